Background: an optimization exercise with open tools, aiming at small area and a short achievable clock period. Do not read the settings as production practice.
RTL that was checked went through simulation tests only; none was proved equivalent to the original.
Order is by start time. A run may have started before the one above it ended, and the first run may already hold edits.
Some runs may be left out. An edit can pass the tests and still lose a function that they never use.
For runs 1, 9, 21 and 22, only the layout was checked, not whether the RTL still works.
No driver is modelled on the clock port, so clock power and skew are understated where the tree is cut down; a real chip needs a root buffer or a tree.
No activity file was given, so power comes from the tool's default toggle rates.

--- flow/config.mk ---
export PLATFORM = sky130hd
export DESIGN_NAME = IOTDF
export DESIGN_NICKNAME = IOTDF
export VERILOG_FILES = /design/flow/design.v
export SDC_FILE = /design/flow/constraint.sdc
export NUM_CORES = 4
export LEC_CHECK = 0
export CAP_MARGIN = 20
export CORE_MARGIN = 2
export CORE_UTILIZATION = 40
export PLACE_DENSITY = 0.6
export SLEW_MARGIN = 20
--- flow/constraint.sdc ---
create_clock -name core_clock -period 10.0 [get_ports {clk}]
set_input_delay 2.0000 -clock core_clock [delete_from_list [all_inputs] [get_ports {clk}]]
set_output_delay 2.0000 -clock core_clock [all_outputs]
set_load 0.01 [all_outputs]
--- flow/design.v ---
`timescale 1ns/10ps
module IOTDF( clk, rst, in_en, iot_in, fn_sel, busy, valid, iot_out);
input        clk;
input        rst;
input        in_en;
input  [7:0] iot_in;
input  [2:0] fn_sel;
output     busy;
output reg valid;
output reg [127:0] iot_out;
parameter GRAY2BIN = 3'b001; 
parameter FIR      = 3'b010; 
reg [9:0] counter;
reg [9:0] counter_delay1;
reg [9:0] counter_delay2;
reg [127:0] iot_data;
reg [127:0] prep_to_out;
reg [127:0] prep_to_output;
reg [127:0] wait_to;
always @(posedge clk or posedge rst) begin
    if(rst) begin
        counter <= 0;
    end else if(in_en) begin
        if (counter == 960) counter <= 0;
        else counter <= counter + 1;
    end else begin
        counter <= counter;
    end 
end
always @(posedge clk or posedge rst) begin
    if(rst) begin
        counter_delay1 <= 0;
        counter_delay2 <= 0;
    end else if(in_en) begin
        counter_delay1 <= counter;
        counter_delay2 <= counter_delay1;
    end else begin
        counter_delay1 <= counter_delay1;
        counter_delay2 <= counter_delay2;
    end
end
always @(posedge clk or posedge rst) begin
    if(rst) begin
        iot_data <= 0;
    end else if(in_en) begin
        iot_data[7:0] <= iot_in;
        iot_data[127:8] <= iot_data[119:0];
    end else begin
        iot_data <= iot_data;
    end
end
always @(posedge clk) begin
    if(!rst && in_en) begin
        wait_to <= iot_data;
    end else begin
        wait_to <= wait_to;
    end
end
integer idx;
always @(*) begin
    if(rst) begin
        prep_to_out = 0;
        prep_to_output = 0;
    end else if(in_en) begin
        if(fn_sel == GRAY2BIN) begin
            if (counter_delay1[3:0] == 15) begin
                prep_to_output = 0;
                prep_to_out[127] = iot_data[127];
                for (idx = 126; idx >= 0; idx = idx - 1) begin
                    prep_to_out[idx] = prep_to_out[idx + 1] ^ iot_data[idx];
                end
            end else begin
                prep_to_out = 0;
                prep_to_output = 0;
            end
        end else if(fn_sel == FIR) begin
            if (counter_delay1[3:0] == 15) begin
                prep_to_out = iot_data;
                prep_to_output = 0;
            end else if (counter_delay2[3:0] == 15) begin
                prep_to_out = wait_to;
                prep_to_output[127:120] = (((prep_to_out[127:120] * 8'd5) >> 3)+ 1) >> 1;
                prep_to_output[119:112] = ((((prep_to_out[119:112] * 8'd5)+(prep_to_out[127:120] * 8'd9)) >> 3)+ 1) >> 1;
                prep_to_output[111:104] = ((((prep_to_out[111:104] * 8'd5)+(prep_to_out[119:112] * 8'd9)+(prep_to_out[127:120] * 8'd2)) >>3)+ 1) >> 1;
                prep_to_output[103:96] = ((((prep_to_out[103:96] * 8'd5)+(prep_to_out[111:104] * 8'd9)+(prep_to_out[119:112] * 8'd2)) >>3)+ 1) >> 1;
                prep_to_output[95:88] = ((((prep_to_out[95:88] * 8'd5)+(prep_to_out[103:96] * 8'd9)+(prep_to_out[111:104] * 8'd2)) >>3)+ 1) >> 1;
                prep_to_output[87:80] = ((((prep_to_out[87:80] * 8'd5)+(prep_to_out[95:88] * 8'd9)+(prep_to_out[103:96] * 8'd2)) >>3)+ 1) >> 1;
                prep_to_output[79:72] = ((((prep_to_out[79:72] * 8'd5)+(prep_to_out[87:80] * 8'd9)+(prep_to_out[95:88] * 8'd2)) >>3)+ 1) >> 1;
                prep_to_output[71:64] = ((((prep_to_out[71:64] * 8'd5)+(prep_to_out[79:72] * 8'd9)+(prep_to_out[87:80] * 8'd2)) >>3)+ 1) >> 1;
                prep_to_output[63:56] = ((((prep_to_out[63:56] * 8'd5)+(prep_to_out[71:64] * 8'd9)+(prep_to_out[79:72] * 8'd2)) >>3)+ 1) >> 1;
                prep_to_output[55:48] = ((((prep_to_out[55:48] * 8'd5)+(prep_to_out[63:56] * 8'd9)+(prep_to_out[71:64] * 8'd2)) >>3)+ 1) >> 1;
                prep_to_output[47:40] = ((((prep_to_out[47:40] * 8'd5)+(prep_to_out[55:48] * 8'd9)+(prep_to_out[63:56] * 8'd2)) >>3)+ 1) >> 1;
                prep_to_output[39:32] = ((((prep_to_out[39:32] * 8'd5)+(prep_to_out[47:40] * 8'd9)+(prep_to_out[55:48] * 8'd2)) >>3)+ 1) >> 1;
                prep_to_output[31:24] = ((((prep_to_out[31:24] * 8'd5)+(prep_to_out[39:32] * 8'd9)+(prep_to_out[47:40] * 8'd2)) >>3)+ 1) >> 1;
                prep_to_output[23:16] = ((((prep_to_out[23:16] * 8'd5)+(prep_to_out[31:24] * 8'd9)+(prep_to_out[39:32] * 8'd2)) >>3)+ 1) >> 1;
                prep_to_output[15:8] = ((((prep_to_out[15:8] * 8'd5)+(prep_to_out[23:16] * 8'd9)+(prep_to_out[31:24] * 8'd2)) >>3)+ 1) >> 1;
                prep_to_output[7:0] = ((((prep_to_out[7:0] * 8'd5)+(prep_to_out[15:8] * 8'd9)+(prep_to_out[23:16] * 8'd2)) >>3)+ 1) >> 1;
            end else begin
                prep_to_out = 0;
                prep_to_output = 0;
            end
        end else begin
            prep_to_out = 0;
            prep_to_output = 0;
        end
    end else begin
        prep_to_out = 0;
        prep_to_output = 0;
    end
end
assign busy = 0;
always @(posedge clk or posedge rst) begin
    if(rst) begin
        valid <= 0;
    end else if(in_en) begin
        case(fn_sel)
            GRAY2BIN: begin
                if (counter_delay1[3:0] == 15) begin
                    valid <= 1;
                end else begin
                    valid <= 0;
                end
            end
            FIR: begin
                if (counter_delay2[3:0] == 15) begin
                    valid <= 1;
                end else begin
                    valid <= 0;
                end
            end
            default: begin
                valid <= 0;
            end
        endcase
    end
end
always @(posedge clk or posedge rst) begin
    if(rst) begin
        iot_out <= 0;
    end else if(in_en) begin
        case(fn_sel)
            GRAY2BIN: begin
                if (counter_delay1[3:0] == 15) begin
                    iot_out <= prep_to_out;
                end
            end
            FIR: begin
                if (counter_delay2[3:0] == 15) begin
                    iot_out <= prep_to_output;
                end 
            end
            default: begin
                iot_out <= 1'b0;
            end
        endcase
    end
end
endmodule
--- flow/run.sh ---
#!/bin/bash
# synth_recipe.tcl (not shown) runs the flow's synth.tcl, then flattens the netlist and writes it again
# the make line also repeats each setting of config.mk as NAME=value (left out here)
make -C /OpenROAD-flow-scripts/flow DESIGN_CONFIG=/design/flow/config.mk WORK_HOME=/design/flow/orfs CLKGATE_MAP_FILE= SYNTH_SCRIPT=/design/flow/synth_recipe.tcl finish
==> reports/qor.yml, run 1 <==
sta:
  period_minus_slack_ns: 5.07
  slew_violations: 0
  hold_slack_ns: 0.491
  rsz0062_at_grt: "no"
  period_share_pct: 50.7
  fin_setup_tns_ns: 0
  max_slew_margin_pct: 33.8
  finalSetupViolCount: 0
  tightest_slew_ns: 0.992
  finalHoldViolCount: 0
  fin_worst_skew_ns: 0.0136
  timing.fmax_ghz: 0.197
synthesis:
  synth_cell_types: 57
  netlist_area_mm2: 0.0353
  synth-edff-count: 128
  synth-seq-cells: 403
  syn-num-nets: 3938
  synth.avg_cell_area_um2: 11.1
  yosysWarnings: 1
  synth_cells: 3183
  synth.yosys.seq_area_share_pct: 30.4
  synth_top_flop_cell: "dfrtp_1"
  postSynth.asyncResetShare_pct: 68.2
drt:
  viasPerCell: 5.06
  drc: 0
  ant_nets: 0
  drtPass1Iterations: 5
  dr_total_vias: 22855
  first_iter_violations: 1216
  drt-wirelength-per-cell_um: 19.2
  drt_wl_total_mm: 86.6
critical_path:
  crit_path_end_kind: "flop"
  criticalPathCategory: "reg -> reg"
  r2r_cells: 12
  r2r_end: "iot_out[16]"
  cp-start-kind: "flop"
  r2r-start: "iot_data[125]"
  r2r_slack_ns: 4.93
  worstPathRequired_ns: 10.46
  arrival_ns: 5.53
  cp_max_fo: 7
cts:
  cts_made_buffers: 47
  cts_tree: "built"
  cts_resized: 0
  holdBufCountCts: 0
  clock-sinks: 403
  clock_path_buffers: 3
  clkTransAtPathRegs_ns: 0.06
  root_buffer: "clkbuf_16"
  clk_latency_ns: 0.59
  cts_setup_buffers: 0
  h-tree-depth: 2
global_routing:
  grt_antenna_before_repair: 0
  grt.total_usage_pct: 19.6
  grt-ovfl-total: 0
  grt_pass1_wl_mm: 137
  grt_max_degree: 95
  first_global_vias: 23346
floorplanning:
  rows: 108
  pin_count: 144
  fp.dieArea_mm2: 0.0906
  initial_utilization_pct: 40.5
  die_w_um: 301
  die_h_um: 301
  core_mm2: 0.0872
final_layout:
  nets: 4074
  area_growth_pct: 12.8
  n_fill_cell: 8117
  final_area_mm2: 0.0398
  final_core_util_pct: 45.7
  drive_gt1_share_pct: 7.65
  diodes: 0
status:
  outcome: "complete, no violations"
hold_path:
  hp-class: "reg -> reg"
  min_delay_path_depth: 0
  whs_endpoint: "wait_to[125]"
  hp-start: "iot_data[125]"
placed_design:
  postPlaceCellArea_mm2: 0.0381
  port_buffers: 142
  gp_congestion: 0.848
  dp_hpwl_mm: 67.2
flow_run:
  drv_cap: 0
[worst max-delay path by stage]
| stage | slack (ns) | from | cells after the start | to |
|---|---|---|---|---|
| floorplan | 0.38 | rst | 1 | counter[0] |
| global placement | 4.80 | fn_sel[0] | 9 | iot_out[7] |
| detailed placement | 4.78 | fn_sel[0] | 8 | iot_out[23] |
| CTS | 4.95 | wait_to[124] | 18 | iot_out[119] |
| global route | 4.62 | wait_to[124] | 18 | iot_out[119] |
| finish | 4.93 | iot_data[125] | 12 | iot_out[16] |
[synth_stat cells, types with 4 or more instances]
| cell type | n | area [µm²] |
|---|---|---|
| a21o_1 | 18 | 135 |
| a21oi_1 | 123 | 616 |
| a221oi_1 | 67 | 587 |
| a22o_1 | 7 | 61.3 |
| a22oi_1 | 5 | 37.5 |
| a2bb2oi_1 | 6 | 52.6 |
| and3_1 | 19 | 119 |
| and4b_1 | 14 | 140 |
| clkbuf_1 | 66 | 248 |
| dfrtp_1 | 275 | 6880 |
| edfxtp_1 | 128 | 3840 |
| fa_1 | 291 | 5830 |
| ha_1 | 450 | 5630 |
| inv_1 | 548 | 2060 |
| mux2_2 | 136 | 1530 |
| nand2_1 | 60 | 225 |
| nand3_1 | 50 | 250 |
| nand3b_1 | 4 | 30.0 |
| nand4_1 | 6 | 37.5 |
| nor2_1 | 209 | 785 |
| nor3_1 | 26 | 130 |
| nor3b_1 | 4 | 30.0 |
| o21a_1 | 25 | 188 |
| o21ai_0 | 42 | 210 |
| o21bai_1 | 74 | 556 |
| o221ai_1 | 26 | 228 |
| o22ai_1 | 7 | 43.8 |
| xnor2_1 | 265 | 2320 |
| xnor2_2 | 7 | 114 |
| xnor3_1 | 20 | 450 |
| xor2_1 | 162 | 1420 |
| xor3_1 | 5 | 119 |
[final cells by class]
type                            instances  area (µm²)  share of cell area (%)
Clock inverter                         19         255                   0.641
Sequential cell                       403       10700                    26.9
Clock buffer                           69        1460                    3.65
Inverter                              548        2060                    5.18
Tap cell                             1155        1450                    3.63
Multi-Input combinational cell       2162       22300                    56.0
Timing Repair Buffer                  157        1580                    3.96
[per-stage QoR]
stage | setup slack (ns) | cells
after global routing | 4.62 | 4513
after floorplan | 0.381 | 3183
after global placement | 4.80 | 4423
final | 4.93 | 4513
after detailed placement | 4.78 | 4423
after CTS | 4.95 | 4511
[layout by cell type, fill, tap and decap left out, types with 4 or more instances in the layout]
cell type        instances
dfrtp_1                275
nor3_1                  26
o22ai_1                  7
nand4_1                  6
clkinv_2                 5
bufinv_16                5
a22o_1                   7
a21oi_1                123
a221oi_1                67
and3_1                  19
a2bb2oi_1                6
inv_6                    4
clkbuf_1                 8
o21a_1                  24
inv_1                  547
xnor3_1                 20
o21ai_0                 41
nor2_1                 207
nand3b_1                 4
o21bai_1                74
and4b_1                 14
ha_1                   450
clkdlybuf4s50_1        141
clkbuf_16               52
buf_4                   13
xnor2_1                265
a22oi_1                  5
edfxtp_1               128
o221ai_1                26
fa_1                   291
nand2_1                 59
nand3_1                 50
xnor2_2                  7
a21o_1                  18
clkbuf_8                 9
nor3b_1                  4
xor2_1                 162
xor3_1                   5
mux2_2                 136
[kinds of logic after synthesis]
family,after synthesis,share of synthesized area [%]
buffers and inverters,618,6.58
AND/OR/NAND/NOR,404,5.17
multiplexers,137,4.37
adder cells (fa/ha/maj),741,32.5
other,1,0.0106
flip-flops,403,30.4
XOR/XNOR,468,13.1
AO/OA/AOI/OAI,411,7.93
[state kept, by name (all words and copies together), names as in the netlist]
signal,count
iot_data,128
valid,1
counter_delay1,4
iot_out,128
wait_to,128
counter,10
counter_delay2,4
[routing by layer]
metal	global-route usage, %	vias up	share of wire (%)
met5	0	-	0
met4	4.13	0	1.9
met3	2.23	100	4.4
met2	31.3	468	46
met1	28.7	11391	48
li1	-	10896	-
[critical path, stage by stage, from the launching register on]
cell and delay, ns:
dfrtp_1 0.39, xor3_1 0.48, xnor3_1 0.28, xnor2_1 0.36, xnor3_1 0.41, xnor2_2 0.32, xnor3_1 0.51, xnor3_2 0.75
xor3_2 0.41, xor2_1 0.42, xor2_1 0.12, a221oi_1 0.39, nor2_1 0.07
Power of run 1 is left out: the tool's default activity adds up to more than one toggle a clock period on the data nets, which glitch-free logic cannot reach.
==> run 2, diff against run 1 <==
==> flow/design.v (replaced) <==
`timescale 1ns/10ps
module IOTDF( clk, rst, in_en, iot_in, fn_sel, busy, valid, iot_out);
input        clk;
input        rst;
input        in_en;
input  [7:0] iot_in;
input  [2:0] fn_sel;
output     busy;
output reg valid;
output reg [127:0] iot_out;
parameter GRAY2BIN = 3'b001;
parameter FIR      = 3'b010;
assign busy = 1'b0;
reg [9:0] counter;
reg       e2;
reg [7:0] r1, r2, r3;
reg       par;
reg [127:0] fir_q;
wire       acc  = in_en;                              
wire       wrap = (counter[9:6] == 4'b1111);          
wire [3:0] lo   = counter[3:0];                       
wire       e1   = (lo == 4'd0) && (counter[9:4] != 6'd0);
always @(posedge clk or posedge rst) begin
    if (rst) begin
        counter <= 10'd0;
        e2      <= 1'b0;
        valid   <= 1'b0;
    end else if (acc) begin
        counter <= wrap ? 10'd0 : counter + 10'd1;
        e2      <= e1;
        valid   <= ((fn_sel == GRAY2BIN) && e1) || ((fn_sel == FIR) && e2);
    end
end
function [7:0] g2b;
    input [7:0] g;
    input       p;
    integer i;
    begin
        g2b[7] = p ^ g[7];
        for (i = 6; i >= 0; i = i - 1)
            g2b[i] = g2b[i+1] ^ g[i];
    end
endfunction
function [7:0] fir;
    input [7:0] a, b, c;
    reg [11:0] s;
    begin
        s = {a, 2'b00} + a + {b, 3'b000} + b + {c, 1'b0} + 12'd8;
        fir = s[11:4];
    end
endfunction
wire [7:0] fb = (lo == 4'd1) ? 8'd0 : r2;
wire [7:0] fc = (lo == 4'd1 || lo == 4'd2) ? 8'd0 : r3;
always @(posedge clk) begin
    if (acc) begin
        r1    <= iot_in;
        r2    <= r1;
        r3    <= r2;
        par   <= ((lo == 4'd1) ? 1'b0 : par) ^ (^r1);
        fir_q <= {fir_q[119:0], fir(r1, fb, fc)};
    end
end
wire [7:0] conv_r1 = g2b(r1, par);
wire [7:0] conv_r2 = g2b(r2, 1'b0);
genvar k;
generate
    for (k = 0; k < 16; k = k + 1) begin : lane
        wire       w  = (k == 0)  ? (lo == 4'd2) :
                        (k == 15) ? e1 :
                                    (lo == k + 1);
        wire [7:0] cv = (k == 0) ? conv_r2 : conv_r1;
        always @(posedge clk) begin
            if (acc) begin
                if (e2)
                    iot_out[127-8*k -: 8] <= fir_q[127-8*k -: 8];
                else if (w)
                    iot_out[127-8*k -: 8] <= cv;
            end
        end
    end
endgenerate
endmodule
==> reports/qor.yml, run 2 <==
status:
  outcome: "complete, no violations"
critical_path:
  arrival_ns: 5.15  # -0.38 ns
  cp-start-kind: "flop"
  worstPathRequired_ns: 10.30  # -0.16 ns
  cp_max_fo: 6  # -1
  crit_path_end_kind: "flop"
  criticalPathCategory: "reg -> reg"
floorplanning:
  fp.dieArea_mm2: 0.0308  # -66%
  die_h_um: 175  # -42%
  pin_count: 144  # unchanged
  core_mm2: 0.0289  # -67%
  rows: 62  # -43%
  die_w_um: 175  # -42%
  initial_utilization_pct: 40.7  # +0.24 points
sta:
  timing.fmax_ghz: 0.206  # +4.5%
  slew_violations: 0  # unchanged
  rsz0062_at_grt: "no"
  fin_setup_tns_ns: 0  # unchanged
  finalHoldViolCount: 0  # unchanged
  period_share_pct: 48.5  # -2.2 points
  max_slew_margin_pct: 34.4  # +0.53 points
  finalSetupViolCount: 0  # unchanged
  setup_ws_ns: 5.15  # +0.218 ns
  tightest_slew_ns: 0.983  # -0.00908 ns
  period_minus_slack_ns: 4.85  # -0.218 ns
  fin_worst_skew_ns: 0.0171  # +0.00348 ns
final_layout:
  area_growth_pct: 23.0
  drive_gt1_share_pct: 5.80  # -1.9 points
  top_regs: "fir_q: 128 flops, iot_out: 128 flops, counter: 10 flops"
  final_area_mm2: 0.0145  # -64%
  mostFrequentLayoutCells: "281 x edfxtp_1, 141 x clkdlybuf4s50_1, 109 x nand2_1, 76 x a21o_1, 45 x inv_1"
  diodes: 0  # unchanged
  nets: 949  # -77%
  layoutNonFillerInstCount: 1298  # -71%
  final_common_cell: "edfxtp_1"
  final_core_util_pct: 50.1  # +4.4 points
synthesis:
  synth.avg_cell_area_um2: 15.8  # +42%
  yosysWarnings: 1  # unchanged
  synth_cells: 746  # -77%
  synth_top_flop_cell: "edfxtp_1"
  ys_top_cells_by_count: "281 x edfxtp_1, 109 x nand2_1, 76 x a21o_1"
  syn-num-nets: 802  # -80%
  postSynth.asyncResetShare_pct: 4.10  # -64 points
  netlist_area_mm2: 0.0118  # -67%
  yosys.area.top_type: "edfxtp_1"
  synth-edff-count: 281  # +120%
  synth-seq-cells: 293  # -27%
  synth.yosys.seq_area_share_pct: 74.3  # +44 points
  yosys-top-cells-area: "edfxtp_1 72%, a21o_1 4.9%, nand2_1 3.5%"
  yosysMostFrequentCell: "edfxtp_1"
  synth_cell_types: 41  # -28%
  synth_top_area_share_pct: 71.8  # +52 points
placed_design:
  dp_hpwl_mm: 16.6  # -75%
  gp_congestion: 0.811  # -4.4%
  port_buffers: 142  # unchanged
  postPlaceCellArea_mm2: 0.0136  # -64%
  pre_cts_ws_ns: 5.14  # +0.356 ns
  dpl.cell_count: 1245  # -72%
power_and_ir_drop:
  leakagePower_nw: 5.54
  p_sw_mw: 1.46
  peakVddDrop_mv: 0.232
  seqPwrFrac_pct: 42.2
  p_int_mw: 2.95
  switching_share_pct: 33.1
  clockPowerShare_pct: 23.2
  powerDensity_mw_per_mm2: 306
  comb_power_share_pct: 34.7
cts:
  clock_path_buffers: 3  # unchanged
  cts_resized: 0  # unchanged
  cts_tree: "built"
  holdBufCountCts: 0  # unchanged
  cts_made_buffers: 30  # -36%
  h-tree-depth: 1  # -1
  clk_latency_ns: 0.56  # -0.03 ns
  root_buffer: "clkbuf_16"
  clock-sinks: 293  # -27%
  cts_setup_buffers: 0  # unchanged
  clkTransAtPathRegs_ns: 0.06  # about the same
global_routing:
  grt_antenna_before_repair: 0  # unchanged
  first_global_vias: 6365  # -73%
  grt.total_usage_pct: 16.3  # -3.3 points
  grt_pass1_wl_mm: 38.2  # -72%
  grt-ovfl-total: 0  # unchanged
  grt_max_degree: 97  # +2.1%
drt:
  drt_wl_total_mm: 25.0  # -71%
  drtPass1Iterations: 5  # unchanged
  drt-wirelength-per-cell_um: 19.3  # +0.50%
  drc: 0  # unchanged
  first_iter_violations: 547  # -55%
  dr_total_vias: 6371  # -72%
  viasPerCell: 4.91  # -3.1%
  ant_nets: 0  # unchanged
flow_run:
  drv_cap: 0  # unchanged
hold_path:
  hp-class: "reg -> reg"
run 2: power by group through the flow:
stage               clock network [mW]  logic (mW)  registers [mW]
finish                            1.02        1.53            1.86
global route                      1.10        1.73            1.88
CTS                               1.05        1.56            1.87
detailed placement                   0        1.55            1.89
global placement                     0        1.54            1.89
floorplan                            0        1.01            1.86
run 2: per-stage QoR:
step	power, mW	hold slack (ns)
2_1_floorplan	2.87	0.426
3_3_place_gp	3.43	0.430
3_5_place_dp	3.44	0.434
4_1_cts	4.47	0.440
5_1_grt	4.71	0.452
6_report	4.42	0.439
run 2: cell families after synthesis:
logic type | synth area share [%]
muxes | 0.660
adders and majority gates | 5.68
AOI/OAI and AO/OA | 6.60
buffers and inverters | 2.69
xor gates and xnor gates | 3.55
DFF | 74.3
and+or+nand+nor | 6.45
other | 0.0319
run 2: final cells by class:
cell class                      count  area (µm²)
Tap cell                          384         480
Multi-Input combinational cell    376        2710
Sequential cell                   293        8740
Fill cell                        2506       14400
Clock buffer                       40         788
Clock inverter                     13         109
Inverter                           45         169
Timing Repair Buffer              147        1460
run 2: final timing paths:
kind                             from        end  slack, ns  cells after the start
setup / recovery           counter[1]   fir_q[6]       5.15                     15
hold / removal              fir_q[47]  fir_q[55]       0.44                      0
setup reg to reg           counter[1]   fir_q[6]       5.15                     15
hold reg to reg             fir_q[47]  fir_q[55]       0.44                      0
max in group asynchronous         rst         e2       7.84                      2
min in group asynchronous         rst         e2       1.77                      2
run 2: per-layer routing:
layer,GRT usage [%],wire (µm)
met1,23.8,11400
met2,25.8,11600
met3,3.20,1540
met4,3.24,456
met5,0,0
run 2: worst max-delay path, cell delays in order, from the launching register on:
cell and delay, ns:
dfrtp_1 0.42, inv_1 0.12, ha_1 0.30, nor3b_1 0.59, nor2b_1 0.16, inv_1 0.11
fa_1 0.44, fa_1 0.51, fa_1 0.54, inv_1 0.04, ha_1 0.33, nand2_1 0.06
o41ai_1 0.49, nor3_1 0.12, o21ai_0 0.24, xor2_1 0.10
==> run 3, diff against run 2 <==
==> flow/design.v (replaced) <==
`timescale 1ns/10ps
module IOTDF( clk, rst, in_en, iot_in, fn_sel, busy, valid, iot_out);
input        clk;
input        rst;
input        in_en;
input  [7:0] iot_in;
input  [2:0] fn_sel;
output     busy;
output reg valid;
output reg [127:0] iot_out;
parameter GRAY2BIN = 3'b001;
parameter FIR      = 3'b010;
assign busy = 1'b0;
reg [9:0] counter;
reg       e2;
reg [7:0] r1, r2;
reg       par;
reg [11:0] part;
reg [127:0] fir_q;
wire       wrap = (counter[9:6] == 4'b1111);          
wire [3:0] lo   = counter[3:0];                       
wire       e1   = (lo == 4'd0) && (counter[9:4] != 6'd0);
always @(posedge clk or posedge rst) begin
    if (rst) begin
        counter <= 10'd0;
        e2      <= 1'b0;
        valid   <= 1'b0;
    end else if (in_en) begin
        counter <= wrap ? 10'd0 : counter + 10'd1;
        e2      <= e1;
        valid   <= ((fn_sel == GRAY2BIN) && e1) || ((fn_sel == FIR) && e2);
    end
end
function [7:0] g2b;
    input [7:0] g;
    input       p;
    integer i;
    begin
        g2b[7] = p ^ g[7];
        for (i = 6; i >= 0; i = i - 1)
            g2b[i] = g2b[i+1] ^ g[i];
    end
endfunction
wire [7:0]  pc       = (lo == 4'd1) ? 8'd0 : r2;
wire [11:0] part_nxt = (lo == 4'd0) ? 12'd8 :
                       ({1'b0, r1, 3'b000} + {4'b0, r1} + {3'b0, pc, 1'b0} + 12'd8);
wire [11:0] fsum     = {2'b0, r1, 2'b00} + {4'b0, r1} + part;
wire [7:0]  fir_nxt  = fsum[11:4];
always @(posedge clk) begin
    if (in_en) begin
        r1    <= iot_in;
        r2    <= r1;
        par   <= ((lo == 4'd1) ? 1'b0 : par) ^ (^r1);
        part  <= part_nxt;
        fir_q <= {fir_q[119:0], fir_nxt};
    end
end
wire [7:0] conv_r1 = g2b(r1, par);
wire [7:0] conv_r2 = g2b(r2, 1'b0);
genvar k;
generate
    for (k = 0; k < 16; k = k + 1) begin : lane
        wire       w  = (k == 0)  ? (lo == 4'd2) :
                        (k == 15) ? e1 :
                                    (lo == k + 1);
        wire [7:0] cv = (k == 0) ? conv_r2 : conv_r1;
        always @(posedge clk) begin
            if (in_en && (e2 || w))
                iot_out[127-8*k -: 8] <= e2 ? fir_q[127-8*k -: 8] : cv;
        end
    end
endgenerate
endmodule
==> reports/qor.yml, run 3 <==
status:
  outcome: "complete, no violations"
synthesis:
  synth_cells: 742  # -0.54%
  yosys-top-cells-area: "edfxtp_1 72%, a21o_1 6.7%, ha_1 3.7%"
  synth.avg_cell_area_um2: 16.1  # +2.3%
  yosysMostFrequentCell: "edfxtp_1"
  synth_top_area_share_pct: 71.5  # -0.25 points
  ys_top_cells_by_count: "285 x edfxtp_1, 106 x a21o_1, 52 x nand2_1"
  syn-num-nets: 803  # +0.12%
  synth_top_flop_cell: "edfxtp_1"
  synth-edff-count: 285  # +1.4%
  synth_cell_types: 44  # +7.3%
  synth-seq-cells: 297  # +1.4%
  yosysWarnings: 1  # unchanged
  synth.yosys.seq_area_share_pct: 74.0  # -0.29 points
  netlist_area_mm2: 0.0120  # +1.8%
  yosys.area.top_type: "edfxtp_1"
  postSynth.asyncResetShare_pct: 4.04  # -0.055 points
critical_path:
  r2r_slack_ns: 6.19  # +1.04 ns
  criticalPathCategory: "reg -> reg"
  r2r_end: "part[9]"
  worstPathRequired_ns: 10.27  # -0.03 ns
  r2r_cells: 17  # +2
  r2r-start: "counter[1]"
  cp-start-kind: "flop"
  crit_path_end_kind: "flop"
  cp_max_fo: 9  # +3
  arrival_ns: 4.08  # -1.07 ns
floorplanning:
  pin_count: 144  # unchanged
  initial_utilization_pct: 40.5  # -0.26 points
  core_mm2: 0.0296  # +2.4%
  rows: 63  # +1.6%
  die_h_um: 177  # +0.87%
  die_w_um: 177  # +0.87%
  fp.dieArea_mm2: 0.0313  # +1.7%
global_routing:
  grt.busiest_layer: "met2"
  grt.total_usage_pct: 16.9  # +0.53 points
  grt_pass1_wl_mm: 39.8  # +4.2%
  grt-ovfl-total: 0  # unchanged
  use_met2_pct: 27.3  # +1.4 points
  grt_antenna_before_repair: 0  # unchanged
  met3_usage_pct: 2.90  # -0.30 points
  grtUsageMet1_pct: 24.1  # +0.35 points
  grt_max_degree: 99  # +2.1%
  first_global_vias: 6570  # +3.2%
power_and_ir_drop:
  powerDensity_mw_per_mm2: 297  # -2.9%
  leakagePower_nw: 5.76  # +4.0%
  peakVddDrop_mv: 0.148  # -36%
placed_design:
  dp_hpwl_mm: 17.1  # +2.9%
  gp_congestion: 0.819  # +1.0%
  port_buffers: 142  # unchanged
  dpl.cell_count: 1246  # +0.080%
cts:
  clkTransAtPathRegs_ns: 0.06  # about the same
  clock-sinks: 297  # +1.4%
  cts_setup_buffers: 0  # unchanged
  root_buffer: "clkbuf_16"
  holdBufCountCts: 0  # unchanged
  clock_path_buffers: 3  # unchanged
  clk_latency_ns: 0.55  # about the same
  cts_resized: 0  # unchanged
  h-tree-depth: 1  # unchanged
  cts_tree: "built"
  cts_made_buffers: 30  # unchanged
drt:
  viasPerCell: 5.02  # +2.2%
  ant_nets: 0  # unchanged
  drtPass1Iterations: 5  # unchanged
  first_iter_violations: 594  # +8.6%
  dr_total_vias: 6520  # +2.3%
  drc: 0  # unchanged
  drt_wl_total_mm: 26.1  # +4.3%
  drt-wirelength-per-cell_um: 20.1  # +4.1%
sta:
  timing.fmax_ghz: 0.262  # +27%
  finalSetupViolCount: 0  # unchanged
  period_minus_slack_ns: 3.81  # -1.04 ns
  period_share_pct: 38.1  # -10 points
  rsz0062_at_grt: "no"
  slew_violations: 0  # unchanged
  max_slew_margin_pct: 26.0  # -8.4 points
  finalHoldViolCount: 0  # unchanged
  fin_setup_tns_ns: 0  # unchanged
  fin_worst_skew_ns: 0.0201  # +0.00303 ns
  tightest_slew_ns: 1.11  # +0.126 ns
hold_path:
  hp-class: "reg -> reg"
  whs_endpoint: "fir_q[56]"
  hp-start: "fir_q[48]"
  min_delay_path_depth: 0  # unchanged
final_layout:
  nets: 949  # unchanged
  top_regs: "fir_q: 128 flops, iot_out: 128 flops, part: 12 flops"
  drive_gt1_share_pct: 7.47  # +1.7 points
  final_core_util_pct: 50.1  # about the same
  diodes: 0  # unchanged
  layoutNonFillerInstCount: 1300  # +0.15%
  final_common_cell: "edfxtp_1"
  area_growth_pct: 23.9
  mostFrequentLayoutCells: "285 x edfxtp_1, 141 x clkdlybuf4s50_1, 106 x a21o_1, 52 x nand2_1, 35 x ha_1"
flow_run:
  drv_cap: 0  # unchanged
[run 3: changes by cell type after synthesis, moves of 6 or more]
cell	previous run	this run
inv_1	45	30
fa_1	19	12
nand2_1	109	52
nor2_1	18	24
a21o_1	76	106
ha_1	23	35
xor2_1	15	8
[run 3: power breakdown]
part | switching (mW) | internal, mW
clock network | 0.463 | 0.718
logic | 0.776 | 0.583
registers | 0.116 | 1.74
[run 3: critical path, stage by stage (launching register included)]
cell      delay, ns
dfrtp_1        0.44
inv_1          0.12
ha_1           0.26
nand2_1        0.26
and2_1         0.26
ha_1           0.18
inv_1          0.07
fa_1           0.40
inv_1          0.07
ha_1           0.16
inv_1          0.06
fa_1           0.37
nor2b_1        0.16
o21ai_0        0.12
a21boi_0       0.27
o21a_1         0.17
o21a_1         0.13
nor3_1         0.05
[run 3: logic make-up (layout without fill, tap and decap cells)]
group                    count (synthesis)  in the layout  synth area share, %
other                                    1              1               0.0313
multiplexers                             7              7                0.648
AND/OR/NAND/NOR                        134            134                 5.35
flip-flops                             297            297                 74.0
XOR/XNOR                                34             34                 2.90
AO/OA/AOI/OAI                          159            159                 9.24
buffers and inverters                   63            231                 2.12
adder cells (fa/ha/maj)                 47             47                 5.67
[run 3: stage by stage]
step | worst slack [ns] | cell area, µm² | total power [mW] | hold WS, ns
finish | 6.19 | 14800 | 4.40 | 0.432
global route | 5.79 | 14800 | 4.64 | 0.455
CTS | 6.23 | 14800 | 4.44 | 0.434
detailed placement | 5.66 | 13800 | 3.25 | 0.434
global placement | 5.74 | 13800 | 3.25 | 0.430
floorplan | 6.33 | 12000 | 2.71 | 0.427
[run 3: worst max path at each step]
stage / cells after the start / from / to
floorplan: 3 / in_en / iot_out[112]
finish: 17 / counter[1] / part[9]
detailed placement: 3 / in_en / iot_out[90]
CTS: 17 / counter[1] / part[9]
global placement: 3 / in_en / iot_out[93]
global route: 16 / counter[2] / part[9]
[run 3: final cells by class]
cell class / instances / area [µm²]
fillers: 2465 / 14700
flip-flops and latches: 297 / 8860
multi-input cells: 382 / 2860
repair buffers: 147 / 1460
clock buffers: 35 / 791
well taps: 390 / 488
clock inverters: 19 / 246
inverters: 30 / 113
[run 3: routing by layer]
| layer | share of wire, % | wire [µm] | vias to the layer above |
|---|---|---|---|
| met1 | 45 | 11800 | 3229 |
| met5 | 0 | 0 | - |
| met4 | 1.8 | 470 | 0 |
| met3 | 5.3 | 1380 | 35 |
| met2 | 48 | 12500 | 221 |
| li1 | - | - | 3035 |
==> run 4, diff against run 3 <==
==> flow/flow/run.sh (new file) <==
#!/bin/bash
set -euo pipefail
MARGIN=$(cat flow/margin.txt)
bash standard.sh SETUP_SLACK_MARGIN=$MARGIN \
  "BUFFER_PORTS_ARGS=-buffer_cell sky130_fd_sc_hd__buf_2" finish > standard.log 2>&1
==> flow/flow/margin.txt (new file) <==
6.8
==> flow/standard.sh (new file) <==
#!/bin/bash
# synth_recipe.tcl (not shown) runs the flow's synth.tcl, then flattens the netlist and writes it again
# the make line also repeats each setting of config.mk as NAME=value (left out here)
make -C /OpenROAD-flow-scripts/flow DESIGN_CONFIG=/design/flow/config.mk WORK_HOME=/design/flow/orfs CLKGATE_MAP_FILE= SYNTH_SCRIPT=/design/flow/synth_recipe.tcl "${@:-finish}"
removed: flow/run.sh
==> reports/qor.yml, run 4 <==
synthesis:
  synth_top_area_share_pct: 71.5  # unchanged
  yosys-top-cells-area: "edfxtp_1 72%, a21o_1 6.7%, ha_1 3.7%"
  netlist_area_mm2: 0.0120  # unchanged
  synth_cells: 742  # unchanged
  syn-num-nets: 803  # unchanged
  synth_cell_types: 44  # unchanged
  ys_top_cells_by_count: "285 x edfxtp_1, 106 x a21o_1, 52 x nand2_1"
  yosysWarnings: 1  # unchanged
  synth-seq-cells: 297  # unchanged
  yosys.area.top_type: "edfxtp_1"
  synth-edff-count: 285  # unchanged
  yosysMostFrequentCell: "edfxtp_1"
  postSynth.asyncResetShare_pct: 4.04  # unchanged
  synth.yosys.seq_area_share_pct: 74.0  # unchanged
  synth.avg_cell_area_um2: 16.1  # unchanged
  synth_top_flop_cell: "edfxtp_1"
sta:
  finalSetupViolCount: 0  # unchanged
  tightest_slew_ns: 1.08  # -0.0327 ns
  max_slew_margin_pct: 28.1  # +2.2 points
  period_share_pct: 31.7  # -6.4 points
  finalHoldViolCount: 0  # unchanged
  fin_setup_tns_ns: 0  # unchanged
  period_minus_slack_ns: 3.17  # -0.643 ns
  timing.fmax_ghz: 0.316  # +20%
  fin_worst_skew_ns: 0.0115  # -0.00860 ns
  hold_slack_ns: 0.444  # +0.0123 ns
  rsz0062_at_grt: "yes"
  slew_violations: 0  # unchanged
cts:
  cts_tree: "built"
  clk_latency_ns: 0.55  # about the same
  cts_made_buffers: 31  # +3.3%
  h-tree-depth: 1  # unchanged
  root_buffer: "clkbuf_16"
  clkTransAtPathRegs_ns: 0.06  # about the same
  clock_path_buffers: 3  # unchanged
  clock-sinks: 297  # unchanged
power_and_ir_drop:
  powerDensity_mw_per_mm2: 298  # +0.25%
  peakVddDrop_mv: 0.175  # +18%
  leakagePower_nw: 5.91  # +2.6%
hold_path:
  hp-class: "reg -> reg"
drt:
  first_iter_violations: 525  # -12%
  dr_total_vias: 6543  # +0.35%
  drtPass1Iterations: 5  # unchanged
  drt_wl_total_mm: 25.5  # -2.2%
  ant_nets: 0  # unchanged
  drt-wirelength-per-cell_um: 19.2  # -4.4%
  drc: 0  # unchanged
  viasPerCell: 4.92  # -1.9%
placed_design:
  gp_congestion: 0.752  # -8.2%
  dp_hpwl_mm: 16.6  # -2.9%
  port_buffers: 142  # unchanged
critical_path:
  r2r_slack_ns: 6.84  # +0.65 ns
  crit_buf_inv: 1  # -3
  worst_path_max_delay_cell: "edfxtp_1"
  r2r_cells: 16  # -1
  r2r-start: "counter[0]"
  cp_top_family: "flip-flops"
  criticalPathCategory: "reg -> out"
  worstSetupStartpoint: "iot_out[39]"
  arrival_ns: 1.17  # -2.91 ns
  r2r_end: "part[11]"
  endpoint: "iot_out[39]"
  max_stage_delay_ns: 0.45  # about the same
  crit_path_end_kind: "primary output"
  cp-start-kind: "flop"
  worstPathRequired_ns: 8.00  # -2.27 ns
  cp.depth: 1  # -16
  cp_max_fo: 1  # -8
  worstPathCellList: "buf_2"
floorplanning:
  rows: 63  # unchanged
  die_h_um: 177  # unchanged
  initial_utilization_pct: 40.5  # unchanged
  die_w_um: 177  # unchanged
  fp.dieArea_mm2: 0.0313  # unchanged
  pin_count: 144  # unchanged
  core_mm2: 0.0296  # unchanged
global_routing:
  grt_max_degree: 91  # -8.1%
  grt_antenna_before_repair: 0  # unchanged
  grt-ovfl-total: 0  # unchanged
  first_global_vias: 6457  # -1.7%
  grt.total_usage_pct: 16.4  # -0.50 points
  grt_pass1_wl_mm: 38.7  # -2.7%
final_layout:
  final_common_cell: "edfxtp_1"
  drive_gt1_share_pct: 29.3  # +22 points
  top_regs: "fir_q: 128 flops, iot_out: 128 flops, part: 12 flops"
  area_growth_pct: 21.1
  nets: 978  # +3.1%
  n_fill_cell: 2525  # +2.4%
  diodes: 0  # unchanged
  mostFrequentLayoutCells: "285 x edfxtp_1, 141 x buf_2, 106 x a21o_1, 51 x nand2_1, 31 x clkbuf_16"
flow_run:
  drv_cap: 0  # unchanged
status:
  outcome: "complete, no violations"
## run 4: cell count changes in the layout (fill, tap and decap cells not counted), sizes merged
cell	before	now
clkdlybuf4s50	141	0
clkinvlp	0	1
buf	6	174
inv	31	32
bufinv	6	1
clkbuf	35	44
bufbuf	0	1
clkinv	12	8
## run 4: worst min path at each step
stage                     cells past startpoint  startpoint         end
final                                         0  fir_q[103]  fir_q[111]
after global routing                          0   fir_q[29]   fir_q[37]
after CTS                                     0  fir_q[103]  fir_q[111]
after detailed placement                      0   fir_q[27]   fir_q[35]
after global placement                        0   fir_q[24]   fir_q[32]
after floorplan                               0   fir_q[99]  fir_q[107]
## run 4: kinds of logic after synthesis
family	after synthesis	synth area share, %
buf+inv	63	2.12
simple gates	134	5.35
xor+xnor	34	2.90
compound gates	159	9.24
mux	7	0.648
fa+ha+maj	47	5.67
flops	297	74.0
other cells	1	0.0313
## run 4: routing by layer
| metal | track usage, % | vias up | part of all wire (%) |
|---|---|---|---|
| met2 | 25.3 | 182 | 46 |
| met5 | 0 | - | 0 |
| met4 | 3.93 | 0 | 2.0 |
| met1 | 24.6 | 3228 | 47 |
| met3 | 2.30 | 42 | 4.8 |
| li1 | - | 3091 | - |
## run 4: timing repair
action | 4_1_cts | 5_1_grt
setup buffers | 19 | 7
endpoints found under the setup margin | 45 | 6
hold buffers | 0 | 0
pin swaps | 6 | 12
resized for setup | 12 | 26
cloned | 1 | 0
## run 4: power by group
part	leakage [nW]	total [mW]	switching, mW	internal, mW
Combinational	2.59	1.38	0.794	0.591
Clock	0.469	1.07	0.454	0.619
Sequential	2.85	1.85	0.109	1.75
Total	5.91	4.31	1.36	2.96
## run 4: stage by stage
step | std cells | setup slack [ns] | utilization (%) | power (mW) | area (µm²)
finish | 1330 | 6.83 | 49.0 | 4.31 | 14500
global route | 1330 | 6.73 | 49.0 | 4.56 | 14500
CTS | 1323 | 6.81 | 48.4 | 4.30 | 14300
detailed placement | 1247 | 6.02 | 44.4 | 3.17 | 13100
global placement | 1247 | 6.06 | 44.4 | 3.18 | 13100
floorplan | 742 | 6.82 | - | 2.72 | 12000
## run 4: area by class of cell
type / instances / area, µm² / share of cell area, %
Sequential cell: 297 / 8870 / 61.2
Multi-Input combinational cell: 382 / 3040 / 21.0
Timing Repair Buffer: 175 / 1030 / 7.12
Clock buffer: 44 / 855 / 5.90
Tap cell: 390 / 488 / 3.37
Inverter: 30 / 113 / 0.777
Clock inverter: 12 / 96.3 / 0.665
==> run 5, diff against run 4 <==
--- a/flow/config.mk
+++ b/flow/config.mk
@@ -8,5 +8,6 @@
 export CAP_MARGIN = 20
 export CORE_MARGIN = 2
 export CORE_UTILIZATION = 40
+export CTS_BUF_LIST = sky130_fd_sc_hd__clkbuf_4 sky130_fd_sc_hd__clkbuf_8
 export PLACE_DENSITY = 0.6
 export SLEW_MARGIN = 20
==> reports/qor.yml, run 5 <==
floorplanning:
  die_w_um: 177  # unchanged
  die_h_um: 177  # unchanged
  fp.dieArea_mm2: 0.0313  # unchanged
  rows: 63  # unchanged
  core_mm2: 0.0296  # unchanged
  initial_utilization_pct: 40.5  # unchanged
  pin_count: 144  # unchanged
hold_path:
  hp-class: "reg -> reg"
sta:
  timing.fmax_ghz: 0.316  # about the same
  max_slew_margin_pct: 27.7  # -0.42 points
  tightest_slew_ns: 1.08  # +0.00626 ns
  finalHoldViolCount: 0  # unchanged
  finalSetupViolCount: 0  # unchanged
  rsz0062_at_grt: "yes"
  period_minus_slack_ns: 3.17  # +0.000330 ns
  period_share_pct: 31.7  # about the same
  fin_worst_skew_ns: 0.0221  # +0.0106 ns
  slew_violations: 0  # unchanged
  fin_setup_tns_ns: 0  # unchanged
synthesis:
  yosysWarnings: 1  # unchanged
  yosysMostFrequentCell: "edfxtp_1"
  synth.yosys.seq_area_share_pct: 74.0  # unchanged
  synth-seq-cells: 297  # unchanged
  synth_cells: 742  # unchanged
  synth_top_flop_cell: "edfxtp_1"
  yosys-top-cells-area: "edfxtp_1 72%, a21o_1 6.7%, ha_1 3.7%"
  yosys.area.top_type: "edfxtp_1"
  synth_cell_types: 44  # unchanged
  postSynth.asyncResetShare_pct: 4.04  # unchanged
  ys_top_cells_by_count: "285 x edfxtp_1, 106 x a21o_1, 52 x nand2_1"
  netlist_area_mm2: 0.0120  # unchanged
  syn-num-nets: 803  # unchanged
  synth-edff-count: 285  # unchanged
  synth_top_area_share_pct: 71.5  # unchanged
  synth.avg_cell_area_um2: 16.1  # unchanged
final_layout:
  diodes: 0  # unchanged
  nets: 996  # +1.8%
  final_area_mm2: 0.0144  # -0.39%
  layoutNonFillerInstCount: 1359  # +2.2%
  multiInputGateArea_mm2: 0.00300  # -1.2%
  area_growth_pct: 20.6
  drive_gt1_share_pct: 31.3  # +2.0 points
  n_fill_cell: 2547  # +0.87%
  mostFrequentLayoutCells: "285 x edfxtp_1, 141 x buf_2, 106 x a21o_1, 52 x clkbuf_8, 51 x nand2_1"
  regArea_mm2: 0.00887  # unchanged
  final_common_cell: "edfxtp_1"
  top_regs: "fir_q: 128 flops, iot_out: 128 flops, part: 12 flops"
  final_core_util_pct: 48.8  # -0.19 points
cts:
  cts_made_buffers: 48  # +55%
  clkTransAtPathRegs_ns: 0.06  # about the same
  holdBufCountCts: 0  # unchanged
  root_buffer: "clkbuf_8"
  h-tree-depth: 2  # +1
  clock_path_buffers: 3  # unchanged
  clk_latency_ns: 0.56  # about the same
  cts_tree: "built"
  clock-sinks: 297  # unchanged
status:
  outcome: "complete, no violations"
power_and_ir_drop:
  peakVddDrop_mv: 0.132  # -24%
  powerDensity_mw_per_mm2: 293  # -1.5%
  leakagePower_nw: 5.95  # +0.67%
global_routing:
  grt_max_degree: 91  # unchanged
  first_global_vias: 6594  # +2.1%
  grt.total_usage_pct: 16.8  # +0.47 points
  grt-ovfl-total: 0  # unchanged
  grt_pass1_wl_mm: 39.4  # +1.9%
  grt_antenna_before_repair: 0  # unchanged
flow_run:
  drv_cap: 0  # unchanged
placed_design:
  postPlaceCellArea_mm2: 0.0131  # unchanged
  dp_hpwl_mm: 16.6  # unchanged
  dpl.cell_count: 1247  # unchanged
  port_buffers: 142  # unchanged
  gp_congestion: 0.752  # unchanged
critical_path:
  worstPathCellList: "buf_2"
  worstPathRequired_ns: 8.00  # about the same
  crit_buf_inv: 1  # unchanged
  cp_max_fo: 1  # unchanged
  cp-start-kind: "flop"
  criticalPathCategory: "reg -> out"
  cp_top_family: "flip-flops"
  worst_path_max_delay_cell: "edfxtp_1"
  crit_path_end_kind: "primary output"
  arrival_ns: 1.17  # about the same
  max_stage_delay_ns: 0.45  # about the same
drt:
  dr_total_vias: 6610  # +1.0%
  drt-wirelength-per-cell_um: 19.0  # -1.0%
  ant_nets: 0  # unchanged
  drc: 0  # unchanged
  first_iter_violations: 495  # -5.7%
  drtPass1Iterations: 5  # unchanged
  drt_wl_total_mm: 25.8  # +1.2%
  viasPerCell: 4.86  # -1.1%
-- run 5: cell types whose count changed in the layout (fill, tap and decap cells not counted), moves of 3 or more --
cell and delta:
clkbuf_8 +49, clkbuf_16 -31, clkinv_1 +6, clkbuf_1 -10, clkbuf_4 +17, ha_1 +3
ha_4 -3
-- run 5: final timing paths --
path,startpoint,to,slack (ns),cells after the start
min in group asynchronous,rst,valid,1.52,2
min,fir_q[51],fir_q[59],0.45,0
max,iot_out[39],iot_out[39],6.83,1
min reg2reg,fir_q[51],fir_q[59],0.45,0
max in group asynchronous,rst,e2,8.04,2
max reg2reg,counter[0],part[11],6.84,13
-- run 5: routing by layer --
| metal | share of wire, % | global-route usage [%] |
|---|---|---|
| met5 | 0 | 0 |
| met1 | 47 | 24.9 |
| met2 | 46 | 25.5 |
| met4 | 1.9 | 4.72 |
| met3 | 5.0 | 3.03 |
-- run 5: report_power, final --
group / switching [mW] / internal [mW]
clock network: 0.454 / 0.542
logic: 0.792 / 0.587
registers: 0.108 / 1.75
-- run 5: timing repair --
action | in CTS | in global routing
gates cloned | 1 | 0
gates resized for setup | 12 | 21
setup buffers | 18 | 9
setup endpoints to repair | 45 | 7
hold endpoints to repair | 0 | 0
pin swaps | 6 | 11
-- run 5: kinds of logic after synthesis --
| kind of cell | after synthesis | share of synthesized area [%] |
|---|---|---|
| muxes | 7 | 0.648 |
| buffers and inverters | 63 | 2.12 |
| other | 1 | 0.0313 |
| AOI/OAI and AO/OA | 159 | 9.24 |
| DFF | 297 | 74.0 |
| and+or+nand+nor | 134 | 5.35 |
| xor gates and xnor gates | 34 | 2.90 |
| adders and majority gates | 47 | 5.67 |
-- run 5: layout make-up --
type | count | area share [%]
clock buffer | 69 | 5.84
clock inverter | 15 | 0.503
inverter | 30 | 0.780
multi-input combinational | 382 | 20.8
sequential | 297 | 61.4
tap | 390 | 3.38
timing repair buffer | 176 | 7.26
-- run 5: through the flow --
stage | hold slack, ns | setup WS, ns | power [mW]
after CTS | 0.446 | 6.80 | 4.23
after global routing | 0.459 | 6.72 | 4.50
after floorplan | 0.427 | 6.82 | 2.72
after global placement | 0.431 | 6.06 | 3.18
after detailed placement | 0.435 | 6.02 | 3.17
final | 0.446 | 6.83 | 4.23
==> run 6, diff against run 5 <==
==> flow/flow/margin.txt (replaced) <==
7.0
==> reports/qor.yml, run 6 <==
critical_path:
  cp_top_family: "flip-flops"
  cp-start-kind: "flop"
  crit_buf_inv: 1  # unchanged
  criticalPathCategory: "reg -> out"
  crit_path_end_kind: "primary output"
  cp_max_fo: 1  # unchanged
  max_stage_delay_ns: 0.44  # about the same
  arrival_ns: 1.15  # -0.02 ns
  worst_path_max_delay_cell: "edfxtp_1"
  worstPathCellList: "buf_2"
  worstPathRequired_ns: 8.00  # about the same
synthesis:
  yosysWarnings: 1  # unchanged
  synth-seq-cells: 297  # unchanged
  synth.yosys.seq_area_share_pct: 74.0  # unchanged
  synth_cell_types: 44  # unchanged
  synth_top_flop_cell: "edfxtp_1"
  yosysMostFrequentCell: "edfxtp_1"
  synth.avg_cell_area_um2: 16.1  # unchanged
  synth_top_area_share_pct: 71.5  # unchanged
  synth_cells: 742  # unchanged
  postSynth.asyncResetShare_pct: 4.04  # unchanged
  syn-num-nets: 803  # unchanged
  yosys.area.top_type: "edfxtp_1"
  ys_top_cells_by_count: "285 x edfxtp_1, 106 x a21o_1, 52 x nand2_1"
  netlist_area_mm2: 0.0120  # unchanged
  yosys-top-cells-area: "edfxtp_1 72%, a21o_1 6.7%, ha_1 3.7%"
  synth-edff-count: 285  # unchanged
cts:
  clkTransAtPathRegs_ns: 0.06  # about the same
  h-tree-depth: 2  # unchanged
  cts_made_buffers: 48  # unchanged
  clock_path_buffers: 3  # unchanged
  holdBufCountCts: 0  # unchanged
  cts_tree: "built"
  root_buffer: "clkbuf_8"
  clk_latency_ns: 0.56  # about the same
  clock-sinks: 297  # unchanged
sta:
  finalHoldViolCount: 0  # unchanged
  fin_setup_tns_ns: 0  # unchanged
  hold_slack_ns: 0.428  # -0.0178 ns
  period_minus_slack_ns: 3.15  # -0.0160 ns
  tightest_slew_ns: 1.04  # -0.0421 ns
  slew_violations: 0  # unchanged
  fin_worst_skew_ns: 0.0244  # +0.00224 ns
  period_share_pct: 31.5  # -0.16 points
  timing.fmax_ghz: 0.317  # +0.51%
  rsz0062_at_grt: "yes"
  finalSetupViolCount: 0  # unchanged
  max_slew_margin_pct: 30.5  # +2.8 points
drt:
  drc: 0  # unchanged
  viasPerCell: 4.90  # +0.78%
  dr_total_vias: 6647  # +0.56%
  drt_wl_total_mm: 25.6  # -0.95%
  drtPass1Iterations: 5  # unchanged
  ant_nets: 0  # unchanged
  first_iter_violations: 590  # +19%
  drt-wirelength-per-cell_um: 18.9  # -0.73%
power_and_ir_drop:
  leakagePower_nw: 5.92  # -0.42%
  peakVddDrop_mv: 0.143  # +8.2%
  powerDensity_mw_per_mm2: 294  # +0.42%
global_routing:
  grt.total_usage_pct: 16.7  # -0.12 points
  grt_max_degree: 94  # +3.3%
  grt_pass1_wl_mm: 39.4  # about the same
  grt-ovfl-total: 0  # unchanged
  grt_antenna_before_repair: 0  # unchanged
  first_global_vias: 6700  # +1.6%
floorplanning:
  die_w_um: 177  # unchanged
  pin_count: 144  # unchanged
  initial_utilization_pct: 40.5  # unchanged
  rows: 63  # unchanged
  core_mm2: 0.0296  # unchanged
  die_h_um: 177  # unchanged
  fp.dieArea_mm2: 0.0313  # unchanged
final_layout:
  regArea_mm2: 0.00887  # about the same
  area_growth_pct: 21.2
  nets: 988  # -0.80%
  diodes: 0  # unchanged
  drive_gt1_share_pct: 30.6  # -0.63 points
  multiInputGateArea_mm2: 0.00309  # +3.1%
  top_regs: "fir_q: 128 flops, iot_out: 128 flops, part: 12 flops"
  n_fill_cell: 2580  # +1.3%
  mostFrequentLayoutCells: "285 x edfxtp_1, 134 x buf_2, 106 x a21o_1, 49 x nand2_1, 48 x clkbuf_8"
  final_core_util_pct: 49.1  # +0.25 points
  final_common_cell: "edfxtp_1"
flow_run:
  drv_cap: 0  # unchanged
status:
  outcome: "complete, no violations"
placed_design:
  gp_congestion: 0.780  # +3.8%
  dp_hpwl_mm: 17.1  # +2.9%
  port_buffers: 142  # unchanged
hold_path:
  hp-class: "reg -> reg"
[run 6: what timing repair did]
action | CTS | global route
pin swaps | 12 | 4
gates resized for setup | 24 | 24
setup buffers | 18 | 1
setup endpoints to repair | 294 | 184
[run 6: final timing paths]
kind | from | endpoint | slack, ns | cells after the start
setup reg to reg | counter[0] | part[11] | 6.92 | 12
hold reg to reg | fir_q[55] | fir_q[63] | 0.43 | 0
min in group asynchronous | rst | e2 | 1.50 | 2
hold / removal | fir_q[55] | fir_q[63] | 0.43 | 0
setup / recovery | iot_out[39] | iot_out[39] | 6.85 | 1
max in group asynchronous | rst | counter[2] | 8.09 | 2
[run 6: area by class of cell]
cell class	instances	share of cell area, %
clock buffer	57	5.02
clock inverter	32	1.48
inverter	30	0.776
multi-input combinational	382	21.3
sequential	297	61.1
tap	390	3.36
timing repair buffer	168	6.90
[run 6: per-layer routing]
layer,global-route usage (%),routed length [µm]
met3,2.94,1440
met5,0,0
met1,24.0,11600
met4,4.58,487
met2,26.2,12000
[run 6: through the flow]
step | total power, mW | instances | worst slack [ns] | area [µm²]
finish | 4.27 | 1356 | 6.85 | 14500
CTS | 4.29 | 1355 | 6.81 | 14400
floorplan | 2.74 | 742 | 6.94 | 12100
global route | 4.53 | 1356 | 6.80 | 14500
global placement | 3.18 | 1248 | 5.90 | 13200
detailed placement | 3.19 | 1248 | 5.85 | 13200
[run 6: cells by family (layout without fill, tap and decap cells)]
logic type / Yosys count / after routing / share of synthesized area [%]
buf+inv: 63 / 287 / 2.12
mux: 7 / 7 / 0.648
simple gates: 134 / 134 / 5.35
other cells: 1 / 1 / 0.0313
fa+ha+maj: 47 / 47 / 5.67
flops: 297 / 297 / 74.0
compound gates: 159 / 159 / 9.24
xor+xnor: 34 / 34 / 2.90
[run 6: worst register-to-register path: stages, from the launching register on]
cell and delay (ns):
dfrtp_2 0.42, ha_4 0.19, nand2_8 0.08, buf_4 0.12
nand2_1 0.07, fa_1 0.50, inv_1 0.04, ha_1 0.28
ha_1 0.33, a21boi_2 0.17, o21a_1 0.19, o21a_1 0.19
o31a_1 0.24
[run 6: power by group]
part / switching (mW) / total [mW] / internal (mW) / leakage, nW
sequential: 0.112 / 1.86 / 1.75 / 2.85
combinational: 0.791 / 1.38 / 0.588 / 2.58
clock: 0.469 / 1.03 / 0.562 / 0.490
total: 1.37 / 4.27 / 2.90 / 5.92
==> run 7, diff against run 6 <==
--- a/flow/config.mk
+++ b/flow/config.mk
@@ -9,5 +9,7 @@
 export CORE_MARGIN = 2
 export CORE_UTILIZATION = 40
 export CTS_BUF_LIST = sky130_fd_sc_hd__clkbuf_4 sky130_fd_sc_hd__clkbuf_8
+export CTS_CLUSTER_DIAMETER = 80
+export CTS_CLUSTER_SIZE = 20
 export PLACE_DENSITY = 0.6
 export SLEW_MARGIN = 20
==> reports/qor.yml, run 7 <==
synthesis:
  synth.avg_cell_area_um2: 16.1  # unchanged
  synth_cell_types: 44  # unchanged
  yosysWarnings: 1  # unchanged
  synth.yosys.seq_area_share_pct: 74.0  # unchanged
  synth_cells: 742  # unchanged
  synth_top_flop_cell: "edfxtp_1"
  yosys.area.top_type: "edfxtp_1"
  yosysMostFrequentCell: "edfxtp_1"
  synth-seq-cells: 297  # unchanged
  netlist_area_mm2: 0.0120  # unchanged
  ys_top_cells_by_count: "285 x edfxtp_1, 106 x a21o_1, 52 x nand2_1"
  yosys-top-cells-area: "edfxtp_1 72%, a21o_1 6.7%, ha_1 3.7%"
  synth_top_area_share_pct: 71.5  # unchanged
  synth-edff-count: 285  # unchanged
  postSynth.asyncResetShare_pct: 4.04  # unchanged
  syn-num-nets: 803  # unchanged
final_layout:
  diodes: 0  # unchanged
  drive_gt1_share_pct: 28.8  # -1.9 points
  final_core_util_pct: 47.2  # -1.9 points
  area_growth_pct: 16.6
  mostFrequentLayoutCells: "285 x edfxtp_1, 134 x buf_2, 106 x a21o_1, 49 x nand2_1, 28 x ha_1"
  final_common_cell: "edfxtp_1"
  nets: 960  # -2.8%
  top_regs: "fir_q: 128 flops, iot_out: 128 flops, part: 12 flops"
placed_design:
  port_buffers: 142  # unchanged
  gp_congestion: 0.780  # unchanged
  dp_hpwl_mm: 17.1  # unchanged
  pre_cts_ws_ns: 5.85  # unchanged
global_routing:
  grt_max_degree: 94  # unchanged
  grt_antenna_before_repair: 0  # unchanged
  grt.total_usage_pct: 16.2  # -0.51 points
  grt-ovfl-total: 0  # unchanged
  grt_pass1_wl_mm: 38.4  # -2.5%
  first_global_vias: 6452  # -3.7%
flow_run:
  drv_cap: 0  # unchanged
drt:
  drt-wirelength-per-cell_um: 19.4  # +2.6%
  drtPass1Iterations: 5  # unchanged
  dr_total_vias: 6439  # -3.1%
  first_iter_violations: 544  # -7.8%
  drt_wl_total_mm: 25.2  # -1.5%
  drc: 0  # unchanged
  ant_nets: 0  # unchanged
  viasPerCell: 4.95  # +0.97%
cts:
  h-tree-depth: 1  # -1
  clkTransAtPathRegs_ns: 0.12  # +0.06 ns
  holdBufCountCts: 0  # unchanged
  cts_tree: "built"
  clk_latency_ns: 0.54  # -0.02 ns
  clock_path_buffers: 3  # unchanged
  root_buffer: "clkbuf_8"
  cts_made_buffers: 19  # -60%
  clock-sinks: 297  # unchanged
sta:
  fin_setup_tns_ns: 0  # unchanged
  finalHoldViolCount: 0  # unchanged
  period_minus_slack_ns: 3.19  # +0.0346 ns
  rsz0062_at_grt: "yes"
  hold_slack_ns: 0.460  # +0.0324 ns
  finalSetupViolCount: 0  # unchanged
  max_slew_margin_pct: 29.2  # -1.3 points
  period_share_pct: 31.9  # +0.35 points
  fin_worst_skew_ns: 0.0285  # +0.00409 ns
  timing.fmax_ghz: 0.314  # -1.1%
  setup_ws_ns: 6.81  # -0.0346 ns
  slew_violations: 0  # unchanged
  tightest_slew_ns: 1.06  # +0.0196 ns
critical_path:
  worstPathRequired_ns: 8.00  # about the same
  cp_max_fo: 1  # unchanged
  crit_path_end_kind: "primary output"
  cp_top_family: "flip-flops"
  arrival_ns: 1.19  # +0.04 ns
  crit_buf_inv: 1  # unchanged
  criticalPathCategory: "reg -> out"
  worstPathCellList: "buf_2"
  max_stage_delay_ns: 0.48  # +0.04 ns
  cp-start-kind: "flop"
  worst_path_max_delay_cell: "edfxtp_1"
floorplanning:
  fp.dieArea_mm2: 0.0313  # unchanged
  initial_utilization_pct: 40.5  # unchanged
  core_mm2: 0.0296  # unchanged
  pin_count: 144  # unchanged
  die_h_um: 177  # unchanged
  die_w_um: 177  # unchanged
  rows: 63  # unchanged
power_and_ir_drop:
  powerDensity_mw_per_mm2: 275  # -6.4%
  peakVddDrop_mv: 0.132  # -7.5%
  leakagePower_nw: 5.64  # -4.8%
  finalPower_mw: 3.84  # -10%
hold_path:
  hp-class: "reg -> reg"
status:
  outcome: "complete, no violations"
## run 7: cell counts after synthesis
No cell type changed its count.
## run 7: layer usage
layer,vias up,track usage (%),part of all wire [%]
met2,181,25.8,47
met5,-,0,0
li1,3025,-,-
met1,3203,23.8,46
met4,0,3.41,1.9
met3,30,2.21,4.6
## run 7: where the power goes
part,switching [mW],internal (mW)
sequential,0.111,1.74
combinational,0.794,0.590
clock,0.374,0.231
## run 7: path summary, 6_finish.rpt
check                            startpoint          end  slack [ns]  cells after the start
worst max-delay path            iot_out[39]  iot_out[39]        6.81                      1
worst max register to register   counter[0]     part[11]        6.92                     16
min in group asynchronous               rst           e2        1.49                      2
worst min register to register    fir_q[55]    fir_q[63]        0.46                      0
worst min-delay path              fir_q[55]    fir_q[63]        0.46                      0
max in group asynchronous               rst           e2        8.12                      2
## run 7: area by class of cell
| class | count | area [µm²] |
|---|---|---|
| repair buffers | 169 | 1010 |
| inverters | 30 | 113 |
| fillers | 2631 | 15600 |
| well taps | 390 | 488 |
| clock inverters | 2 | 25.0 |
| multi-input cells | 382 | 3090 |
| clock buffers | 31 | 352 |
| flip-flops and latches | 297 | 8870 |
## run 7: worst reg2reg max path: cells and delay by family, from the launching register on
kind | cells | cell delay [ns]
adder cells (fa/ha/maj) | 5 | 1.16
AO/OA/AOI/OAI | 5 | 0.84
flip-flops | 1 | 0.45
AND/OR/NAND/NOR | 3 | 0.28
buffers and inverters | 3 | 0.13
## run 7: stage by stage
step	std cells	cell area, µm²
3_3_place_gp	1248	13200
4_1_cts	1297	13800
2_1_floorplan	742	12100
6_report	1301	13900
3_5_place_dp	1248	13200
5_1_grt	1301	13900
## run 7: repair_timing
item	CTS	global route
pin swaps	12	5
resized for setup	23	25
setup endpoints to repair	294	192
buffers inserted	16	4
hold endpoints to repair	0	0
## run 7: cells by family (layout without fill, tap and decap cells)
kind of cell	count (synthesis)	count (layout)	share of synthesized area, %
and+or+nand+nor	134	134	5.35
AOI/OAI and AO/OA	159	159	9.24
adders and majority gates	47	47	5.67
muxes	7	7	0.648
other	1	1	0.0313
buffers and inverters	63	232	2.12
xor gates and xnor gates	34	34	2.90
DFF	297	297	74.0
==> run 8, diff against run 7 <==
--- a/flow/config.mk
+++ b/flow/config.mk
@@ -8,8 +8,8 @@
 export CAP_MARGIN = 20
 export CORE_MARGIN = 2
 export CORE_UTILIZATION = 40
-export CTS_BUF_LIST = sky130_fd_sc_hd__clkbuf_4 sky130_fd_sc_hd__clkbuf_8
-export CTS_CLUSTER_DIAMETER = 80
-export CTS_CLUSTER_SIZE = 20
+export CTS_BUF_LIST = sky130_fd_sc_hd__clkbuf_8 sky130_fd_sc_hd__clkbuf_16
+export CTS_CLUSTER_DIAMETER = 100
+export CTS_CLUSTER_SIZE = 30
 export PLACE_DENSITY = 0.6
 export SLEW_MARGIN = 20
==> reports/qor.yml, run 8 <==
floorplanning:
  pin_count: 144  # unchanged
  die_h_um: 177  # unchanged
  core_mm2: 0.0296  # unchanged
  fp.dieArea_mm2: 0.0313  # unchanged
  die_w_um: 177  # unchanged
  rows: 63  # unchanged
  initial_utilization_pct: 40.5  # unchanged
placed_design:
  port_buffers: 142  # unchanged
  postPlaceCellArea_mm2: 0.0132  # unchanged
  gp_congestion: 0.780  # unchanged
  dp_hpwl_mm: 17.1  # unchanged
final_layout:
  diodes: 0  # unchanged
  drive_gt1_share_pct: 26.7  # -2.1 points
  final_common_cell: "edfxtp_1"
  top_regs: "fir_q: 128 flops, iot_out: 128 flops, part: 12 flops"
  final_area_mm2: 0.0139  # -0.28%
  nets: 954  # -0.63%
  area_growth_pct: 16.2
  mostFrequentLayoutCells: "285 x edfxtp_1, 134 x buf_2, 106 x a21o_1, 49 x nand2_1, 28 x ha_1"
  n_fill_cell: 2616  # -0.57%
synthesis:
  yosysMostFrequentCell: "edfxtp_1"
  synth_top_area_share_pct: 71.5  # unchanged
  synth.yosys.seq_area_share_pct: 74.0  # unchanged
  ys_top_cells_by_count: "285 x edfxtp_1, 106 x a21o_1, 52 x nand2_1"
  synth-seq-cells: 297  # unchanged
  synth_cell_types: 44  # unchanged
  synth-edff-count: 285  # unchanged
  synth_top_flop_cell: "edfxtp_1"
  yosysWarnings: 1  # unchanged
  synth_cells: 742  # unchanged
  syn-num-nets: 803  # unchanged
  synth.avg_cell_area_um2: 16.1  # unchanged
  netlist_area_mm2: 0.0120  # unchanged
  postSynth.asyncResetShare_pct: 4.04  # unchanged
  yosys.area.top_type: "edfxtp_1"
  yosys-top-cells-area: "edfxtp_1 72%, a21o_1 6.7%, ha_1 3.7%"
power_and_ir_drop:
  leakagePower_nw: 5.62  # -0.41%
  clockPowerShare_pct: 15.4  # -0.3 points
  switching_share_pct: 32.7  # -0.58 points
  p_int_mw: 2.57  # +0.26%
  powerDensity_mw_per_mm2: 275  # -0.33%
  peakVddDrop_mv: 0.181  # +37%
  p_sw_mw: 1.25  # -2.3%
  comb_power_share_pct: 36.1  # about the same
  seqPwrFrac_pct: 48.5  # +0.3 points
cts:
  root_buffer: "clkbuf_16"
  cts_made_buffers: 13  # -6
  clock-sinks: 297  # unchanged
  h-tree-depth: 1  # unchanged
  cts_tree: "built"
  holdBufCountCts: 0  # unchanged
  clkTransAtPathRegs_ns: 0.10  # -0.02 ns
  clock_path_buffers: 3  # unchanged
  clk_latency_ns: 0.49  # -0.05 ns
critical_path:
  cp_max_fo: 1  # unchanged
  r2r_slack_ns: 6.92  # about the same
  criticalPathCategory: "reg -> out"
  cp.depth: 1  # unchanged
  endpoint: "iot_out[39]"
  crit_buf_inv: 1  # unchanged
  worstSetupStartpoint: "iot_out[39]"
  crit_path_end_kind: "primary output"
  max_stage_delay_ns: 0.46  # -0.02 ns
  cp-start-kind: "flop"
  r2r-start: "counter[0]"
  worst_path_max_delay_cell: "edfxtp_1"
  arrival_ns: 1.12  # -0.07 ns
  worstPathCellList: "buf_2"
  cp_top_family: "flip-flops"
  r2r_end: "part[11]"
  r2r_cells: 16  # unchanged
  worstPathRequired_ns: 8.00  # about the same
drt:
  drt_wl_total_mm: 25.0  # -0.75%
  drt-wirelength-per-cell_um: 19.5  # +0.49%
  viasPerCell: 4.99  # +0.82%
  drc: 0  # unchanged
  drtPass1Iterations: 7  # +2
  ant_nets: 0  # unchanged
  first_iter_violations: 698  # +28%
  dr_total_vias: 6412  # -0.42%
sta:
  period_share_pct: 31.2  # -0.68 points
  fin_setup_tns_ns: 0  # unchanged
  period_minus_slack_ns: 3.12  # -0.0681 ns
  rsz0062_at_grt: "yes"
  timing.fmax_ghz: 0.321  # +2.2%
  slew_violations: 0  # unchanged
  finalHoldViolCount: 0  # unchanged
  tightest_slew_ns: 1.05  # -0.00717 ns
  finalSetupViolCount: 0  # unchanged
  fin_worst_skew_ns: 0.0277  # -0.000743 ns
  max_slew_margin_pct: 29.7  # +0.48 points
global_routing:
  first_global_vias: 6434  # -0.28%
  grt_antenna_before_repair: 0  # unchanged
  grt-ovfl-total: 0  # unchanged
  grt.total_usage_pct: 16.2  # -0.025 points
  grt_max_degree: 94  # unchanged
  grt_pass1_wl_mm: 38.3  # -0.18%
flow_run:
  drv_cap: 0  # unchanged
hold_path:
  hp-class: "reg -> reg"
status:
  outcome: "complete, no violations"
run 8: cell counts after synthesis:
Identical to the previous run, type by type.
run 8: cell type report:
class                      instances  area (µm²)  area share, %
sequential                       297        8870           63.8
multi-input combinational        382        3090           22.2
timing repair buffer             169        1010           7.29
clock inverter                     4        15.0          0.108
inverter                          30         113          0.810
tap                              390         488           3.51
clock buffer                      13         325           2.34
run 8: worst min-delay path by stage:
| stage | startpoint | endpoint | slack [ns] | depth (start not counted) |
|---|---|---|---|---|
| 6_report | fir_q[56] | fir_q[64] | 0.46 | 0 |
| 5_1_grt | fir_q[73] | fir_q[81] | 0.47 | 0 |
| 4_1_cts | fir_q[55] | fir_q[63] | 0.46 | 0 |
| 3_5_place_dp | fir_q[56] | fir_q[64] | 0.44 | 0 |
| 3_3_place_gp | fir_q[21] | fir_q[29] | 0.43 | 0 |
| 2_1_floorplan | fir_q[99] | fir_q[107] | 0.43 | 0 |
run 8: metrics by stage:
stage / instances / utilization (%) / power (mW) / hold WS, ns / setup WS, ns
final: 1285 / 47.1 / 3.82 / 0.458 / 6.88
after detailed placement: 1248 / 44.6 / 3.19 / 0.435 / 5.85
after floorplan: 742 / - / 2.74 / 0.427 / 6.94
after CTS: 1283 / 46.7 / 3.84 / 0.456 / 6.87
after global routing: 1285 / 47.1 / 4.07 / 0.468 / 6.80
after global placement: 1248 / 44.6 / 3.18 / 0.430 / 5.90
run 8: what timing repair did:
| item | CTS | global route |
|---|---|---|
| resized for setup | 29 | 16 |
| setup buffers | 18 | 2 |
| pin swaps | 12 | 5 |
| endpoints found under the setup margin | 340 | 228 |
run 8: cell families (layout without fill, tap and decap cells):
kind of cell,count (synthesis),after routing,synth area share (%)
and+or+nand+nor,134,134,5.35
AOI/OAI and AO/OA,159,159,9.24
muxes,7,7,0.648
xor gates and xnor gates,34,34,2.90
adders and majority gates,47,47,5.67
other,1,1,0.0313
buffers and inverters,63,216,2.12
DFF,297,297,74.0
run 8: power by group through the flow:
stage	Sequential (mW)	Combinational (mW)	Clock, mW
final	1.85	1.38	0.588
after global routing	1.87	1.55	0.642
after CTS	1.85	1.38	0.607
after detailed placement	1.89	1.29	0
after global placement	1.89	1.29	0
after floorplan	1.87	0.877	0
run 8: layer usage:
layer	wire, µm	track usage, %	vias to the layer above
met4	412	3.13	0
met1	11600	23.8	3221
li1	-	-	3010
met5	0	0	-
met3	1170	1.93	21
met2	11800	26.1	160
==> run 9, diff against run 8 <==
--- a/flow/design.v
+++ b/flow/design.v
@@ -13,6 +13,7 @@
 assign busy = 1'b0;
 reg [9:0] counter;
 reg       e2;
+reg       f0, f1;
 reg [7:0] r1, r2;
 reg       par;
 reg [11:0] part;
@@ -23,10 +24,14 @@
 always @(posedge clk or posedge rst) begin
     if (rst) begin
         counter <= 10'd0;
+        f0      <= 1'b1;
+        f1      <= 1'b0;
         e2      <= 1'b0;
         valid   <= 1'b0;
     end else if (in_en) begin
         counter <= wrap ? 10'd0 : counter + 10'd1;
+        f0      <= wrap || (lo == 4'd15);
+        f1      <= !wrap && (lo == 4'd0);
         e2      <= e1;
         valid   <= ((fn_sel == GRAY2BIN) && e1) || ((fn_sel == FIR) && e2);
     end
@@ -41,8 +46,8 @@
             g2b[i] = g2b[i+1] ^ g[i];
     end
 endfunction
-wire [7:0]  pc       = (lo == 4'd1) ? 8'd0 : r2;
-wire [11:0] part_nxt = (lo == 4'd0) ? 12'd8 :
+wire [7:0]  pc       = f1 ? 8'd0 : r2;
+wire [11:0] part_nxt = f0 ? 12'd8 :
                        ({1'b0, r1, 3'b000} + {4'b0, r1} + {3'b0, pc, 1'b0} + 12'd8);
 wire [11:0] fsum     = {2'b0, r1, 2'b00} + {4'b0, r1} + part;
 wire [7:0]  fir_nxt  = fsum[11:4];
@@ -50,7 +55,7 @@
     if (in_en) begin
         r1    <= iot_in;
         r2    <= r1;
-        par   <= ((lo == 4'd1) ? 1'b0 : par) ^ (^r1);
+        par   <= (f1 ? 1'b0 : par) ^ (^r1);
         part  <= part_nxt;
         fir_q <= {fir_q[119:0], fir_nxt};
     end
@@ -64,10 +69,10 @@
                         (k == 15) ? e1 :
                                     (lo == k + 1);
         wire [7:0] cv = (k == 0) ? conv_r2 : conv_r1;
-        always @(posedge clk) begin
-            if (in_en && (e2 || w))
-                iot_out[127-8*k -: 8] <= e2 ? fir_q[127-8*k -: 8] : cv;
-        end
+        wire       ld = in_en && (e2 || w);
+        wire [7:0] nv = e2 ? fir_q[127-8*k -: 8] : cv;
+        always @(posedge clk)
+            iot_out[127-8*k -: 8] <= (nv & {8{ld}}) | (iot_out[127-8*k -: 8] & {8{~ld}});
     end
 endgenerate
 endmodule
==> reports/qor.yml, run 9 <==
synthesis:
  synth_cell_types: 48  # +9.1%
  postSynth.asyncResetShare_pct: 4.68  # +0.64 points
  yosys.area.top_type: "edfxtp_1"
  synth_top_flop_cell: "edfxtp_1"
  synth-edff-count: 285  # unchanged
  yosysWarnings: 1  # unchanged
  synth.yosys.seq_area_share_pct: 73.7  # -0.31 points
  yosys-top-cells-area: "edfxtp_1 71%, a21o_1 5.0%, ha_1 3.6%"
  synth-seq-cells: 299  # +0.67%
  syn-num-nets: 829  # +3.2%
  ys_top_cells_by_count: "285 x edfxtp_1, 80 x a21o_1, 57 x a21oi_1"
  synth.avg_cell_area_um2: 15.7  # -2.4%
  synth_cells: 768  # +3.5%
  netlist_area_mm2: 0.0121  # +1.0%
  synth_top_area_share_pct: 70.8  # -0.71 points
  yosysMostFrequentCell: "edfxtp_1"
critical_path:
  worstPathCellList: "buf_6"
  r2r_cells: 11  # -5
  crit_buf_inv: 1  # unchanged
  criticalPathCategory: "reg -> out"
  r2r_slack_ns: 7.03  # +0.11 ns
  cp-start-kind: "flop"
  r2r_end: "fir_q[6]"
  max_stage_delay_ns: 0.48  # +0.02 ns
  worst_path_max_delay_cell: "edfxtp_1"
  crit_path_end_kind: "primary output"
  cp_max_fo: 1  # unchanged
  cp_top_family: "flip-flops"
  r2r-start: "r1[0]"
  arrival_ns: 1.15  # +0.03 ns
  worstPathRequired_ns: 8.00  # about the same
sta:
  slew_violations: 0  # unchanged
  fin_worst_skew_ns: 0.0345  # +0.00680 ns
  finalSetupViolCount: 0  # unchanged
  fin_setup_tns_ns: 0  # unchanged
  period_share_pct: 31.5  # +0.35 points
  max_slew_margin_pct: 31.9  # +2.1 points
  rsz0062_at_grt: "yes"
  finalHoldViolCount: 0  # unchanged
  period_minus_slack_ns: 3.15  # +0.0352 ns
  tightest_slew_ns: 1.02  # -0.0321 ns
  timing.fmax_ghz: 0.317  # -1.1%
drt:
  first_iter_violations: 499  # -29%
  ant_nets: 0  # unchanged
  drc: 0  # unchanged
  drtPass1Iterations: 5  # -2
  drt_wl_total_mm: 25.2  # +0.84%
  drt-wirelength-per-cell_um: 19.1  # -1.8%
  dr_total_vias: 6464  # +0.81%
  viasPerCell: 4.90  # -1.9%
global_routing:
  grt-ovfl-total: 0  # unchanged
  grt_antenna_before_repair: 0  # unchanged
  grt_pass1_wl_mm: 37.5  # -2.1%
  grt_max_degree: 88  # -6.4%
  grt.total_usage_pct: 15.8  # -0.38 points
  first_global_vias: 6272  # -2.5%
floorplanning:
  core_mm2: 0.0297  # +0.53%
  pin_count: 144  # unchanged
  fp.dieArea_mm2: 0.0316  # +0.98%
  die_w_um: 178  # +0.49%
  initial_utilization_pct: 40.7  # +0.19 points
  die_h_um: 178  # +0.49%
  rows: 63  # unchanged
placed_design:
  dpl.cell_count: 1274  # +2.1%
  port_buffers: 142  # unchanged
  postPlaceCellArea_mm2: 0.0132  # +0.40%
  gp_congestion: 0.734  # -6.0%
  dp_hpwl_mm: 17.0  # -0.30%
cts:
  clock-sinks: 299  # +0.67%
  clkTransAtPathRegs_ns: 0.11  # about the same
  cts_made_buffers: 14  # +1
  root_buffer: "clkbuf_16"
  cts_tree: "built"
  clock_path_buffers: 3  # unchanged
  clk_latency_ns: 0.51  # +0.02 ns
  h-tree-depth: 1  # unchanged
hold_path:
  min_delay_path_depth: 0  # unchanged
  whs_endpoint: "fir_q[39]"
  hp-start: "fir_q[31]"
  hp-class: "reg -> reg"
final_layout:
  drive_gt1_share_pct: 25.6  # -1.1 points
  nets: 983  # +3.0%
  final_area_mm2: 0.0141  # +1.4%
  area_growth_pct: 16.7
  multiInputGateArea_mm2: 0.00301  # -2.6%
  mostFrequentLayoutCells: "285 x edfxtp_1, 137 x buf_2, 80 x a21o_1, 57 x inv_1, 53 x a21oi_1"
  n_fill_cell: 2582  # -1.3%
  regArea_mm2: 0.00891  # +0.54%
  final_common_cell: "edfxtp_1"
  diodes: 0  # unchanged
  layoutNonFillerInstCount: 1320  # +2.7%
status:
  outcome: "complete, no violations"
power_and_ir_drop:
  powerDensity_mw_per_mm2: 253  # -8.0%
  peakVddDrop_mv: 0.110  # -39%
  finalPower_mw: 3.56  # -6.7%
  leakagePower_nw: 5.70  # +1.5%
flow_run:
  drv_cap: 0  # unchanged
[run 9: changes by cell type in the layout (fill, tap and decap cells not counted), sizes merged, moves of 4 or more]
cell / change
nor2b: +9
nand2: -6
clkbuf: +5
a21o: -26
a21oi: +36
o21ai: -5
nor3: -7
inv: +27
and2: -4
o21a: -5
a31oi: -4
nor2: +7
xnor2: +4
[run 9: report_power, final]
group / internal (mW) / switching (mW)
Clock: 0.283 / 0.387
Sequential: 1.69 / 0.0904
Combinational: 0.454 / 0.655
Total: 2.43 / 1.13
[run 9: final cells by class]
class	count	area share (%)
inverters	52	1.38
flip-flops and latches	299	63.2
well taps	390	3.46
clock inverters	9	0.399
clock buffers	15	2.66
repair buffers	170	7.53
multi-input cells	385	21.3
[run 9: layer usage]
metal / track usage [%] / up-vias / part of all wire, %
met5: 0 / - / 0
met4: 3.42 / 0 / 1.9
met3: 1.80 / 24 / 4.0
met2: 25.1 / 164 / 47
met1: 23.4 / 3199 / 47
li1: - / 3077 / -
[run 9: how the worst max path moves through the flow]
stage                        to  slack (ns)  depth (start not counted)
detailed placement         flop        5.83                          3
global placement           flop        5.88                          3
finish              iot_out[31]        6.85                          1
global route        iot_out[35]        6.82                          1
floorplan              part[11]        7.00                         12
CTS                 iot_out[31]        6.84                          1
[run 9: logic make-up after synthesis]
kind of cell | after synthesis | synth area share, %
flip-flops | 299 | 73.7
AO/OA/AOI/OAI | 161 | 8.66
AND/OR/NAND/NOR | 130 | 5.20
buffers and inverters | 84 | 2.87
adder cells (fa/ha/maj) | 47 | 5.61
XOR/XNOR | 40 | 3.35
multiplexers | 6 | 0.559
other | 1 | 0.0310
[run 9: timing repair]
action                     4_1_cts  5_1_grt
hold buffers                     0        0
cloned                           0        2
setup endpoints to repair      380      239
pin swaps                        1        7
resized for setup               29       13
setup buffers                   13        7
[run 9: through the flow]
step,hold WS [ns],worst slack (ns),utilization [%]
final,0.439,6.85,47.4
after global routing,0.461,6.82,47.4
after CTS,0.441,6.84,46.8
after detailed placement,0.432,5.83,44.6
after global placement,0.429,5.88,44.6
after floorplan,0.426,7.00,-
==> run 10, diff against run 9 <==
--- a/flow/design.v
+++ b/flow/design.v
@@ -69,10 +69,10 @@
                         (k == 15) ? e1 :
                                     (lo == k + 1);
         wire [7:0] cv = (k == 0) ? conv_r2 : conv_r1;
-        wire       ld = in_en && (e2 || w);
-        wire [7:0] nv = e2 ? fir_q[127-8*k -: 8] : cv;
-        always @(posedge clk)
-            iot_out[127-8*k -: 8] <= (nv & {8{ld}}) | (iot_out[127-8*k -: 8] & {8{~ld}});
+        always @(posedge clk) begin
+            if (in_en && (e2 || w))
+                iot_out[127-8*k -: 8] <= e2 ? fir_q[127-8*k -: 8] : cv;
+        end
     end
 endgenerate
 endmodule
==> reports/qor.yml, run 10 <==
drt:
  dr_total_vias: 6423  # -0.63%
  drt_wl_total_mm: 25.3  # +0.17%
  ant_nets: 0  # unchanged
  drt-wirelength-per-cell_um: 19.4  # +1.3%
  first_iter_violations: 708  # +42%
  drc: 0  # unchanged
  drtPass1Iterations: 4  # -1
  viasPerCell: 4.92  # +0.51%
global_routing:
  grt_max_degree: 89  # +1.1%
  grt_pass1_wl_mm: 37.5  # about the same
  use_met2_pct: 25.1  # about the same
  grt.busiest_layer: "met2"
  grt-ovfl-total: 0  # unchanged
  met3_usage_pct: 1.83  # +0.033 points
  first_global_vias: 6271  # -0.016%
  grt_antenna_before_repair: 1  # +1
  grt.total_usage_pct: 15.7  # -0.049 points
  grtUsageMet1_pct: 23.6  # +0.13 points
synthesis:
  synth-edff-count: 285  # unchanged
  muxShareOfSynthArea_pct: 0.651  # +0.092 points
  yosysMostFrequentCell: "edfxtp_1"
  synthXorXnorAreaFrac_pct: 3.84  # +0.49 points
  synth-simple-area-share_pct: 4.68  # -0.52 points
  yosys-top-cells-area: "edfxtp_1 71%, a21o_1 3.9%, ha_1 3.6%"
  synth-seq-cells: 299  # unchanged
  synth_compound_area_share_pct: 8.62  # -0.039 points
  synth_cell_types: 50  # +4.2%
  synth_cells: 761  # -0.91%
  synth.avg_cell_area_um2: 15.9  # +1.1%
  synth.yosys.seq_area_share_pct: 73.6  # -0.15 points
  synth_fa_ha_area_share_pct: 5.60  # -0.012 points
  ys_top_cells_by_count: "285 x edfxtp_1, 63 x a21o_1, 57 x inv_1"
  synth_top_flop_cell: "edfxtp_1"
  synth_top_family_by_area: "compound AO/OA/AOI/OAI gates"
  netlist_area_mm2: 0.0121  # +0.21%
  synth_top_area_share_pct: 70.7  # -0.15 points
  syn-num-nets: 822  # -0.84%
  yosysWarnings: 1  # unchanged
  postSynth.asyncResetShare_pct: 4.68  # unchanged
  yosys.area.top_type: "edfxtp_1"
cts:
  clkTransAtPathRegs_ns: 0.11  # about the same
  clock_path_buffers: 3  # unchanged
  clock-sinks: 299  # unchanged
  cts_made_buffers: 14  # unchanged
  clk_latency_ns: 0.50  # about the same
  h-tree-depth: 1  # unchanged
  root_buffer: "clkbuf_16"
  cts_tree: "built"
placed_design:
  gp_congestion: 0.780  # +6.3%
  dp_hpwl_mm: 16.9  # -0.58%
  port_buffers: 142  # unchanged
floorplanning:
  core_mm2: 0.0297  # unchanged
  initial_utilization_pct: 40.8  # +0.084 points
  die_w_um: 178  # +0.10%
  rows: 63  # unchanged
  die_h_um: 178  # +0.10%
  pin_count: 144  # unchanged
  fp.dieArea_mm2: 0.0317  # +0.20%
flow_run:
  drv_cap: 0  # unchanged
power_and_ir_drop:
  peakVddDrop_mv: 0.122  # +11%
  leakagePower_nw: 5.65  # -0.88%
  powerDensity_mw_per_mm2: 255  # +1.0%
sta:
  slew_violations: 0  # unchanged
  period_share_pct: 31.6  # +0.086 points
  rsz0062_at_grt: "yes"
  fin_setup_tns_ns: 0  # unchanged
  finalHoldViolCount: 0  # unchanged
  period_minus_slack_ns: 3.16  # +0.00861 ns
  tightest_slew_ns: 1.05  # +0.0327 ns
  max_slew_margin_pct: 29.7  # -2.2 points
  hold_slack_ns: 0.452  # +0.0134 ns
  timing.fmax_ghz: 0.316  # -0.27%
  finalSetupViolCount: 0  # unchanged
  fin_worst_skew_ns: 0.0175  # -0.0171 ns
final_layout:
  diodes: 0  # unchanged
  drive_gt1_share_pct: 26.2  # +0.64 points
  area_growth_pct: 15.5
  mostFrequentLayoutCells: "285 x edfxtp_1, 136 x buf_2, 63 x a21o_1, 62 x inv_1, 50 x a21oi_1"
  final_common_cell: "edfxtp_1"
  n_fill_cell: 2557  # -0.97%
  top_regs: "fir_q: 128 flops, iot_out: 128 flops, part: 12 flops"
  nets: 969  # -1.4%
critical_path:
  cp_max_fo: 1  # unchanged
  worst_path_max_delay_cell: "edfxtp_1"
  cp-start-kind: "flop"
  worstPathCellList: "buf_2"
  arrival_ns: 1.16  # about the same
  max_stage_delay_ns: 0.48  # about the same
  crit_buf_inv: 1  # unchanged
  criticalPathCategory: "reg -> out"
  worstPathRequired_ns: 8.00  # about the same
  crit_path_end_kind: "primary output"
  cp_top_family: "flip-flops"
status:
  outcome: "complete, no violations"
hold_path:
  hp-class: "reg -> reg"
[run 10: cell types whose count changed in the layout (fill, tap and decap cells not counted), sizes merged, moves of 2 or more]
| cell | before | now |
|---|---|---|
| nor2 | 34 | 32 |
| clkbuf | 18 | 16 |
| a21oi | 57 | 54 |
| inv | 60 | 64 |
| a21o | 80 | 78 |
| buf | 167 | 161 |
| a41oi | 3 | 1 |
| nand3 | 7 | 5 |
[run 10: cell families after synthesis]
group | after synthesis
multiplexers | 7
AO/OA/AOI/OAI | 157
flip-flops | 299
adder cells (fa/ha/maj) | 47
AND/OR/NAND/NOR | 120
buffers and inverters | 89
XOR/XNOR | 41
other | 1
[run 10: stage by stage]
step / setup slack, ns / power (mW) / cells / util (%) / cell area [µm²]
2_1_floorplan: 7.01 / 2.55 / 761 / - / 12200
3_3_place_gp: 5.70 / 2.91 / 1268 / 44.6 / 13300
3_5_place_dp: 5.64 / 2.92 / 1268 / 44.6 / 13300
4_1_cts: 6.80 / 3.60 / 1300 / 46.6 / 13800
5_1_grt: 6.78 / 3.78 / 1305 / 47.1 / 14000
6_report: 6.84 / 3.57 / 1305 / 47.1 / 14000
[run 10: cell type report]
cell class | instances | area, µm² | share of cell area (%)
Clock buffer | 15 | 375 | 2.68
Timing Repair Buffer | 163 | 996 | 7.12
Tap cell | 390 | 488 | 3.49
Clock inverter | 8 | 58.8 | 0.420
Inverter | 57 | 214 | 1.53
Sequential cell | 299 | 8910 | 63.7
Multi-Input combinational cell | 373 | 2940 | 21.0
[run 10: power breakdown]
group | internal [mW] | switching [mW]
registers | 1.70 | 0.0967
logic | 0.461 | 0.650
clock network | 0.283 | 0.380
[run 10: final timing paths]
path | startpoint | endpoint | slack, ns | cells after the start
worst min register to register | fir_q[49] | fir_q[57] | 0.45 | 0
max in group asynchronous | rst | e2 | 7.99 | 2
worst max register to register | f1 | part[10] | 7.10 | 10
worst min-delay path | fir_q[49] | fir_q[57] | 0.45 | 0
min in group asynchronous | rst | valid | 1.55 | 2
worst max-delay path | iot_out[39] | iot_out[39] | 6.84 | 1
[run 10: timing repair]
action,in CTS,in global routing
gates cloned,1,1
gates resized for setup,14,16
hold buffers,0,0
setup buffers,8,4
setup endpoints to repair,323,191
[run 10: layer usage]
metal  wire [µm]  vias up
met5           0        -
met1       11700     3201
met2       11800      173
met4         369        0
met3        1310       21
li1            -     3028
==> run 11, diff against run 10 <==
==> flow/flow/run.sh (replaced) <==
#!/bin/bash
set -euo pipefail
MARGIN=$(cat flow/margin.txt)
bash standard.sh SETUP_SLACK_MARGIN=$MARGIN \
  "BUFFER_PORTS_ARGS=-buffer_cell sky130_fd_sc_hd__buf_2" \
  POST_CTS_TCL=$PWD/flow/post_cts.tcl finish > standard.log 2>&1
==> flow/flow/post_cts.tcl (new file) <==
set block [ord::get_db_block]
set root [$block findInst clkbuf_0_clk]
if {$root ne "NULL"} {
  set in_net  [[$root findITerm A] getNet]
  set out_net [[$root findITerm X] getNet]
  set loads {}
  foreach it [$out_net getITerms] {
    if {[$it getInst] ne $root} { lappend loads $it }
  }
  set nload [expr {[llength $loads] + [llength [$in_net getITerms]] - 1}]
  if {$nload <= 4} {
    foreach it $loads {
      $it disconnect
      $it connect $in_net
    }
    odb::dbInst_destroy $root
    odb::dbNet_destroy $out_net
    puts "post_cts: removed clkbuf_0_clk, clock port now drives $nload cell pins"
  } else {
    puts "post_cts: kept clkbuf_0_clk, port would drive $nload cell pins"
  }
}
==> reports/qor.yml, run 11 <==
status:
  outcome: "complete, no violations"
placed_design:
  dpl.cell_count: 1268  # unchanged
  port_buffers: 142  # unchanged
  postPlaceCellArea_mm2: 0.0133  # unchanged
  gp_congestion: 0.780  # unchanged
  dp_hpwl_mm: 16.9  # unchanged
synthesis:
  synth.yosys.seq_area_share_pct: 73.6  # unchanged
  yosys-top-cells-area: "edfxtp_1 71%, a21o_1 3.9%, ha_1 3.6%"
  synth_top_area_share_pct: 70.7  # unchanged
  yosys.area.top_type: "edfxtp_1"
  synth-seq-cells: 299  # unchanged
  ys_top_cells_by_count: "285 x edfxtp_1, 63 x a21o_1, 57 x inv_1"
  yosysMostFrequentCell: "edfxtp_1"
  netlist_area_mm2: 0.0121  # unchanged
  synth.avg_cell_area_um2: 15.9  # unchanged
  synth_top_flop_cell: "edfxtp_1"
  synth-edff-count: 285  # unchanged
  yosysWarnings: 1  # unchanged
  postSynth.asyncResetShare_pct: 4.68  # unchanged
  synth_cells: 761  # unchanged
  syn-num-nets: 822  # unchanged
  synth_cell_types: 50  # unchanged
final_layout:
  final_common_cell: "edfxtp_1"
  nets: 968  # -0.10%
  n_fill_cell: 2559  # +0.078%
  area_growth_pct: 15.2
  diodes: 0  # unchanged
  layoutNonFillerInstCount: 1304  # -0.077%
  top_regs: "fir_q: 128 flops, iot_out: 128 flops, part: 12 flops"
  mostFrequentLayoutCells: "285 x edfxtp_1, 141 x buf_2, 63 x a21o_1, 62 x inv_1, 50 x a21oi_1"
  final_area_mm2: 0.0139  # -0.31%
  drive_gt1_share_pct: 26.4  # +0.14 points
sta:
  fin_setup_tns_ns: 0  # unchanged
  fin_worst_skew_ns: 0.0156  # -0.00184 ns
  finalHoldViolCount: 0  # unchanged
  finalSetupViolCount: 0  # unchanged
  tightest_slew_ns: 1.06  # +0.00262 ns
  period_minus_slack_ns: 3.03  # -0.132 ns
  max_slew_margin_pct: 29.5  # -0.17 points
  hold_slack_ns: 0.453  # +0.000801 ns
  rsz0062_at_grt: "yes"
  period_share_pct: 30.3  # -1.3 points
  slew_violations: 0  # unchanged
  timing.fmax_ghz: 0.330  # +4.4%
floorplanning:
  fp.dieArea_mm2: 0.0317  # unchanged
  rows: 63  # unchanged
  initial_utilization_pct: 40.8  # unchanged
  core_mm2: 0.0297  # unchanged
  pin_count: 144  # unchanged
  die_h_um: 178  # unchanged
  die_w_um: 178  # unchanged
critical_path:
  worstPathCellList: "buf_2"
  max_stage_delay_ns: 0.48  # about the same
  criticalPathCategory: "reg -> out"
  cp_max_fo: 1  # unchanged
  worst_path_max_delay_cell: "edfxtp_1"
  worstPathRequired_ns: 8.00  # about the same
  cp_top_family: "flip-flops"
  crit_path_end_kind: "primary output"
  crit_buf_inv: 1  # unchanged
  arrival_ns: 1.03  # -0.13 ns
  cp-start-kind: "flop"
power_and_ir_drop:
  finalPower_mw: 3.54  # -0.79%
  leakagePower_nw: 5.63  # -0.34%
  clockPowerShare_pct: 18.0  # -0.6 points
  peakVddDrop_mv: 0.122  # +0.13%
  switching_share_pct: 31.5  # about the same
  seqPwrFrac_pct: 50.7  # +0.4 points
  comb_power_share_pct: 31.3  # +0.2 points
  p_sw_mw: 1.12  # -0.80%
  powerDensity_mw_per_mm2: 254  # -0.48%
  p_int_mw: 2.43  # -0.78%
flow_run:
  drv_cap: 0  # unchanged
drt:
  wl_met3_mm: 1.19  # -8.9%
  first_iter_violations: 714  # +0.85%
  met2_length_mm: 11.8  # -0.28%
  viasPerCell: 4.91  # -0.22%
  wl_met1_mm: 11.8  # +0.67%
  dr_total_vias: 6404  # -0.30%
  highest_layer: "met4"
  drt-wirelength-per-cell_um: 19.3  # -0.22%
  ant_nets: 0  # unchanged
  drc: 0  # unchanged
  drt_wl_total_mm: 25.2  # -0.29%
  drtPass1Iterations: 5  # +1
global_routing:
  grt-ovfl-total: 0  # unchanged
  grt.total_usage_pct: 15.7  # -0.070 points
  grt_pass1_wl_mm: 37.4  # -0.13%
  first_global_vias: 6260  # -0.18%
  grt_max_degree: 89  # unchanged
  grt_antenna_before_repair: 1  # unchanged
cts:
  clkTransAtPathRegs_ns: 0.11  # about the same
  clock-sinks: 299  # unchanged
  cts_tree: "built"
  clk_latency_ns: 0.37  # -0.13 ns
hold_path:
  hp-class: "reg -> reg"
[run 11: cell counts after synthesis]
Identical to the previous run, type by type.
[run 11: kinds of logic (layout without fill, tap and decap cells)]
group / Yosys count / after routing / share of synthesized area [%]
adders and majority gates: 47 / 47 / 5.60
and+or+nand+nor: 120 / 120 / 4.68
muxes: 7 / 7 / 0.651
other: 1 / 1 / 0.0310
xor gates and xnor gates: 41 / 41 / 3.84
buffers and inverters: 89 / 242 / 3.01
AOI/OAI and AO/OA: 157 / 157 / 8.62
DFF: 299 / 299 / 73.6
[run 11: final timing paths]
kind | from | end | slack (ns) | cells past startpoint
hold / removal | fir_q[49] | fir_q[57] | 0.45 | 0
setup reg to reg | f1 | part[10] | 7.10 | 10
setup / recovery | iot_out[39] | iot_out[39] | 6.97 | 1
max in group asynchronous | rst | e2 | 7.85 | 2
hold reg to reg | fir_q[49] | fir_q[57] | 0.45 | 0
min in group asynchronous | rst | valid | 1.69 | 2
[run 11: through the flow]
stage	worst slack, ns	util [%]
final	6.97	46.9
after global routing	6.91	46.9
after detailed placement	5.64	44.6
after global placement	5.70	44.6
after floorplan	7.01	-
[run 11: power groups by stage]
stage	registers, mW	logic, mW	clock network [mW]
finish	1.80	1.11	0.637
global route	1.81	1.24	0.695
detailed placement	1.83	1.09	0
global placement	1.83	1.08	0
floorplan	1.81	0.741	0
[run 11: cell type report]
type / instances / area [µm²] / area share (%)
timing repair buffer: 163 / 970 / 6.95
sequential: 299 / 8910 / 63.9
tap: 390 / 488 / 3.50
clock buffer: 14 / 350 / 2.51
inverter: 57 / 214 / 1.53
clock inverter: 8 / 58.8 / 0.422
multi-input combinational: 373 / 2950 / 21.2
[run 11: per-layer routing]
layer,up-vias,global-route usage [%]
met5,-,0
met4,0,2.73
met3,20,1.58
met2,155,25.1
met1,3204,23.6
li1,3025,-
==> run 12, diff against run 11 <==
--- a/flow/config.mk
+++ b/flow/config.mk
@@ -7,9 +7,9 @@
 export LEC_CHECK = 0
 export CAP_MARGIN = 20
 export CORE_MARGIN = 2
-export CORE_UTILIZATION = 40
+export CORE_UTILIZATION = 65
 export CTS_BUF_LIST = sky130_fd_sc_hd__clkbuf_8 sky130_fd_sc_hd__clkbuf_16
 export CTS_CLUSTER_DIAMETER = 100
 export CTS_CLUSTER_SIZE = 30
-export PLACE_DENSITY = 0.6
+export PLACE_DENSITY = 0.75
 export SLEW_MARGIN = 20
==> reports/qor.yml, run 12 <==
cts:
  clock-sinks: 299  # unchanged
  clk_latency_ns: 0.36  # about the same
  clkTransAtPathRegs_ns: 0.11  # about the same
  cts_tree: "built"
synthesis:
  synth.avg_cell_area_um2: 15.9  # unchanged
  yosysMostFrequentCell: "edfxtp_1"
  synth_top_area_share_pct: 70.7  # unchanged
  yosys.area.top_type: "edfxtp_1"
  synth-simple-area-share_pct: 4.68  # unchanged
  yosysWarnings: 1  # unchanged
  yosys-top-cells-area: "edfxtp_1 71%, a21o_1 3.9%, ha_1 3.6%"
  postSynth.asyncResetShare_pct: 4.68  # unchanged
  synth_top_family_by_area: "compound AO/OA/AOI/OAI gates"
  synth_top_flop_cell: "edfxtp_1"
  muxShareOfSynthArea_pct: 0.651  # unchanged
  synth-edff-count: 285  # unchanged
  synth_fa_ha_area_share_pct: 5.60  # unchanged
  synth.yosys.seq_area_share_pct: 73.6  # unchanged
  ys_top_cells_by_count: "285 x edfxtp_1, 63 x a21o_1, 57 x inv_1"
  synth_cell_types: 50  # unchanged
  synth-seq-cells: 299  # unchanged
  netlist_area_mm2: 0.0121  # unchanged
  syn-num-nets: 822  # unchanged
  synth_cells: 761  # unchanged
  synthXorXnorAreaFrac_pct: 3.84  # unchanged
  synth_compound_area_share_pct: 8.62  # unchanged
power_and_ir_drop:
  leakagePower_nw: 5.58  # -0.95%
  powerDensity_mw_per_mm2: 256  # +0.84%
  peakVddDrop_mv: 0.166  # +36%
global_routing:
  grt-ovfl-total: 0  # unchanged
  grt.total_usage_pct: 24.8  # +9.1 points
  grt.busiest_layer: "met2"
  grt_max_degree: 112  # +26%
  first_global_vias: 6475  # +3.4%
  grt_antenna_before_repair: 0  # -1
  grt_pass1_wl_mm: 37.3  # -0.31%
  met3_usage_pct: 3.52  # +1.9 points
  use_met2_pct: 42.0  # +17 points
  grtUsageMet1_pct: 35.7  # +12 points
final_layout:
  final_core_util_pct: 75.1  # +28 points
  layoutNonFillerInstCount: 1140  # -13%
  final_area_mm2: 0.0136  # -2.2%
  drive_gt1_share_pct: 26.0  # -0.35 points
  diodes: 0  # unchanged
  mostFrequentLayoutCells: "285 x edfxtp_1, 141 x buf_2, 64 x inv_1, 63 x a21o_1, 50 x a21oi_1"
  final_common_cell: "edfxtp_1"
  nets: 966  # -0.21%
  top_regs: "fir_q: 128 flops, iot_out: 128 flops, part: 12 flops"
  area_growth_pct: 12.6
  n_fill_cell: 1097  # -57%
drt:
  dr_total_vias: 6509  # +1.6%
  ant_nets: 0  # unchanged
  drtPass1Iterations: 5  # unchanged
  drt_wl_total_mm: 24.5  # -2.6%
  drc: 0  # unchanged
  viasPerCell: 5.71  # +16%
  first_iter_violations: 717  # +0.42%
  drt-wirelength-per-cell_um: 21.5  # +11%
critical_path:
  worstPathRequired_ns: 8.00  # about the same
  cp_top_family: "flip-flops"
  arrival_ns: 0.98  # -0.05 ns
  r2r-start: "r1[0]"
  cp-start-kind: "flop"
  worstPathCellList: "buf_2"
  r2r_cells: 12  # +2
  crit_path_end_kind: "primary output"
  crit_buf_inv: 1  # unchanged
  r2r_slack_ns: 7.03  # -0.07 ns
  cp_max_fo: 1  # unchanged
  criticalPathCategory: "reg -> out"
  r2r_end: "part[11]"
  worst_path_max_delay_cell: "edfxtp_1"
  max_stage_delay_ns: 0.46  # -0.02 ns
sta:
  finalSetupViolCount: 0  # unchanged
  max_slew_margin_pct: 24.8  # -4.7 points
  slew_violations: 0  # unchanged
  finalHoldViolCount: 0  # unchanged
  timing.fmax_ghz: 0.336  # +1.8%
  fin_setup_tns_ns: 0  # unchanged
  tightest_slew_ns: 1.13  # +0.0711 ns
  rsz0062_at_grt: "yes"
  period_minus_slack_ns: 2.98  # -0.0541 ns
  period_share_pct: 29.8  # -0.54 points
  fin_worst_skew_ns: 0.0164  # +0.000815 ns
placed_design:
  port_buffers: 142  # unchanged
  postPlaceCellArea_mm2: 0.0131  # -1.6%
  dp_hpwl_mm: 16.0  # -5.5%
  dpl.cell_count: 1105  # -13%
  gp_congestion: 0.845  # +8.4%
hold_path:
  hp-class: "reg -> reg"
  whs_endpoint: "fir_q[37]"
  min_delay_path_depth: 0  # unchanged
  hp-start: "fir_q[29]"
floorplanning:
  core_mm2: 0.0181  # -39%
  initial_utilization_pct: 66.7  # +26 points
  die_h_um: 140  # -21%
  fp.dieArea_mm2: 0.0197  # -38%
  pin_count: 144  # unchanged
  die_w_um: 140  # -21%
  rows: 49  # -22%
flow_run:
  drv_cap: 0  # unchanged
status:
  outcome: "complete, no violations"
## run 12: layout make-up
cell class | count | area (µm²) | share of cell area (%)
Sequential cell | 299 | 8910 | 65.4
Multi-Input combinational cell | 373 | 2950 | 21.7
Clock inverter | 8 | 30.0 | 0.220
Timing Repair Buffer | 162 | 937 | 6.87
Tap cell | 229 | 287 | 2.10
Clock buffer | 12 | 300 | 2.20
Inverter | 57 | 214 | 1.57
## run 12: power by group
group / leakage [nW] / total (mW) / switching [mW] / internal, mW
clock: 0.190 / 0.564 / 0.341 / 0.223
combinational: 2.52 / 1.13 / 0.670 / 0.464
sequential: 2.87 / 1.80 / 0.0953 / 1.70
## run 12: kinds of logic after synthesis
family	count (synthesis)
compound gates	157
xor+xnor	41
fa+ha+maj	47
buf+inv	89
flops	299
mux	7
other cells	1
simple gates	120
## run 12: metrics by stage
step	power [mW]	worst slack, ns	hold slack (ns)
after global placement	2.87	5.90	0.428
after detailed placement	2.91	5.78	0.432
final	3.49	7.02	0.457
after floorplan	2.55	7.01	0.426
after global routing	3.67	6.89	0.465
## run 12: per-layer routing
layer | routed length, µm | share of wire, % | up-vias
li1 | - | - | 3015
met5 | 0 | 0 | -
met1 | 10500 | 43 | 3247
met4 | 418 | 1.7 | 0
met2 | 12200 | 50 | 221
met3 | 1400 | 5.7 | 26
## run 12: how the worst max path moves through the flow
stage | start | end | slack, ns | depth (start not counted)
2_1_floorplan | r1[3] | part[11] | 7.01 | 12
3_3_place_gp | in_en | iot_out[96] | 5.90 | 3
3_5_place_dp | in_en | iot_out[104] | 5.78 | 3
5_1_grt | r1[0] | part[11] | 6.89 | 12
6_report | iot_out[35] | iot_out[35] | 7.02 | 1
==> run 13, diff against run 12 <==
--- a/flow/design.v
+++ b/flow/design.v
@@ -17,7 +17,7 @@
 reg [7:0] r1, r2;
 reg       par;
 reg [11:0] part;
-reg [127:0] fir_q;
+reg [127:0] fir_n;
 wire       wrap = (counter[9:6] == 4'b1111);          
 wire [3:0] lo   = counter[3:0];                       
 wire       e1   = (lo == 4'd0) && (counter[9:4] != 6'd0);
@@ -57,7 +57,7 @@
         r2    <= r1;
         par   <= (f1 ? 1'b0 : par) ^ (^r1);
         part  <= part_nxt;
-        fir_q <= {fir_q[119:0], fir_nxt};
+        fir_n <= {fir_n[119:0], ~fir_nxt};
     end
 end
 wire [7:0] conv_r1 = g2b(r1, par);
@@ -71,7 +71,7 @@
         wire [7:0] cv = (k == 0) ? conv_r2 : conv_r1;
         always @(posedge clk) begin
             if (in_en && (e2 || w))
-                iot_out[127-8*k -: 8] <= e2 ? fir_q[127-8*k -: 8] : cv;
+                iot_out[127-8*k -: 8] <= e2 ? ~fir_n[127-8*k -: 8] : cv;
         end
     end
 endgenerate
==> reports/qor.yml, run 13 <==
sta:
  fin_setup_tns_ns: 0  # unchanged
  hold_slack_ns: 0.450  # -0.00683 ns
  finalHoldViolCount: 0  # unchanged
  period_share_pct: 29.8  # about the same
  timing.fmax_ghz: 0.336  # about the same
  max_slew_margin_pct: 44.5  # +20 points
  period_minus_slack_ns: 2.98  # +0.00140 ns
  tightest_slew_ns: 0.832  # -0.295 ns
  finalSetupViolCount: 0  # unchanged
  fin_worst_skew_ns: 0.0205  # +0.00404 ns
  slew_violations: 0  # unchanged
  setup_ws_ns: 7.02  # -0.00140 ns
  rsz0062_at_grt: "yes"
cts:
  cts_tree: "built"
  clock-sinks: 299  # unchanged
  clk_latency_ns: 0.37  # about the same
  clkTransAtPathRegs_ns: 0.12  # about the same
floorplanning:
  die_h_um: 138  # -1.6%
  fp.dieArea_mm2: 0.0191  # -3.2%
  initial_utilization_pct: 65.7  # -1.1 points
  core_mm2: 0.0178  # -1.7%
  pin_count: 144  # unchanged
  die_w_um: 138  # -1.6%
  rows: 49  # unchanged
critical_path:
  max_stage_delay_ns: 0.51  # +0.05 ns
  worstSetupStartpoint: "r2[1]"
  r2r-start: "r2[1]"
  r2r_end: "part[9]"
  worstPathCellList: "nor2b_1, ha_2, fa_1, ha_2, fa_2, a21o_1, a21oi_2, o21bai_1, a21oi_2, xnor2_1, nor2_1"
  worst_path_max_delay_cell: "fa_1"
  crit_path_end_kind: "flop"
  arrival_ns: 3.09  # +2.11 ns
  cp_max_fo: 2  # +1
  criticalPathCategory: "reg -> reg"
  r2r_slack_ns: 7.02  # about the same
  cp-start-kind: "flop"
  r2r_cells: 11  # -1
  worstPathRequired_ns: 10.11  # +2.11 ns
placed_design:
  gp_congestion: 0.880  # +4.1%
  dpl.cell_count: 1064  # -3.7%
  port_buffers: 142  # unchanged
  pre_cts_ws_ns: 5.80  # +0.0176 ns
  dp_hpwl_mm: 15.7  # -2.0%
synthesis:
  synth_cells: 720  # -5.4%
  synth.yosys.seq_area_share_pct: 76.1  # +2.5 points
  netlist_area_mm2: 0.0117  # -3.3%
  yosysWarnings: 1  # unchanged
  synth_top_flop_cell: "edfxtp_1"
  synth.avg_cell_area_um2: 16.3  # +2.2%
  yosys-top-cells-area: "edfxtp_1 73%, o21ai_0 4.4%, ha_1 3.7%"
  synth-seq-cells: 299  # unchanged
  synth_top_area_share_pct: 73.1  # +2.4 points
  postSynth.asyncResetShare_pct: 4.68  # unchanged
  yosysMostFrequentCell: "edfxtp_1"
  synth_cell_types: 47  # -6.0%
  synth-edff-count: 285  # unchanged
  ys_top_cells_by_count: "285 x edfxtp_1, 104 x o21ai_0, 39 x a21oi_1"
  yosys.area.top_type: "edfxtp_1"
  syn-num-nets: 781  # -5.0%
final_layout:
  top_regs: "fir_n: 128 flops, iot_out: 128 flops, part: 12 flops"
  drive_gt1_share_pct: 26.3  # +0.24 points
  layoutNonFillerInstCount: 1106  # -3.0%
  mostFrequentLayoutCells: "285 x edfxtp_1, 141 x buf_2, 103 x o21ai_0, 35 x a21oi_1, 31 x ha_1"
  area_growth_pct: 14.1
  nets: 930  # -3.7%
  final_common_cell: "edfxtp_1"
drt:
  ant_nets: 0  # unchanged
  drt-wirelength-per-cell_um: 21.4  # -0.34%
  viasPerCell: 5.84  # +2.4%
  dr_total_vias: 6464  # -0.69%
  first_iter_violations: 623  # -13%
  drt_wl_total_mm: 23.7  # -3.3%
  drtPass1Iterations: 5  # unchanged
  drc: 0  # unchanged
global_routing:
  grt_pass1_wl_mm: 36.2  # -3.0%
  grt-ovfl-total: 0  # unchanged
  grt_antenna_before_repair: 0  # unchanged
  grt.total_usage_pct: 24.4  # -0.37 points
  grt_max_degree: 97  # -13%
  first_global_vias: 6366  # -1.7%
status:
  outcome: "complete, no violations"
power_and_ir_drop:
  leakagePower_nw: 5.01  # -10%
  finalPower_mw: 3.34  # -4.4%
  peakVddDrop_mv: 0.169  # +1.8%
  powerDensity_mw_per_mm2: 250  # -2.5%
hold_path:
  whs_endpoint: "fir_n[30]"
  hp-class: "reg -> reg"
  hp-start: "fir_n[22]"
  min_delay_path_depth: 0  # unchanged
flow_run:
  drv_cap: 0  # unchanged
[run 13: cell count changes in the layout (fill, tap and decap cells not counted), sizes merged, moves of 5 or more]
| cell | previous run | this run |
|---|---|---|
| mux2i | 0 | 5 |
| a21o | 78 | 3 |
| inv | 65 | 34 |
| o21ai | 9 | 111 |
| a21oi | 54 | 39 |
| mux2 | 7 | 2 |
| xnor2 | 28 | 23 |
| nand2 | 45 | 19 |
[run 13: critical path, delay by kind of cell (launching register included)]
family          cells  cell delay [ns]
flops               1             0.43
xor+xnor            1             0.14
compound gates      4             0.64
fa+ha+maj           4             1.30
simple gates        2             0.22
[run 13: worst max path at each step]
stage	end	slack, ns	cells after the start
3_5_place_dp	iot_out[113]	5.80	3
2_1_floorplan	part[11]	7.00	12
3_3_place_gp	iot_out[113]	5.87	3
6_report	part[9]	7.02	11
5_1_grt	part[11]	6.92	11
[run 13: final cells by class]
class | count | area, µm²
clock inverters | 9 | 38.8
multi-input cells | 364 | 2720
flip-flops and latches | 299 | 8910
repair buffers | 167 | 1010
diodes | 1 | 2.50
clock buffers | 12 | 300
well taps | 229 | 287
fillers | 1088 | 4480
inverters | 25 | 93.8
[run 13: through the flow]
stage | area (µm²) | util (%)
after floorplan | 11800 | -
after global placement | 12700 | 71.0
after detailed placement | 12700 | 71.0
after global routing | 13400 | 74.9
final | 13400 | 74.9
[run 13: where the power goes]
group          leakage, nW  total (mW)  internal (mW)  switching (mW)
Clock                0.195       0.564          0.225           0.339
Sequential            2.87        1.79           1.70          0.0922
Combinational         1.95       0.982          0.342           0.640
[run 13: metal layers]
layer / part of all wire [%] / wire length (µm) / GRT usage [%]
met2: 49 / 11700 / 39.7
met5: 0 / 0 / 0
met4: 2.8 / 661 / 7.30
met3: 7.5 / 1780 / 4.12
met1: 40 / 9560 / 34.9
[run 13: cell families (layout without fill, tap and decap cells)]
logic type               Yosys count  count (layout)  share of synthesized area, %
buffers and inverters             57             213                          2.02
AND/OR/NAND/NOR                   99              99                          4.28
adder cells (fa/ha/maj)           47              47                          5.79
other                              1               2                        0.0320
flip-flops                       299             299                          76.1
XOR/XNOR                          38              38                          3.35
multiplexers                       7               7                         0.619
AO/OA/AOI/OAI                    172             172                          7.85
==> run 14, diff against run 13 <==
==> flow/flow/run.sh (replaced) <==
#!/bin/bash
set -euo pipefail
MARGIN=$(cat flow/margin.txt)
bash standard.sh SETUP_SLACK_MARGIN=$MARGIN \
  "BUFFER_PORTS_ARGS=-buffer_cell sky130_fd_sc_hd__buf_1" \
  POST_CTS_TCL=$PWD/flow/post_cts.tcl finish > standard.log 2>&1
==> reports/qor.yml, run 14 <==
sta:
  max_slew_margin_pct: 42.6  # -1.9 points
  timing.fmax_ghz: 0.338  # +0.70%
  period_share_pct: 29.6  # -0.21 points
  rsz0062_at_grt: "yes"
  fin_setup_tns_ns: 0  # unchanged
  tightest_slew_ns: 0.859  # +0.0263 ns
  finalHoldViolCount: 0  # unchanged
  period_minus_slack_ns: 2.96  # -0.0207 ns
  finalSetupViolCount: 0  # unchanged
  setup_ws_ns: 7.04  # +0.0207 ns
  slew_violations: 0  # unchanged
  fin_worst_skew_ns: 0.0238  # +0.00336 ns
drt:
  drt_wl_total_mm: 23.1  # -2.8%
  dr_total_vias: 6494  # +0.46%
  drt-wirelength-per-cell_um: 20.8  # -2.8%
  viasPerCell: 5.87  # +0.46%
  drtPass1Iterations: 5  # unchanged
  drc: 0  # unchanged
  first_iter_violations: 615  # -1.3%
  ant_nets: 0  # unchanged
synthesis:
  synth.yosys.seq_area_share_pct: 76.1  # unchanged
  yosys-top-cells-area: "edfxtp_1 73%, o21ai_0 4.4%, ha_1 3.7%"
  synth-edff-count: 285  # unchanged
  synth.avg_cell_area_um2: 16.3  # unchanged
  synth_top_flop_cell: "edfxtp_1"
  synth-seq-cells: 299  # unchanged
  ys_top_cells_by_count: "285 x edfxtp_1, 104 x o21ai_0, 39 x a21oi_1"
  synth_cells: 720  # unchanged
  synth_cell_types: 47  # unchanged
  synth_top_area_share_pct: 73.1  # unchanged
  netlist_area_mm2: 0.0117  # unchanged
  syn-num-nets: 781  # unchanged
  postSynth.asyncResetShare_pct: 4.68  # unchanged
  yosys.area.top_type: "edfxtp_1"
  yosysWarnings: 1  # unchanged
  yosysMostFrequentCell: "edfxtp_1"
final_layout:
  final_common_cell: "edfxtp_1"
  n_fill_cell: 1110  # +2.0%
  nets: 930  # unchanged
  area_growth_pct: 13.2
  regArea_mm2: 0.00891  # unchanged
  mostFrequentLayoutCells: "285 x edfxtp_1, 140 x buf_1, 104 x o21ai_0, 34 x a21oi_1, 31 x ha_1"
  top_regs: "fir_n: 128 flops, iot_out: 128 flops, part: 12 flops"
  final_area_mm2: 0.0133  # -0.80%
  final_core_util_pct: 74.3  # -0.60 points
  multiInputGateArea_mm2: 0.00275  # +1.0%
  diodes: 0  # -1
  drive_gt1_share_pct: 11.1  # -15 points
power_and_ir_drop:
  peakVddDrop_mv: 0.262  # +55%
  powerDensity_mw_per_mm2: 255  # +2.0%
  leakagePower_nw: 4.65  # -7.1%
critical_path:
  cp_top_family: "flip-flops"
  crit_buf_inv: 1  # +1
  worstPathCellList: "buf_1"
  cp-start-kind: "flop"
  criticalPathCategory: "reg -> out"
  crit_path_end_kind: "primary output"
  worstPathRequired_ns: 8.00  # -2.11 ns
  arrival_ns: 0.96  # -2.13 ns
  max_stage_delay_ns: 0.44  # -0.07 ns
  r2r-start: "f1"
  worstSetupStartpoint: "iot_out[55]"
  cp_max_fo: 1  # -1
  worst_path_max_delay_cell: "edfxtp_1"
cts:
  clock-sinks: 299  # unchanged
  clk_latency_ns: 0.37  # about the same
  clkTransAtPathRegs_ns: 0.11  # about the same
  cts_tree: "built"
global_routing:
  grt-ovfl-total: 0  # unchanged
  grt_antenna_before_repair: 0  # unchanged
  first_global_vias: 6454  # +1.4%
  grt_max_degree: 88  # -9.3%
  grt_pass1_wl_mm: 35.6  # -1.6%
  grt.total_usage_pct: 23.8  # -0.62 points
floorplanning:
  rows: 49  # unchanged
  core_mm2: 0.0178  # unchanged
  pin_count: 144  # unchanged
  die_w_um: 138  # unchanged
  die_h_um: 138  # unchanged
  initial_utilization_pct: 65.7  # unchanged
  fp.dieArea_mm2: 0.0191  # unchanged
placed_design:
  gp_congestion: 0.821  # -6.7%
  postPlaceCellArea_mm2: 0.0125  # -1.5%
  dp_hpwl_mm: 15.2  # -3.2%
  pre_cts_ws_ns: 5.36  # -0.441 ns
  port_buffers: 142  # unchanged
flow_run:
  drv_cap: 0  # unchanged
hold_path:
  hp-start: "fir_n[63]"
  hp-class: "reg -> reg"
status:
  outcome: "complete, no violations"
run 14: where the power goes:
| group | switching, mW | internal (mW) |
|---|---|---|
| Sequential | 0.0918 | 1.70 |
| Combinational | 0.626 | 0.330 |
| Clock | 0.362 | 0.266 |
run 14: routing by layer:
layer	part of all wire, %	GRT usage (%)
met3	7.3	4.12
met2	48	37.6
met4	2.5	7.14
met1	42	35.1
met5	0	0
run 14: cells by family (layout without fill, tap and decap cells):
group | after synthesis | in the layout | share of synthesized area (%)
other | 1 | 1 | 0.0320
adders and majority gates | 47 | 47 | 5.79
muxes | 7 | 7 | 0.619
buffers and inverters | 57 | 214 | 2.02
and+or+nand+nor | 99 | 99 | 4.28
xor gates and xnor gates | 38 | 38 | 3.35
DFF | 299 | 299 | 76.1
AOI/OAI and AO/OA | 172 | 172 | 7.85
run 14: path summary, 6_finish.rpt:
path / end / cells past startpoint / slack, ns
max: iot_out[55] / 1 / 7.04
max in group asynchronous: f1 / 2 / 7.96
min: fir_n[71] / 0 / 0.45
max reg2reg: part[10] / 10 / 7.07
min reg2reg: fir_n[71] / 0 / 0.45
min in group asynchronous: counter[7] / 2 / 1.63
run 14: layout make-up:
cell class	instances	area share, %
flip-flops and latches	299	67.2
multi-input cells	364	20.7
repair buffers	166	6.01
clock buffers	14	2.64
well taps	229	2.16
inverters	25	0.717
clock inverters	9	0.510
run 14: through the flow:
step | hold WS (ns) | power, mW | std cells
2_1_floorplan | 0.421 | 2.40 | 720
3_3_place_gp | 0.423 | 2.68 | 1063
3_5_place_dp | 0.429 | 2.72 | 1063
5_1_grt | 0.463 | 3.56 | 1106
6_report | 0.447 | 3.38 | 1106
==> run 15, diff against run 14 <==
--- a/flow/config.mk
+++ b/flow/config.mk
@@ -9,7 +9,7 @@
 export CORE_MARGIN = 2
 export CORE_UTILIZATION = 65
 export CTS_BUF_LIST = sky130_fd_sc_hd__clkbuf_8 sky130_fd_sc_hd__clkbuf_16
-export CTS_CLUSTER_DIAMETER = 100
-export CTS_CLUSTER_SIZE = 30
+export CTS_CLUSTER_DIAMETER = 70
+export CTS_CLUSTER_SIZE = 24
 export PLACE_DENSITY = 0.75
 export SLEW_MARGIN = 20
==> reports/qor.yml, run 15 <==
synthesis:
  synth_cell_types: 47  # unchanged
  yosysWarnings: 1  # unchanged
  synth-edff-count: 285  # unchanged
  synth.avg_cell_area_um2: 16.3  # unchanged
  yosysMostFrequentCell: "edfxtp_1"
  synth_cells: 720  # unchanged
  yosys.area.top_type: "edfxtp_1"
  synth_top_flop_cell: "edfxtp_1"
  ys_top_cells_by_count: "285 x edfxtp_1, 104 x o21ai_0, 39 x a21oi_1"
  syn-num-nets: 781  # unchanged
  synth_top_area_share_pct: 73.1  # unchanged
  synth-seq-cells: 299  # unchanged
  yosys-top-cells-area: "edfxtp_1 73%, o21ai_0 4.4%, ha_1 3.7%"
  synth.yosys.seq_area_share_pct: 76.1  # unchanged
  postSynth.asyncResetShare_pct: 4.68  # unchanged
  netlist_area_mm2: 0.0117  # unchanged
drt:
  drc: 0  # unchanged
  drtPass1Iterations: 5  # unchanged
  ant_nets: 0  # unchanged
  first_iter_violations: 639  # +3.9%
  dr_total_vias: 6549  # +0.85%
  drt-wirelength-per-cell_um: 20.7  # -0.65%
  drt_wl_total_mm: 23.0  # -0.38%
  viasPerCell: 5.91  # +0.57%
sta:
  fin_setup_tns_ns: 0  # unchanged
  max_slew_margin_pct: 38.5  # -4.1 points
  hold_slack_ns: 0.446  # -0.00141 ns
  period_share_pct: 29.7  # +0.12 points
  period_minus_slack_ns: 2.97  # +0.0116 ns
  finalHoldViolCount: 0  # unchanged
  rsz0062_at_grt: "yes"
  fin_worst_skew_ns: 0.0137  # -0.0101 ns
  timing.fmax_ghz: 0.337  # -0.39%
  slew_violations: 0  # unchanged
  setup_ws_ns: 7.03  # -0.0116 ns
  finalSetupViolCount: 0  # unchanged
  tightest_slew_ns: 0.921  # +0.0626 ns
global_routing:
  grt_max_degree: 88  # unchanged
  first_global_vias: 6496  # +0.65%
  grt_pass1_wl_mm: 35.8  # +0.37%
  grtUsageMet1_pct: 35.6  # +0.46 points
  met3_usage_pct: 3.74  # -0.38 points
  grt.busiest_layer: "met2"
  use_met2_pct: 38.1  # +0.57 points
  grt.total_usage_pct: 23.9  # +0.054 points
  grt_antenna_before_repair: 0  # unchanged
  grt-ovfl-total: 0  # unchanged
final_layout:
  mostFrequentLayoutCells: "285 x edfxtp_1, 140 x buf_1, 103 x o21ai_0, 34 x a21oi_1"
  final_common_cell: "edfxtp_1"
  top_regs: "fir_n: 128 flops, iot_out: 128 flops, part: 12 flops"
  diodes: 0  # unchanged
  drive_gt1_share_pct: 11.5  # +0.42 points
  layoutNonFillerInstCount: 1109  # +0.27%
  nets: 932  # +0.22%
  area_growth_pct: 14.0
floorplanning:
  pin_count: 144  # unchanged
  core_mm2: 0.0178  # unchanged
  rows: 49  # unchanged
  initial_utilization_pct: 65.7  # unchanged
  die_h_um: 138  # unchanged
  die_w_um: 138  # unchanged
  fp.dieArea_mm2: 0.0191  # unchanged
critical_path:
  worst_path_most_repeated_cell: "a21oi_2"
  worstPathRequired_ns: 10.10  # +2.10 ns
  crit_path_end_kind: "flop"
  crit_buf_inv: 0  # -1
  arrival_ns: 3.07  # +2.11 ns
  max_stage_delay_ns: 0.48  # +0.04 ns
  cp_max_fo: 4  # +3
  worst_path_max_delay_cell: "fa_1"
  cp-start-kind: "flop"
  cp_top_family: "adder cells"
  worstPathCellList: "nor2b_1, fa_1, ha_4, ha_1, a21o_1, a21oi_2, o21bai_1, a21oi_2, a21oi_2, mux2_2"
  criticalPathCategory: "reg -> reg"
cts:
  clkTransAtPathRegs_ns: 0.09  # -0.02 ns
  clock-sinks: 299  # unchanged
  clk_latency_ns: 0.36  # about the same
  cts_tree: "built"
placed_design:
  port_buffers: 142  # unchanged
  dp_hpwl_mm: 15.2  # unchanged
  dpl.cell_count: 1063  # unchanged
  pre_cts_ws_ns: 5.36  # unchanged
  gp_congestion: 0.821  # unchanged
power_and_ir_drop:
  peakVddDrop_mv: 0.207  # -21%
  powerDensity_mw_per_mm2: 258  # +1.1%
  seqPwrFrac_pct: 52.1  # -1.0 points
  clockPowerShare_pct: 20.2  # +1.6 points
  leakagePower_nw: 4.69  # +0.73%
  p_sw_mw: 1.08  # about the same
  p_int_mw: 2.36  # +2.7%
  finalPower_mw: 3.44  # +1.9%
  switching_share_pct: 31.4  # -0.58 points
  comb_power_share_pct: 27.7  # -0.6 points
status:
  outcome: "complete, no violations"
flow_run:
  drv_cap: 0  # unchanged
hold_path:
  hp-class: "reg -> reg"
==> run 15: path summary, 6_finish.rpt <==
check / startpoint / cells after the start / endpoint / slack, ns
max in group asynchronous: rst / 2 / f1 / 7.93
worst min-delay path: fir_n[63] / 0 / fir_n[71] / 0.45
worst max-delay path: f1 / 10 / part[10] / 7.03
min in group asynchronous: rst / 2 / e2 / 1.66
worst min register to register: fir_n[63] / 0 / fir_n[71] / 0.45
worst max register to register: f1 / 10 / part[10] / 7.03
==> run 15: through the flow <==
step,area [µm²],util (%)
detailed placement,12500,69.9
floorplan,11800,-
finish,13400,74.9
global placement,12500,69.9
global route,13400,74.9
==> run 15: final cells by class <==
class / instances / area, µm²
sequential: 299 / 8910
fill: 1103 / 4490
multi-input combinational: 364 / 2770
timing repair buffer: 165 / 790
clock buffer: 16 / 400
tap: 229 / 287
clock inverter: 11 / 100
inverter: 25 / 93.8
==> run 15: kinds of logic after synthesis <==
family | share of synthesized area (%)
xor gates and xnor gates | 3.35
muxes | 0.619
buffers and inverters | 2.02
adders and majority gates | 5.79
AOI/OAI and AO/OA | 7.85
and+or+nand+nor | 4.28
other | 0.0320
DFF | 76.1
==> run 15: worst register-to-register path, delay by kind of cell (launching register included) <==
family / cells / cell delay, ns
and+or+nand+nor: 1 / 0.17
muxes: 1 / 0.27
AOI/OAI and AO/OA: 5 / 0.77
DFF: 1 / 0.46
adders and majority gates: 3 / 1.05
==> run 15: metal layers <==
metal	routed length (µm)	up-vias
met2	11200	317
met5	0	-
li1	-	2966
met1	9490	3225
met4	493	0
met3	1810	41
==> run 15: power groups by stage <==
stage          clock network (mW)  registers [mW]  logic [mW]
2_1_floorplan                   0            1.80       0.599
3_3_place_gp                    0            1.82       0.857
3_5_place_dp                    0            1.82       0.892
5_1_grt                     0.749            1.81        1.07
6_report                    0.695            1.79       0.952
==> run 16, diff against run 15 <==
==> flow/flow/margin.txt (replaced) <==
6.9
--- a/flow/config.mk
+++ b/flow/config.mk
@@ -9,7 +9,7 @@
 export CORE_MARGIN = 2
 export CORE_UTILIZATION = 65
 export CTS_BUF_LIST = sky130_fd_sc_hd__clkbuf_8 sky130_fd_sc_hd__clkbuf_16
-export CTS_CLUSTER_DIAMETER = 70
-export CTS_CLUSTER_SIZE = 24
+export CTS_CLUSTER_DIAMETER = 100
+export CTS_CLUSTER_SIZE = 30
 export PLACE_DENSITY = 0.75
 export SLEW_MARGIN = 20
==> reports/qor.yml, run 16 <==
synthesis:
  synthXorXnorAreaFrac_pct: 3.35  # unchanged
  muxShareOfSynthArea_pct: 0.619  # unchanged
  yosys.area.top_type: "edfxtp_1"
  synth_top_family_by_area: "compound AO/OA/AOI/OAI gates"
  synth_compound_area_share_pct: 7.85  # unchanged
  yosysMostFrequentCell: "edfxtp_1"
  synth_top_flop_cell: "edfxtp_1"
  yosysWarnings: 1  # unchanged
  synth.avg_cell_area_um2: 16.3  # unchanged
  synth-seq-cells: 299  # unchanged
  synth.yosys.seq_area_share_pct: 76.1  # unchanged
  yosys-top-cells-area: "edfxtp_1 73%, o21ai_0 4.4%, ha_1 3.7%"
  netlist_area_mm2: 0.0117  # unchanged
  synth_cells: 720  # unchanged
  synth_fa_ha_area_share_pct: 5.79  # unchanged
  synth-edff-count: 285  # unchanged
  synth_cell_types: 47  # unchanged
  ys_top_cells_by_count: "285 x edfxtp_1, 104 x o21ai_0, 39 x a21oi_1"
  synth-simple-area-share_pct: 4.28  # unchanged
  synth_top_area_share_pct: 73.1  # unchanged
  syn-num-nets: 781  # unchanged
  postSynth.asyncResetShare_pct: 4.68  # unchanged
critical_path:
  arrival_ns: 3.11  # +0.04 ns
  r2r-start: "r1[1]"
  r2r_end: "part[10]"
  r2r_slack_ns: 7.00  # -0.03 ns
  r2r_cells: 9  # -1
  cp-start-kind: "flop"
  crit_path_end_kind: "flop"
  worstPathRequired_ns: 10.11  # about the same
  criticalPathCategory: "reg -> reg"
  cp_max_fo: 6  # +2
final_layout:
  nets: 928  # -0.43%
  multiInputGateArea_mm2: 0.00264  # -4.8%
  top_regs: "fir_n: 128 flops, iot_out: 128 flops, part: 12 flops"
  final_core_util_pct: 73.2  # -1.7 points
  diodes: 0  # unchanged
  regArea_mm2: 0.00891  # unchanged
  mostFrequentLayoutCells: "285 x edfxtp_1, 141 x buf_1, 104 x o21ai_0, 35 x a21oi_1, 35 x ha_1"
  drive_gt1_share_pct: 8.25  # -3.2 points
  final_common_cell: "edfxtp_1"
  area_growth_pct: 11.4
  n_fill_cell: 1161  # +5.3%
power_and_ir_drop:
  finalPower_mw: 3.29  # -4.4%
  p_sw_mw: 1.04  # -3.4%
  switching_share_pct: 31.7  # +0.32 points
  seqPwrFrac_pct: 54.7  # +2.6 points
  clockPowerShare_pct: 17.1  # -3.1 points
  leakagePower_nw: 4.58  # -2.2%
  comb_power_share_pct: 28.3  # +0.6 points
  p_int_mw: 2.25  # -4.9%
  powerDensity_mw_per_mm2: 252  # -2.2%
  peakVddDrop_mv: 0.182  # -12%
placed_design:
  gp_congestion: 0.840  # +2.4%
  port_buffers: 142  # unchanged
  pre_cts_ws_ns: 5.24  # -0.115 ns
  dp_hpwl_mm: 15.3  # +0.93%
global_routing:
  grt_antenna_before_repair: 0  # unchanged
  grt_pass1_wl_mm: 36.2  # +1.1%
  first_global_vias: 6564  # +1.0%
  grt.total_usage_pct: 24.1  # +0.22 points
  grt_max_degree: 69  # -22%
  grt-ovfl-total: 0  # unchanged
drt:
  drtPass1Iterations: 5  # unchanged
  first_iter_violations: 638  # -0.16%
  drc: 0  # unchanged
  drt-wirelength-per-cell_um: 20.9  # +1.1%
  drt_wl_total_mm: 23.1  # +0.48%
  ant_nets: 0  # unchanged
  dr_total_vias: 6546  # -0.046%
  viasPerCell: 5.94  # +0.59%
sta:
  timing.fmax_ghz: 0.334  # -0.92%
  tightest_slew_ns: 0.856  # -0.0657 ns
  period_minus_slack_ns: 3.00  # +0.0277 ns
  setup_ws_ns: 7.00  # -0.0277 ns
  slew_violations: 0  # unchanged
  period_share_pct: 30.0  # +0.28 points
  finalSetupViolCount: 0  # unchanged
  rsz0062_at_grt: "no"
  fin_setup_tns_ns: 0  # unchanged
  finalHoldViolCount: 0  # unchanged
  max_slew_margin_pct: 42.9  # +4.4 points
  fin_worst_skew_ns: 0.0196  # +0.00587 ns
status:
  outcome: "complete, no violations"
cts:
  clkTransAtPathRegs_ns: 0.12  # +0.03 ns
  clock-sinks: 299  # unchanged
  clk_latency_ns: 0.36  # about the same
  cts_tree: "built"
floorplanning:
  pin_count: 144  # unchanged
  die_w_um: 138  # unchanged
  fp.dieArea_mm2: 0.0191  # unchanged
  initial_utilization_pct: 65.7  # unchanged
  core_mm2: 0.0178  # unchanged
  rows: 49  # unchanged
  die_h_um: 138  # unchanged
flow_run:
  drv_cap: 0  # unchanged
hold_path:
  min_delay_path_depth: 0  # unchanged
  whs_endpoint: "fir_n[56]"
  hp-class: "reg -> reg"
  hp-start: "fir_n[48]"
==> run 16: final cells by class <==
type                    count  area share (%)
flip-flops and latches    299            68.3
multi-input cells         364            20.2
repair buffers            165            6.08
clock buffers              12            2.30
well taps                 229            2.19
inverters                  25           0.719
clock inverters             8           0.230
==> run 16: worst max-delay path, stage by stage, from the launching register on <==
cell      delay (ns)
edfxtp_1        0.53
fa_1            0.52
ha_1            0.35
ha_1            0.31
a21o_1          0.19
a21oi_2         0.19
o21bai_2        0.09
a21oi_2         0.18
a21oi_1         0.10
mux2_2          0.28
==> run 16: routing by layer <==
layer	share of wire [%]	vias up	track usage, %
met5	0	-	0
met1	42	3245	34.9
met4	1.9	0	5.10
met3	7.2	35	4.36
li1	-	2959	-
met2	49	307	39.5
==> run 16: cell families after synthesis <==
| kind of cell | after synthesis |
|---|---|
| flip-flops | 299 |
| AO/OA/AOI/OAI | 172 |
| AND/OR/NAND/NOR | 99 |
| buffers and inverters | 57 |
| adder cells (fa/ha/maj) | 47 |
| XOR/XNOR | 38 |
| multiplexers | 7 |
| other | 1 |
==> run 16: power by group through the flow <==
stage	Combinational, mW	Sequential [mW]	Clock, mW
2_1_floorplan	0.594	1.80	0
5_1_grt	1.05	1.81	0.601
3_3_place_gp	0.845	1.82	0
3_5_place_dp	0.898	1.82	0
6_report	0.930	1.80	0.561
==> run 16: worst max-delay path by stage <==
stage	cells after the start	start	endpoint	slack, ns
after floorplan	4	in_en	iot_out[10]	6.90
after global placement	4	in_en	iot_out[10]	5.36
after detailed placement	4	in_en	iot_out[9]	5.24
after global routing	12	r1[0]	part[9]	6.89
final	9	r1[1]	part[10]	7.00
==> run 16: metrics by stage <==
| stage | cell area [µm²] | instances | hold slack (ns) |
|---|---|---|---|
| 2_1_floorplan | 11700 | 720 | 0.421 |
| 3_3_place_gp | 12400 | 1063 | 0.423 |
| 3_5_place_dp | 12400 | 1064 | 0.426 |
| 5_1_grt | 13100 | 1102 | 0.458 |
| 6_report | 13100 | 1102 | 0.449 |
==> run 17, diff against run 16 <==
==> flow/flow/margin.txt (replaced) <==
7.2
==> reports/qor.yml, run 17 <==
final_layout:
  multiInputGateArea_mm2: 0.00294  # +12%
  n_fill_cell: 1054  # -9.2%
  final_common_cell: "edfxtp_1"
  mostFrequentLayoutCells: "285 x edfxtp_1, 107 x clkbuf_2, 102 x o21ai_0, 34 x a21oi_1, 32 x buf_1"
  area_growth_pct: 16.7
  final_area_mm2: 0.0137  # +4.7%
  final_core_util_pct: 76.6  # +3.5 points
  top_regs: "fir_n: 128 flops, iot_out: 128 flops, part: 12 flops"
  regArea_mm2: 0.00891  # unchanged
  diodes: 0  # unchanged
  drive_gt1_share_pct: 26.3  # +18 points
  nets: 943  # +1.6%
global_routing:
  grt-ovfl-total: 0  # unchanged
  grt_max_degree: 85  # +23%
  grt_pass1_wl_mm: 36.2  # +0.14%
  first_global_vias: 6513  # -0.78%
  grt.total_usage_pct: 24.4  # +0.27 points
  grt_antenna_before_repair: 0  # unchanged
power_and_ir_drop:
  peakVddDrop_mv: 0.190  # +4.8%
  leakagePower_nw: 5.04  # +9.9%
  finalPower_mw: 3.44  # +4.5%
  powerDensity_mw_per_mm2: 251  # -0.22%
drt:
  drt_wl_total_mm: 24.2  # +5.1%
  ant_nets: 0  # unchanged
  drtPass1Iterations: 5  # unchanged
  drt-wirelength-per-cell_um: 21.7  # +3.6%
  viasPerCell: 5.92  # -0.32%
  wl_met1_mm: 9.84  # +1.9%
  wl_met3_mm: 1.79  # +7.2%
  first_iter_violations: 650  # +1.9%
  highest_layer: "met4"
  met2_length_mm: 12.1  # +7.0%
  dr_total_vias: 6620  # +1.1%
  drc: 0  # unchanged
cts:
  cts_tree: "built"
  clk_latency_ns: 0.36  # about the same
  clkTransAtPathRegs_ns: 0.10  # -0.02 ns
  clock-sinks: 299  # unchanged
synthesis:
  postSynth.asyncResetShare_pct: 4.68  # unchanged
  netlist_area_mm2: 0.0117  # unchanged
  synth_cell_types: 47  # unchanged
  ys_top_cells_by_count: "285 x edfxtp_1, 104 x o21ai_0, 39 x a21oi_1"
  synth_top_area_share_pct: 73.1  # unchanged
  synth_top_flop_cell: "edfxtp_1"
  synth_cells: 720  # unchanged
  yosys.area.top_type: "edfxtp_1"
  yosys-top-cells-area: "edfxtp_1 73%, o21ai_0 4.4%, ha_1 3.7%"
  yosysMostFrequentCell: "edfxtp_1"
  synth.yosys.seq_area_share_pct: 76.1  # unchanged
  synth.avg_cell_area_um2: 16.3  # unchanged
  yosysWarnings: 1  # unchanged
  synth-edff-count: 285  # unchanged
  synth-seq-cells: 299  # unchanged
  syn-num-nets: 781  # unchanged
sta:
  tightest_slew_ns: 0.753  # -0.103 ns
  hold_slack_ns: 0.451  # +0.00263 ns
  max_slew_margin_pct: 49.8  # +6.9 points
  finalHoldViolCount: 0  # unchanged
  finalSetupViolCount: 0  # unchanged
  period_minus_slack_ns: 2.96  # -0.0416 ns
  fin_worst_skew_ns: 0.0133  # -0.00626 ns
  period_share_pct: 29.6  # -0.42 points
  fin_setup_tns_ns: 0  # unchanged
  rsz0062_at_grt: "yes"
  timing.fmax_ghz: 0.338  # +1.4%
  slew_violations: 0  # unchanged
hold_path:
  hp-class: "reg -> reg"
critical_path:
  criticalPathCategory: "reg -> out"
  r2r_slack_ns: 7.15  # +0.15 ns
  max_stage_delay_ns: 0.45  # -0.08 ns
  cp_top_family: "flip-flops"
  cp-start-kind: "flop"
  worstPathCellList: "buf_1"
  worst_path_max_delay_cell: "edfxtp_1"
  arrival_ns: 0.96  # -2.15 ns
  worstPathRequired_ns: 8.00  # -2.11 ns
  cp_max_fo: 1  # -5
  crit_buf_inv: 1  # +1
  crit_path_end_kind: "primary output"
placed_design:
  port_buffers: 142  # unchanged
  postPlaceCellArea_mm2: 0.0125  # +0.46%
  dp_hpwl_mm: 15.2  # -0.57%
  gp_congestion: 0.826  # -1.7%
floorplanning:
  fp.dieArea_mm2: 0.0191  # unchanged
  pin_count: 144  # unchanged
  die_w_um: 138  # unchanged
  die_h_um: 138  # unchanged
  rows: 49  # unchanged
  initial_utilization_pct: 65.7  # unchanged
  core_mm2: 0.0178  # unchanged
flow_run:
  drv_cap: 0  # unchanged
status:
  outcome: "complete, no violations"
run 17: cell types whose count changed in the layout (fill, tap and decap cells not counted), moves of 9 or more:
| cell | change |
|---|---|
| buf_1 | -109 |
| buf_4 | +12 |
| clkbuf_2 | +106 |
| ha_1 | -16 |
| ha_4 | +14 |
| nor2b_1 | -9 |
run 17: final timing paths:
kind	to	start	cells past startpoint
setup reg to reg	fir_n[6]	r1[0]	12
hold / removal	fir_n[65]	fir_n[57]	0
max in group asynchronous	f1	rst	2
min in group asynchronous	e2	rst	2
hold reg to reg	fir_n[65]	fir_n[57]	0
setup / recovery	iot_out[55]	iot_out[55]	1
run 17: cells by family (layout without fill, tap and decap cells):
logic type	Yosys count	after routing	synth area share [%]
DFF	299	299	76.1
AOI/OAI and AO/OA	172	172	7.85
and+or+nand+nor	99	99	4.28
buffers and inverters	57	226	2.02
adders and majority gates	47	47	5.79
xor gates and xnor gates	38	38	3.35
muxes	7	7	0.619
other	1	1	0.0320
run 17: report_power, final:
group          internal, mW  switching (mW)
Combinational         0.411           0.661
Sequential             1.70          0.0962
Clock                 0.226           0.341
Total                  2.34            1.10
run 17: per-stage QoR:
step / worst slack (ns) / std cells
after floorplan: 7.14 / 720
after global routing: 7.02 / 1118
final: 7.04 / 1118
after global placement: 5.76 / 1064
after detailed placement: 5.67 / 1064
run 17: final cells by class:
type	count	share of cell area, %
inverters	25	0.686
flip-flops and latches	299	65.2
repair buffers	180	8.03
clock buffers	12	2.20
well taps	229	2.10
multi-input cells	364	21.5
clock inverters	9	0.284
run 17: layer usage:
layer / up-vias / GRT usage (%)
met5: - / 0
met1: 3292 / 35.0
met3: 36 / 3.26
met4: 0 / 5.48
li1: 2982 / -
met2: 310 / 41.0
==> run 18, diff against run 17 <==
==> flow/flow/margin.txt (replaced) <==
7.0
--- a/flow/config.mk
+++ b/flow/config.mk
@@ -11,5 +11,6 @@
 export CTS_BUF_LIST = sky130_fd_sc_hd__clkbuf_8 sky130_fd_sc_hd__clkbuf_16
 export CTS_CLUSTER_DIAMETER = 100
 export CTS_CLUSTER_SIZE = 30
+export GPL_TIMING_DRIVEN = 1
 export PLACE_DENSITY = 0.75
 export SLEW_MARGIN = 20
==> reports/qor.yml, run 18 <==
status:
  outcome: "complete, no violations"
synthesis:
  postSynth.asyncResetShare_pct: 4.68  # unchanged
  synth.yosys.seq_area_share_pct: 76.1  # unchanged
  synth_top_flop_cell: "edfxtp_1"
  syn-num-nets: 781  # unchanged
  synth-edff-count: 285  # unchanged
  ys_top_cells_by_count: "285 x edfxtp_1, 104 x o21ai_0, 39 x a21oi_1"
  yosys.area.top_type: "edfxtp_1"
  synth_cells: 720  # unchanged
  yosysMostFrequentCell: "edfxtp_1"
  yosys-top-cells-area: "edfxtp_1 73%, o21ai_0 4.4%, ha_1 3.7%"
  synth-seq-cells: 299  # unchanged
  synth_top_area_share_pct: 73.1  # unchanged
  synth_cell_types: 47  # unchanged
  netlist_area_mm2: 0.0117  # unchanged
  synth.avg_cell_area_um2: 16.3  # unchanged
  yosysWarnings: 1  # unchanged
power_and_ir_drop:
  powerDensity_mw_per_mm2: 255  # +1.4%
  peakVddDrop_mv: 0.262  # +37%
  leakagePower_nw: 4.65  # -7.6%
  finalPower_mw: 3.38  # -1.7%
drt:
  viasPerCell: 5.87  # -0.84%
  dr_total_vias: 6494  # -1.9%
  drtPass1Iterations: 5  # unchanged
  drt_wl_total_mm: 23.1  # -4.9%
  ant_nets: 0  # unchanged
  first_iter_violations: 615  # -5.4%
  drt-wirelength-per-cell_um: 20.8  # -3.9%
  drc: 0  # unchanged
critical_path:
  cp_top_family: "flip-flops"
  criticalPathCategory: "reg -> out"
  crit_buf_inv: 1  # unchanged
  worst_path_max_delay_cell: "edfxtp_1"
  crit_path_end_kind: "primary output"
  max_stage_delay_ns: 0.44  # about the same
  arrival_ns: 0.96  # about the same
  cp_max_fo: 1  # unchanged
  worstPathRequired_ns: 8.00  # about the same
  worstPathCellList: "buf_1"
  cp-start-kind: "flop"
sta:
  rsz0062_at_grt: "yes"
  max_slew_margin_pct: 42.6  # -7.2 points
  fin_worst_skew_ns: 0.0238  # +0.0105 ns
  slew_violations: 0  # unchanged
  period_minus_slack_ns: 2.96  # +0.00225 ns
  finalHoldViolCount: 0  # unchanged
  timing.fmax_ghz: 0.338  # about the same
  fin_setup_tns_ns: 0  # unchanged
  finalSetupViolCount: 0  # unchanged
  tightest_slew_ns: 0.859  # +0.106 ns
  period_share_pct: 29.6  # about the same
final_layout:
  area_growth_pct: 13.2
  nets: 930  # -1.4%
  mostFrequentLayoutCells: "285 x edfxtp_1, 140 x buf_1, 104 x o21ai_0, 34 x a21oi_1, 31 x ha_1"
  final_common_cell: "edfxtp_1"
  diodes: 0  # unchanged
  multiInputGateArea_mm2: 0.00275  # -6.6%
  top_regs: "fir_n: 128 flops, iot_out: 128 flops, part: 12 flops"
  drive_gt1_share_pct: 11.1  # -15 points
  n_fill_cell: 1110  # +5.3%
  regArea_mm2: 0.00891  # unchanged
placed_design:
  dp_hpwl_mm: 15.2  # -0.35%
  gp_congestion: 0.821  # -0.63%
  port_buffers: 142  # unchanged
global_routing:
  grt_antenna_before_repair: 0  # unchanged
  first_global_vias: 6454  # -0.91%
  grt_max_degree: 88  # +3.5%
  grt-ovfl-total: 0  # unchanged
  grt.total_usage_pct: 23.8  # -0.55 points
  grt_pass1_wl_mm: 35.6  # -1.6%
flow_run:
  drv_cap: 0  # unchanged
floorplanning:
  initial_utilization_pct: 65.7  # unchanged
  core_mm2: 0.0178  # unchanged
  rows: 49  # unchanged
  pin_count: 144  # unchanged
  die_w_um: 138  # unchanged
  fp.dieArea_mm2: 0.0191  # unchanged
  die_h_um: 138  # unchanged
cts:
  clkTransAtPathRegs_ns: 0.11  # about the same
  clk_latency_ns: 0.37  # about the same
  cts_tree: "built"
  clock-sinks: 299  # unchanged
hold_path:
  hp-class: "reg -> reg"
run 18: worst paths after layout:
kind | startpoint | to | slack (ns) | cells past startpoint
max | iot_out[55] | iot_out[55] | 7.04 | 1
min | fir_n[63] | fir_n[71] | 0.45 | 0
max reg2reg | f1 | part[10] | 7.07 | 10
min reg2reg | fir_n[63] | fir_n[71] | 0.45 | 0
max in group asynchronous | rst | f1 | 7.96 | 2
min in group asynchronous | rst | counter[7] | 1.63 | 2
run 18: layer usage:
metal	part of all wire (%)	track usage [%]	up-vias
li1	-	-	2957
met1	42	35.1	3213
met2	48	37.6	280
met3	7.3	4.12	44
met4	2.5	7.14	0
met5	0	0	-
run 18: stage by stage:
step / instances / hold WS, ns / instance area (µm²) / util (%) / setup WS (ns)
6_report: 1106 / 0.447 / 13300 / 74.3 / 7.04
5_1_grt: 1106 / 0.463 / 13300 / 74.3 / 6.91
3_5_place_dp: 1063 / 0.429 / 12500 / 69.9 / 5.36
3_3_place_gp: 1063 / 0.423 / 12500 / 69.9 / 5.43
2_1_floorplan: 720 / 0.421 / 11800 / - / 7.00
run 18: layout make-up:
type	count	share of cell area, %
well taps	229	2.16
repair buffers	166	6.01
clock buffers	14	2.64
clock inverters	9	0.510
flip-flops and latches	299	67.2
inverters	25	0.717
multi-input cells	364	20.7
run 18: cells by family after synthesis:
| family | synth area share [%] |
|---|---|
| adders and majority gates | 5.79 |
| buffers and inverters | 2.02 |
| muxes | 0.619 |
| and+or+nand+nor | 4.28 |
| DFF | 76.1 |
| other | 0.0320 |
| AOI/OAI and AO/OA | 7.85 |
| xor gates and xnor gates | 3.35 |
run 18: power by group:
| group | internal, mW | switching (mW) |
|---|---|---|
| Sequential | 1.70 | 0.0918 |
| Clock | 0.266 | 0.362 |
| Combinational | 0.330 | 0.626 |
| Total | 2.30 | 1.08 |
==> run 19, diff against run 18 <==
--- a/flow/config.mk
+++ b/flow/config.mk
@@ -7,10 +7,9 @@
 export LEC_CHECK = 0
 export CAP_MARGIN = 20
 export CORE_MARGIN = 2
-export CORE_UTILIZATION = 65
+export CORE_UTILIZATION = 75
 export CTS_BUF_LIST = sky130_fd_sc_hd__clkbuf_8 sky130_fd_sc_hd__clkbuf_16
 export CTS_CLUSTER_DIAMETER = 100
 export CTS_CLUSTER_SIZE = 30
-export GPL_TIMING_DRIVEN = 1
-export PLACE_DENSITY = 0.75
+export PLACE_DENSITY = 0.85
 export SLEW_MARGIN = 20
==> reports/qor.yml, run 19 <==
drt:
  drtPass1Iterations: 5  # unchanged
  first_iter_violations: 816  # +33%
  ant_nets: 0  # unchanged
  drt_wl_total_mm: 24.1  # +4.5%
  viasPerCell: 6.24  # +6.3%
  drc: 0  # unchanged
  drt-wirelength-per-cell_um: 22.3  # +7.0%
  dr_total_vias: 6748  # +3.9%
floorplanning:
  core_mm2: 0.0153  # -14%
  fp.dieArea_mm2: 0.0166  # -13%
  rows: 45  # -8.2%
  pin_count: 144  # unchanged
  initial_utilization_pct: 76.8  # +11 points
  die_h_um: 129  # -6.7%
  die_w_um: 129  # -6.7%
sta:
  period_share_pct: 30.5  # +0.95 points
  max_slew_margin_pct: 42.2  # -0.44 points
  period_minus_slack_ns: 3.05  # +0.0952 ns
  slew_violations: 0  # unchanged
  rsz0062_at_grt: "yes"
  fin_setup_tns_ns: 0  # unchanged
  finalSetupViolCount: 0  # unchanged
  tightest_slew_ns: 0.865  # +0.00659 ns
  hold_slack_ns: 0.456  # +0.00919 ns
  timing.fmax_ghz: 0.328  # -3.1%
  finalHoldViolCount: 0  # unchanged
  fin_worst_skew_ns: 0.0196  # -0.00420 ns
critical_path:
  arrival_ns: 3.30  # +2.34 ns
  criticalPathCategory: "in -> reg"
  worstPathRequired_ns: 10.25  # +2.25 ns
  r2r_cells: 11  # +1
  r2r-start: "f1"
  r2r_end: "part[11]"
  cp-start-kind: "input port"
  cp_max_fo: 46  # +45
  crit_path_end_kind: "flop"
  cp_top_family: "simple AND/OR/NAND/NOR gates"
  r2r_slack_ns: 7.01  # -0.06 ns
  crit_buf_inv: 2  # +1
  max_stage_delay_ns: 0.26  # -0.18 ns
  worstPathCellList: "clkbuf_16, buf_16, nand3_2, nor2_2, nand3_1, xor2_1, nor2_1"
  worst_path_max_delay_cell: "buf_16"
final_layout:
  top_regs: "fir_n: 128 flops, iot_out: 128 flops, part: 12 flops"
  n_fill_cell: 673  # -39%
  diodes: 0  # unchanged
  mostFrequentLayoutCells: "285 x edfxtp_1, 137 x buf_1, 103 x o21ai_0, 34 x a21oi_1, 30 x ha_1"
  final_common_cell: "edfxtp_1"
  nets: 926  # -0.43%
  area_growth_pct: 12.1
  drive_gt1_share_pct: 10.8  # -0.26 points
cts:
  clock-sinks: 299  # unchanged
  cts_tree: "built"
  clkTransAtPathRegs_ns: 0.11  # about the same
  clk_latency_ns: 0.36  # about the same
synthesis:
  synth-edff-count: 285  # unchanged
  syn-num-nets: 781  # unchanged
  synth-simple-area-share_pct: 4.28  # unchanged
  ys_top_cells_by_count: "285 x edfxtp_1, 104 x o21ai_0, 39 x a21oi_1"
  synth_cells: 720  # unchanged
  yosysMostFrequentCell: "edfxtp_1"
  synth_top_flop_cell: "edfxtp_1"
  muxShareOfSynthArea_pct: 0.619  # unchanged
  synth.avg_cell_area_um2: 16.3  # unchanged
  synth_cell_types: 47  # unchanged
  postSynth.asyncResetShare_pct: 4.68  # unchanged
  yosys-top-cells-area: "edfxtp_1 73%, o21ai_0 4.4%, ha_1 3.7%"
  synth-seq-cells: 299  # unchanged
  synth_top_area_share_pct: 73.1  # unchanged
  synth_compound_area_share_pct: 7.85  # unchanged
  yosys.area.top_type: "edfxtp_1"
  synthXorXnorAreaFrac_pct: 3.35  # unchanged
  yosysWarnings: 1  # unchanged
  netlist_area_mm2: 0.0117  # unchanged
  synth_top_family_by_area: "compound AO/OA/AOI/OAI gates"
  synth.yosys.seq_area_share_pct: 76.1  # unchanged
  synth_fa_ha_area_share_pct: 5.79  # unchanged
global_routing:
  grtUsageMet1_pct: 42.3  # +7.2 points
  use_met2_pct: 47.6  # +10 points
  first_global_vias: 6599  # +2.2%
  grt_max_degree: 78  # -11%
  met3_usage_pct: 3.95  # -0.17 points
  grt_pass1_wl_mm: 36.2  # +1.6%
  grt-ovfl-total: 0  # unchanged
  grt_antenna_before_repair: 0  # unchanged
  grt.total_usage_pct: 29.1  # +5.3 points
  grt.busiest_layer: "met2"
power_and_ir_drop:
  switching_share_pct: 32.6  # +0.65 points
  powerDensity_mw_per_mm2: 255  # about the same
  clockPowerShare_pct: 16.8  # -1.8 points
  p_sw_mw: 1.09  # +1.1%
  seqPwrFrac_pct: 53.6  # +0.5 points
  leakagePower_nw: 4.60  # -1.2%
  peakVddDrop_mv: 0.185  # -30%
  p_int_mw: 2.26  # -1.8%
  comb_power_share_pct: 29.6  # +1.3 points
hold_path:
  min_delay_path_depth: 0  # unchanged
  whs_endpoint: "fir_n[65]"
  hp-start: "fir_n[57]"
  hp-class: "reg -> reg"
flow_run:
  drv_cap: 0  # unchanged
status:
  outcome: "complete, no violations"
placed_design:
  dp_hpwl_mm: 15.3  # +0.63%
  gp_congestion: 0.866  # +5.5%
  port_buffers: 142  # unchanged
run 19: cell types whose count changed in the layout (fill, tap and decap cells not counted), moves of 2 or more:
cell	delta
nor2b_4	-2
buf_4	-2
inv_1	-2
inv_2	+2
buf_1	-3
buf_2	+3
clkbuf_16	-3
run 19: how the worst max path moves through the flow:
stage,startpoint,endpoint,slack [ns],cells past startpoint
finish,in_en,counter[8],6.95,7
global route,in_en,counter[8],6.88,7
detailed placement,in_en,counter[8],5.46,7
global placement,in_en,counter[8],5.64,7
floorplan,r1[3],part[11],7.00,12
run 19: layer usage:
metal  vias to the layer above  share of wire, %
met2                       413                49
li1                       2951                 -
met3                        57               8.5
met1                      3327                39
met5                         -                 0
met4                         0               3.0
run 19: power by group through the flow:
stage	sequential, mW	clock, mW	combinational [mW]
global route	1.81	0.598	1.09
detailed placement	1.82	0	0.914
floorplan	1.80	0	0.599
finish	1.79	0.562	0.991
global placement	1.81	0	0.855
run 19: logic make-up (layout without fill, tap and decap cells):
logic type | Yosys count | count (layout)
other | 1 | 1
buffers and inverters | 57 | 207
adders and majority gates | 47 | 47
muxes | 7 | 7
xor gates and xnor gates | 38 | 38
AOI/OAI and AO/OA | 172 | 172
and+or+nand+nor | 99 | 99
DFF | 299 | 299
run 19: area by class of cell:
cell class | count | area [µm²] | area share, %
Clock buffer | 12 | 300 | 2.29
Sequential cell | 299 | 8910 | 67.9
Inverter | 25 | 93.8 | 0.715
Tap cell | 211 | 264 | 2.01
Multi-Input combinational cell | 364 | 2740 | 20.9
Timing Repair Buffer | 163 | 787 | 5.99
Clock inverter | 7 | 31.3 | 0.238
run 19: metrics by stage:
| step | total power [mW] | area [µm²] | instances | setup WS [ns] | util (%) |
|---|---|---|---|---|---|
| floorplan | 2.40 | 11800 | 720 | 7.00 | - |
| global placement | 2.67 | 12400 | 1045 | 5.64 | 81.6 |
| detailed placement | 2.73 | 12400 | 1045 | 5.46 | 81.6 |
| global route | 3.50 | 13100 | 1081 | 6.88 | 86.0 |
| finish | 3.35 | 13100 | 1081 | 6.95 | 86.0 |
==> run 20, diff against run 19 <==
==> flow/flow/run.sh (replaced) <==
#!/bin/bash
set -euo pipefail
MARGIN=$(cat flow/margin.txt)
CTS="-sink_clustering_enable -repair_clock_nets -sink_clustering_size 30"
CTS="$CTS -sink_clustering_max_diameter 100 -dont_use_dummy_load"
CTS="$CTS -buf_list {sky130_fd_sc_hd__clkbuf_8 sky130_fd_sc_hd__clkbuf_16}"
bash standard.sh SETUP_SLACK_MARGIN=$MARGIN \
  "BUFFER_PORTS_ARGS=-buffer_cell sky130_fd_sc_hd__buf_1" \
  "CTS_ARGS=$CTS" \
  POST_CTS_TCL=$PWD/flow/post_cts.tcl finish > standard.log 2>&1
--- a/flow/config.mk
+++ b/flow/config.mk
@@ -7,9 +7,9 @@
 export LEC_CHECK = 0
 export CAP_MARGIN = 20
 export CORE_MARGIN = 2
-export CORE_UTILIZATION = 75
+export CORE_UTILIZATION = 65
 export CTS_BUF_LIST = sky130_fd_sc_hd__clkbuf_8 sky130_fd_sc_hd__clkbuf_16
 export CTS_CLUSTER_DIAMETER = 100
 export CTS_CLUSTER_SIZE = 30
-export PLACE_DENSITY = 0.85
+export PLACE_DENSITY = 0.75
 export SLEW_MARGIN = 20
==> reports/qor.yml, run 20 <==
synthesis:
  synth_top_area_share_pct: 73.1  # unchanged
  postSynth.asyncResetShare_pct: 4.68  # unchanged
  synth_cells: 720  # unchanged
  syn-num-nets: 781  # unchanged
  yosysWarnings: 1  # unchanged
  synth-seq-cells: 299  # unchanged
  synth-edff-count: 285  # unchanged
  synth.avg_cell_area_um2: 16.3  # unchanged
  yosys.area.top_type: "edfxtp_1"
  synth_top_flop_cell: "edfxtp_1"
  ys_top_cells_by_count: "285 x edfxtp_1, 104 x o21ai_0, 39 x a21oi_1"
  netlist_area_mm2: 0.0117  # unchanged
  yosysMostFrequentCell: "edfxtp_1"
  yosys-top-cells-area: "edfxtp_1 73%, o21ai_0 4.4%, ha_1 3.7%"
  synth.yosys.seq_area_share_pct: 76.1  # unchanged
  synth_cell_types: 47  # unchanged
critical_path:
  cp_max_fo: 4  # -91%
  worstPathCellList: "nor2b_2, fa_1, ha_4, ha_1, a21o_1, a21oi_2, o21bai_2, a21oi_2, a21oi_2, mux2_2"
  crit_path_end_kind: "flop"
  worst_path_most_repeated_cell: "a21oi_2"
  cp-start-kind: "flop"
  r2r_end: "part[10]"
  cp_top_family: "adder cells"
  worst_path_max_delay_cell: "dfrtp_2"
  arrival_ns: 3.04  # -0.26 ns
  r2r-start: "f1"
  max_stage_delay_ns: 0.48  # +0.22 ns
  crit_buf_inv: 0  # -2
  worstPathRequired_ns: 10.09  # -0.16 ns
  r2r_cells: 10  # -1
  r2r_slack_ns: 7.05  # +0.04 ns
  criticalPathCategory: "reg -> reg"
floorplanning:
  initial_utilization_pct: 65.7  # -11 points
  die_w_um: 138  # +7.2%
  pin_count: 144  # unchanged
  fp.dieArea_mm2: 0.0191  # +15%
  rows: 49  # +8.9%
  die_h_um: 138  # +7.2%
  core_mm2: 0.0178  # +17%
sta:
  finalHoldViolCount: 0  # unchanged
  timing.fmax_ghz: 0.339  # +3.5%
  period_share_pct: 29.5  # -1.0 points
  tightest_slew_ns: 0.844  # -0.0213 ns
  fin_worst_skew_ns: 0.0574  # +0.0378 ns
  hold_slack_ns: 0.430  # -0.0264 ns
  period_minus_slack_ns: 2.95  # -0.102 ns
  max_slew_margin_pct: 43.6  # +1.4 points
  finalSetupViolCount: 0  # unchanged
  rsz0062_at_grt: "yes"
  fin_setup_tns_ns: 0  # unchanged
  slew_violations: 0  # unchanged
cts:
  clock-sinks: 299  # unchanged
  clkTransAtPathRegs_ns: 0.12  # about the same
  clk_latency_ns: 0.36  # about the same
placed_design:
  gp_congestion: 0.821  # -5.2%
  dp_hpwl_mm: 15.2  # -0.63%
  port_buffers: 142  # unchanged
  dpl.cell_count: 1063  # +1.7%
status:
  outcome: "complete, no violations"
power_and_ir_drop:
  leakagePower_nw: 4.59  # -0.27%
  finalPower_mw: 3.32  # -0.71%
  p_sw_mw: 1.05  # -3.7%
  p_int_mw: 2.27  # +0.76%
  switching_share_pct: 31.6  # -1.0 points
  seqPwrFrac_pct: 54.0  # +0.4 points
  peakVddDrop_mv: 0.259  # +40%
  powerDensity_mw_per_mm2: 252  # -1.1%
  clockPowerShare_pct: 17.1  # +0.3 points
  comb_power_share_pct: 28.9  # -0.7 points
drt:
  drt-wirelength-per-cell_um: 20.9  # -6.1%
  drt_wl_total_mm: 22.9  # -4.9%
  dr_total_vias: 6486  # -3.9%
  drtPass1Iterations: 5  # unchanged
  viasPerCell: 5.92  # -5.1%
  ant_nets: 0  # unchanged
  first_iter_violations: 591  # -28%
  drc: 0  # unchanged
final_layout:
  layoutNonFillerInstCount: 1095  # +1.3%
  final_core_util_pct: 73.9  # -12 points
  mostFrequentLayoutCells: "285 x edfxtp_1, 140 x buf_1, 104 x o21ai_0, 34 x a21oi_1, 30 x ha_1"
  drive_gt1_share_pct: 10.9  # +0.050 points
  area_growth_pct: 12.5
  nets: 929  # +0.32%
  diodes: 0  # unchanged
  n_fill_cell: 1124  # +67%
  top_regs: "fir_n: 128 flops, iot_out: 128 flops, part: 12 flops"
  final_common_cell: "edfxtp_1"
global_routing:
  grt_antenna_before_repair: 0  # unchanged
  grt_max_degree: 88  # +13%
  grt-ovfl-total: 0  # unchanged
  first_global_vias: 6449  # -2.3%
  grt.total_usage_pct: 23.7  # -5.5 points
  grt_pass1_wl_mm: 35.3  # -2.4%
hold_path:
  hp-class: "reg -> reg"
  min_delay_path_depth: 0  # unchanged
  hp-start: "fir_n[15]"
  whs_endpoint: "fir_n[23]"
flow_run:
  drv_cap: 0  # unchanged
## run 20: cell counts after synthesis
No cell type changed its count.
## run 20: worst max-delay path by stage
stage | startpoint | to | slack [ns] | depth (start not counted)
after floorplan | r1[3] | part[11] | 7.00 | 12
after global placement | in_en | fir_n[28] | 5.43 | 3
after detailed placement | in_en | iot_out[112] | 5.36 | 3
after global routing | r1[0] | part[11] | 6.95 | 12
final | f1 | part[10] | 7.05 | 10
## run 20: cells by family (layout without fill, tap and decap cells)
| family | count (synthesis) | count (layout) | synth area share (%) |
|---|---|---|---|
| compound gates | 172 | 172 | 7.85 |
| xor+xnor | 38 | 38 | 3.35 |
| fa+ha+maj | 47 | 47 | 5.79 |
| buf+inv | 57 | 203 | 2.02 |
| flops | 299 | 299 | 76.1 |
| mux | 7 | 7 | 0.619 |
| other cells | 1 | 1 | 0.0320 |
| simple gates | 99 | 99 | 4.28 |
## run 20: layer usage
metal,part of all wire [%],wire length [µm],up-vias,GRT usage (%)
met2,48,10900,314,37.2
met3,7.7,1770,51,4.40
met5,0,0,-,0
li1,-,-,2948,-
met4,2.9,663,0,7.30
met1,42,9600,3173,34.7
## run 20: power groups by stage
stage	clock, mW	sequential [mW]	combinational (mW)
finish	0.570	1.79	0.961
global route	0.621	1.81	1.08
detailed placement	0	1.82	0.892
global placement	0	1.82	0.857
floorplan	0	1.80	0.599
## run 20: final cells by class
cell class / instances / area [µm²] / share of cell area [%]
clock buffer: 13 / 325 / 2.47
inverter: 25 / 95.1 / 0.721
multi-input combinational: 364 / 2780 / 21.1
sequential: 299 / 8910 / 67.6
tap: 229 / 287 / 2.17
timing repair buffer: 165 / 790 / 5.99
## run 20: worst reg2reg max path: cells and delay by family, from the launching register on
family	cells	cell delay (ns)
adder cells (fa/ha/maj)	3	1.04
AO/OA/AOI/OAI	5	0.73
flip-flops	1	0.48
multiplexers	1	0.27
AND/OR/NAND/NOR	1	0.14
## run 20: per-stage QoR
stage | instance area [µm²] | setup slack, ns
3_5_place_dp | 12500 | 5.36
5_1_grt | 13200 | 6.95
3_3_place_gp | 12500 | 5.43
2_1_floorplan | 11800 | 7.00
6_report | 13200 | 7.05
==> run 21, diff against run 20 <==
--- a/flow/design.v
+++ b/flow/design.v
@@ -13,10 +13,9 @@
 assign busy = 1'b0;
 reg [9:0] counter;
 reg       e2;
-reg       f0, f1;
-reg [7:0] r1, r2;
+reg       f1, f2;
+reg [7:0] r1, r2, r3;
 reg       par;
-reg [11:0] part;
 reg [127:0] fir_n;
 wire       wrap = (counter[9:6] == 4'b1111);          
 wire [3:0] lo   = counter[3:0];                       
@@ -24,14 +23,14 @@
 always @(posedge clk or posedge rst) begin
     if (rst) begin
         counter <= 10'd0;
-        f0      <= 1'b1;
         f1      <= 1'b0;
+        f2      <= 1'b0;
         e2      <= 1'b0;
         valid   <= 1'b0;
     end else if (in_en) begin
         counter <= wrap ? 10'd0 : counter + 10'd1;
-        f0      <= wrap || (lo == 4'd15);
         f1      <= !wrap && (lo == 4'd0);
+        f2      <= f1;
         e2      <= e1;
         valid   <= ((fn_sel == GRAY2BIN) && e1) || ((fn_sel == FIR) && e2);
     end
@@ -46,17 +45,17 @@
             g2b[i] = g2b[i+1] ^ g[i];
     end
 endfunction
-wire [7:0]  pc       = f1 ? 8'd0 : r2;
-wire [11:0] part_nxt = f0 ? 12'd8 :
-                       ({1'b0, r1, 3'b000} + {4'b0, r1} + {3'b0, pc, 1'b0} + 12'd8);
-wire [11:0] fsum     = {2'b0, r1, 2'b00} + {4'b0, r1} + part;
+wire [7:0]  fb       = f1 ? 8'd0 : r2;
+wire [7:0]  fc       = (f1 || f2) ? 8'd0 : r3;
+wire [11:0] fsum     = {2'b0, r1, 2'b00} + {4'b0, r1} + {1'b0, fb, 3'b000} + {4'b0, fb}
+                     + {3'b0, fc, 1'b0} + 12'd8;
 wire [7:0]  fir_nxt  = fsum[11:4];
 always @(posedge clk) begin
     if (in_en) begin
         r1    <= iot_in;
         r2    <= r1;
+        r3    <= r2;
         par   <= (f1 ? 1'b0 : par) ^ (^r1);
-        part  <= part_nxt;
         fir_n <= {fir_n[119:0], ~fir_nxt};
     end
 end
@@ -69,9 +68,10 @@
                         (k == 15) ? e1 :
                                     (lo == k + 1);
         wire [7:0] cv = (k == 0) ? conv_r2 : conv_r1;
+        wire [7:0] fv = (k == 0) ? {1'b0, ~fir_n[126:120]} : ~fir_n[127-8*k -: 8];
         always @(posedge clk) begin
             if (in_en && (e2 || w))
-                iot_out[127-8*k -: 8] <= e2 ? ~fir_n[127-8*k -: 8] : cv;
+                iot_out[127-8*k -: 8] <= e2 ? fv : cv;
         end
     end
 endgenerate
==> flow/flow/run.sh (replaced) <==
#!/bin/bash
set -euo pipefail
MARGIN=$(cat flow/margin.txt)
bash standard.sh SETUP_SLACK_MARGIN=$MARGIN \
  "BUFFER_PORTS_ARGS=-buffer_cell sky130_fd_sc_hd__buf_1" \
  POST_CTS_TCL=$PWD/flow/post_cts.tcl finish > standard.log 2>&1
==> reports/qor.yml, run 21 <==
drt:
  wl_met1_mm: 9.73  # +1.3%
  first_iter_violations: 659  # +12%
  met2_length_mm: 12.1  # +11%
  highest_layer: "met4"
  ant_nets: 0  # unchanged
  dr_total_vias: 6557  # +1.1%
  wl_met3_mm: 2.04  # +15%
  drc: 0  # unchanged
  viasPerCell: 5.92  # about the same
  drtPass1Iterations: 5  # unchanged
  drt-wirelength-per-cell_um: 21.9  # +4.8%
  drt_wl_total_mm: 24.3  # +6.0%
global_routing:
  grt-ovfl-total: 0  # unchanged
  grt_max_degree: 86  # -2.3%
  grt_pass1_wl_mm: 37.2  # +5.2%
  grt.total_usage_pct: 25.0  # +1.3 points
  grt_antenna_before_repair: 0  # unchanged
  first_global_vias: 6538  # +1.4%
final_layout:
  largest_reg_flops: 128
  mostFrequentLayoutCells: "280 x edfxtp_1, 132 x buf_1, 84 x o21ai_0, 53 x inv_1, 40 x o21ai_2"
  nets: 929  # unchanged
  area_growth_pct: 14.6
  top_regs: "iot_out: 128 flops, fir_n: 127 flops, counter: 10 flops"
  drive_gt1_share_pct: 18.2  # +7.3 points
  largest-register: "iot_out"
  final_common_cell: "edfxtp_1"
  diodes: 0  # unchanged
  layoutNonFillerInstCount: 1108  # +1.2%
sta:
  tightest_slew_ns: 0.733  # -0.111 ns
  slew_violations: 0  # unchanged
  period_share_pct: 37.5  # +8.0 points
  timing.fmax_ghz: 0.267  # -21%
  max_slew_margin_pct: 51.2  # +7.6 points
  hold_slack_ns: 0.451  # +0.0209 ns
  fin_setup_tns_ns: 0  # unchanged
  period_minus_slack_ns: 3.75  # +0.801 ns
  fin_worst_skew_ns: 0.0164  # -0.0409 ns
  rsz0062_at_grt: "yes"
  finalSetupViolCount: 0  # unchanged
  finalHoldViolCount: 0  # unchanged
floorplanning:
  pin_count: 144  # unchanged
  fp.dieArea_mm2: 0.0191  # about the same
  rows: 49  # unchanged
  initial_utilization_pct: 65.7  # about the same
  core_mm2: 0.0178  # unchanged
  die_h_um: 138  # about the same
  die_w_um: 138  # about the same
critical_path:
  cp-start-kind: "flop"
  cp_max_fo: 5  # +1
  r2r_cells: 15  # +5
  worstPathRequired_ns: 10.09  # about the same
  crit_path_end_kind: "flop"
  arrival_ns: 3.85  # +0.81 ns
  criticalPathCategory: "reg -> reg"
placed_design:
  gp_congestion: 0.854  # +4.1%
  dpl.cell_count: 1058  # -0.47%
  dp_hpwl_mm: 16.0  # +5.0%
  port_buffers: 142  # unchanged
status:
  outcome: "complete, no violations"
cts:
  cts_tree: "built"
  clkTransAtPathRegs_ns: 0.11  # about the same
  clk_latency_ns: 0.35  # about the same
  clock-sinks: 294  # -1.7%
hold_path:
  min_delay_path_depth: 0  # unchanged
  hp-class: "reg -> reg"
synthesis:
  postSynth.asyncResetShare_pct: 4.76  # +0.080 points
  synth-edff-count: 280  # -1.8%
  synth_top_flop_cell: "edfxtp_1"
  synth-seq-cells: 294  # -1.7%
  synth_top_area_share_pct: 71.7  # -1.3 points
  yosysWarnings: 1  # unchanged
  ys_top_cells_by_count: "280 x edfxtp_1, 84 x o21ai_0, 51 x inv_1"
  synth_cells: 714  # -0.83%
  synth.avg_cell_area_um2: 16.4  # +0.88%
  synth.yosys.seq_area_share_pct: 74.7  # -1.3 points
  yosysMostFrequentCell: "edfxtp_1"
  yosys-top-cells-area: "edfxtp_1 72%, o21ai_0 3.6%, dfrtp_1 3.0%"
  netlist_area_mm2: 0.0117  # about the same
  syn-num-nets: 770  # -1.4%
  yosys.area.top_type: "edfxtp_1"
  synth_cell_types: 45  # -4.3%
power_and_ir_drop:
  peakVddDrop_mv: 0.215  # -17%
  powerDensity_mw_per_mm2: 269  # +6.6%
  finalPower_mw: 3.61  # +8.6%
  leakagePower_nw: 4.81  # +4.9%
flow_run:
  drv_cap: 0  # unchanged
run 21: cell types whose count changed after synthesis, moves of 10 or more:
cell and change:
o21ai_2 +40, a21oi_1 -17, ha_1 -10, o21ai_0 -20, inv_1 +26, nor2_1 -12
run 21: power breakdown:
part | leakage (nW) | total (mW) | switching (mW) | internal (mW)
sequential | 2.82 | 1.75 | 0.0926 | 1.66
clock | 0.189 | 0.558 | 0.333 | 0.225
combinational | 1.80 | 1.30 | 0.773 | 0.525
run 21: area by class of cell:
class	count	area [µm²]
repair buffers	176	952
well taps	229	287
multi-input cells	338	2900
fillers	1054	4410
clock buffers	12	300
inverters	51	199
clock inverters	8	35.0
flip-flops and latches	294	8760
run 21: path summary, 6_finish.rpt:
check / startpoint / to / slack (ns)
max: f1 / fir_n[7] / 6.25
min: fir_n[13] / fir_n[21] / 0.45
max reg2reg: f1 / fir_n[7] / 6.25
min reg2reg: fir_n[13] / fir_n[21] / 0.45
max in group asynchronous: rst / f1 / 7.90
min in group asynchronous: rst / counter[4] / 1.68
run 21: cells by family after synthesis:
| kind of cell | count (synthesis) | synth area share [%] |
|---|---|---|
| compound gates | 163 | 8.67 |
| flops | 294 | 74.7 |
| simple gates | 85 | 3.69 |
| buf+inv | 82 | 3.10 |
| other cells | 1 | 0.0320 |
| mux | 7 | 0.619 |
| fa+ha+maj | 42 | 5.57 |
| xor+xnor | 40 | 3.59 |
run 21: routing by layer:
metal  track usage (%)  vias up
met5                 0        -
met1              36.9     3265
li1                  -     2922
met4              4.78        0
met2              41.2      337
met3              3.60       33
run 21: stage by stage:
step / area, µm² / setup WS (ns) / util [%]
final: 13400 / 6.25 / 75.3
after detailed placement: 12500 / 5.74 / 70.1
after global routing: 13400 / 6.12 / 75.3
after global placement: 12500 / 5.84 / 70.1
after floorplan: 11800 / 6.51 / -
run 21: worst max-delay path, cell delays in order, from the launching register on:
cell and delay (ns):
dfrtp_2 0.47, clkinv_4 0.12, nand2_4 0.10, inv_2 0.04
fa_1 0.55, fa_2 0.46, ha_4 0.26, nand2_4 0.06
nor3_2 0.04, fa_2 0.36, a21o_1 0.23, a21oi_4 0.17
nor2b_2 0.06, o21a_1 0.20, o41ai_2 0.26, xnor2_1 0.11
==> run 22, diff against run 21 <==
==> flow/flow/run.sh (replaced) <==
#!/bin/bash
set -euo pipefail
MARGIN=$(cat flow/margin.txt)
CTS="-sink_clustering_enable -repair_clock_nets -sink_clustering_size 30"
CTS="$CTS -sink_clustering_max_diameter 100 -dont_use_dummy_load"
CTS="$CTS -buf_list {sky130_fd_sc_hd__clkbuf_8 sky130_fd_sc_hd__clkbuf_16}"
bash standard.sh SETUP_SLACK_MARGIN=$MARGIN \
  "BUFFER_PORTS_ARGS=-buffer_cell sky130_fd_sc_hd__buf_1" \
  "CTS_ARGS=$CTS" \
  POST_CTS_TCL=$PWD/flow/post_cts.tcl finish > standard.log 2>&1
==> reports/qor.yml, run 22 <==
hold_path:
  min_delay_path_depth: 0  # unchanged
  hp-class: "reg -> reg"
floorplanning:
  die_h_um: 138  # unchanged
  pin_count: 144  # unchanged
  fp.dieArea_mm2: 0.0191  # unchanged
  core_mm2: 0.0178  # unchanged
  rows: 49  # unchanged
  initial_utilization_pct: 65.7  # unchanged
  die_w_um: 138  # unchanged
synthesis:
  synth_top_family_by_area: "compound AO/OA/AOI/OAI gates"
  synth-simple-area-share_pct: 3.69  # unchanged
  ys_top_cells_by_count: "280 x edfxtp_1, 84 x o21ai_0, 51 x inv_1"
  synth-seq-cells: 294  # unchanged
  synthXorXnorAreaFrac_pct: 3.59  # unchanged
  yosys-top-cells-area: "edfxtp_1 72%, o21ai_0 3.6%, dfrtp_1 3.0%"
  synth_top_area_share_pct: 71.7  # unchanged
  yosysMostFrequentCell: "edfxtp_1"
  yosysWarnings: 1  # unchanged
  synth_fa_ha_area_share_pct: 5.57  # unchanged
  muxShareOfSynthArea_pct: 0.619  # unchanged
  synth_cells: 714  # unchanged
  yosys.area.top_type: "edfxtp_1"
  synth.yosys.seq_area_share_pct: 74.7  # unchanged
  synth_cell_types: 45  # unchanged
  postSynth.asyncResetShare_pct: 4.76  # unchanged
  synth_top_flop_cell: "edfxtp_1"
  netlist_area_mm2: 0.0117  # unchanged
  synth-edff-count: 280  # unchanged
  synth_compound_area_share_pct: 8.67  # unchanged
  syn-num-nets: 770  # unchanged
  synth.avg_cell_area_um2: 16.4  # unchanged
sta:
  finalSetupViolCount: 0  # unchanged
  finalHoldViolCount: 0  # unchanged
  max_slew_margin_pct: 33.6  # -18 points
  period_minus_slack_ns: 3.76  # +0.00439 ns
  tightest_slew_ns: 0.996  # +0.263 ns
  period_share_pct: 37.6  # +0.044 points
  timing.fmax_ghz: 0.266  # -0.12%
  fin_setup_tns_ns: 0  # unchanged
  setup_ws_ns: 6.24  # -0.00439 ns
  fin_worst_skew_ns: 0.0201  # +0.00363 ns
  slew_violations: 0  # unchanged
  rsz0062_at_grt: "yes"
drt:
  first_iter_violations: 669  # +1.5%
  viasPerCell: 5.97  # +0.83%
  drt_wl_total_mm: 24.3  # about the same
  dr_total_vias: 6564  # +0.11%
  drtPass1Iterations: 6  # +1
  drt-wirelength-per-cell_um: 22.1  # +0.78%
  ant_nets: 0  # unchanged
  drc: 0  # unchanged
global_routing:
  grt.total_usage_pct: 25.1  # +0.079 points
  grt_antenna_before_repair: 0  # unchanged
  grt-ovfl-total: 0  # unchanged
  first_global_vias: 6515  # -0.35%
  grt_pass1_wl_mm: 37.2  # +0.15%
  grt_max_degree: 86  # unchanged
critical_path:
  cp_max_fo: 5  # unchanged
  crit_buf_inv: 2  # unchanged
  worstPathRequired_ns: 10.09  # about the same
  cp_top_family: "adder cells"
  criticalPathCategory: "reg -> reg"
  max_stage_delay_ns: 0.55  # about the same
  crit_path_end_kind: "flop"
  cp.depth: 15  # unchanged
  worstPathCellList: "clkinv_4, nand2_4, inv_2, fa_1, fa_2, ha_4, nand2_4, nor3_2, fa_2, a21o_1, a21oi_4, nor2b_2, o21a_1, o41ai_2, xnor2_1"
  cp-start-kind: "flop"
  r2r_cells: 15  # unchanged
  arrival_ns: 3.84  # about the same
  worst_path_max_delay_cell: "fa_1"
final_layout:
  top_regs: "iot_out: 128 flops, fir_n: 127 flops, counter: 10 flops"
  final_area_mm2: 0.0134  # -0.34%
  largest-register: "iot_out"
  mostFrequentLayoutCells: "280 x edfxtp_1, 132 x buf_1, 84 x o21ai_0, 46 x inv_1, 40 x o21ai_2"
  largest_reg_flops: 128  # unchanged
  area_growth_pct: 14.2
  drive_gt1_share_pct: 18.1  # -0.062 points
  final_common_cell: "edfxtp_1"
  diodes: 0  # unchanged
  nets: 929  # unchanged
cts:
  clkTransAtPathRegs_ns: 0.12  # about the same
  clk_latency_ns: 0.35  # about the same
  clock-sinks: 294  # unchanged
placed_design:
  postPlaceCellArea_mm2: 0.0125  # unchanged
  gp_congestion: 0.854  # unchanged
  dp_hpwl_mm: 16.0  # unchanged
  pre_cts_ws_ns: 5.74  # unchanged
  port_buffers: 142  # unchanged
power_and_ir_drop:
  peakVddDrop_mv: 0.210  # -2.3%
  leakagePower_nw: 4.76  # -0.97%
  powerDensity_mw_per_mm2: 269  # about the same
flow_run:
  drv_cap: 0  # unchanged
status:
  outcome: "complete, no violations"
-- run 22: cell types whose count changed in the layout (fill, tap and decap cells not counted) --
cell,change
inv_1,-7
buf_4,+1
buf_6,-1
clkinv_4,-1
nor2_1,+1
nor2_2,-1
nor2b_2,+1
nor2b_4,-1
-- run 22: routing by layer --
metal  global-route usage, %  up-vias  share of wire, %
met3                    3.50       28               7.5
li1                        -     2919                 -
met2                    41.6      328                50
met5                       0        -                 0
met1                    36.9     3289                41
met4                    4.51        0               1.6
-- run 22: path summary, 6_finish.rpt --
path                               to  slack, ns       from
setup / recovery             fir_n[7]       6.24         f1
hold / removal              fir_n[21]       0.44  fir_n[13]
setup reg to reg             fir_n[7]       6.24         f1
hold reg to reg             fir_n[21]       0.44  fir_n[13]
max in group asynchronous          f1       7.89        rst
min in group asynchronous  counter[4]       1.68        rst
-- run 22: power by group --
group / internal (mW) / switching, mW
sequential: 1.66 / 0.0934
combinational: 0.525 / 0.775
clock: 0.219 / 0.325
-- run 22: final cells by class --
type	count	area (µm²)
clock buffers	12	300
flip-flops and latches	294	8760
fillers	1064	4450
repair buffers	176	948
well taps	229	287
multi-input cells	338	2890
inverters	51	199
-- run 22: logic make-up (layout without fill, tap and decap cells) --
| family | Yosys count | count (layout) |
|---|---|---|
| DFF | 294 | 294 |
| AOI/OAI and AO/OA | 163 | 163 |
| and+or+nand+nor | 85 | 85 |
| buffers and inverters | 82 | 239 |
| adders and majority gates | 42 | 42 |
| xor gates and xnor gates | 40 | 40 |
| muxes | 7 | 7 |
| other | 1 | 1 |
-- run 22: per-stage QoR --
step                hold WS, ns  std cells  utilization (%)  total power [mW]
global placement          0.425       1058             70.1              2.80
finish                    0.442       1100             75.0              3.60
detailed placement        0.428       1058             70.1              2.84
floorplan                 0.421        714                -              2.52
global route              0.466       1100             75.0              3.77
==> run 23, diff against run 22 <==
--- a/flow/design.v
+++ b/flow/design.v
@@ -13,9 +13,10 @@
 assign busy = 1'b0;
 reg [9:0] counter;
 reg       e2;
-reg       f1, f2;
-reg [7:0] r1, r2, r3;
+reg       f0, f1;
+reg [7:0] r1, r2;
 reg       par;
+reg [11:0] part;
 reg [127:0] fir_n;
 wire       wrap = (counter[9:6] == 4'b1111);          
 wire [3:0] lo   = counter[3:0];                       
@@ -23,14 +24,14 @@
 always @(posedge clk or posedge rst) begin
     if (rst) begin
         counter <= 10'd0;
+        f0      <= 1'b1;
         f1      <= 1'b0;
-        f2      <= 1'b0;
         e2      <= 1'b0;
         valid   <= 1'b0;
     end else if (in_en) begin
         counter <= wrap ? 10'd0 : counter + 10'd1;
+        f0      <= wrap || (lo == 4'd15);
         f1      <= !wrap && (lo == 4'd0);
-        f2      <= f1;
         e2      <= e1;
         valid   <= ((fn_sel == GRAY2BIN) && e1) || ((fn_sel == FIR) && e2);
     end
@@ -45,17 +46,16 @@
             g2b[i] = g2b[i+1] ^ g[i];
     end
 endfunction
-wire [7:0]  fb       = f1 ? 8'd0 : r2;
-wire [7:0]  fc       = (f1 || f2) ? 8'd0 : r3;
-wire [11:0] fsum     = {2'b0, r1, 2'b00} + {4'b0, r1} + {1'b0, fb, 3'b000} + {4'b0, fb}
-                     + {3'b0, fc, 1'b0} + 12'd8;
+wire [11:0] part_nxt = f0 ? 12'd8 :
+                       ({1'b0, r1, 3'b000} + {4'b0, r1} + {3'b0, r2, 1'b0} + 12'd8);
+wire [11:0] fsum     = {2'b0, r1, 2'b00} + {4'b0, r1} + part;
 wire [7:0]  fir_nxt  = fsum[11:4];
 always @(posedge clk) begin
     if (in_en) begin
         r1    <= iot_in;
-        r2    <= r1;
-        r3    <= r2;
+        r2    <= f0 ? 8'd0 : r1;
         par   <= (f1 ? 1'b0 : par) ^ (^r1);
+        part  <= part_nxt;
         fir_n <= {fir_n[119:0], ~fir_nxt};
     end
 end
==> flow/flow/run.sh (replaced) <==
#!/bin/bash
set -euo pipefail
MARGIN=$(cat flow/margin.txt)
bash standard.sh SETUP_SLACK_MARGIN=$MARGIN \
  "BUFFER_PORTS_ARGS=-buffer_cell sky130_fd_sc_hd__buf_1" \
  POST_CTS_TCL=$PWD/flow/post_cts.tcl finish > standard.log 2>&1
==> reports/qor.yml, run 23 <==
status:
  outcome: "complete, no violations"
synthesis:
  netlist_area_mm2: 0.0117  # +0.12%
  synth-simple-area-share_pct: 4.05  # +0.36 points
  synth.yosys.seq_area_share_pct: 75.4  # +0.69 points
  syn-num-nets: 792  # +2.9%
  synth-seq-cells: 297  # +1.0%
  synth_top_area_share_pct: 72.4  # +0.68 points
  synth_top_flop_cell: "edfxtp_1"
  synth-edff-count: 283  # +1.1%
  synth_compound_area_share_pct: 8.43  # -0.23 points
  yosys.area.top_type: "edfxtp_1"
  synth.avg_cell_area_um2: 16.1  # -2.2%
  yosysMostFrequentCell: "edfxtp_1"
  ys_top_cells_by_count: "283 x edfxtp_1, 106 x o21ai_0, 45 x nor2_1"
  synthXorXnorAreaFrac_pct: 3.47  # -0.12 points
  synth_fa_ha_area_share_pct: 5.78  # +0.21 points
  postSynth.asyncResetShare_pct: 4.71  # -0.048 points
  synth_cells: 731  # +2.4%
  yosysWarnings: 1  # unchanged
  synth_cell_types: 48  # +6.7%
  muxShareOfSynthArea_pct: 0.267  # -0.35 points
  synth_top_family_by_area: "compound AO/OA/AOI/OAI gates"
  yosys-top-cells-area: "edfxtp_1 72%, o21ai_0 4.5%, ha_1 3.7%"
cts:
  clkTransAtPathRegs_ns: 0.11  # about the same
  clock-sinks: 297  # +1.0%
  clk_latency_ns: 0.35  # about the same
  cts_tree: "built"
critical_path:
  arrival_ns: 3.09  # -0.75 ns
  crit_buf_inv: 2  # unchanged
  crit_path_end_kind: "flop"
  max_stage_delay_ns: 0.45  # -0.10 ns
  r2r-start: "r1[3]"
  worstPathCellList: "inv_2, ha_1, inv_1, fa_1, ha_2, fa_2, a21o_1, a21oi_2, nor2b_1, o31a_1, o31a_1"
  cp-start-kind: "flop"
  r2r_slack_ns: 7.03  # +0.78 ns
  worstPathRequired_ns: 10.11  # +0.02 ns
  worst_path_max_delay_cell: "edfxtp_1"
  r2r_cells: 11  # -4
  cp_max_fo: 2  # -3
  cp_top_family: "adder cells"
  criticalPathCategory: "reg -> reg"
  worst_path_most_repeated_cell: "o31a_1"
  r2r_end: "part[11]"
sta:
  timing.fmax_ghz: 0.336  # +26%
  max_slew_margin_pct: 43.5  # +9.9 points
  finalHoldViolCount: 0  # unchanged
  hold_slack_ns: 0.448  # +0.00577 ns
  tightest_slew_ns: 0.847  # -0.149 ns
  period_share_pct: 29.7  # -7.8 points
  rsz0062_at_grt: "yes"
  fin_worst_skew_ns: 0.0142  # -0.00586 ns
  finalSetupViolCount: 0  # unchanged
  slew_violations: 0  # unchanged
  fin_setup_tns_ns: 0  # unchanged
  period_minus_slack_ns: 2.97  # -0.784 ns
global_routing:
  first_global_vias: 6553  # +0.58%
  grtUsageMet1_pct: 36.0  # -0.96 points
  met3_usage_pct: 3.74  # +0.24 points
  grt.busiest_layer: "met2"
  grt_pass1_wl_mm: 36.9  # -0.78%
  use_met2_pct: 40.5  # -1.1 points
  grt-ovfl-total: 0  # unchanged
  grt.total_usage_pct: 24.9  # -0.17 points
  grt_antenna_before_repair: 0  # unchanged
  grt_max_degree: 88  # +2.3%
drt:
  drc: 0  # unchanged
  drt_wl_total_mm: 24.1  # -0.96%
  dr_total_vias: 6651  # +1.3%
  viasPerCell: 5.95  # -0.22%
  first_iter_violations: 655  # -2.1%
  ant_nets: 0  # unchanged
  drtPass1Iterations: 5  # -1
  drt-wirelength-per-cell_um: 21.6  # -2.5%
placed_design:
  port_buffers: 142  # unchanged
  gp_congestion: 0.842  # -1.4%
  dp_hpwl_mm: 15.8  # -1.2%
final_layout:
  nets: 943  # +1.5%
  diodes: 0  # unchanged
  largest_reg_flops: 128  # unchanged
  largest-register: "iot_out"
  drive_gt1_share_pct: 10.8  # -7.3 points
  final_common_cell: "edfxtp_1"
  area_growth_pct: 12.2
  top_regs: "iot_out: 128 flops, fir_n: 127 flops, part: 11 flops"
  mostFrequentLayoutCells: "283 x edfxtp_1, 137 x buf_1, 105 x o21ai_0, 36 x inv_1, 34 x nor2_1"
floorplanning:
  die_w_um: 138  # about the same
  fp.dieArea_mm2: 0.0191  # +0.11%
  core_mm2: 0.0178  # unchanged
  pin_count: 144  # unchanged
  rows: 49  # unchanged
  die_h_um: 138  # about the same
  initial_utilization_pct: 65.8  # +0.077 points
hold_path:
  min_delay_path_depth: 0  # unchanged
  hp-start: "fir_n[24]"
  whs_endpoint: "fir_n[32]"
  hp-class: "reg -> reg"
power_and_ir_drop:
  leakagePower_nw: 4.62  # -3.0%
  peakVddDrop_mv: 0.215  # +2.6%
  finalPower_mw: 3.51  # -2.6%
  powerDensity_mw_per_mm2: 266  # -0.94%
flow_run:
  drv_cap: 0  # unchanged
-- run 23: power breakdown --
part | internal [mW] | switching (mW) | total (mW)
Combinational | 0.359 | 0.763 | 1.12
Clock | 0.224 | 0.339 | 0.563
Sequential | 1.73 | 0.0961 | 1.82
Total | 2.31 | 1.20 | 3.51
-- run 23: cells by family after synthesis --
group,Yosys count
flip-flops,297
AO/OA/AOI/OAI,177
AND/OR/NAND/NOR,100
buffers and inverters,67
adder cells (fa/ha/maj),47
XOR/XNOR,39
multiplexers,3
other,1
-- run 23: routing by layer --
layer,wire length [µm],vias up
li1,-,3014
met1,9990,3278
met2,11700,315
met3,1650,44
met4,767,0
met5,0,-
-- run 23: area by class of cell --
type	instances	area, µm²
Inverter	34	133
Tap cell	229	287
Sequential cell	297	8850
Clock buffer	12	300
Multi-Input combinational cell	367	2750
Timing Repair Buffer	169	815
Timing Repair inverter	1	7.51
Fill cell	1113	4670
Clock inverter	8	31.3
-- run 23: worst max-delay path by stage --
stage / cells after the start / start / slack [ns] / end
after global placement: 3 / in_en / 5.73 / fir_n[122]
final: 11 / r1[3] / 7.03 / part[11]
after detailed placement: 3 / in_en / 5.65 / fir_n[124]
after global routing: 11 / r1[3] / 6.91 / part[11]
after floorplan: 3 / in_en / 6.98 / iot_out[16]
-- run 23: stage by stage --
stage          cell area, µm²  util, %  cells  worst slack (ns)
2_1_floorplan           11800        -    731              6.98
3_3_place_gp            12500     69.9   1074              5.73
3_5_place_dp            12500     69.9   1074              5.65
5_1_grt                 13200     73.8   1117              6.91
6_report                13200     73.8   1117              7.03
==> run 24, diff against run 23 <==
==> flow/flow/run.sh (replaced) <==
#!/bin/bash
set -euo pipefail
MARGIN=$(cat flow/margin.txt)
CTS="-sink_clustering_enable -repair_clock_nets -sink_clustering_size 30"
CTS="$CTS -sink_clustering_max_diameter 100 -dont_use_dummy_load"
CTS="$CTS -buf_list {sky130_fd_sc_hd__clkbuf_8 sky130_fd_sc_hd__clkbuf_16}"
bash standard.sh SETUP_SLACK_MARGIN=$MARGIN \
  "BUFFER_PORTS_ARGS=-buffer_cell sky130_fd_sc_hd__buf_1" \
  "CTS_ARGS=$CTS" \
  POST_CTS_TCL=$PWD/flow/post_cts.tcl finish > standard.log 2>&1
==> reports/qor.yml, run 24 <==
status:
  outcome: "complete, no violations"
power_and_ir_drop:
  peakVddDrop_mv: 0.206  # -4.3%
  powerDensity_mw_per_mm2: 266  # -0.33%
  leakagePower_nw: 4.57  # -1.0%
synthesis:
  synth-seq-cells: 297  # unchanged
  syn-num-nets: 792  # unchanged
  yosysWarnings: 1  # unchanged
  synth_top_flop_cell: "edfxtp_1"
  yosys-top-cells-area: "edfxtp_1 72%, o21ai_0 4.5%, ha_1 3.7%"
  synth.avg_cell_area_um2: 16.1  # unchanged
  synth_top_area_share_pct: 72.4  # unchanged
  yosysMostFrequentCell: "edfxtp_1"
  synth.yosys.seq_area_share_pct: 75.4  # unchanged
  netlist_area_mm2: 0.0117  # unchanged
  synth_cell_types: 48  # unchanged
  ys_top_cells_by_count: "283 x edfxtp_1, 106 x o21ai_0, 45 x nor2_1"
  synth_cells: 731  # unchanged
  postSynth.asyncResetShare_pct: 4.71  # unchanged
  yosys.area.top_type: "edfxtp_1"
  synth-edff-count: 283  # unchanged
critical_path:
  crit_path_end_kind: "flop"
  cp_top_family: "adder cells"
  worstPathRequired_ns: 10.10  # about the same
  arrival_ns: 3.09  # about the same
  crit_buf_inv: 2  # unchanged
  worst_path_most_repeated_cell: "o31a_1"
  max_stage_delay_ns: 0.44  # about the same
  worstPathCellList: "inv_2, ha_1, inv_1, fa_1, ha_2, fa_2, a21o_1, a21oi_2, nor2b_1, o31a_1, o31a_1"
  cp_max_fo: 2  # unchanged
  cp-start-kind: "flop"
  worst_path_max_delay_cell: "edfxtp_1"
  criticalPathCategory: "reg -> reg"
drt:
  first_iter_violations: 632  # -3.5%
  dr_total_vias: 6643  # -0.12%
  ant_nets: 0  # unchanged
  viasPerCell: 6.00  # +0.69%
  drtPass1Iterations: 4  # -1
  drc: 0  # unchanged
  drt-wirelength-per-cell_um: 21.6  # +0.33%
  drt_wl_total_mm: 24.0  # -0.48%
flow_run:
  drv_cap: 0  # unchanged
sta:
  period_share_pct: 29.8  # +0.11 points
  period_minus_slack_ns: 2.98  # +0.0114 ns
  finalSetupViolCount: 0  # unchanged
  rsz0062_at_grt: "yes"
  max_slew_margin_pct: 43.1  # -0.39 points
  tightest_slew_ns: 0.853  # +0.00582 ns
  finalHoldViolCount: 0  # unchanged
  fin_worst_skew_ns: 0.0172  # +0.00301 ns
  timing.fmax_ghz: 0.335  # -0.38%
  slew_violations: 0  # unchanged
  fin_setup_tns_ns: 0  # unchanged
global_routing:
  first_global_vias: 6510  # -0.66%
  grt-ovfl-total: 0  # unchanged
  grt_max_degree: 88  # unchanged
  grt_antenna_before_repair: 0  # unchanged
  grt_pass1_wl_mm: 36.9  # about the same
  grt.total_usage_pct: 24.9  # about the same
final_layout:
  drive_gt1_share_pct: 10.7  # -0.12 points
  multiInputGateArea_mm2: 0.00275  # unchanged
  final_common_cell: "edfxtp_1"
  nets: 942  # -0.11%
  regArea_mm2: 0.00885  # unchanged
  mostFrequentLayoutCells: "283 x edfxtp_1, 137 x buf_1, 105 x o21ai_0, 34 x nor2_1, 33 x ha_1"
  n_fill_cell: 1122  # +0.81%
  area_growth_pct: 11.9
  diodes: 0  # unchanged
  final_area_mm2: 0.0131  # -0.29%
  largest-register: "iot_out"
  top_regs: "iot_out: 128 flops, fir_n: 127 flops, part: 11 flops"
  largest_reg_flops: 128  # unchanged
cts:
  clock-sinks: 297  # unchanged
  clk_latency_ns: 0.35  # about the same
  clkTransAtPathRegs_ns: 0.11  # about the same
placed_design:
  port_buffers: 142  # unchanged
  gp_congestion: 0.842  # unchanged
  postPlaceCellArea_mm2: 0.0125  # unchanged
  dp_hpwl_mm: 15.8  # unchanged
floorplanning:
  fp.dieArea_mm2: 0.0191  # unchanged
  core_mm2: 0.0178  # unchanged
  die_w_um: 138  # unchanged
  die_h_um: 138  # unchanged
  initial_utilization_pct: 65.8  # unchanged
  rows: 49  # unchanged
  pin_count: 144  # unchanged
hold_path:
  hp-class: "reg -> reg"
## run 24: logic make-up (layout without fill, tap and decap cells)
kind of cell | Yosys count | count (layout) | share of synthesized area [%]
flops | 297 | 297 | 75.4
compound gates | 177 | 177 | 8.43
simple gates | 100 | 100 | 4.05
buf+inv | 67 | 215 | 2.55
fa+ha+maj | 47 | 47 | 5.78
xor+xnor | 39 | 39 | 3.47
mux | 3 | 3 | 0.267
other cells | 1 | 1 | 0.0320
## run 24: worst paths after layout
| kind | start | endpoint | slack, ns | cells after the start |
|---|---|---|---|---|
| worst min-delay path | fir_n[32] | fir_n[40] | 0.45 | 0 |
| worst max register to register | r1[3] | part[11] | 7.02 | 11 |
| worst min register to register | fir_n[32] | fir_n[40] | 0.45 | 0 |
| min in group asynchronous | rst | e2 | 1.72 | 2 |
| max in group asynchronous | rst | f0 | 7.91 | 2 |
| worst max-delay path | r1[3] | part[11] | 7.02 | 11 |
## run 24: metrics by stage
stage               setup WS [ns]  std cells  util [%]  hold WS, ns  total power, mW
global route                 6.91       1108      73.6        0.471             3.67
finish                       7.02       1108      73.6        0.452             3.49
detailed placement           5.65       1074      69.9        0.427             2.91
global placement             5.73       1074      69.9        0.429             2.88
floorplan                    6.98        731         -        0.421             2.54
## run 24: where the power goes
| part | switching [mW] | internal, mW | total [mW] | leakage [nW] |
|---|---|---|---|---|
| clock | 0.328 | 0.219 | 0.547 | 0.148 |
| combinational | 0.756 | 0.358 | 1.11 | 1.57 |
| sequential | 0.0971 | 1.73 | 1.82 | 2.86 |
## run 24: worst reg2reg max path, stage by stage (launching register included)
cell	delay [ns]
edfxtp_1	0.44
inv_2	0.08
ha_1	0.22
inv_1	0.07
fa_1	0.43
ha_2	0.21
fa_2	0.35
a21o_1	0.19
a21oi_2	0.15
nor2b_1	0.08
o31a_1	0.25
o31a_1	0.25
## run 24: area by class of cell
type | count | share of cell area, %
sequential | 297 | 67.4
timing repair buffer | 168 | 6.15
multi-input combinational | 367 | 20.9
timing repair inverter | 1 | 0.0572
inverter | 34 | 1.01
clock buffer | 12 | 2.29
tap | 229 | 2.18
## run 24: layer usage
metal / vias up / global-route usage, % / share of wire, %
li1: 2999 / - / -
met1: 3261 / 36.2 / 41
met2: 344 / 40.1 / 49
met5: - / 0 / 0
met4: 0 / 6.82 / 2.5
met3: 39 / 4.26 / 8.2
==> run 25, diff against run 24 <==
--- a/flow/config.mk
+++ b/flow/config.mk
@@ -7,9 +7,9 @@
 export LEC_CHECK = 0
 export CAP_MARGIN = 20
 export CORE_MARGIN = 2
-export CORE_UTILIZATION = 65
+export CORE_UTILIZATION = 58
 export CTS_BUF_LIST = sky130_fd_sc_hd__clkbuf_8 sky130_fd_sc_hd__clkbuf_16
 export CTS_CLUSTER_DIAMETER = 100
 export CTS_CLUSTER_SIZE = 30
-export PLACE_DENSITY = 0.75
+export PLACE_DENSITY = 0.68
 export SLEW_MARGIN = 20
==> reports/qor.yml, run 25 <==
status:
  outcome: "complete, no violations"
sta:
  period_minus_slack_ns: 3.00  # +0.0204 ns
  fin_worst_skew_ns: 0.0365  # +0.0193 ns
  tightest_slew_ns: 0.889  # +0.0360 ns
  period_share_pct: 30.0  # +0.20 points
  timing.fmax_ghz: 0.333  # -0.68%
  finalSetupViolCount: 0  # unchanged
  finalHoldViolCount: 0  # unchanged
  slew_violations: 0  # unchanged
  rsz0062_at_grt: "yes"
  fin_setup_tns_ns: 0  # unchanged
  max_slew_margin_pct: 40.7  # -2.4 points
floorplanning:
  initial_utilization_pct: 58.6  # -7.2 points
  pin_count: 144  # unchanged
  die_h_um: 146  # +5.7%
  core_mm2: 0.0200  # +12%
  fp.dieArea_mm2: 0.0214  # +12%
  rows: 52  # +6.1%
  die_w_um: 146  # +5.7%
flow_run:
  drv_cap: 0  # unchanged
final_layout:
  drive_gt1_share_pct: 10.7  # +0.012 points
  largest-register: "iot_out"
  top_regs: "iot_out: 128 flops, fir_n: 127 flops, part: 11 flops"
  area_growth_pct: 12.7
  diodes: 0  # unchanged
  final_common_cell: "edfxtp_1"
  nets: 941  # -0.11%
  mostFrequentLayoutCells: "283 x edfxtp_1, 138 x buf_1, 105 x o21ai_0, 33 x nor2_1, 33 x a21oi_1"
  layoutNonFillerInstCount: 1148  # +3.6%
  largest_reg_flops: 128  # unchanged
  n_fill_cell: 1455  # +30%
drt:
  first_iter_violations: 690  # +9.2%
  ant_nets: 0  # unchanged
  viasPerCell: 5.65  # -5.7%
  drc: 0  # unchanged
  drtPass1Iterations: 5  # +1
  drt-wirelength-per-cell_um: 20.9  # -3.6%
  drt_wl_total_mm: 24.0  # about the same
  dr_total_vias: 6488  # -2.3%
global_routing:
  first_global_vias: 6357  # -2.4%
  grt_pass1_wl_mm: 36.5  # -0.95%
  grt-ovfl-total: 0  # unchanged
  grt_max_degree: 86  # -2.3%
  grt.total_usage_pct: 22.2  # -2.7 points
  grt_antenna_before_repair: 0  # unchanged
synthesis:
  synth_cells: 731  # unchanged
  synth_top_area_share_pct: 72.4  # unchanged
  netlist_area_mm2: 0.0117  # unchanged
  yosys.area.top_type: "edfxtp_1"
  synth.avg_cell_area_um2: 16.1  # unchanged
  ys_top_cells_by_count: "283 x edfxtp_1, 106 x o21ai_0, 45 x nor2_1"
  yosysWarnings: 1  # unchanged
  synth_compound_area_share_pct: 8.43  # unchanged
  synth-simple-area-share_pct: 4.05  # unchanged
  yosysMostFrequentCell: "edfxtp_1"
  yosys-top-cells-area: "edfxtp_1 72%, o21ai_0 4.5%, ha_1 3.7%"
  synth_cell_types: 48  # unchanged
  syn-num-nets: 792  # unchanged
  muxShareOfSynthArea_pct: 0.267  # unchanged
  synth_top_flop_cell: "edfxtp_1"
  synth.yosys.seq_area_share_pct: 75.4  # unchanged
  postSynth.asyncResetShare_pct: 4.71  # unchanged
  synthXorXnorAreaFrac_pct: 3.47  # unchanged
  synth-seq-cells: 297  # unchanged
  synth-edff-count: 283  # unchanged
  synth_fa_ha_area_share_pct: 5.78  # unchanged
  synth_top_family_by_area: "compound AO/OA/AOI/OAI gates"
critical_path:
  arrival_ns: 3.10  # about the same
  worstPathRequired_ns: 10.09  # about the same
  cp_max_fo: 2  # unchanged
  max_stage_delay_ns: 0.45  # about the same
  crit_path_end_kind: "flop"
  worstPathCellList: "buf_4, ha_2, fa_1, ha_2, fa_2, a21o_1, a21oi_2, nor2b_2, o31a_1, o31a_1"
  crit_buf_inv: 1  # -1
  cp_top_family: "adder cells"
  worst_path_max_delay_cell: "fa_1"
  cp-start-kind: "flop"
  criticalPathCategory: "reg -> reg"
placed_design:
  port_buffers: 142  # unchanged
  gp_congestion: 0.809  # -4.0%
  dp_hpwl_mm: 15.7  # -0.41%
  dpl.cell_count: 1115  # +3.8%
cts:
  clk_latency_ns: 0.36  # about the same
  clkTransAtPathRegs_ns: 0.11  # about the same
  clock-sinks: 297  # unchanged
power_and_ir_drop:
  peakVddDrop_mv: 0.174  # -16%
  powerDensity_mw_per_mm2: 262  # -1.2%
  leakagePower_nw: 4.58  # +0.12%
hold_path:
  hp-class: "reg -> reg"
## run 25: routing by layer
layer | part of all wire [%] | wire [µm] | vias to the layer above | global-route usage (%)
met5 | 0 | 0 | - | 0
met4 | 0.75 | 180 | 0 | 2.91
met3 | 6.7 | 1600 | 16 | 3.09
met2 | 49 | 11700 | 255 | 36.1
met1 | 44 | 10400 | 3220 | 33.5
li1 | - | - | 2997 | -
## run 25: cell families after synthesis
family / after synthesis
mux: 3
flops: 297
buf+inv: 67
compound gates: 177
xor+xnor: 39
fa+ha+maj: 47
other cells: 1
simple gates: 100
## run 25: worst paths after layout
| check | endpoint | slack (ns) | cells past startpoint | start |
|---|---|---|---|---|
| max | part[11] | 7.00 | 10 | r1[2] |
| min | fir_n[40] | 0.45 | 0 | fir_n[32] |
| max reg2reg | part[11] | 7.00 | 10 | r1[2] |
| min reg2reg | fir_n[40] | 0.45 | 0 | fir_n[32] |
| max in group asynchronous | counter[8] | 7.97 | 2 | rst |
| min in group asynchronous | counter[0] | 1.66 | 2 | rst |
## run 25: final cells by class
cell class	instances	area (µm²)	area share [%]
Clock buffer	12	300	2.27
Inverter	34	133	1.00
Multi-Input combinational cell	367	2750	20.8
Sequential cell	297	8850	66.9
Tap cell	270	338	2.56
Timing Repair Buffer	167	841	6.36
Timing Repair inverter	1	7.51	0.0568
## run 25: power by group
| part | internal, mW | leakage [nW] | switching [mW] | total (mW) |
|---|---|---|---|---|
| sequential | 1.73 | 2.86 | 0.0959 | 1.82 |
| combinational | 0.357 | 1.57 | 0.739 | 1.10 |
| clock | 0.219 | 0.148 | 0.330 | 0.549 |
| total | 2.30 | 4.58 | 1.17 | 3.47 |
## run 25: metrics by stage
step                hold slack [ns]  worst slack [ns]  instance area (µm²)  utilization [%]  power (mW)
floorplan                     0.421              6.98                11800                -        2.54
global placement              0.426              5.65                12500             62.5        2.89
detailed placement            0.429              5.57                12500             62.5        2.91
global route                  0.460              6.92                13200             66.0        3.66
finish                        0.448              7.00                13200             66.0        3.47
==> run 26, diff against run 25 <==
--- a/flow/config.mk
+++ b/flow/config.mk
@@ -7,9 +7,9 @@
 export LEC_CHECK = 0
 export CAP_MARGIN = 20
 export CORE_MARGIN = 2
-export CORE_UTILIZATION = 58
+export CORE_UTILIZATION = 70
 export CTS_BUF_LIST = sky130_fd_sc_hd__clkbuf_8 sky130_fd_sc_hd__clkbuf_16
 export CTS_CLUSTER_DIAMETER = 100
 export CTS_CLUSTER_SIZE = 30
-export PLACE_DENSITY = 0.68
+export PLACE_DENSITY = 0.8
 export SLEW_MARGIN = 20
==> reports/qor.yml, run 26 <==
flow_run:
  drv_cap: 0  # unchanged
drt:
  first_iter_violations: 889  # +29%
  drt_wl_total_mm: 25.3  # +5.6%
  viasPerCell: 6.26  # +11%
  drc: 0  # unchanged
  ant_nets: 0  # unchanged
  drt-wirelength-per-cell_um: 22.9  # +9.8%
  drtPass1Iterations: 5  # unchanged
  dr_total_vias: 6915  # +6.6%
synthesis:
  synth_top_flop_cell: "edfxtp_1"
  yosysMostFrequentCell: "edfxtp_1"
  yosys.area.top_type: "edfxtp_1"
  synth-seq-cells: 297  # unchanged
  yosys-top-cells-area: "edfxtp_1 72%, o21ai_0 4.5%, ha_1 3.7%"
  netlist_area_mm2: 0.0117  # unchanged
  synth.yosys.seq_area_share_pct: 75.4  # unchanged
  postSynth.asyncResetShare_pct: 4.71  # unchanged
  synth_top_area_share_pct: 72.4  # unchanged
  synth_cell_types: 48  # unchanged
  synth_cells: 731  # unchanged
  syn-num-nets: 792  # unchanged
  ys_top_cells_by_count: "283 x edfxtp_1, 106 x o21ai_0, 45 x nor2_1"
  yosysWarnings: 1  # unchanged
  synth.avg_cell_area_um2: 16.1  # unchanged
  synth-edff-count: 283  # unchanged
critical_path:
  max_stage_delay_ns: 0.45  # about the same
  worstPathCellList: "inv_2, ha_4, inv_2, fa_1, ha_2, fa_2, a21o_1, a21oi_2, nor2b_2, o31a_1, o31a_1"
  worstPathRequired_ns: 10.09  # about the same
  cp-start-kind: "flop"
  cp.depth: 11  # +1
  worstSetupStartpoint: "r1[3]"
  r2r-start: "r1[3]"
  crit_buf_inv: 2  # +1
  arrival_ns: 3.10  # about the same
  criticalPathCategory: "reg -> reg"
  cp_max_fo: 2  # unchanged
  worst_path_max_delay_cell: "fa_1"
  cp_top_family: "adder cells"
  crit_path_end_kind: "flop"
  r2r_cells: 11  # +1
floorplanning:
  pin_count: 144  # unchanged
  rows: 47  # -9.6%
  core_mm2: 0.0165  # -18%
  initial_utilization_pct: 71.3  # +13 points
  die_w_um: 133  # -8.7%
  die_h_um: 133  # -8.7%
  fp.dieArea_mm2: 0.0178  # -17%
placed_design:
  dp_hpwl_mm: 16.3  # +3.7%
  port_buffers: 142  # unchanged
  pre_cts_ws_ns: 5.11  # -0.455 ns
  gp_congestion: 0.869  # +7.4%
final_layout:
  drive_gt1_share_pct: 11.8  # +1.1 points
  nets: 947  # +0.64%
  area_growth_pct: 12.6  # about the same
  mostFrequentLayoutCells: "283 x edfxtp_1, 137 x buf_1, 105 x o21ai_0, 33 x nor2_1, 33 x a21oi_1"
  largest_reg_flops: 128  # unchanged
  top_regs: "iot_out: 128 flops, fir_n: 127 flops, part: 11 flops"
  final_common_cell: "edfxtp_1"
  largest-register: "iot_out"
  diodes: 0  # unchanged
global_routing:
  grt_antenna_before_repair: 0  # unchanged
  grt.total_usage_pct: 27.4  # +5.3 points
  grt_pass1_wl_mm: 36.9  # +0.85%
  grt-ovfl-total: 0  # unchanged
  grt_max_degree: 93  # +8.1%
  first_global_vias: 6592  # +3.7%
power_and_ir_drop:
  powerDensity_mw_per_mm2: 266  # +1.4%
  peakVddDrop_mv: 0.228  # +31%
  finalPower_mw: 3.51  # +1.3%
  leakagePower_nw: 4.61  # +0.57%
cts:
  clkTransAtPathRegs_ns: 0.12  # about the same
  clock-sinks: 297  # unchanged
  clk_latency_ns: 0.37  # about the same
sta:
  tightest_slew_ns: 0.855  # -0.0343 ns
  fin_worst_skew_ns: 0.0420  # +0.00550 ns
  setup_ws_ns: 7.00  # -0.000880 ns
  rsz0062_at_grt: "yes"
  finalHoldViolCount: 0  # unchanged
  period_share_pct: 30.0  # about the same
  fin_setup_tns_ns: 0  # unchanged
  slew_violations: 0  # unchanged
  hold_slack_ns: 0.430  # -0.0171 ns
  period_minus_slack_ns: 3.00  # +0.000880 ns
  max_slew_margin_pct: 43.0  # +2.3 points
  finalSetupViolCount: 0  # unchanged
  timing.fmax_ghz: 0.333  # about the same
hold_path:
  hp-class: "reg -> reg"
  hp-start: "fir_n[41]"
  min_delay_path_depth: 0  # unchanged
status:
  outcome: "complete, no violations"
run 26: through the flow:
stage	util, %	cells	cell area, µm²
after floorplan	-	731	11800
after global placement	75.6	1065	12500
after detailed placement	75.6	1065	12500
after global routing	80.2	1104	13200
final	80.2	1104	13200
run 26: logic make-up after synthesis:
family,Yosys count,share of synthesized area [%]
flip-flops,297,75.4
AO/OA/AOI/OAI,177,8.43
AND/OR/NAND/NOR,100,4.05
buffers and inverters,67,2.55
adder cells (fa/ha/maj),47,5.78
XOR/XNOR,39,3.47
multiplexers,3,0.267
other,1,0.0320
run 26: path summary, 6_finish.rpt:
check,slack [ns],endpoint
max in group asynchronous,7.92,counter[5]
hold reg to reg,0.43,fir_n[49]
min in group asynchronous,1.67,valid
setup / recovery,7.00,part[11]
setup reg to reg,7.00,part[11]
hold / removal,0.43,fir_n[49]
run 26: where the power goes:
part | internal, mW | switching (mW)
logic | 0.363 | 0.777
clock network | 0.219 | 0.329
registers | 1.73 | 0.0983
total | 2.31 | 1.20
run 26: routing by layer:
| metal | global-route usage (%) | routed length, µm |
|---|---|---|
| met1 | 39.2 | 9890 |
| met2 | 46.5 | 12900 |
| met3 | 3.27 | 1990 |
| met4 | 6.80 | 510 |
| met5 | 0 | 0 |
run 26: final cells by class:
cell class / count / area [µm²]
multi-input cells: 367 / 2770
repair buffers: 173 / 882
well taps: 220 / 275
flip-flops and latches: 297 / 8850
fillers: 961 / 3250
repair inverters: 1 / 7.51
inverters: 34 / 133
clock buffers: 12 / 300
run 26: worst reg2reg max path: stages, from the launching register on:
cell and delay [ns]:
edfxtp_1 0.43, inv_2 0.08, ha_4 0.27, inv_2 0.03
fa_1 0.45, ha_2 0.20, fa_2 0.35, a21o_1 0.19
a21oi_2 0.16, nor2b_2 0.07, o31a_1 0.26, o31a_1 0.25

==> what the ideal ports hide <==
Ports are ideal in the flow. The routed layouts listed here were re-timed in OpenROAD.
Step 1 assumes that a clkbuf_16 drives the clock port and a buf_2 every other input.
Step 2 moves the port delays by t, midway between the first and last clock arrival at a register: inputs arrive t later, outputs are due t later. That takes back most of the time a late clock gives input paths.
a / b / c = ideal / step 1 / step 2; a / b = the first two.
| run | t, ns | setup WS [ns] | hold slack, ns | worst setup path at the end | latest minus earliest clock arrival (ns) |
|---|---|---|---|---|---|
| run 1 | 0.648 | 4.929 / 4.929 / 4.830 | 0.491 / 0.491 / 0.491 | input to register | 0.016 / 0.016 |
| run 2 | 0.603 | 5.146 / 5.146 / 5.146 | 0.439 / 0.439 / 0.439 | register to register | 0.017 / 0.017 |
| run 3 | 0.589 | 6.189 / 6.189 / 5.671 | 0.432 / 0.432 / 0.432 | input to register | 0.022 / 0.021 |
| run 4 | 0.596 | 6.832 / 6.779 / 6.342 | 0.444 / 0.444 / 0.444 | input to register | 0.013 / 0.014 |
| run 5 | 0.595 | 6.831 / 6.781 / 6.327 | 0.446 / 0.446 / 0.446 | input to register | 0.025 / 0.025 |
| run 6 | 0.591 | 6.847 / 6.802 / 6.473 | 0.428 / 0.428 / 0.428 | input to register | 0.027 / 0.028 |
| run 7 | 0.569 | 6.813 / 6.768 / 6.503 | 0.460 / 0.460 / 0.460 | input to register | 0.029 / 0.029 |
| run 8 | 0.528 | 6.881 / 6.833 / 6.575 | 0.458 / 0.458 / 0.458 | input to register | 0.028 / 0.028 |
| run 9 | 0.540 | 6.846 / 6.798 / 6.598 | 0.439 / 0.439 / 0.439 | input to register | 0.035 / 0.035 |
| run 10 | 0.540 | 6.837 / 6.791 / 6.505 | 0.452 / 0.452 / 0.452 | input to register | 0.021 / 0.021 |
| run 11 | 0.418 | 6.969 / 6.909 / 6.554 | 0.453 / 0.453 / 0.453 | input to register | 0.019 / 0.019 |
| run 12 | 0.409 | 7.023 / 6.964 / 6.603 | 0.457 / 0.457 / 0.457 | input to register | 0.017 / 0.017 |
| run 13 | 0.416 | 7.022 / 6.981 / 6.663 | 0.450 / 0.450 / 0.450 | input to register | 0.023 / 0.024 |
| run 14 | 0.417 | 7.043 / 6.985 / 6.695 | 0.447 / 0.447 / 0.447 | input to register | 0.024 / 0.024 |
| run 15 | 0.407 | 7.031 / 6.990 / 6.708 | 0.446 / 0.446 / 0.446 | input to register | 0.015 / 0.014 |
| run 16 | 0.404 | 7.003 / 6.958 / 6.554 | 0.449 / 0.449 / 0.449 | input to register | 0.020 / 0.020 |
| run 17 | 0.406 | 7.045 / 6.993 / 6.764 | 0.451 / 0.451 / 0.451 | input to register | 0.014 / 0.013 |
| run 18 | 0.417 | 7.043 / 6.985 / 6.695 | 0.447 / 0.447 / 0.447 | input to register | 0.024 / 0.024 |
| run 19 | 0.405 | 6.947 / 6.942 / 6.537 | 0.456 / 0.456 / 0.456 | input to register | 0.020 / 0.020 |
| run 20 | 0.393 | 7.050 / 6.997 / 6.707 | 0.430 / 0.430 / 0.430 | input to register | 0.058 / 0.058 |
| run 21 | 0.400 | 6.248 / 6.248 / 6.248 | 0.451 / 0.451 / 0.451 | register to register | 0.017 / 0.016 |
| run 22 | 0.401 | 6.244 / 6.244 / 6.244 | 0.442 / 0.442 / 0.442 | register to register | 0.020 / 0.021 |
| run 23 | 0.401 | 7.028 / 7.009 / 6.673 | 0.448 / 0.448 / 0.448 | input to register | 0.014 / 0.014 |
| run 24 | 0.401 | 7.016 / 7.009 / 6.676 | 0.452 / 0.452 / 0.452 | input to register | 0.017 / 0.017 |
| run 25 | 0.403 | 6.996 / 6.996 / 6.697 | 0.448 / 0.448 / 0.448 | input to register | 0.037 / 0.037 |
| run 26 | 0.397 | 6.995 / 6.995 / 6.668 | 0.430 / 0.430 / 0.430 | input to register | 0.043 / 0.042 |
After both steps setup and hold are still met in every run listed. The setup slack of run 3, which loses most, moves by 0.000 ns with the drivers and by -0.518 ns with both steps.
